Context: an optimization exercise on an open-source flow, tuned for small area. The choices shown serve that exercise and are no tape-out recipe.
At most, simulation tests tie the RTL to the original design; equivalence was not proved.
Order is by start time. A run may have started before the one above it ended, and the first run may already hold edits.
The series may have gaps, and a smaller design here may also do less where the tests do not look.
Function not checked in runs 6 to 10: the RTL went through the layout flow alone.

==> design/flow/design.v <==
module ControlLoop(
    input  logic       clock, reset, start, 
	input  logic signed [8:0] pitch_kP, pitch_kI, pitch_kD,  
    input  logic signed [8:0] yaw_kP, yaw_kI, yaw_kD,  
	input  logic signed [9:0] mpu_pitch, mpu_yaw,   
	input  logic signed [8:0] set_pitch, set_yaw,  
  	output logic signed [9:0] target_speed_left, target_speed_right
);
  logic [9:0] P, I, D;  
  logic starting;  
	logic signed [9:0] pitch_correction;
    logic signed [9:0] yaw_correction;
	PID pitch_pid(.clock(clock), 
				  .reset(reset), 
				  .set_point(set_pitch), 
				  .process_point(mpu_pitch), 
				  .out(pitch_correction), 
				  .KP(pitch_kP), 
				  .KI(pitch_kI),
				  .KD(pitch_kD));
	PID yaw_pid(.clock(clock), 
				.reset(reset), 
				.set_point(set_yaw), 
				.process_point(mpu_yaw), 
				.out(yaw_correction), 
				.KP(yaw_kP),  
				.KI(yaw_kI),
				.KD(yaw_kD));
	logic signed [11:0] full_left, full_right;
    always_comb begin
        full_left  = pitch_correction + yaw_correction;
        full_right = pitch_correction - yaw_correction;
		if (full_left > 10'sd511)  target_speed_left = 10'sd511;
    	else if (full_left < -10'sd511) target_speed_left = -10'sd511;
    	else target_speed_left = full_left[9:0];
		if (full_right > 10'sd511)  target_speed_right = 10'sd511;
    	else if (full_right < -10'sd511) target_speed_right = -10'sd511;
    	else target_speed_right = full_right[9:0];
    end
	always_ff @(posedge clock) begin
		if(reset) begin
			starting <= 1'd0;
		end
		else if(start) begin
			starting <= 1'd1;
		end
	end
endmodule
module PID
#(parameter WIDTH = 9)
(
	input  logic signed [8:0] KP, KI, KD,
	input  logic clock, reset,
	input  logic signed [8:0] set_point, process_point,
	output logic signed [9:0] out
);
logic [WIDTH:0] error, prev_error;
logic signed [31:0] P, I, D;
logic signed [31:0] integral;
assign error = set_point - process_point;
always_ff @(posedge clock, posedge reset) begin
        if (reset) begin
            prev_error <= 0;
            integral   <= 0;
        end else begin
            prev_error <= error;
            if (integral < 32'sd100000 && integral > -32'sd100000) 
                integral <= integral + error;
        end
end
assign P = error * KP;
assign I = integral * KI;
assign D = (error - prev_error) * KD;
assign out = (P + I + D) >>> 8;
endmodule
module MotorDriver(
    input logic clock, 
    input logic reset_n, 
    input logic dir_in,   
    input logic [9:0] speed,  
    input logic run_en, 
    output logic dir,
    output logic step, 
    output logic en_n, 
    output logic ms1, ms2, ms3
);
localparam PULSE_WIDTH = 32'd500;
logic [31:0] speed_period;
always_comb begin
    if (speed <= 10'd0) begin 
        speed_period = 32'd0;
    end
    else begin
        speed_period = 32'd100000000 / speed ;
        if (speed_period < 32'd100000)
            speed_period = 32'd100000;  
    end
end
logic [31:0] count;
logic reset_count;
logic count_en;
always_ff @ (posedge clock) begin
   if (~reset_n || reset_count)
      count <= 32'd0;
   else if (count_en) 
      count <= count + 32'd1;    
end
enum logic [1:0] {IDLE, HIGH, LOW} state, nextState;
always_ff @ (posedge clock) begin
  if (~reset_n) 
    state <= IDLE;
  else 
    state <= nextState;
end
always_comb begin
    count_en = 1'b0; 
    reset_count = 1'b0;
    case(state)
        IDLE: begin
            if (run_en && speed_period > 32'd0)
                nextState = HIGH;
            else
                nextState = IDLE;
        end
        HIGH: begin
            count_en = 1'b1;
            if (count >= (PULSE_WIDTH-1'b1))  
                nextState = LOW;
            else 
                nextState = HIGH;
        end
        LOW: begin
            if (~run_en || speed_period == 32'd0 )begin
                reset_count = 1'b1;
                nextState = IDLE;
            end
            else if (count >= (speed_period-1'b1)) begin
                reset_count = 1'b1;
                nextState = HIGH;
            end
            else begin
                count_en = 1'b1;
                nextState = LOW;
            end
        end
        default: nextState = IDLE;
    endcase 
end
assign step = (state == HIGH);
assign dir = dir_in;
assign en_n = ~run_en;
assign ms1 = 1'b0;
assign ms2 = 1'b0;
assign ms3 = 1'b0;
endmodule
module bb8_drive (
  input  logic              clock,
  input  logic              reset,    
  input  logic              run_en,
  input  logic signed [8:0] pitch_kP, pitch_kI, pitch_kD,
  input  logic signed [8:0] yaw_kP, yaw_kI, yaw_kD,
  input  logic signed [9:0] mpu_pitch, mpu_yaw,
  input  logic signed [8:0] set_pitch, set_yaw,
  output logic signed [9:0] target_speed_left, target_speed_right,
  output logic              step_l, dir_l,
  output logic              step_r, dir_r,
  output logic              en_n
);
  logic reset_n;
  assign reset_n = ~reset;
  ControlLoop controlloop (.clock(clock), .reset(reset), .start(1'b0),
                           .pitch_kP(pitch_kP), .pitch_kI(pitch_kI), .pitch_kD(pitch_kD),
                           .yaw_kP(yaw_kP), .yaw_kI(yaw_kI), .yaw_kD(yaw_kD),
                           .mpu_pitch(mpu_pitch), .mpu_yaw(mpu_yaw),
                           .set_pitch(set_pitch), .set_yaw(set_yaw),
                           .target_speed_left(target_speed_left),
                           .target_speed_right(target_speed_right));
  logic       motor_dir_x, motor_dir_y;
  logic [9:0] motor_speed_x, motor_speed_y;
  always_comb begin
    motor_dir_x   = (target_speed_left < 0) ? 1'b0 : 1'b1;
    motor_speed_x = (target_speed_left < 0) ? -target_speed_left : target_speed_left;
    motor_dir_y   = (target_speed_right < 0) ? 1'b0 : 1'b1;
    motor_speed_y = (target_speed_right < 0) ? -target_speed_right : target_speed_right;
  end
  logic en_n_x, en_n_y;
  logic ms1_x, ms2_x, ms3_x, ms1_y, ms2_y, ms3_y;
  MotorDriver motor_x (.clock(clock), .reset_n(reset_n),
                       .dir_in(motor_dir_x), .speed(motor_speed_x), .run_en(run_en),
                       .step(step_l), .dir(dir_l), .en_n(en_n_x),
                       .ms1(ms1_x), .ms2(ms2_x), .ms3(ms3_x));
  MotorDriver motor_y (.clock(clock), .reset_n(reset_n),
                       .dir_in(motor_dir_y), .speed(motor_speed_y), .run_en(run_en),
                       .step(step_r), .dir(dir_r), .en_n(en_n_y),
                       .ms1(ms1_y), .ms2(ms2_y), .ms3(ms3_y));
  assign en_n = en_n_x;
endmodule
==> design/flow/run.sh <==
#!/bin/bash
# synth_recipe.tcl (not shown) runs the flow's synth.tcl, then flattens the netlist and writes it again
# the make line also repeats each setting of config.mk as NAME=value (left out here)
make -C /OpenROAD-flow-scripts/flow DESIGN_CONFIG=/design/flow/config.mk WORK_HOME=/design/flow/orfs CLKGATE_MAP_FILE= SYNTH_SCRIPT=/design/flow/synth_recipe.tcl finish
==> design/flow/config.mk <==
export PLATFORM = sky130hd
export DESIGN_NAME = bb8_drive
export DESIGN_NICKNAME = bb8_drive
export VERILOG_FILES = /design/flow/design.v
export SDC_FILE = /design/flow/constraint.sdc
export NUM_CORES = 4
export LEC_CHECK = 0
export CAP_MARGIN = 20
export CORE_MARGIN = 2
export CORE_UTILIZATION = 40
export SLEW_MARGIN = 20
==> design/flow/constraint.sdc <==
create_clock -name core_clock -period 130.0 [get_ports {clock}]
set_input_delay 26.0000 -clock core_clock [delete_from_list [all_inputs] [get_ports {clock}]]
set_output_delay 26.0000 -clock core_clock [all_outputs]
set_load 0.01 [all_outputs]
==> results.ini, run 1 <==
[cts]
cts_root_buf=clkbuf_16
clock_sinks=152
clkTransAtPathRegs_ns=0.08
clk_latency_ns=0.51
cts_buffer_depth=2
numCtsBuffers=17
htree_levels=4
cts_tree=built
cts_hold_buffers=0

[synthesis]
synth.distinct_cells=210
synthTopCellsByArea=fa_1 13%, ha_1 12%, a21oi_1 5.2%
synthFlopType=dfrtp_1
syn-cell-area_um2=82200
ys_warn_count=6
synth.avg_cell_area_um2=7.59
ys_ff_latch=152
synth_top_area_share_pct=13.2
async_flop_share_pct=55.3
ys_seq_area_share_pct=4.21
synth_edf_count=0
synth_cells=10827
yosys.area.top_type=fa_1

[setup_path]
critPathBufInv=42
required_ns=130.39
path_class=in2reg
r2r_end=motor_y.count[23]
start_kind=primary input
critPathMaxFanout=22
crit_path_frequent_cell=a21oi_1
worstRegToRegCells=496
cp-end-kind=flop
arrival_ns=123.02
crit_family=compound AO/OA/AOI/OAI gates
crit_path_top_delay_cell=or4_4
critPathLaunch=mpu_yaw[0]
cp.depth=499
reg2reg_from=controlloop.yaw_pid.prev_error[1]
r2r_slack_ns=33.79
cp_slowest_stage_delay_ns=0.61
cp-endpoint=motor_y.count[23]

[routing]
vias=80798
final_antenna_net_count=0
routedWlPerCell_um=18.5
drt_iter0_drc=5541
vias_per_cell=5.85
drc=0
wl_um=256000
drtPass1Iterations=6

[global_route]
first_global_vias=79529
grt_max_degree=68
grt_pass1_wl_um=416000
gr-total-overflow=0
grtUsageTotal_pct=23.7
antenna_found_initial=3

[timing]
slew_headroom_pct=27.2
final.setup.worst_slack_ns=7.37
maxSlewViolCount=0
period_needed_ns=122.63
tns_ns=0
min_period_over_period_pct=94.3
finalClockSkew_ns=0.0272
fmax_mhz=8.15
finalHoldViolCount=0
worst_pin_slew_ns=1.09
setup_violations=0

[die]
core_area_um2=204000
rows=166
ioPinCount=120
start_util_pct=40.2
die_h_um=457
dieArea_um2=209000
die_w_um=457

[final_layout]
final_nets=12549
layout-area-overhead-vs-synth_pct=8.93
drive_gt1_share_pct=13.6

[outcome]
outcome=finished clean

[min_path]
worst_hold_path.num_cells=2
min_from=motor_x.count[1]
hold_path.class=reg2reg
hold_end=motor_x.count[1]

[place]
hpwl_um=207000
io_buffer_count=117
finalWeightedCongestion=0.912
pre_cts_slack_ns=0.119

[job]
maxCapViolCount=0

cell usage in the layout (no fill, tap or decap), types with 61 or more instances in the layout:
cell type	instances
a211oi_1	67
a21o_1	217
a21o_2	61
a21oi_1	821
a31oi_1	103
and2_1	299
and3_1	71
buf_4	440
clkdlybuf4s50_1	117
dfrtp_1	84
dfxtp_1	68
fa_1	539
ha_1	789
inv_1	1034
mux2_2	121
mux2i_1	78
nand2_1	929
nand2b_1	206
nand3_1	264
nand4_1	137
nor2_1	871
nor2b_1	151
nor3_1	251
nor4_1	91
o211ai_1	87
o21a_1	154
o21ai_0	426
o21bai_1	123
o31ai_1	97
or2_2	72
or3_1	78
xnor2_1	477
xor2_1	257
sequential cells by signal, indices dropped and copies added (netlist names):
register / flops
controlloop.pitch_pid.integral: 32
controlloop.pitch_pid.prev_error: 10
controlloop.yaw_pid.integral: 32
controlloop.yaw_pid.prev_error: 10
motor_x.count: 32
motor_x.state: 2
motor_y.count: 32
motor_y.state: 2
cells in the mapped netlist, drive strengths merged (35+ instances only):
cell type / number
a2111oi: 50
a211oi: 93
a21o: 281
a21oi: 866
a221oi: 35
a31o: 35
a31oi: 110
and2: 353
and3: 120
and4: 36
buf: 124
clkbuf: 209
dfrtp: 84
dfxtp: 68
fa: 540
ha: 796
inv: 1044
mux2: 129
mux2i: 86
nand2: 950
nand2b: 209
nand3: 276
nand4: 152
nor2: 908
nor2b: 157
nor3: 280
nor4: 133
o211ai: 98
o21a: 157
o21ai: 493
o21bai: 127
o22ai: 42
o31ai: 103
or2: 90
or3: 107
or4: 45
xnor2: 487
xor2: 265
metrics by stage:
stage / instance area (um^2) / cells / hold slack (ns) / util (%)
after global placement: 87600 / 13723 / 0.483 / 42.8
after floorplan: 82400 / 10873 / 0.470 / -
after global routing: 89500 / 13821 / 0.525 / 43.8
after detailed placement: 87600 / 13723 / 0.493 / 42.8
after CTS: 88100 / 13755 / 0.509 / 43.1
final: 89500 / 13821 / 0.509 / 43.8
layer usage:
layer | share of wire (%) | vias to the layer above | routed length [um] | track usage, %
li1 | - | 39243 | - | -
met1 | 46 | 39043 | 117000 | 32.0
met2 | 47 | 2130 | 119000 | 40.2
met3 | 4.3 | 382 | 10900 | 1.60
met4 | 3.4 | 0 | 8670 | 7.67
met5 | 0 | - | 0 | 0
worst max path at each step:
stage                           end  slack [ns]  cells past startpoint
floorplan         motor_y.count[23]        7.21                    534
global placement  motor_y.count[29]        1.49                    496
cell type report:
| class | instances | area [um^2] |
|---|---|---|
| inverter | 1044 | 3930 |
| fill | 20772 | 115000 |
| antenna | 2 | 5.00 |
| clock inverter | 14 | 131 |
| clock buffer | 18 | 450 |
| multi-input combinational | 9341 | 73600 |
| timing repair buffer | 562 | 4570 |
| tap | 2688 | 3360 |
| sequential | 152 | 3460 |
logic make-up (layout without fill, tap and decap cells):
kind of cell             count (synthesis)  count (layout)  synth area share, %
AND/OR/NAND/NOR                       4004            4005                 26.1
AO/OA/AOI/OAI                         2983            2983                 25.7
buffers and inverters                 1381            1638                 7.71
adder cells (fa/ha/maj)               1337            1337                 25.3
XOR/XNOR                               753             753                 8.14
multiplexers                           215             215                 2.88
flip-flops                             152             152                 4.21
other                                    2              50              0.00914
repair_timing:
action,CTS,global route
endpoints found under the setup margin,0,68
resized for setup,0,195
setup buffers,0,62
Power of run 1 is not shown: the default activity estimate is doubtful for this run.
==> inputs of run 2 (changes only) <==
==> design/flow/design.v (replaced) <==
module PID (
  input  logic       clock,
  input  logic       reset,
  input  logic [8:0] KP, KI, KD,
  input  logic [8:0] set_point, process_point,
  output logic [9:0] out
);
  logic [9:0]  e, prev_e;
  logic [16:0] integ;
  assign e = {set_point[8], set_point} - {process_point[8], process_point};
  always_ff @(posedge clock, posedge reset) begin
    if (reset) begin
      prev_e <= 10'd0;
      integ  <= 17'd0;
    end else begin
      prev_e <= e;
      if (integ < 17'd100000)
        integ <= integ + {7'd0, e};
    end
  end
  logic [17:0] P, I, D, sum;
  assign P   = {8'd0, e} * {9'd0, KP};
  assign I   = {1'b0, integ} * {{9{KI[8]}}, KI};
  assign D   = ({8'd0, e} - {8'd0, prev_e}) * {9'd0, KD};
  assign sum = P + I + D;
  assign out = sum[17:8];
endmodule
module ControlLoop (
  input  logic       clock, reset,
  input  logic [8:0] pitch_kP, pitch_kI, pitch_kD,
  input  logic [8:0] yaw_kP, yaw_kI, yaw_kD,
  input  logic [8:0] mpu_pitch, mpu_yaw,
  input  logic [8:0] set_pitch, set_yaw,
  output logic [9:0] target_speed_left, target_speed_right
);
  logic [9:0] p, y;
  PID pitch_pid (.clock(clock), .reset(reset), .KP(pitch_kP), .KI(pitch_kI), .KD(pitch_kD),
                 .set_point(set_pitch), .process_point(mpu_pitch), .out(p));
  PID yaw_pid   (.clock(clock), .reset(reset), .KP(yaw_kP), .KI(yaw_kI), .KD(yaw_kD),
                 .set_point(set_yaw), .process_point(mpu_yaw), .out(y));
  logic [10:0] l, r;
  assign l = {p[9], p} + {y[9], y};
  assign r = {p[9], p} - {y[9], y};
  function automatic logic [9:0] clamp(input logic [10:0] v);
    if (!v[10] && v[9])                   clamp = 10'd511;             
    else if (v[10] && (!v[9] || v[8:0] == 9'd0)) clamp = 10'b1000000001;  
    else                                  clamp = v[9:0];
  endfunction
  assign target_speed_left  = clamp(l);
  assign target_speed_right = clamp(r);
endmodule
module MotorDriver (
  input  logic       clock,
  input  logic       reset,
  input  logic       run_en,
  input  logic [8:0] speed,
  output logic       step
);
  localparam logic [26:0] R_INIT = 27'd99998978;    
  localparam logic [26:0] N_INIT = 27'd3;           
  logic        hi, lo;        
  logic [26:0] n;             
  logic [26:0] r;
  logic [8:0]  s;
  logic go, hend, gt, inc, borrow;
  logic [26:0] r_nx;
  assign go     = run_en & (|speed);
  assign hend   = (n == 27'd502);                   
  assign gt     = (speed > s);
  assign inc    = hi | (lo & go & ~gt);
  assign borrow = (r < {18'd0, s});
  assign r_nx   = borrow ? (r + n - {18'd0, s}) : (r - {18'd0, s});
  always_ff @(posedge clock) begin
    if (reset) begin
      hi <= 1'b0;
      lo <= 1'b0;
    end else begin
      hi <= (~hi & ~lo & go) | (hi & ~hend) | (lo & go & gt);
      lo <= (hi & hend) | (lo & go & ~gt);
    end
    if (reset || !inc) begin
      n <= N_INIT;
      r <= R_INIT;
      s <= 9'd511;
    end else begin
      n <= n + 27'd1;
      r <= r_nx;
      s <= s - {8'd0, borrow};
    end
  end
  assign step = hi;
endmodule
module bb8_drive (
  input  logic              clock,
  input  logic              reset,    
  input  logic              run_en,
  input  logic signed [8:0] pitch_kP, pitch_kI, pitch_kD,
  input  logic signed [8:0] yaw_kP, yaw_kI, yaw_kD,
  input  logic signed [9:0] mpu_pitch, mpu_yaw,
  input  logic signed [8:0] set_pitch, set_yaw,
  output logic signed [9:0] target_speed_left, target_speed_right,
  output logic              step_l, dir_l,
  output logic              step_r, dir_r,
  output logic              en_n
);
  ControlLoop controlloop (.clock(clock), .reset(reset),
                           .pitch_kP(pitch_kP), .pitch_kI(pitch_kI), .pitch_kD(pitch_kD),
                           .yaw_kP(yaw_kP), .yaw_kI(yaw_kI), .yaw_kD(yaw_kD),
                           .mpu_pitch(mpu_pitch[8:0]), .mpu_yaw(mpu_yaw[8:0]),
                           .set_pitch(set_pitch), .set_yaw(set_yaw),
                           .target_speed_left(target_speed_left),
                           .target_speed_right(target_speed_right));
  logic [8:0] speed_l, speed_r;
  assign dir_l   = ~target_speed_left[9];
  assign dir_r   = ~target_speed_right[9];
  assign speed_l = target_speed_left[9]  ? -target_speed_left[8:0]  : target_speed_left[8:0];
  assign speed_r = target_speed_right[9] ? -target_speed_right[8:0] : target_speed_right[8:0];
  MotorDriver motor_l (.clock(clock), .reset(reset), .run_en(run_en), .speed(speed_l), .step(step_l));
  MotorDriver motor_r (.clock(clock), .reset(reset), .run_en(run_en), .speed(speed_r), .step(step_r));
  assign en_n = ~run_en;
endmodule
==> results.ini, run 2 <==
[place]
placedCellCount=5487
finalWeightedCongestion=0.840
hpwl_um=74000
io_buffer_count=117

[global_route]
grtUsageTotal_pct=19.7
grt_max_degree=64
grt_pass1_wl_um=148000
gr-total-overflow=0
antenna_found_initial=0
busiest_layer=met2
grt_use_met2_pct=33.1
met1_usage_pct=26.8
first_global_vias=28480
grtUsageMet3_pct=2.86

[synthesis]
synth_top_area_share_pct=30.6
syn-cell-area_um2=36700
synth_cells=4272
synth_edf_count=0
ys_ff_latch=184
synth.avg_cell_area_um2=8.60
async_flop_share_pct=29.3
ys_warn_count=3
synthFlopType=dfxtp_1
synth.distinct_cells=95
ys_seq_area_share_pct=10.8
yosysMostFrequentCell=inv_1
yosys.area.top_type=fa_1
synth_top_cells_by_count=871 x inv_1, 562 x fa_1, 408 x ha_1
synthTopCellsByArea=fa_1 31%, ha_1 14%, inv_1 8.9%

[routing]
drtPass1Iterations=5
drt_iter0_drc=1281
wl_um=88100
final_antenna_net_count=0
routedWlPerCell_um=16.0
drc=0
vias=27367
vias_per_cell=4.96

[setup_path]
start_kind=primary input
crit_path_top_delay_cell=clkdlybuf4s50_1
crit_path_frequent_cell=xnor2_1
arrival_ns=39.46
cp-end-kind=output port
cp_slowest_stage_delay_ns=0.67
path_class=in2out
required_ns=104.00
critPathMaxFanout=17

[timing]
maxSlewViolCount=0
setup_violations=0
min_period_over_period_pct=50.4
worst_pin_slew_ns=0.942
finalClockSkew_ns=0.0183
fmax_mhz=15.3
slew_headroom_pct=36.7
period_needed_ns=65.46
tns_ns=0
rsz0062_at_grt=no
finalHoldViolCount=0

[final_layout]
num_antenna_cells=0
layout-area-overhead-vs-synth_pct=8.29
n_fill_cell=9107
mostFrequentLayoutCells=871 x inv_1, 562 x fa_1, 408 x ha_1
instances_no_fill=5519
drive_gt1_share_pct=2.63
final_nets=5385
final_common_cell=inv_1

[job]
maxCapViolCount=0

[die]
ioPinCount=120
rows=111
die_w_um=307
core_area_um2=91400
die_h_um=307
start_util_pct=40.2
dieArea_um2=94300

[cts]
cts_hold_buffers=0
cts_tree=built
postCtsSetupRepairBufs=0
htree_levels=4
cts_repair_resize_count=0
clkTransAtPathRegs_ns=0.08
cts_root_buf=clkbuf_16
clock_sinks=184
numCtsBuffers=17
clk_latency_ns=0.53
cts_buffer_depth=2

[outcome]
outcome=finished clean

[min_path]
hold_path.class=reg2reg

[run 2: cell types whose count changed after synthesis, sizes merged, moves of 208 or more]
cell   before  now
nand3     276   53
a21o      281   28
xor2      265   49
nor3      280   72
a21oi     866  136
xnor2     487  238
nor2      908  216
o21ai     493  111
ha        796  408
nand2     950  404
[run 2: logic make-up (layout without fill, tap and decap cells)]
kind of cell / count (synthesis) / in the layout / synth area share [%]
compound gates: 503 / 503 / 9.15
xor+xnor: 287 / 287 / 6.84
fa+ha+maj: 972 / 972 / 44.6
buf+inv: 995 / 1056 / 10.3
flops: 184 / 184 / 10.8
mux: 10 / 10 / 0.290
simple gates: 1321 / 1321 / 18.1
[run 2: critical path, delay by kind of cell]
family          cells  cell delay, ns
fa+ha+maj          12            4.98
compound gates      9            2.55
buf+inv            10            2.38
xor+xnor           11            2.26
simple gates        7            1.29
[run 2: area by class of cell]
| type | instances | area, um^2 | area share, % |
|---|---|---|---|
| clock buffer | 17 | 425 | 1.07 |
| clock inverter | 15 | 203 | 0.510 |
| inverter | 876 | 3290 | 8.27 |
| multi-input combinational | 3093 | 29000 | 73.0 |
| sequential | 184 | 3950 | 9.94 |
| tap | 1186 | 1480 | 3.73 |
| timing repair buffer | 148 | 1400 | 3.53 |
[run 2: worst paths after layout]
path / startpoint / end / slack, ns / cells past startpoint
worst min register to register: motor_r.n[0] / motor_r.n[0] / 0.44 / 1
worst min-delay path: motor_r.n[0] / motor_r.n[0] / 0.44 / 1
worst max-delay path: set_pitch[0] / target_speed_left[8] / 64.54 / 49
min in group asynchronous: reset / controlloop.yaw_pid.integ[14] / 26.33 / 2
max in group asynchronous: reset / controlloop.pitch_pid.integ[10] / 102.71 / 3
worst max register to register: controlloop.pitch_pid.prev_e[0] / motor_l.r[24] / 115.34 / 54
[run 2: metrics by stage]
stage	worst slack [ns]	util [%]	instance area, um^2	hold slack (ns)
2_1_floorplan	67.30	-	36700	0.400
4_1_cts	64.45	43.5	39800	0.444
6_report	64.54	43.5	39800	0.437
3_3_place_gp	64.52	42.8	39200	0.418
3_5_place_dp	64.46	42.8	39200	0.421
5_1_grt	63.59	43.5	39800	0.470
[run 2: metal layers]
| metal | vias up | routed length [um] |
|---|---|---|
| li1 | 13432 | - |
| met1 | 13467 | 41800 |
| met2 | 400 | 41300 |
| met3 | 68 | 3590 |
| met4 | 0 | 1430 |
| met5 | - | 0 |
Power of run 2 is left out: the tool's default activity adds up to more than one toggle a clock period on the data nets, which glitch-free logic cannot reach.
==> inputs of run 3 (changes only) <==
==> design/flow/design.v (replaced) <==
module PID (
  input  logic       clock,
  input  logic       reset,
  input  logic [8:0] KP, KI, KD,
  input  logic [8:0] set_point, process_point,
  output logic [9:0] out
);
  logic [9:0]  e, prev_e, ie;
  logic [10:0] d;
  logic [16:0] integ, integ_nx;
  logic        lt;
  assign e[0] = ~(set_point[0] ^ ~process_point[0]);
  wire eac1 = set_point[0] | ~process_point[0];
  wire eac2;
  FA ea1 (.a(set_point[1]), .b(~process_point[1]), .ci(eac1), .s(e[1]), .co(eac2));
  wire eac3;
  FA ea2 (.a(set_point[2]), .b(~process_point[2]), .ci(eac2), .s(e[2]), .co(eac3));
  wire eac4;
  FA ea3 (.a(set_point[3]), .b(~process_point[3]), .ci(eac3), .s(e[3]), .co(eac4));
  wire eac5;
  FA ea4 (.a(set_point[4]), .b(~process_point[4]), .ci(eac4), .s(e[4]), .co(eac5));
  wire eac6;
  FA ea5 (.a(set_point[5]), .b(~process_point[5]), .ci(eac5), .s(e[5]), .co(eac6));
  wire eac7;
  FA ea6 (.a(set_point[6]), .b(~process_point[6]), .ci(eac6), .s(e[6]), .co(eac7));
  wire eac8;
  FA ea7 (.a(set_point[7]), .b(~process_point[7]), .ci(eac7), .s(e[7]), .co(eac8));
  wire eac9;
  FA ea8 (.a(set_point[8]), .b(~process_point[8]), .ci(eac8), .s(e[8]), .co(eac9));
  assign e[9] = set_point[8] ^ ~process_point[8] ^ eac9;
  assign d[0] = ~(e[0] ^ ~prev_e[0]);
  wire dac1 = e[0] | ~prev_e[0];
  wire dac2;
  FA da1 (.a(e[1]), .b(~prev_e[1]), .ci(dac1), .s(d[1]), .co(dac2));
  wire dac3;
  FA da2 (.a(e[2]), .b(~prev_e[2]), .ci(dac2), .s(d[2]), .co(dac3));
  wire dac4;
  FA da3 (.a(e[3]), .b(~prev_e[3]), .ci(dac3), .s(d[3]), .co(dac4));
  wire dac5;
  FA da4 (.a(e[4]), .b(~prev_e[4]), .ci(dac4), .s(d[4]), .co(dac5));
  wire dac6;
  FA da5 (.a(e[5]), .b(~prev_e[5]), .ci(dac5), .s(d[5]), .co(dac6));
  wire dac7;
  FA da6 (.a(e[6]), .b(~prev_e[6]), .ci(dac6), .s(d[6]), .co(dac7));
  wire dac8;
  FA da7 (.a(e[7]), .b(~prev_e[7]), .ci(dac7), .s(d[7]), .co(dac8));
  wire dac9;
  FA da8 (.a(e[8]), .b(~prev_e[8]), .ci(dac8), .s(d[8]), .co(dac9));
  wire dac10;
  FA da9 (.a(e[9]), .b(~prev_e[9]), .ci(dac9), .s(d[9]), .co(dac10));
  assign d[10] = ~(1'b0 ^ dac10);
  assign lt = integ < 17'd100000;
  assign ie = e & {10{lt}};
  assign integ_nx[0] = integ[0] ^ ie[0];
  wire iac1 = integ[0] & ie[0];
  wire iac2;
  FA ia1 (.a(integ[1]), .b(ie[1]), .ci(iac1), .s(integ_nx[1]), .co(iac2));
  wire iac3;
  FA ia2 (.a(integ[2]), .b(ie[2]), .ci(iac2), .s(integ_nx[2]), .co(iac3));
  wire iac4;
  FA ia3 (.a(integ[3]), .b(ie[3]), .ci(iac3), .s(integ_nx[3]), .co(iac4));
  wire iac5;
  FA ia4 (.a(integ[4]), .b(ie[4]), .ci(iac4), .s(integ_nx[4]), .co(iac5));
  wire iac6;
  FA ia5 (.a(integ[5]), .b(ie[5]), .ci(iac5), .s(integ_nx[5]), .co(iac6));
  wire iac7;
  FA ia6 (.a(integ[6]), .b(ie[6]), .ci(iac6), .s(integ_nx[6]), .co(iac7));
  wire iac8;
  FA ia7 (.a(integ[7]), .b(ie[7]), .ci(iac7), .s(integ_nx[7]), .co(iac8));
  wire iac9;
  FA ia8 (.a(integ[8]), .b(ie[8]), .ci(iac8), .s(integ_nx[8]), .co(iac9));
  wire iac10;
  FA ia9 (.a(integ[9]), .b(ie[9]), .ci(iac9), .s(integ_nx[9]), .co(iac10));
  assign integ_nx[10] = integ[10] ^ iac10;
  wire iac11 = integ[10] & iac10;
  assign integ_nx[11] = integ[11] ^ iac11;
  wire iac12 = integ[11] & iac11;
  assign integ_nx[12] = integ[12] ^ iac12;
  wire iac13 = integ[12] & iac12;
  assign integ_nx[13] = integ[13] ^ iac13;
  wire iac14 = integ[13] & iac13;
  assign integ_nx[14] = integ[14] ^ iac14;
  wire iac15 = integ[14] & iac14;
  assign integ_nx[15] = integ[15] ^ iac15;
  wire iac16 = integ[15] & iac15;
  assign integ_nx[16] = integ[16] ^ iac16;
  always_ff @(posedge clock, posedge reset) begin
    if (reset) begin
      prev_e <= 10'd0;
      integ  <= 17'd0;
    end else begin
      prev_e <= e;
      integ  <= integ_nx;
    end
  end
  wire n1 = ~(e[0] & KP[0]);
  wire n2 = ~(e[0] & KP[1]);
  wire n3 = ~(e[0] & KP[2]);
  wire n4 = ~(e[0] & KP[3]);
  wire n5 = ~(e[0] & KP[4]);
  wire n6 = ~(e[0] & KP[5]);
  wire n7 = ~(e[0] & KP[6]);
  wire n8 = ~(e[0] & KP[7]);
  wire n9 = ~(e[0] & KP[8]);
  wire n10 = ~(e[1] & KP[0]);
  wire n11 = ~(e[1] & KP[1]);
  wire n12 = ~(e[1] & KP[2]);
  wire n13 = ~(e[1] & KP[3]);
  wire n14 = ~(e[1] & KP[4]);
  wire n15 = ~(e[1] & KP[5]);
  wire n16 = ~(e[1] & KP[6]);
  wire n17 = ~(e[1] & KP[7]);
  wire n18 = ~(e[1] & KP[8]);
  wire n19 = ~(e[2] & KP[0]);
  wire n20 = ~(e[2] & KP[1]);
  wire n21 = ~(e[2] & KP[2]);
  wire n22 = ~(e[2] & KP[3]);
  wire n23 = ~(e[2] & KP[4]);
  wire n24 = ~(e[2] & KP[5]);
  wire n25 = ~(e[2] & KP[6]);
  wire n26 = ~(e[2] & KP[7]);
  wire n27 = ~(e[2] & KP[8]);
  wire n28 = ~(e[3] & KP[0]);
  wire n29 = ~(e[3] & KP[1]);
  wire n30 = ~(e[3] & KP[2]);
  wire n31 = ~(e[3] & KP[3]);
  wire n32 = ~(e[3] & KP[4]);
  wire n33 = ~(e[3] & KP[5]);
  wire n34 = ~(e[3] & KP[6]);
  wire n35 = ~(e[3] & KP[7]);
  wire n36 = ~(e[3] & KP[8]);
  wire n37 = ~(e[4] & KP[0]);
  wire n38 = ~(e[4] & KP[1]);
  wire n39 = ~(e[4] & KP[2]);
  wire n40 = ~(e[4] & KP[3]);
  wire n41 = ~(e[4] & KP[4]);
  wire n42 = ~(e[4] & KP[5]);
  wire n43 = ~(e[4] & KP[6]);
  wire n44 = ~(e[4] & KP[7]);
  wire n45 = ~(e[4] & KP[8]);
  wire n46 = ~(e[5] & KP[0]);
  wire n47 = ~(e[5] & KP[1]);
  wire n48 = ~(e[5] & KP[2]);
  wire n49 = ~(e[5] & KP[3]);
  wire n50 = ~(e[5] & KP[4]);
  wire n51 = ~(e[5] & KP[5]);
  wire n52 = ~(e[5] & KP[6]);
  wire n53 = ~(e[5] & KP[7]);
  wire n54 = ~(e[5] & KP[8]);
  wire n55 = ~(e[6] & KP[0]);
  wire n56 = ~(e[6] & KP[1]);
  wire n57 = ~(e[6] & KP[2]);
  wire n58 = ~(e[6] & KP[3]);
  wire n59 = ~(e[6] & KP[4]);
  wire n60 = ~(e[6] & KP[5]);
  wire n61 = ~(e[6] & KP[6]);
  wire n62 = ~(e[6] & KP[7]);
  wire n63 = ~(e[6] & KP[8]);
  wire n64 = ~(e[7] & KP[0]);
  wire n65 = ~(e[7] & KP[1]);
  wire n66 = ~(e[7] & KP[2]);
  wire n67 = ~(e[7] & KP[3]);
  wire n68 = ~(e[7] & KP[4]);
  wire n69 = ~(e[7] & KP[5]);
  wire n70 = ~(e[7] & KP[6]);
  wire n71 = ~(e[7] & KP[7]);
  wire n72 = ~(e[7] & KP[8]);
  wire n73 = ~(e[8] & KP[0]);
  wire n74 = ~(e[8] & KP[1]);
  wire n75 = ~(e[8] & KP[2]);
  wire n76 = ~(e[8] & KP[3]);
  wire n77 = ~(e[8] & KP[4]);
  wire n78 = ~(e[8] & KP[5]);
  wire n79 = ~(e[8] & KP[6]);
  wire n80 = ~(e[8] & KP[7]);
  wire n81 = ~(e[8] & KP[8]);
  wire n82 = ~(e[9] & KP[0]);
  wire n83 = ~(e[9] & KP[1]);
  wire n84 = ~(e[9] & KP[2]);
  wire n85 = ~(e[9] & KP[3]);
  wire n86 = ~(e[9] & KP[4]);
  wire n87 = ~(e[9] & KP[5]);
  wire n88 = ~(e[9] & KP[6]);
  wire n89 = ~(e[9] & KP[7]);
  wire n90 = ~(e[9] & KP[8]);
  wire n91 = ~(d[0] & KD[0]);
  wire n92 = ~(d[0] & KD[1]);
  wire n93 = ~(d[0] & KD[2]);
  wire n94 = ~(d[0] & KD[3]);
  wire n95 = ~(d[0] & KD[4]);
  wire n96 = ~(d[0] & KD[5]);
  wire n97 = ~(d[0] & KD[6]);
  wire n98 = ~(d[0] & KD[7]);
  wire n99 = ~(d[0] & KD[8]);
  wire n100 = ~(d[1] & KD[0]);
  wire n101 = ~(d[1] & KD[1]);
  wire n102 = ~(d[1] & KD[2]);
  wire n103 = ~(d[1] & KD[3]);
  wire n104 = ~(d[1] & KD[4]);
  wire n105 = ~(d[1] & KD[5]);
  wire n106 = ~(d[1] & KD[6]);
  wire n107 = ~(d[1] & KD[7]);
  wire n108 = ~(d[1] & KD[8]);
  wire n109 = ~(d[2] & KD[0]);
  wire n110 = ~(d[2] & KD[1]);
  wire n111 = ~(d[2] & KD[2]);
  wire n112 = ~(d[2] & KD[3]);
  wire n113 = ~(d[2] & KD[4]);
  wire n114 = ~(d[2] & KD[5]);
  wire n115 = ~(d[2] & KD[6]);
  wire n116 = ~(d[2] & KD[7]);
  wire n117 = ~(d[2] & KD[8]);
  wire n118 = ~(d[3] & KD[0]);
  wire n119 = ~(d[3] & KD[1]);
  wire n120 = ~(d[3] & KD[2]);
  wire n121 = ~(d[3] & KD[3]);
  wire n122 = ~(d[3] & KD[4]);
  wire n123 = ~(d[3] & KD[5]);
  wire n124 = ~(d[3] & KD[6]);
  wire n125 = ~(d[3] & KD[7]);
  wire n126 = ~(d[3] & KD[8]);
  wire n127 = ~(d[4] & KD[0]);
  wire n128 = ~(d[4] & KD[1]);
  wire n129 = ~(d[4] & KD[2]);
  wire n130 = ~(d[4] & KD[3]);
  wire n131 = ~(d[4] & KD[4]);
  wire n132 = ~(d[4] & KD[5]);
  wire n133 = ~(d[4] & KD[6]);
  wire n134 = ~(d[4] & KD[7]);
  wire n135 = ~(d[4] & KD[8]);
  wire n136 = ~(d[5] & KD[0]);
  wire n137 = ~(d[5] & KD[1]);
  wire n138 = ~(d[5] & KD[2]);
  wire n139 = ~(d[5] & KD[3]);
  wire n140 = ~(d[5] & KD[4]);
  wire n141 = ~(d[5] & KD[5]);
  wire n142 = ~(d[5] & KD[6]);
  wire n143 = ~(d[5] & KD[7]);
  wire n144 = ~(d[5] & KD[8]);
  wire n145 = ~(d[6] & KD[0]);
  wire n146 = ~(d[6] & KD[1]);
  wire n147 = ~(d[6] & KD[2]);
  wire n148 = ~(d[6] & KD[3]);
  wire n149 = ~(d[6] & KD[4]);
  wire n150 = ~(d[6] & KD[5]);
  wire n151 = ~(d[6] & KD[6]);
  wire n152 = ~(d[6] & KD[7]);
  wire n153 = ~(d[6] & KD[8]);
  wire n154 = ~(d[7] & KD[0]);
  wire n155 = ~(d[7] & KD[1]);
  wire n156 = ~(d[7] & KD[2]);
  wire n157 = ~(d[7] & KD[3]);
  wire n158 = ~(d[7] & KD[4]);
  wire n159 = ~(d[7] & KD[5]);
  wire n160 = ~(d[7] & KD[6]);
  wire n161 = ~(d[7] & KD[7]);
  wire n162 = ~(d[7] & KD[8]);
  wire n163 = ~(d[8] & KD[0]);
  wire n164 = ~(d[8] & KD[1]);
  wire n165 = ~(d[8] & KD[2]);
  wire n166 = ~(d[8] & KD[3]);
  wire n167 = ~(d[8] & KD[4]);
  wire n168 = ~(d[8] & KD[5]);
  wire n169 = ~(d[8] & KD[6]);
  wire n170 = ~(d[8] & KD[7]);
  wire n171 = ~(d[8] & KD[8]);
  wire n172 = ~(d[9] & KD[0]);
  wire n173 = ~(d[9] & KD[1]);
  wire n174 = ~(d[9] & KD[2]);
  wire n175 = ~(d[9] & KD[3]);
  wire n176 = ~(d[9] & KD[4]);
  wire n177 = ~(d[9] & KD[5]);
  wire n178 = ~(d[9] & KD[6]);
  wire n179 = ~(d[9] & KD[7]);
  wire n180 = ~(d[9] & KD[8]);
  wire p181 = d[10] & KD[0];
  wire p182 = d[10] & KD[1];
  wire p183 = d[10] & KD[2];
  wire p184 = d[10] & KD[3];
  wire p185 = d[10] & KD[4];
  wire p186 = d[10] & KD[5];
  wire p187 = d[10] & KD[6];
  wire p188 = d[10] & KD[7];
  wire n189 = ~(integ[0] & KI[0]);
  wire n190 = ~(integ[0] & KI[1]);
  wire n191 = ~(integ[0] & KI[2]);
  wire n192 = ~(integ[0] & KI[3]);
  wire n193 = ~(integ[0] & KI[4]);
  wire n194 = ~(integ[0] & KI[5]);
  wire n195 = ~(integ[0] & KI[6]);
  wire n196 = ~(integ[0] & KI[7]);
  wire p197 = integ[0] & KI[8];
  wire n198 = ~(integ[1] & KI[0]);
  wire n199 = ~(integ[1] & KI[1]);
  wire n200 = ~(integ[1] & KI[2]);
  wire n201 = ~(integ[1] & KI[3]);
  wire n202 = ~(integ[1] & KI[4]);
  wire n203 = ~(integ[1] & KI[5]);
  wire n204 = ~(integ[1] & KI[6]);
  wire n205 = ~(integ[1] & KI[7]);
  wire p206 = integ[1] & KI[8];
  wire n207 = ~(integ[2] & KI[0]);
  wire n208 = ~(integ[2] & KI[1]);
  wire n209 = ~(integ[2] & KI[2]);
  wire n210 = ~(integ[2] & KI[3]);
  wire n211 = ~(integ[2] & KI[4]);
  wire n212 = ~(integ[2] & KI[5]);
  wire n213 = ~(integ[2] & KI[6]);
  wire n214 = ~(integ[2] & KI[7]);
  wire p215 = integ[2] & KI[8];
  wire n216 = ~(integ[3] & KI[0]);
  wire n217 = ~(integ[3] & KI[1]);
  wire n218 = ~(integ[3] & KI[2]);
  wire n219 = ~(integ[3] & KI[3]);
  wire n220 = ~(integ[3] & KI[4]);
  wire n221 = ~(integ[3] & KI[5]);
  wire n222 = ~(integ[3] & KI[6]);
  wire n223 = ~(integ[3] & KI[7]);
  wire p224 = integ[3] & KI[8];
  wire n225 = ~(integ[4] & KI[0]);
  wire n226 = ~(integ[4] & KI[1]);
  wire n227 = ~(integ[4] & KI[2]);
  wire n228 = ~(integ[4] & KI[3]);
  wire n229 = ~(integ[4] & KI[4]);
  wire n230 = ~(integ[4] & KI[5]);
  wire n231 = ~(integ[4] & KI[6]);
  wire n232 = ~(integ[4] & KI[7]);
  wire p233 = integ[4] & KI[8];
  wire n234 = ~(integ[5] & KI[0]);
  wire n235 = ~(integ[5] & KI[1]);
  wire n236 = ~(integ[5] & KI[2]);
  wire n237 = ~(integ[5] & KI[3]);
  wire n238 = ~(integ[5] & KI[4]);
  wire n239 = ~(integ[5] & KI[5]);
  wire n240 = ~(integ[5] & KI[6]);
  wire n241 = ~(integ[5] & KI[7]);
  wire p242 = integ[5] & KI[8];
  wire n243 = ~(integ[6] & KI[0]);
  wire n244 = ~(integ[6] & KI[1]);
  wire n245 = ~(integ[6] & KI[2]);
  wire n246 = ~(integ[6] & KI[3]);
  wire n247 = ~(integ[6] & KI[4]);
  wire n248 = ~(integ[6] & KI[5]);
  wire n249 = ~(integ[6] & KI[6]);
  wire n250 = ~(integ[6] & KI[7]);
  wire p251 = integ[6] & KI[8];
  wire n252 = ~(integ[7] & KI[0]);
  wire n253 = ~(integ[7] & KI[1]);
  wire n254 = ~(integ[7] & KI[2]);
  wire n255 = ~(integ[7] & KI[3]);
  wire n256 = ~(integ[7] & KI[4]);
  wire n257 = ~(integ[7] & KI[5]);
  wire n258 = ~(integ[7] & KI[6]);
  wire n259 = ~(integ[7] & KI[7]);
  wire p260 = integ[7] & KI[8];
  wire n261 = ~(integ[8] & KI[0]);
  wire n262 = ~(integ[8] & KI[1]);
  wire n263 = ~(integ[8] & KI[2]);
  wire n264 = ~(integ[8] & KI[3]);
  wire n265 = ~(integ[8] & KI[4]);
  wire n266 = ~(integ[8] & KI[5]);
  wire n267 = ~(integ[8] & KI[6]);
  wire n268 = ~(integ[8] & KI[7]);
  wire p269 = integ[8] & KI[8];
  wire n270 = ~(integ[9] & KI[0]);
  wire n271 = ~(integ[9] & KI[1]);
  wire n272 = ~(integ[9] & KI[2]);
  wire n273 = ~(integ[9] & KI[3]);
  wire n274 = ~(integ[9] & KI[4]);
  wire n275 = ~(integ[9] & KI[5]);
  wire n276 = ~(integ[9] & KI[6]);
  wire n277 = ~(integ[9] & KI[7]);
  wire p278 = integ[9] & KI[8];
  wire n279 = ~(integ[10] & KI[0]);
  wire n280 = ~(integ[10] & KI[1]);
  wire n281 = ~(integ[10] & KI[2]);
  wire n282 = ~(integ[10] & KI[3]);
  wire n283 = ~(integ[10] & KI[4]);
  wire n284 = ~(integ[10] & KI[5]);
  wire n285 = ~(integ[10] & KI[6]);
  wire n286 = ~(integ[10] & KI[7]);
  wire n287 = ~(integ[11] & KI[0]);
  wire n288 = ~(integ[11] & KI[1]);
  wire n289 = ~(integ[11] & KI[2]);
  wire n290 = ~(integ[11] & KI[3]);
  wire n291 = ~(integ[11] & KI[4]);
  wire n292 = ~(integ[11] & KI[5]);
  wire n293 = ~(integ[11] & KI[6]);
  wire n294 = ~(integ[12] & KI[0]);
  wire n295 = ~(integ[12] & KI[1]);
  wire n296 = ~(integ[12] & KI[2]);
  wire n297 = ~(integ[12] & KI[3]);
  wire n298 = ~(integ[12] & KI[4]);
  wire n299 = ~(integ[12] & KI[5]);
  wire n300 = ~(integ[13] & KI[0]);
  wire n301 = ~(integ[13] & KI[1]);
  wire n302 = ~(integ[13] & KI[2]);
  wire n303 = ~(integ[13] & KI[3]);
  wire n304 = ~(integ[13] & KI[4]);
  wire n305 = ~(integ[14] & KI[0]);
  wire n306 = ~(integ[14] & KI[1]);
  wire n307 = ~(integ[14] & KI[2]);
  wire n308 = ~(integ[14] & KI[3]);
  wire n309 = ~(integ[15] & KI[0]);
  wire n310 = ~(integ[15] & KI[1]);
  wire n311 = ~(integ[15] & KI[2]);
  wire n312 = ~(integ[16] & KI[0]);
  wire n313 = ~(integ[16] & KI[1]);
  wire c314 = (n1 & n91) | (n1 & n189) | (n91 & n189);
  wire s316, c315;
  FA uc315 (.a(n2), .b(n10), .ci(n92), .s(s316), .co(c315));
  wire s318, c317;
  FA uc317 (.a(n100), .b(n190), .ci(n198), .s(s318), .co(c317));
  wire c319 = (c314 & s316) | (c314 & s318) | (s316 & s318);
  wire s321, c320;
  FA uc320 (.a(n3), .b(n11), .ci(n19), .s(s321), .co(c320));
  wire s323, c322;
  FA uc322 (.a(n93), .b(n101), .ci(n109), .s(s323), .co(c322));
  wire s325, c324;
  FA uc324 (.a(n191), .b(n199), .ci(n207), .s(s325), .co(c324));
  wire s327, c326;
  FA uc326 (.a(c315), .b(c317), .ci(c319), .s(s327), .co(c326));
  wire s329, c328;
  FA uc328 (.a(s321), .b(s323), .ci(s325), .s(s329), .co(c328));
  wire c330 = s327 | s329;
  wire s332, c331;
  FA uc331 (.a(n4), .b(n12), .ci(n20), .s(s332), .co(c331));
  wire s334, c333;
  FA uc333 (.a(n28), .b(n94), .ci(n102), .s(s334), .co(c333));
  wire s336, c335;
  FA uc335 (.a(n110), .b(n118), .ci(n192), .s(s336), .co(c335));
  wire s338, c337;
  FA uc337 (.a(n200), .b(n208), .ci(n216), .s(s338), .co(c337));
  wire s340, c339;
  FA uc339 (.a(c320), .b(c322), .ci(c324), .s(s340), .co(c339));
  wire s342, c341;
  FA uc341 (.a(c326), .b(c328), .ci(c330), .s(s342), .co(c341));
  wire s344, c343;
  FA uc343 (.a(s332), .b(s334), .ci(s336), .s(s344), .co(c343));
  wire s346, c345;
  FA uc345 (.a(s338), .b(s340), .ci(s342), .s(s346), .co(c345));
  wire c347 = s344 | s346;
  wire s349, c348;
  FA uc348 (.a(n5), .b(n13), .ci(n21), .s(s349), .co(c348));
  wire s351, c350;
  FA uc350 (.a(n29), .b(n37), .ci(n95), .s(s351), .co(c350));
  wire s353, c352;
  FA uc352 (.a(n103), .b(n111), .ci(n119), .s(s353), .co(c352));
  wire s355, c354;
  FA uc354 (.a(n127), .b(n193), .ci(n201), .s(s355), .co(c354));
  wire s357, c356;
  FA uc356 (.a(n209), .b(n217), .ci(n225), .s(s357), .co(c356));
  wire s359, c358;
  FA uc358 (.a(c331), .b(c333), .ci(c335), .s(s359), .co(c358));
  wire s361, c360;
  FA uc360 (.a(c337), .b(c339), .ci(c341), .s(s361), .co(c360));
  wire s363, c362;
  FA uc362 (.a(c343), .b(c345), .ci(c347), .s(s363), .co(c362));
  wire s365, c364;
  FA uc364 (.a(s349), .b(s351), .ci(s353), .s(s365), .co(c364));
  wire s367, c366;
  FA uc366 (.a(s355), .b(s357), .ci(s359), .s(s367), .co(c366));
  wire s369, c368;
  FA uc368 (.a(s361), .b(s363), .ci(s365), .s(s369), .co(c368));
  wire c370 = s367 | s369;
  wire s372, c371;
  FA uc371 (.a(n6), .b(n14), .ci(n22), .s(s372), .co(c371));
  wire s374, c373;
  FA uc373 (.a(n30), .b(n38), .ci(n46), .s(s374), .co(c373));
  wire s376, c375;
  FA uc375 (.a(n96), .b(n104), .ci(n112), .s(s376), .co(c375));
  wire s378, c377;
  FA uc377 (.a(n120), .b(n128), .ci(n136), .s(s378), .co(c377));
  wire s380, c379;
  FA uc379 (.a(n194), .b(n202), .ci(n210), .s(s380), .co(c379));
  wire s382, c381;
  FA uc381 (.a(n218), .b(n226), .ci(n234), .s(s382), .co(c381));
  wire s384, c383;
  FA uc383 (.a(c348), .b(c350), .ci(c352), .s(s384), .co(c383));
  wire s386, c385;
  FA uc385 (.a(c354), .b(c356), .ci(c358), .s(s386), .co(c385));
  wire s388, c387;
  FA uc387 (.a(c360), .b(c362), .ci(c364), .s(s388), .co(c387));
  wire s390, c389;
  FA uc389 (.a(c366), .b(c368), .ci(c370), .s(s390), .co(c389));
  wire s392, c391;
  FA uc391 (.a(s372), .b(s374), .ci(s376), .s(s392), .co(c391));
  wire s394, c393;
  FA uc393 (.a(s378), .b(s380), .ci(s382), .s(s394), .co(c393));
  wire s396, c395;
  FA uc395 (.a(s384), .b(s386), .ci(s388), .s(s396), .co(c395));
  wire s398, c397;
  FA uc397 (.a(s390), .b(s392), .ci(s394), .s(s398), .co(c397));
  wire c399 = s396 | s398;
  wire s401, c400;
  FA uc400 (.a(n7), .b(n15), .ci(n23), .s(s401), .co(c400));
  wire s403, c402;
  FA uc402 (.a(n31), .b(n39), .ci(n47), .s(s403), .co(c402));
  wire s405, c404;
  FA uc404 (.a(n55), .b(n97), .ci(n105), .s(s405), .co(c404));
  wire s407, c406;
  FA uc406 (.a(n113), .b(n121), .ci(n129), .s(s407), .co(c406));
  wire s409, c408;
  FA uc408 (.a(n137), .b(n145), .ci(n195), .s(s409), .co(c408));
  wire s411, c410;
  FA uc410 (.a(n203), .b(n211), .ci(n219), .s(s411), .co(c410));
  wire s413, c412;
  FA uc412 (.a(n227), .b(n235), .ci(n243), .s(s413), .co(c412));
  wire s415, c414;
  FA uc414 (.a(c371), .b(c373), .ci(c375), .s(s415), .co(c414));
  wire s417, c416;
  FA uc416 (.a(c377), .b(c379), .ci(c381), .s(s417), .co(c416));
  wire s419, c418;
  FA uc418 (.a(c383), .b(c385), .ci(c387), .s(s419), .co(c418));
  wire s421, c420;
  FA uc420 (.a(c389), .b(c391), .ci(c393), .s(s421), .co(c420));
  wire s423, c422;
  FA uc422 (.a(c395), .b(c397), .ci(c399), .s(s423), .co(c422));
  wire s425, c424;
  FA uc424 (.a(s401), .b(s403), .ci(s405), .s(s425), .co(c424));
  wire s427, c426;
  FA uc426 (.a(s407), .b(s409), .ci(s411), .s(s427), .co(c426));
  wire s429, c428;
  FA uc428 (.a(s413), .b(s415), .ci(s417), .s(s429), .co(c428));
  wire s431, c430;
  FA uc430 (.a(s419), .b(s421), .ci(s423), .s(s431), .co(c430));
  wire s433, c432;
  FA uc432 (.a(s425), .b(s427), .ci(s429), .s(s433), .co(c432));
  wire c434 = s431 | s433;
  wire s436, c435;
  FA uc435 (.a(n8), .b(n16), .ci(n24), .s(s436), .co(c435));
  wire s438, c437;
  FA uc437 (.a(n32), .b(n40), .ci(n48), .s(s438), .co(c437));
  wire s440, c439;
  FA uc439 (.a(n56), .b(n64), .ci(n98), .s(s440), .co(c439));
  wire s442, c441;
  FA uc441 (.a(n106), .b(n114), .ci(n122), .s(s442), .co(c441));
  wire s444, c443;
  FA uc443 (.a(n130), .b(n138), .ci(n146), .s(s444), .co(c443));
  wire s446, c445;
  FA uc445 (.a(n154), .b(n196), .ci(n204), .s(s446), .co(c445));
  wire s448, c447;
  FA uc447 (.a(n212), .b(n220), .ci(n228), .s(s448), .co(c447));
  wire s450, c449;
  FA uc449 (.a(n236), .b(n244), .ci(n252), .s(s450), .co(c449));
  wire s452, c451;
  FA uc451 (.a(c400), .b(c402), .ci(c404), .s(s452), .co(c451));
  wire s454, c453;
  FA uc453 (.a(c406), .b(c408), .ci(c410), .s(s454), .co(c453));
  wire s456, c455;
  FA uc455 (.a(c412), .b(c414), .ci(c416), .s(s456), .co(c455));
  wire s458, c457;
  FA uc457 (.a(c418), .b(c420), .ci(c422), .s(s458), .co(c457));
  wire s460, c459;
  FA uc459 (.a(c424), .b(c426), .ci(c428), .s(s460), .co(c459));
  wire s462, c461;
  FA uc461 (.a(c430), .b(c432), .ci(c434), .s(s462), .co(c461));
  wire s464, c463;
  FA uc463 (.a(s436), .b(s438), .ci(s440), .s(s464), .co(c463));
  wire s466, c465;
  FA uc465 (.a(s442), .b(s444), .ci(s446), .s(s466), .co(c465));
  wire s468, c467;
  FA uc467 (.a(s448), .b(s450), .ci(s452), .s(s468), .co(c467));
  wire s470, c469;
  FA uc469 (.a(s454), .b(s456), .ci(s458), .s(s470), .co(c469));
  wire s472, c471;
  FA uc471 (.a(s460), .b(s462), .ci(s464), .s(s472), .co(c471));
  wire s474, c473;
  FA uc473 (.a(s466), .b(s468), .ci(s470), .s(s474), .co(c473));
  wire c475 = s472 | s474;
  wire s476 = n9 ^ n17;
  wire c477 = n9 & n17;
  wire s479, c478;
  FA uc478 (.a(n25), .b(n33), .ci(n41), .s(s479), .co(c478));
  wire s481, c480;
  FA uc480 (.a(n49), .b(n57), .ci(n65), .s(s481), .co(c480));
  wire s483, c482;
  FA uc482 (.a(n73), .b(n99), .ci(n107), .s(s483), .co(c482));
  wire s485, c484;
  FA uc484 (.a(n115), .b(n123), .ci(n131), .s(s485), .co(c484));
  wire s487, c486;
  FA uc486 (.a(n139), .b(n147), .ci(n155), .s(s487), .co(c486));
  wire s489, c488;
  FA uc488 (.a(n163), .b(p197), .ci(n205), .s(s489), .co(c488));
  wire s491, c490;
  FA uc490 (.a(n213), .b(n221), .ci(n229), .s(s491), .co(c490));
  wire s493, c492;
  FA uc492 (.a(n237), .b(n245), .ci(n253), .s(s493), .co(c492));
  wire s495, c494;
  FA uc494 (.a(n261), .b(c435), .ci(c437), .s(s495), .co(c494));
  wire s497, c496;
  FA uc496 (.a(c439), .b(c441), .ci(c443), .s(s497), .co(c496));
  wire s499, c498;
  FA uc498 (.a(c445), .b(c447), .ci(c449), .s(s499), .co(c498));
  wire s501, c500;
  FA uc500 (.a(c451), .b(c453), .ci(c455), .s(s501), .co(c500));
  wire s503, c502;
  FA uc502 (.a(c457), .b(c459), .ci(c461), .s(s503), .co(c502));
  wire s505, c504;
  FA uc504 (.a(c463), .b(c465), .ci(c467), .s(s505), .co(c504));
  wire s507, c506;
  FA uc506 (.a(c469), .b(c471), .ci(c473), .s(s507), .co(c506));
  wire s509, c508;
  FA uc508 (.a(c475), .b(s476), .ci(s479), .s(s509), .co(c508));
  wire s511, c510;
  FA uc510 (.a(s481), .b(s483), .ci(s485), .s(s511), .co(c510));
  wire s513, c512;
  FA uc512 (.a(s487), .b(s489), .ci(s491), .s(s513), .co(c512));
  wire s515, c514;
  FA uc514 (.a(s493), .b(s495), .ci(s497), .s(s515), .co(c514));
  wire s517, c516;
  FA uc516 (.a(s499), .b(s501), .ci(s503), .s(s517), .co(c516));
  wire s519, c518;
  FA uc518 (.a(s505), .b(s507), .ci(s509), .s(s519), .co(c518));
  wire s521, c520;
  FA uc520 (.a(s511), .b(s513), .ci(s515), .s(s521), .co(c520));
  wire s523, c522;
  FA uc522 (.a(s517), .b(s519), .ci(s521), .s(s523), .co(c522));
  wire s525, c524;
  FA uc524 (.a(n18), .b(n26), .ci(n34), .s(s525), .co(c524));
  wire s527, c526;
  FA uc526 (.a(n42), .b(n50), .ci(n58), .s(s527), .co(c526));
  wire s529, c528;
  FA uc528 (.a(n66), .b(n74), .ci(n82), .s(s529), .co(c528));
  wire s531, c530;
  FA uc530 (.a(n108), .b(n116), .ci(n124), .s(s531), .co(c530));
  wire s533, c532;
  FA uc532 (.a(n132), .b(n140), .ci(n148), .s(s533), .co(c532));
  wire s535, c534;
  FA uc534 (.a(n156), .b(n164), .ci(n172), .s(s535), .co(c534));
  wire s537, c536;
  FA uc536 (.a(p206), .b(n214), .ci(n222), .s(s537), .co(c536));
  wire s539, c538;
  FA uc538 (.a(n230), .b(n238), .ci(n246), .s(s539), .co(c538));
  wire s541, c540;
  FA uc540 (.a(n254), .b(n262), .ci(n270), .s(s541), .co(c540));
  wire s543, c542;
  FA uc542 (.a(c477), .b(c478), .ci(c480), .s(s543), .co(c542));
  wire s545, c544;
  FA uc544 (.a(c482), .b(c484), .ci(c486), .s(s545), .co(c544));
  wire s547, c546;
  FA uc546 (.a(c488), .b(c490), .ci(c492), .s(s547), .co(c546));
  wire s549, c548;
  FA uc548 (.a(c494), .b(c496), .ci(c498), .s(s549), .co(c548));
  wire s551, c550;
  FA uc550 (.a(c500), .b(c502), .ci(c504), .s(s551), .co(c550));
  wire s553, c552;
  FA uc552 (.a(c506), .b(c508), .ci(c510), .s(s553), .co(c552));
  wire s555, c554;
  FA uc554 (.a(c512), .b(c514), .ci(c516), .s(s555), .co(c554));
  wire s557, c556;
  FA uc556 (.a(c518), .b(c520), .ci(c522), .s(s557), .co(c556));
  wire s559, c558;
  FA uc558 (.a(s525), .b(s527), .ci(s529), .s(s559), .co(c558));
  wire s561, c560;
  FA uc560 (.a(s531), .b(s533), .ci(s535), .s(s561), .co(c560));
  wire s563, c562;
  FA uc562 (.a(s537), .b(s539), .ci(s541), .s(s563), .co(c562));
  wire s565, c564;
  FA uc564 (.a(s543), .b(s545), .ci(s547), .s(s565), .co(c564));
  wire s567, c566;
  FA uc566 (.a(s549), .b(s551), .ci(s553), .s(s567), .co(c566));
  wire s569, c568;
  FA uc568 (.a(s555), .b(s557), .ci(s559), .s(s569), .co(c568));
  wire s571, c570;
  FA uc570 (.a(s561), .b(s563), .ci(s565), .s(s571), .co(c570));
  wire s573, c572;
  FA uc572 (.a(s567), .b(s569), .ci(s571), .s(s573), .co(c572));
  wire s574 = n27 ^ n35;
  wire c575 = n27 & n35;
  wire s577, c576;
  FA uc576 (.a(n43), .b(n51), .ci(n59), .s(s577), .co(c576));
  wire s579, c578;
  FA uc578 (.a(n67), .b(n75), .ci(n83), .s(s579), .co(c578));
  wire s581, c580;
  FA uc580 (.a(n117), .b(n125), .ci(n133), .s(s581), .co(c580));
  wire s583, c582;
  FA uc582 (.a(n141), .b(n149), .ci(n157), .s(s583), .co(c582));
  wire s585, c584;
  FA uc584 (.a(n165), .b(n173), .ci(p181), .s(s585), .co(c584));
  wire s587, c586;
  FA uc586 (.a(p215), .b(n223), .ci(n231), .s(s587), .co(c586));
  wire s589, c588;
  FA uc588 (.a(n239), .b(n247), .ci(n255), .s(s589), .co(c588));
  wire s591, c590;
  FA uc590 (.a(n263), .b(n271), .ci(n279), .s(s591), .co(c590));
  wire s593, c592;
  FA uc592 (.a(c524), .b(c526), .ci(c528), .s(s593), .co(c592));
  wire s595, c594;
  FA uc594 (.a(c530), .b(c532), .ci(c534), .s(s595), .co(c594));
  wire s597, c596;
  FA uc596 (.a(c536), .b(c538), .ci(c540), .s(s597), .co(c596));
  wire s599, c598;
  FA uc598 (.a(c542), .b(c544), .ci(c546), .s(s599), .co(c598));
  wire s601, c600;
  FA uc600 (.a(c548), .b(c550), .ci(c552), .s(s601), .co(c600));
  wire s603, c602;
  FA uc602 (.a(c554), .b(c556), .ci(c558), .s(s603), .co(c602));
  wire s605, c604;
  FA uc604 (.a(c560), .b(c562), .ci(c564), .s(s605), .co(c604));
  wire s607, c606;
  FA uc606 (.a(c566), .b(c568), .ci(c570), .s(s607), .co(c606));
  wire s609, c608;
  FA uc608 (.a(c572), .b(s574), .ci(s577), .s(s609), .co(c608));
  wire s611, c610;
  FA uc610 (.a(s579), .b(s581), .ci(s583), .s(s611), .co(c610));
  wire s613, c612;
  FA uc612 (.a(s585), .b(s587), .ci(s589), .s(s613), .co(c612));
  wire s615, c614;
  FA uc614 (.a(s591), .b(s593), .ci(s595), .s(s615), .co(c614));
  wire s617, c616;
  FA uc616 (.a(s597), .b(s599), .ci(s601), .s(s617), .co(c616));
  wire s619, c618;
  FA uc618 (.a(s603), .b(s605), .ci(s607), .s(s619), .co(c618));
  wire s621, c620;
  FA uc620 (.a(s609), .b(s611), .ci(s613), .s(s621), .co(c620));
  wire s623, c622;
  FA uc622 (.a(s615), .b(s617), .ci(s619), .s(s623), .co(c622));
  wire c624 = s621 | s623;
  wire s625 = ~(s621 ^ s623);
  wire s627, c626;
  FA uc626 (.a(n36), .b(n44), .ci(n52), .s(s627), .co(c626));
  wire s629, c628;
  FA uc628 (.a(n60), .b(n68), .ci(n76), .s(s629), .co(c628));
  wire s631, c630;
  FA uc630 (.a(n84), .b(n126), .ci(n134), .s(s631), .co(c630));
  wire s633, c632;
  FA uc632 (.a(n142), .b(n150), .ci(n158), .s(s633), .co(c632));
  wire s635, c634;
  FA uc634 (.a(n166), .b(n174), .ci(p182), .s(s635), .co(c634));
  wire s637, c636;
  FA uc636 (.a(p224), .b(n232), .ci(n240), .s(s637), .co(c636));
  wire s639, c638;
  FA uc638 (.a(n248), .b(n256), .ci(n264), .s(s639), .co(c638));
  wire s641, c640;
  FA uc640 (.a(n272), .b(n280), .ci(n287), .s(s641), .co(c640));
  wire s643, c642;
  FA uc642 (.a(c575), .b(c576), .ci(c578), .s(s643), .co(c642));
  wire s645, c644;
  FA uc644 (.a(c580), .b(c582), .ci(c584), .s(s645), .co(c644));
  wire s647, c646;
  FA uc646 (.a(c586), .b(c588), .ci(c590), .s(s647), .co(c646));
  wire s649, c648;
  FA uc648 (.a(c592), .b(c594), .ci(c596), .s(s649), .co(c648));
  wire s651, c650;
  FA uc650 (.a(c598), .b(c600), .ci(c602), .s(s651), .co(c650));
  wire s653, c652;
  FA uc652 (.a(c604), .b(c606), .ci(c608), .s(s653), .co(c652));
  wire s655, c654;
  FA uc654 (.a(c610), .b(c612), .ci(c614), .s(s655), .co(c654));
  wire s657, c656;
  FA uc656 (.a(c616), .b(c618), .ci(c620), .s(s657), .co(c656));
  wire s659, c658;
  FA uc658 (.a(c622), .b(c624), .ci(s627), .s(s659), .co(c658));
  wire s661, c660;
  FA uc660 (.a(s629), .b(s631), .ci(s633), .s(s661), .co(c660));
  wire s663, c662;
  FA uc662 (.a(s635), .b(s637), .ci(s639), .s(s663), .co(c662));
  wire s665, c664;
  FA uc664 (.a(s641), .b(s643), .ci(s645), .s(s665), .co(c664));
  wire s667, c666;
  FA uc666 (.a(s647), .b(s649), .ci(s651), .s(s667), .co(c666));
  wire s669, c668;
  FA uc668 (.a(s653), .b(s655), .ci(s657), .s(s669), .co(c668));
  wire s671, c670;
  FA uc670 (.a(s659), .b(s661), .ci(s663), .s(s671), .co(c670));
  wire s673, c672;
  FA uc672 (.a(s665), .b(s667), .ci(s669), .s(s673), .co(c672));
  wire c674 = s671 | s673;
  wire s675 = ~(s671 ^ s673);
  wire s677, c676;
  FA uc676 (.a(n45), .b(n53), .ci(n61), .s(s677), .co(c676));
  wire s679, c678;
  FA uc678 (.a(n69), .b(n77), .ci(n85), .s(s679), .co(c678));
  wire s681, c680;
  FA uc680 (.a(n135), .b(n143), .ci(n151), .s(s681), .co(c680));
  wire s683, c682;
  FA uc682 (.a(n159), .b(n167), .ci(n175), .s(s683), .co(c682));
  wire s685, c684;
  FA uc684 (.a(p183), .b(p233), .ci(n241), .s(s685), .co(c684));
  wire s687, c686;
  FA uc686 (.a(n249), .b(n257), .ci(n265), .s(s687), .co(c686));
  wire s689, c688;
  FA uc688 (.a(n273), .b(n281), .ci(n288), .s(s689), .co(c688));
  wire s691, c690;
  FA uc690 (.a(n294), .b(c626), .ci(c628), .s(s691), .co(c690));
  wire s693, c692;
  FA uc692 (.a(c630), .b(c632), .ci(c634), .s(s693), .co(c692));
  wire s695, c694;
  FA uc694 (.a(c636), .b(c638), .ci(c640), .s(s695), .co(c694));
  wire s697, c696;
  FA uc696 (.a(c642), .b(c644), .ci(c646), .s(s697), .co(c696));
  wire s699, c698;
  FA uc698 (.a(c648), .b(c650), .ci(c652), .s(s699), .co(c698));
  wire s701, c700;
  FA uc700 (.a(c654), .b(c656), .ci(c658), .s(s701), .co(c700));
  wire s703, c702;
  FA uc702 (.a(c660), .b(c662), .ci(c664), .s(s703), .co(c702));
  wire s705, c704;
  FA uc704 (.a(c666), .b(c668), .ci(c670), .s(s705), .co(c704));
  wire s707, c706;
  FA uc706 (.a(c672), .b(c674), .ci(s677), .s(s707), .co(c706));
  wire s709, c708;
  FA uc708 (.a(s679), .b(s681), .ci(s683), .s(s709), .co(c708));
  wire s711, c710;
  FA uc710 (.a(s685), .b(s687), .ci(s689), .s(s711), .co(c710));
  wire s713, c712;
  FA uc712 (.a(s691), .b(s693), .ci(s695), .s(s713), .co(c712));
  wire s715, c714;
  FA uc714 (.a(s697), .b(s699), .ci(s701), .s(s715), .co(c714));
  wire s717, c716;
  FA uc716 (.a(s703), .b(s705), .ci(s707), .s(s717), .co(c716));
  wire s719, c718;
  FA uc718 (.a(s709), .b(s711), .ci(s713), .s(s719), .co(c718));
  wire s721, c720;
  FA uc720 (.a(s715), .b(s717), .ci(s719), .s(s721), .co(c720));
  wire s723, c722;
  FA uc722 (.a(n54), .b(n62), .ci(n70), .s(s723), .co(c722));
  wire s725, c724;
  FA uc724 (.a(n78), .b(n86), .ci(n144), .s(s725), .co(c724));
  wire s727, c726;
  FA uc726 (.a(n152), .b(n160), .ci(n168), .s(s727), .co(c726));
  wire s729, c728;
  FA uc728 (.a(n176), .b(p184), .ci(p242), .s(s729), .co(c728));
  wire s731, c730;
  FA uc730 (.a(n250), .b(n258), .ci(n266), .s(s731), .co(c730));
  wire s733, c732;
  FA uc732 (.a(n274), .b(n282), .ci(n289), .s(s733), .co(c732));
  wire s735, c734;
  FA uc734 (.a(n295), .b(n300), .ci(c676), .s(s735), .co(c734));
  wire s737, c736;
  FA uc736 (.a(c678), .b(c680), .ci(c682), .s(s737), .co(c736));
  wire s739, c738;
  FA uc738 (.a(c684), .b(c686), .ci(c688), .s(s739), .co(c738));
  wire s741, c740;
  FA uc740 (.a(c690), .b(c692), .ci(c694), .s(s741), .co(c740));
  wire s743, c742;
  FA uc742 (.a(c696), .b(c698), .ci(c700), .s(s743), .co(c742));
  wire s745, c744;
  FA uc744 (.a(c702), .b(c704), .ci(c706), .s(s745), .co(c744));
  wire s747, c746;
  FA uc746 (.a(c708), .b(c710), .ci(c712), .s(s747), .co(c746));
  wire s749, c748;
  FA uc748 (.a(c714), .b(c716), .ci(c718), .s(s749), .co(c748));
  wire s751, c750;
  FA uc750 (.a(c720), .b(s723), .ci(s725), .s(s751), .co(c750));
  wire s753, c752;
  FA uc752 (.a(s727), .b(s729), .ci(s731), .s(s753), .co(c752));
  wire s755, c754;
  FA uc754 (.a(s733), .b(s735), .ci(s737), .s(s755), .co(c754));
  wire s757, c756;
  FA uc756 (.a(s739), .b(s741), .ci(s743), .s(s757), .co(c756));
  wire s759, c758;
  FA uc758 (.a(s745), .b(s747), .ci(s749), .s(s759), .co(c758));
  wire s761, c760;
  FA uc760 (.a(s751), .b(s753), .ci(s755), .s(s761), .co(c760));
  wire s763, c762;
  FA uc762 (.a(s757), .b(s759), .ci(s761), .s(s763), .co(c762));
  wire s765, c764;
  FA uc764 (.a(n63), .b(n71), .ci(n79), .s(s765), .co(c764));
  wire s767, c766;
  FA uc766 (.a(n87), .b(n153), .ci(n161), .s(s767), .co(c766));
  wire s769, c768;
  FA uc768 (.a(n169), .b(n177), .ci(p185), .s(s769), .co(c768));
  wire s771, c770;
  FA uc770 (.a(p251), .b(n259), .ci(n267), .s(s771), .co(c770));
  wire s773, c772;
  FA uc772 (.a(n275), .b(n283), .ci(n290), .s(s773), .co(c772));
  wire s775, c774;
  FA uc774 (.a(n296), .b(n301), .ci(n305), .s(s775), .co(c774));
  wire s777, c776;
  FA uc776 (.a(c722), .b(c724), .ci(c726), .s(s777), .co(c776));
  wire s779, c778;
  FA uc778 (.a(c728), .b(c730), .ci(c732), .s(s779), .co(c778));
  wire s781, c780;
  FA uc780 (.a(c734), .b(c736), .ci(c738), .s(s781), .co(c780));
  wire s783, c782;
  FA uc782 (.a(c740), .b(c742), .ci(c744), .s(s783), .co(c782));
  wire s785, c784;
  FA uc784 (.a(c746), .b(c748), .ci(c750), .s(s785), .co(c784));
  wire s787, c786;
  FA uc786 (.a(c752), .b(c754), .ci(c756), .s(s787), .co(c786));
  wire s789, c788;
  FA uc788 (.a(c758), .b(c760), .ci(c762), .s(s789), .co(c788));
  wire s791, c790;
  FA uc790 (.a(s765), .b(s767), .ci(s769), .s(s791), .co(c790));
  wire s793, c792;
  FA uc792 (.a(s771), .b(s773), .ci(s775), .s(s793), .co(c792));
  wire s795, c794;
  FA uc794 (.a(s777), .b(s779), .ci(s781), .s(s795), .co(c794));
  wire s797, c796;
  FA uc796 (.a(s783), .b(s785), .ci(s787), .s(s797), .co(c796));
  wire s799, c798;
  FA uc798 (.a(s789), .b(s791), .ci(s793), .s(s799), .co(c798));
  wire s801, c800;
  FA uc800 (.a(s795), .b(s797), .ci(s799), .s(s801), .co(c800));
  wire s803, c802;
  FA uc802 (.a(n72), .b(n80), .ci(n88), .s(s803), .co(c802));
  wire s805, c804;
  FA uc804 (.a(n162), .b(n170), .ci(n178), .s(s805), .co(c804));
  wire s807, c806;
  FA uc806 (.a(p186), .b(p260), .ci(n268), .s(s807), .co(c806));
  wire s809, c808;
  FA uc808 (.a(n276), .b(n284), .ci(n291), .s(s809), .co(c808));
  wire s811, c810;
  FA uc810 (.a(n297), .b(n302), .ci(n306), .s(s811), .co(c810));
  wire s813, c812;
  FA uc812 (.a(n309), .b(c764), .ci(c766), .s(s813), .co(c812));
  wire s815, c814;
  FA uc814 (.a(c768), .b(c770), .ci(c772), .s(s815), .co(c814));
  wire s817, c816;
  FA uc816 (.a(c774), .b(c776), .ci(c778), .s(s817), .co(c816));
  wire s819, c818;
  FA uc818 (.a(c780), .b(c782), .ci(c784), .s(s819), .co(c818));
  wire s821, c820;
  FA uc820 (.a(c786), .b(c788), .ci(c790), .s(s821), .co(c820));
  wire s823, c822;
  FA uc822 (.a(c792), .b(c794), .ci(c796), .s(s823), .co(c822));
  wire s825, c824;
  FA uc824 (.a(c798), .b(c800), .ci(s803), .s(s825), .co(c824));
  wire s827, c826;
  FA uc826 (.a(s805), .b(s807), .ci(s809), .s(s827), .co(c826));
  wire s829, c828;
  FA uc828 (.a(s811), .b(s813), .ci(s815), .s(s829), .co(c828));
  wire s831, c830;
  FA uc830 (.a(s817), .b(s819), .ci(s821), .s(s831), .co(c830));
  wire s833, c832;
  FA uc832 (.a(s823), .b(s825), .ci(s827), .s(s833), .co(c832));
  wire s835, c834;
  FA uc834 (.a(s829), .b(s831), .ci(s833), .s(s835), .co(c834));
  wire s837, c836;
  FA uc836 (.a(n81), .b(n89), .ci(n171), .s(s837), .co(c836));
  wire s839, c838;
  FA uc838 (.a(n179), .b(p187), .ci(p269), .s(s839), .co(c838));
  wire s841, c840;
  FA uc840 (.a(n277), .b(n285), .ci(n292), .s(s841), .co(c840));
  wire s843, c842;
  FA uc842 (.a(n298), .b(n303), .ci(n307), .s(s843), .co(c842));
  wire s845, c844;
  FA uc844 (.a(n310), .b(n312), .ci(c802), .s(s845), .co(c844));
  wire s847, c846;
  FA uc846 (.a(c804), .b(c806), .ci(c808), .s(s847), .co(c846));
  wire s849, c848;
  FA uc848 (.a(c810), .b(c812), .ci(c814), .s(s849), .co(c848));
  wire s851, c850;
  FA uc850 (.a(c816), .b(c818), .ci(c820), .s(s851), .co(c850));
  wire s853, c852;
  FA uc852 (.a(c822), .b(c824), .ci(c826), .s(s853), .co(c852));
  wire s855, c854;
  FA uc854 (.a(c828), .b(c830), .ci(c832), .s(s855), .co(c854));
  wire s857, c856;
  FA uc856 (.a(c834), .b(s837), .ci(s839), .s(s857), .co(c856));
  wire s859, c858;
  FA uc858 (.a(s841), .b(s843), .ci(s845), .s(s859), .co(c858));
  wire s861, c860;
  FA uc860 (.a(s847), .b(s849), .ci(s851), .s(s861), .co(c860));
  wire s863, c862;
  FA uc862 (.a(s853), .b(s855), .ci(s857), .s(s863), .co(c862));
  wire s865, c864;
  FA uc864 (.a(s859), .b(s861), .ci(s863), .s(s865), .co(c864));
  wire o866 = ~n90 ^ ~n180 ^ ~p188 ^ ~p278 ^ ~n286 ^ ~n293 ^ ~n299 ^ ~n304 ^ ~n308 ^ ~n311 ^ ~n313 ^ ~c836 ^ ~c838 ^ ~c840 ^ ~c842 ^ ~c844 ^ ~c846 ^ ~c848 ^ ~c850 ^ ~c852 ^ ~c854 ^ ~c856 ^ ~c858 ^ ~c860 ^ ~c862 ^ ~c864;
  assign out = {o866, ~s865, ~s835, ~s801, ~s763, ~s721, ~s675, ~s625, ~s573, ~s523};
endmodule
module FA (input logic a, b, ci, output logic s, co);
  assign s  = a ^ b ^ ci;
  assign co = (a & b) | (a & ci) | (b & ci);
endmodule
module ControlLoop (
  input  logic       clock, reset,
  input  logic [8:0] pitch_kP, pitch_kI, pitch_kD,
  input  logic [8:0] yaw_kP, yaw_kI, yaw_kD,
  input  logic [8:0] mpu_pitch, mpu_yaw,
  input  logic [8:0] set_pitch, set_yaw,
  output logic [9:0] target_speed_left, target_speed_right
);
  logic [9:0] p, y;
  PID pitch_pid (.clock(clock), .reset(reset), .KP(pitch_kP), .KI(pitch_kI), .KD(pitch_kD),
                 .set_point(set_pitch), .process_point(mpu_pitch), .out(p));
  PID yaw_pid   (.clock(clock), .reset(reset), .KP(yaw_kP), .KI(yaw_kI), .KD(yaw_kD),
                 .set_point(set_yaw), .process_point(mpu_yaw), .out(y));
  logic [10:0] l, r;
  logic [10:0] lc, rc;
  assign lc[0] = 1'b0;
  assign rc[0] = 1'b1;
  genvar i;
  generate for (i = 0; i < 10; i = i + 1) begin : g_mix
    FA fal (.a(p[i]), .b(y[i]), .ci(lc[i]), .s(l[i]), .co(lc[i+1]));
    FA far (.a(p[i]), .b(~y[i]), .ci(rc[i]), .s(r[i]), .co(rc[i+1]));
  end endgenerate
  assign l[10] = p[9] ^ y[9] ^ lc[10];
  assign r[10] = p[9] ^ ~y[9] ^ rc[10];
  always_comb begin
    if (!l[10] && l[9])                        target_speed_left = 10'd511;
    else if (l[10] && (!l[9] || l[8:0] == 9'd0)) target_speed_left = 10'b1000000001;
    else                                       target_speed_left = l[9:0];
    if (!r[10] && r[9])                        target_speed_right = 10'd511;
    else if (r[10] && (!r[9] || r[8:0] == 9'd0)) target_speed_right = 10'b1000000001;
    else                                       target_speed_right = r[9:0];
  end
endmodule
module MotorDriver (
  input  logic       clock,
  input  logic       reset,
  input  logic       run_en,
  input  logic [8:0] speed,
  output logic       step
);
  localparam logic [26:0] R_INIT = 27'd99998978;    
  localparam logic [26:0] N_INIT = 27'd3;           
  logic        hi, lo;        
  logic [26:0] n;             
  logic [26:0] r;
  logic [8:0]  s;
  logic go, hend, gt, inc;
  assign go   = run_en & (|speed);
  assign hend = n[8] & n[7] & n[6] & n[5] & n[4] & n[2] & n[1];    
  assign gt   = speed > s;
  assign inc  = hi | (lo & go & ~gt);
  logic [26:0] n1;
  logic [27:0] nc;
  assign nc[0] = 1'b1;
  genvar i;
  generate for (i = 0; i < 27; i = i + 1) begin : g_n
    HA ha (.a(n[i]), .b(nc[i]), .s(n1[i]), .co(nc[i+1]));
  end endgenerate
  logic [8:0] t;
  logic [9:0] tc;
  assign tc[0] = 1'b1;
  generate for (i = 0; i < 9; i = i + 1) begin : g_t
    FA fa (.a(r[i]), .b(~s[i]), .ci(tc[i]), .s(t[i]), .co(tc[i+1]));
  end endgenerate
  logic b9, borrow;
  assign b9     = ~tc[9];
  assign borrow = b9 & ~(|r[26:9]);             
  logic [8:0] u;
  logic [9:0] uc;
  assign uc[0] = 1'b0;
  generate for (i = 0; i < 9; i = i + 1) begin : g_u
    FA fa (.a(n[i]), .b(t[i]), .ci(uc[i]), .s(u[i]), .co(uc[i+1]));
  end endgenerate
  logic [17:0] x, y;
  logic [18:0] xb;
  assign x     = borrow ? n[26:9] : r[26:9];
  assign xb[0] = borrow ? ~uc[9] : b9;
  generate for (i = 0; i < 18; i = i + 1) begin : g_x
    assign y[i]    = x[i] ^ xb[i];
    assign xb[i+1] = ~x[i] & xb[i];
  end endgenerate
  logic [26:0] r_nx;
  assign r_nx = {y, borrow ? u : t};
  logic [8:0] s1;
  logic [9:0] sb;
  assign sb[0] = borrow;
  generate for (i = 0; i < 9; i = i + 1) begin : g_s
    assign s1[i]   = s[i] ^ sb[i];
    assign sb[i+1] = ~s[i] & sb[i];
  end endgenerate
  always_ff @(posedge clock) begin
    if (reset) begin
      hi <= 1'b0;
      lo <= 1'b0;
    end else begin
      hi <= (~hi & ~lo & go) | (hi & ~hend) | (lo & go & gt);
      lo <= (hi & hend) | (lo & go & ~gt);
    end
    if (reset || !inc) begin
      n <= N_INIT;
      r <= R_INIT;
      s <= 9'd511;
    end else begin
      n <= n1;
      r <= r_nx;
      s <= s1;
    end
  end
  assign step = hi;
endmodule
module HA (input logic a, b, output logic s, co);
  assign s  = a ^ b;
  assign co = a & b;
endmodule
module bb8_drive (
  input  logic              clock,
  input  logic              reset,    
  input  logic              run_en,
  input  logic signed [8:0] pitch_kP, pitch_kI, pitch_kD,
  input  logic signed [8:0] yaw_kP, yaw_kI, yaw_kD,
  input  logic signed [9:0] mpu_pitch, mpu_yaw,
  input  logic signed [8:0] set_pitch, set_yaw,
  output logic signed [9:0] target_speed_left, target_speed_right,
  output logic              step_l, dir_l,
  output logic              step_r, dir_r,
  output logic              en_n
);
  ControlLoop controlloop (.clock(clock), .reset(reset),
                           .pitch_kP(pitch_kP), .pitch_kI(pitch_kI), .pitch_kD(pitch_kD),
                           .yaw_kP(yaw_kP), .yaw_kI(yaw_kI), .yaw_kD(yaw_kD),
                           .mpu_pitch(mpu_pitch[8:0]), .mpu_yaw(mpu_yaw[8:0]),
                           .set_pitch(set_pitch), .set_yaw(set_yaw),
                           .target_speed_left(target_speed_left),
                           .target_speed_right(target_speed_right));
  logic [8:0] speed_l, speed_r;
  assign dir_l   = ~target_speed_left[9];
  assign dir_r   = ~target_speed_right[9];
  logic [8:0] xl, xr;
  logic [9:0] cl, cr;
  assign xl = target_speed_left[8:0]  ^ {9{target_speed_left[9]}};
  assign xr = target_speed_right[8:0] ^ {9{target_speed_right[9]}};
  assign cl[0] = target_speed_left[9];
  assign cr[0] = target_speed_right[9];
  genvar i;
  generate for (i = 0; i < 9; i = i + 1) begin : g_abs
    HA hal (.a(xl[i]), .b(cl[i]), .s(speed_l[i]), .co(cl[i+1]));
    HA har (.a(xr[i]), .b(cr[i]), .s(speed_r[i]), .co(cr[i+1]));
  end endgenerate
  MotorDriver motor_l (.clock(clock), .reset(reset), .run_en(run_en), .speed(speed_l), .step(step_l));
  MotorDriver motor_r (.clock(clock), .reset(reset), .run_en(run_en), .speed(speed_r), .step(step_r));
  assign en_n = ~run_en;
endmodule
--- a/design/flow/config.mk
+++ b/design/flow/config.mk
@@ -5,7 +5,9 @@
 export SDC_FILE = /design/flow/constraint.sdc
 export NUM_CORES = 4
 export LEC_CHECK = 0
+export ABC_AREA = 1
 export CAP_MARGIN = 20
 export CORE_MARGIN = 2
 export CORE_UTILIZATION = 40
 export SLEW_MARGIN = 20
+export SYNTH_HIERARCHICAL = 1
==> results.ini, run 3 <==
[outcome]
outcome=finished clean

[setup_path]
start_kind=primary input
crit_path_top_delay_cell=fa_1
cp-end-kind=output port
r2r_end=motor_r.s[1]
cp_slowest_stage_delay_ns=0.84
critPathMaxFanout=13
critPathLaunch=set_yaw[0]
r2r_slack_ns=102.36
arrival_ns=51.78
required_ns=104.00
reg2reg_from=controlloop.yaw_pid.prev_e[0]
cp-endpoint=target_speed_right[6]
path_class=in2out
worstRegToRegCells=91
crit_path_frequent_cell=fa_1

[final_layout]
final_common_cell=nand2_1
drive_gt1_share_pct=4.74
final_nets=3763
layout-area-overhead-vs-synth_pct=8.41
num_antenna_cells=0
mostFrequentLayoutCells=970 x nand2_1, 644 x fa_1, 364 x inv_1

[synthesis]
synthTopCellsByArea=fa_1 48%, nand2_1 14%, dfxtp_1 9.7%
syn-cell-area_um2=26700
synth_top_cells_by_count=970 x nand2_1, 644 x fa_1, 366 x inv_1
ys_ff_latch=184
synth_cells=2842
ys_seq_area_share_pct=14.8
synthFlopType=dfxtp_1
synth_top_area_share_pct=48.2
synth_edf_count=0
ys_warn_count=9
yosysMostFrequentCell=nand2_1
yosys.area.top_type=fa_1
async_flop_share_pct=29.3
synth.distinct_cells=41
synth.avg_cell_area_um2=9.41

[die]
core_area_um2=66000
dieArea_um2=68900
die_h_um=263
die_w_um=263
rows=94
start_util_pct=40.5
ioPinCount=120

[cts]
numCtsBuffers=17
cts_tree=built
postCtsSetupRepairBufs=0
clock_sinks=184
cts_buffer_depth=2
clk_latency_ns=0.50
htree_levels=4
cts_hold_buffers=0
cts_root_buf=clkbuf_16
cts_repair_resize_count=0
clkTransAtPathRegs_ns=0.07

[global_route]
busiest_layer=met2
grtUsageMet3_pct=5.06
gr-total-overflow=0
antenna_found_initial=0
met1_usage_pct=27.2
first_global_vias=21144
grtUsageTotal_pct=21.2
grt_use_met2_pct=34.9
grt_max_degree=38
grt_pass1_wl_um=113000

[routing]
drc=0
drtPass1Iterations=6
routedWlPerCell_um=18.3
vias_per_cell=4.97
final_antenna_net_count=0
wl_um=68400
drt_iter0_drc=1108
vias=18554

[place]
io_buffer_count=117
finalWeightedCongestion=0.885
hpwl_um=54900

[timing]
maxSlewViolCount=0
setup_violations=0
period_needed_ns=77.78
finalHoldViolCount=0
tns_ns=0
finalClockSkew_ns=0.0266
min_period_over_period_pct=59.8
rsz0062_at_grt=no
worst_pin_slew_ns=0.939
slew_headroom_pct=37.2
fmax_mhz=12.9

[job]
maxCapViolCount=0

[min_path]
hold_path.class=reg2reg

-- run 3: cell types whose count changed after synthesis, sizes merged, moves of 70 or more --
cell   change
a21oi    -100
ha       -242
and2     -288
nor3      -70
nand2    +604
inv      -496
xnor2    -230
fa        +82
o21ai    -101
nor2b     -82
-- run 3: kinds of logic (layout without fill, tap and decap cells) --
logic type,count (synthesis),in the layout,synth area share (%)
xor gates and xnor gates,22,22,0.777
buffers and inverters,528,555,8.41
adders and majority gates,814,814,56.1
and+or+nand+nor,1236,1236,18.7
AOI/OAI and AO/OA,50,50,1.09
DFF,184,184,14.8
muxes,2,2,0.0749
other,6,8,0.0842
-- run 3: per-module statistics from Yosys, one instance, submodules excluded --
| module | cell area (um^2) | flops+latches | copies in the design |
|---|---|---|---|
| HA | 12.5 | 0 | 72 |
| FA | 20.0 | 0 | 644 |
| MotorDriver | 2850 | 65 | 2 |
| PID | 3190 | 27 | 2 |
| ControlLoop | 549 | 0 | 1 |
| bb8_drive | 304 | 0 | 1 |
-- run 3: metal layers --
metal	share of wire (%)	vias to the layer above
li1	-	8337
met1	41	9348
met2	48	711
met3	7.8	158
met4	3.3	0
met5	0	-
-- run 3: area by class of cell --
| cell class | count | area (um^2) |
|---|---|---|
| Clock buffer | 17 | 425 |
| Clock inverter | 15 | 209 |
| Fill cell | 6223 | 37000 |
| Inverter | 386 | 1450 |
| Multi-Input combinational cell | 2132 | 20500 |
| Sequential cell | 184 | 3950 |
| Tap cell | 864 | 1080 |
| Timing Repair Buffer | 137 | 1320 |
-- run 3: worst max-delay path, delay by kind of cell --
family / cells / cell delay (ns)
buffers and inverters: 13 / 2.03
adders and majority gates: 44 / 20.84
and+or+nand+nor: 19 / 2.92
-- run 3: worst min-delay path by stage --
| stage | from | to | slack, ns | cells after the start |
|---|---|---|---|---|
| after floorplan | motor_l.s[8] | motor_l.s[8] | 0.46 | 2 |
| after global placement | motor_r.s[8] | motor_r.s[8] | 0.48 | 2 |
| after detailed placement | motor_l.s[8] | motor_l.s[8] | 0.49 | 2 |
| after CTS | motor_l.s[8] | motor_l.s[8] | 0.51 | 2 |
| after global routing | motor_l.s[8] | motor_l.s[8] | 0.54 | 2 |
| final | motor_l.s[8] | motor_l.s[8] | 0.51 | 2 |
-- run 3: through the flow --
step           worst slack, ns  cell area [um^2]  util [%]  instances  hold WS (ns)
2_1_floorplan            54.95             26700         -       2844         0.463
3_3_place_gp             52.56             28400      43.0       3703         0.476
3_5_place_dp             52.21             28400      43.0       3703         0.487
4_1_cts                  52.19             29000      43.9       3735         0.509
5_1_grt                  51.11             29000      43.9       3735         0.538
6_report                 52.22             29000      43.9       3735         0.509
Power of run 3 is left out for the same reason.
==> inputs of run 4 (changes only) <==
--- a/design/flow/config.mk
+++ b/design/flow/config.mk
@@ -5,7 +5,6 @@
 export SDC_FILE = /design/flow/constraint.sdc
 export NUM_CORES = 4
 export LEC_CHECK = 0
-export ABC_AREA = 1
 export CAP_MARGIN = 20
 export CORE_MARGIN = 2
 export CORE_UTILIZATION = 40
==> results.ini, run 4 <==
[global_route]
first_global_vias=19403
grtUsageTotal_pct=21.1
gr-total-overflow=0
grt_pass1_wl_um=107000
grt_max_degree=64
antenna_found_initial=0

[routing]
final_antenna_net_count=0
vias_per_cell=5.25
vias=16647
drtPass1Iterations=5
drc=0
drt_iter0_drc=1321
wl_um=65600
routedWlPerCell_um=20.7

[timing]
period_needed_ns=78.25
fmax_mhz=12.8
slew_headroom_pct=34.6
finalClockSkew_ns=0.0110
rsz0062_at_grt=no
maxSlewViolCount=0
finalHoldViolCount=0
hold_slack_ns=0.500
setup_violations=0
worst_pin_slew_ns=0.978
tns_ns=0
min_period_over_period_pct=60.2

[place]
io_buffer_count=117
hpwl_um=52600
finalWeightedCongestion=0.888

[cts]
clkTransAtPathRegs_ns=0.07
htree_levels=4
numCtsBuffers=17
cts_repair_resize_count=0
cts_hold_buffers=0
cts_root_buf=clkbuf_16
clk_latency_ns=0.50
postCtsSetupRepairBufs=0
cts_buffer_depth=2
clock_sinks=184
cts_tree=built

[synthesis]
ys_seq_area_share_pct=15.5
synth_edf_count=0
yosysMostFrequentCell=fa_1
synthTopCellsByArea=fa_1 51%, dfxtp_1 10%, nand2_1 9.2%
ys_ff_latch=184
async_flop_share_pct=29.3
syn-cell-area_um2=25500
synth.avg_cell_area_um2=11.2
synth_cells=2286
synth_top_cells_by_count=644 x fa_1, 622 x nand2_1, 166 x ha_1
synth.distinct_cells=50
yosys.area.top_type=fa_1
synthFlopType=dfxtp_1
synth_top_area_share_pct=50.6
ys_warn_count=9

[setup_path]
crit_path_top_delay_cell=fa_1
critPathMaxFanout=12
path_class=in2out
critPathLaunch=set_yaw[0]
worstRegToRegCells=77
r2r_end=motor_r.n[15]
required_ns=104.00
arrival_ns=52.25
cp-end-kind=output port
cp_slowest_stage_delay_ns=0.84
start_kind=primary input
r2r_slack_ns=101.50
reg2reg_from=controlloop.yaw_pid.prev_e[0]
crit_path_frequent_cell=fa_1

[final_layout]
regArea_um2=3950
final_common_cell=fa_1
num_antenna_cells=0
n_fill_cell=5894
multi_input_area_um2=20500
final_nets=3217
layout-area-overhead-vs-synth_pct=9.53
drive_gt1_share_pct=6.62
mostFrequentLayoutCells=644 x fa_1, 622 x nand2_1, 166 x ha_1

[die]
ioPinCount=120
rows=92
die_h_um=256
core_area_um2=63100
dieArea_um2=65800
die_w_um=256
start_util_pct=40.4

[job]
maxCapViolCount=0

[min_path]
worst_hold_path.num_cells=2
hold_path.class=reg2reg
hold_end=motor_l.s[8]
min_from=motor_l.s[8]

[outcome]
outcome=finished clean

## run 4: cells by family (layout without fill, tap and decap cells)
logic type,Yosys count,count (layout),share of synthesized area (%)
AOI/OAI and AO/OA,74,74,1.69
xor gates and xnor gates,79,79,3.10
adders and majority gates,830,830,59.5
buffers and inverters,253,290,4.30
DFF,184,184,15.5
muxes,20,20,0.785
other,6,8,0.0883
and+or+nand+nor,840,840,15.0
## run 4: Yosys stat by module, one instance, submodules excluded
| module | flops+latches | cell area, um^2 |
|---|---|---|
| PID | 27 | 2870 |
| MotorDriver | 65 | 2700 |
| ControlLoop | 0 | 388 |
| bb8_drive | 0 | 191 |
| FA | 0 | 20.0 |
| HA | 0 | 12.5 |
## run 4: critical path: cells and delay by family
| family | cells | cell delay [ns] |
|---|---|---|
| simple gates | 7 | 1.99 |
| buf+inv | 9 | 1.96 |
| fa+ha+maj | 44 | 20.92 |
| xor+xnor | 5 | 1.33 |
## run 4: how the worst max path moves through the flow
stage / end
detailed placement: dir_r
global placement: dir_r
finish: dir_r
global route: dir_r
CTS: dir_r
floorplan: dir_r
## run 4: cell type report
cell class                 instances  area share [%]
tap                              846            3.79
inverter                         109            1.47
multi-input combinational       1851            73.3
timing repair buffer             149            5.10
clock buffer                      18            1.57
clock inverter                    14           0.663
sequential                       184            14.2
## run 4: through the flow
stage	utilization (%)	instances	setup WS [ns]	area, um^2
2_1_floorplan	-	2288	54.56	25500
3_3_place_gp	43.2	3138	52.03	27300
3_5_place_dp	43.3	3139	51.74	27300
4_1_cts	44.3	3171	51.68	27900
5_1_grt	44.3	3171	50.88	27900
6_report	44.3	3171	51.75	27900
## run 4: routing by layer
layer  vias up  GRT usage, %  wire length, um
met5         -             0                0
met4         0          7.15             1950
met3       160          5.42             5270
met2       733          34.5            31800
met1      8690          27.4            26600
li1       7064             -                -
Power of run 4 is left out for the same reason.
==> inputs of run 5 (changes only) <==
==> design/flow/flow/run.sh (new file) <==
#!/bin/bash
# Own layout flow: the standard ORFS flow, with two changes:
#  - the port buffers that global placement inserts are the smallest buffer
#    (sky130_fd_sc_hd__buf_1) instead of the one buffer_ports picks itself;
#  - after global routing, cells on paths with positive slack are downsized
#    (RECOVER_POWER=100), which undoes the upsizing done by ABC in synthesis.
# Everything else (synthesis, floorplan, power grid, taps, CTS, routing) is
# the standard flow unchanged.  The make output goes to flow_make.log; each
# ORFS step keeps its own log under orfs/logs/.
set -euo pipefail
bash standard.sh "BUFFER_PORTS_ARGS=-buffer_cell sky130_fd_sc_hd__buf_1" RECOVER_POWER=100 finish > flow_make.log 2>&1
==> design/flow/standard.sh (new file) <==
#!/bin/bash
# synth_recipe.tcl (not shown) runs the flow's synth.tcl, then flattens the netlist and writes it again
# the make line also repeats each setting of config.mk as NAME=value (left out here)
make -C /OpenROAD-flow-scripts/flow DESIGN_CONFIG=/design/flow/config.mk WORK_HOME=/design/flow/orfs CLKGATE_MAP_FILE= SYNTH_SCRIPT=/design/flow/synth_recipe.tcl "${@:-finish}"
removed: design/flow/run.sh
==> results.ini, run 5 <==
[synthesis]
yosysMostFrequentCell=fa_1
yosys.area.top_type=fa_1
syn-cell-area_um2=25500
ys_warn_count=9
synth_edf_count=0
async_flop_share_pct=29.3
synth_cells=2286
synthTopCellsByArea=fa_1 51%, dfxtp_1 10%, nand2_1 9.2%
synth_top_cells_by_count=644 x fa_1, 622 x nand2_1, 166 x ha_1
synthFlopType=dfxtp_1
synth.avg_cell_area_um2=11.2
synth_top_area_share_pct=50.6
ys_seq_area_share_pct=15.5
synth.distinct_cells=50
ys_ff_latch=184

[die]
rows=92
dieArea_um2=65800
die_w_um=256
start_util_pct=40.4
die_h_um=256
ioPinCount=120
core_area_um2=63100

[outcome]
violations=max-capacitance violations, max-slew violations
outcome=failed layout checks

[timing]
tns_ns=0
fmax_mhz=12.8
hold_slack_ns=0.500
maxSlewViolCount=64
rsz0062_at_grt=no
finalHoldViolCount=0
slew_headroom_pct=-50.2
finalClockSkew_ns=0.0150
setup_violations=0
min_period_over_period_pct=60.0
worst_pin_slew_ns=2.25
period_needed_ns=78.04

[global_route]
first_global_vias=19268
grt_max_degree=64
grtUsageTotal_pct=21.2
gr-total-overflow=0
grt_pass1_wl_um=106000
antenna_found_initial=1

[setup_path]
crit_family=adder cells
start_kind=primary input
crit_path_frequent_cell=fa_1
critPathMaxFanout=12
worstRegToRegCells=77
arrival_ns=52.04
cp-end-kind=output port
crit_path_top_delay_cell=fa_1
cp_slowest_stage_delay_ns=1.02
critPathBufInv=9
cp.depth=65
path_class=in2out
required_ns=104.00

[job]
maxCapViolCount=1

[routing]
wl_um=65600
vias=16736
drtPass1Iterations=11
final_antenna_net_count=0
drt_iter0_drc=1210
drc=0
routedWlPerCell_um=20.6
vias_per_cell=5.26

[cts]
clkTransAtPathRegs_ns=0.07
cts_buffer_depth=2
clk_latency_ns=0.50
clock_sinks=184
cts_hold_buffers=0
cts_repair_resize_count=0
cts_root_buf=clkbuf_16
cts_tree=built
numCtsBuffers=17
htree_levels=4
postCtsSetupRepairBufs=0

[place]
hpwl_um=52200
finalWeightedCongestion=0.874
placedCellCount=3146
io_buffer_count=117

[min_path]
hold_path.class=reg2reg
worst_hold_path.num_cells=2

[final_layout]
utilization_pct=42.8
instances_no_fill=3179
mostFrequentLayoutCells=644 x fa_1, 622 x nand2_1, 166 x ha_1
final_common_cell=fa_1
drive_gt1_share_pct=5.57
layout-area-overhead-vs-synth_pct=5.95
final_nets=3224

run 5: cell types whose count changed in the layout (fill, tap and decap cells not counted), sizes merged:
cell / previous run / this run
clkdlybuf4s50: 117 / 0
buf: 32 / 139
clkbuf: 18 / 35
inv: 117 / 113
clkinv: 6 / 9
clkinvlp: 0 / 1
diode: 0 / 1
run 5: layer usage:
layer	wire length, um	vias up	global-route usage [%]
li1	-	7072	-
met1	26700	8752	27.9
met2	31200	748	33.9
met3	5350	162	5.03
met4	2310	2	7.90
met5	77	-	0.804
run 5: area by class of cell:
class / count / area (um^2)
Clock inverter: 14 / 136
Multi-Input combinational cell: 1851 / 20300
Clock buffer: 18 / 439
Inverter: 109 / 409
Antenna cell: 1 / 2.50
Tap cell: 846 / 1060
Fill cell: 6055 / 36100
Timing Repair Buffer: 156 / 672
Sequential cell: 184 / 3950
run 5: metrics by stage:
| step | instance area (um^2) | setup WS [ns] |
|---|---|---|
| 3_3_place_gp | 26600 | 52.78 |
| 3_5_place_dp | 26600 | 52.51 |
| 6_report | 27000 | 51.96 |
| 4_1_cts | 27200 | 52.48 |
| 2_1_floorplan | 25500 | 54.56 |
| 5_1_grt | 27000 | 51.05 |
run 5: final timing paths:
kind                                                    start                               to  slack [ns]
worst max-delay path                               set_yaw[0]                            dir_r       51.96
worst min-delay path                             motor_r.s[8]                     motor_r.s[8]        0.50
worst max register to register  controlloop.yaw_pid.prev_e[0]                    motor_r.n[12]       99.78
worst min register to register                   motor_r.s[8]                     motor_r.s[8]        0.50
max in group asynchronous                               reset    controlloop.yaw_pid.prev_e[0]      103.09
min in group asynchronous                               reset  controlloop.pitch_pid.prev_e[3]       26.19
run 5: worst reg2reg max path, delay by kind of cell (launching register included):
family | cells | cell delay, ns
adder cells (fa/ha/maj) | 53 | 22.06
AND/OR/NAND/NOR | 9 | 2.78
buffers and inverters | 6 | 2.42
XOR/XNOR | 6 | 2.06
AO/OA/AOI/OAI | 3 | 0.49
flip-flops | 1 | 0.33
run 5: logic make-up after synthesis:
logic type / Yosys count / share of synthesized area, %
adders and majority gates: 830 / 59.5
xor gates and xnor gates: 79 / 3.10
muxes: 20 / 0.785
other: 6 / 0.0883
buffers and inverters: 253 / 4.30
AOI/OAI and AO/OA: 74 / 1.69
and+or+nand+nor: 840 / 15.0
DFF: 184 / 15.5
run 5: modules after synthesis, one instance, submodules excluded:
module	flip-flops and latches	cells inside	cell area (um^2)
MotorDriver	65	252	2700
HA	0	1	12.5
bb8_drive	0	23	191
ControlLoop	0	47	388
FA	0	1	20.0
PID	27	498	2870
Power of run 5 is left out for the same reason.
==> inputs of run 6 (changes only) <==
--- a/design/flow/design.v
+++ b/design/flow/design.v
@@ -3,7 +3,7 @@
   input  logic       reset,
   input  logic [8:0] KP, KI, KD,
   input  logic [8:0] set_point, process_point,
-  output logic [9:0] out
+  output logic [9:0] out_n       
 );
   logic [9:0]  e, prev_e, ie;
   logic [10:0] d;
@@ -959,7 +959,7 @@
   wire s865, c864;
   FA uc864 (.a(s859), .b(s861), .ci(s863), .s(s865), .co(c864));
   wire o866 = ~n90 ^ ~n180 ^ ~p188 ^ ~p278 ^ ~n286 ^ ~n293 ^ ~n299 ^ ~n304 ^ ~n308 ^ ~n311 ^ ~n313 ^ ~c836 ^ ~c838 ^ ~c840 ^ ~c842 ^ ~c844 ^ ~c846 ^ ~c848 ^ ~c850 ^ ~c852 ^ ~c854 ^ ~c856 ^ ~c858 ^ ~c860 ^ ~c862 ^ ~c864;
-  assign out = {o866, ~s865, ~s835, ~s801, ~s763, ~s721, ~s675, ~s625, ~s573, ~s523};
+  assign out_n = {~o866, s865, s835, s801, s763, s721, s675, s625, s573, s523};
 endmodule
 module FA (input logic a, b, ci, output logic s, co);
   assign s  = a ^ b ^ ci;
@@ -973,22 +973,24 @@
   input  logic [8:0] set_pitch, set_yaw,
   output logic [9:0] target_speed_left, target_speed_right
 );
-  logic [9:0] p, y;
+  logic [9:0] pn, yn;     
   PID pitch_pid (.clock(clock), .reset(reset), .KP(pitch_kP), .KI(pitch_kI), .KD(pitch_kD),
-                 .set_point(set_pitch), .process_point(mpu_pitch), .out(p));
+                 .set_point(set_pitch), .process_point(mpu_pitch), .out_n(pn));
   PID yaw_pid   (.clock(clock), .reset(reset), .KP(yaw_kP), .KI(yaw_kI), .KD(yaw_kD),
-                 .set_point(set_yaw), .process_point(mpu_yaw), .out(y));
-  logic [10:0] l, r;
+                 .set_point(set_yaw), .process_point(mpu_yaw), .out_n(yn));
+  logic [10:0] l, r, ln, rn;
   logic [10:0] lc, rc;
-  assign lc[0] = 1'b0;
-  assign rc[0] = 1'b1;
+  assign lc[0] = 1'b1;
+  assign rc[0] = 1'b0;
   genvar i;
   generate for (i = 0; i < 10; i = i + 1) begin : g_mix
-    FA fal (.a(p[i]), .b(y[i]), .ci(lc[i]), .s(l[i]), .co(lc[i+1]));
-    FA far (.a(p[i]), .b(~y[i]), .ci(rc[i]), .s(r[i]), .co(rc[i+1]));
+    FA fal (.a(pn[i]), .b(yn[i]), .ci(lc[i]), .s(ln[i]), .co(lc[i+1]));
+    FA far (.a(pn[i]), .b(~yn[i]), .ci(rc[i]), .s(rn[i]), .co(rc[i+1]));
   end endgenerate
-  assign l[10] = p[9] ^ y[9] ^ lc[10];
-  assign r[10] = p[9] ^ ~y[9] ^ rc[10];
+  assign ln[10] = pn[9] ^ yn[9] ^ lc[10];
+  assign rn[10] = pn[9] ^ ~yn[9] ^ rc[10];
+  assign l = ~ln;
+  assign r = ~rn;
   always_comb begin
     if (!l[10] && l[9])                        target_speed_left = 10'd511;
     else if (l[10] && (!l[9] || l[8:0] == 9'd0)) target_speed_left = 10'b1000000001;
@@ -1010,11 +1012,11 @@
   logic        hi, lo;        
   logic [26:0] n;             
   logic [26:0] r;
-  logic [8:0]  s;
+  logic [8:0]  sn;            
   logic go, hend, gt, inc;
   assign go   = run_en & (|speed);
   assign hend = n[8] & n[7] & n[6] & n[5] & n[4] & n[2] & n[1];    
-  assign gt   = speed > s;
+  assign gt   = speed > ~sn;
   assign inc  = hi | (lo & go & ~gt);
   logic [26:0] n1;
   logic [27:0] nc;
@@ -1027,7 +1029,7 @@
   logic [9:0] tc;
   assign tc[0] = 1'b1;
   generate for (i = 0; i < 9; i = i + 1) begin : g_t
-    FA fa (.a(r[i]), .b(~s[i]), .ci(tc[i]), .s(t[i]), .co(tc[i+1]));
+    FA fa (.a(r[i]), .b(sn[i]), .ci(tc[i]), .s(t[i]), .co(tc[i+1]));
   end endgenerate
   logic b9, borrow;
   assign b9     = ~tc[9];
@@ -1040,7 +1042,7 @@
   end endgenerate
   logic [17:0] x, y;
   logic [18:0] xb;
-  assign x     = borrow ? n[26:9] : r[26:9];
+  assign x     = r[26:9] | ({18{borrow}} & n[26:9]);    
   assign xb[0] = borrow ? ~uc[9] : b9;
   generate for (i = 0; i < 18; i = i + 1) begin : g_x
     assign y[i]    = x[i] ^ xb[i];
@@ -1048,12 +1050,11 @@
   end endgenerate
   logic [26:0] r_nx;
   assign r_nx = {y, borrow ? u : t};
-  logic [8:0] s1;
+  logic [8:0] sn1;
   logic [9:0] sb;
   assign sb[0] = borrow;
   generate for (i = 0; i < 9; i = i + 1) begin : g_s
-    assign s1[i]   = s[i] ^ sb[i];
-    assign sb[i+1] = ~s[i] & sb[i];
+    HA ha (.a(sn[i]), .b(sb[i]), .s(sn1[i]), .co(sb[i+1]));
   end endgenerate
   always_ff @(posedge clock) begin
     if (reset) begin
@@ -1066,11 +1067,11 @@
     if (reset || !inc) begin
       n <= N_INIT;
       r <= R_INIT;
-      s <= 9'd511;
+      sn <= 9'd0;
     end else begin
       n <= n1;
       r <= r_nx;
-      s <= s1;
+      sn <= sn1;
     end
   end
   assign step = hi;
==> design/flow/flow/run.sh (replaced) <==
#!/bin/bash
# Own layout flow: the standard ORFS flow (standard.sh) unchanged except
# that the buffers global placement puts on every input and output port are
# the smallest buffer, sky130_fd_sc_hd__buf_1, instead of the cell
# buffer_ports picks by itself (clkdlybuf4s50_1).  repair_design still runs
# after it and fixes any slew or capacitance the small buffers cause.
# make's output goes to flow_make.log; each ORFS step keeps its own log under
# orfs/logs/.
set -euo pipefail
bash standard.sh "BUFFER_PORTS_ARGS=-buffer_cell sky130_fd_sc_hd__buf_1" finish > flow_make.log 2>&1
==> results.ini, run 6 <==
[die]
ioPinCount=120
die_w_um=256
start_util_pct=40.3
core_area_um2=62900
rows=92
die_h_um=256
dieArea_um2=65300

[timing]
finalHoldViolCount=0
fmax_mhz=12.9
maxSlewViolCount=0
hold_slack_ns=0.524
tns_ns=0
rsz0062_at_grt=no
worst_pin_slew_ns=1.04
setup_violations=0
slew_headroom_pct=30.6
period_needed_ns=77.80
finalClockSkew_ns=0.0127
min_period_over_period_pct=59.8

[synthesis]
synth_edf_count=0
yosysMostFrequentCell=fa_1
async_flop_share_pct=29.3
ys_seq_area_share_pct=15.6
synth_top_area_share_pct=50.9
synthFlopType=dfxtp_1
synth.avg_cell_area_um2=11.0
ys_warn_count=9
synthTopCellsByArea=fa_1 51%, dfxtp_1 10%, nand2_1 9.1%
ys_ff_latch=184
synth_cells=2291
yosys.area.top_type=fa_1
syn-cell-area_um2=25300
synth_top_cells_by_count=644 x fa_1, 616 x nand2_1, 168 x ha_1
synth.distinct_cells=47

[cts]
numCtsBuffers=17
clkTransAtPathRegs_ns=0.07
cts_hold_buffers=0
cts_buffer_depth=2
cts_repair_resize_count=0
cts_root_buf=clkbuf_16
htree_levels=4
postCtsSetupRepairBufs=0
cts_tree=built
clock_sinks=184
clk_latency_ns=0.50

[setup_path]
crit_path_frequent_cell=fa_1
crit_path_top_delay_cell=fa_1
required_ns=104.00
path_class=in2out
arrival_ns=51.80
start_kind=primary input
critPathMaxFanout=30
cp_slowest_stage_delay_ns=1.03
cp-end-kind=output port

[final_layout]
utilization_pct=43.0
layout-area-overhead-vs-synth_pct=6.77
n_fill_cell=5944
final_nets=3216
instances_no_fill=3169
mostFrequentLayoutCells=644 x fa_1, 616 x nand2_1, 168 x ha_1
drive_gt1_share_pct=4.13
final_common_cell=fa_1

[routing]
wl_um=65600
drc=0
drt_iter0_drc=1200
drtPass1Iterations=6
routedWlPerCell_um=20.7
vias=16546
final_antenna_net_count=0
vias_per_cell=5.22

[place]
io_buffer_count=117
finalWeightedCongestion=0.897
placedCellCount=3134
hpwl_um=52000

[job]
maxCapViolCount=0

[global_route]
grt_pass1_wl_um=106000
first_global_vias=19423
grt_max_degree=40
grtUsageTotal_pct=21.2
gr-total-overflow=0
antenna_found_initial=0

[outcome]
outcome=finished clean

[min_path]
hold_path.class=reg2reg

## run 6: changes by cell type after synthesis, sizes merged, moves of 16 or more
cell / change
nor2b: -28
a21o: +16
inv: -28
maj3: -16
and2: +18
nor2: +26
## run 6: layout make-up
class | count | area [um^2] | share of cell area [%]
clock buffer | 22 | 505 | 1.87
timing repair buffer | 157 | 779 | 2.89
sequential | 184 | 3950 | 14.6
multi-input combinational | 1868 | 20300 | 75.1
inverter | 81 | 304 | 1.13
antenna | 1 | 2.50 | 0.00926
clock inverter | 10 | 116 | 0.431
tap | 846 | 1060 | 3.92
## run 6: per-layer routing
layer	GRT usage [%]	vias up	part of all wire, %
li1	-	7070	-
met1	26.9	8599	39
met2	34.8	721	48
met3	5.82	156	9.0
met4	7.63	0	3.1
met5	0	-	0
## run 6: critical path, delay by kind of cell
kind                       cells  cell delay [ns]
adders and majority gates     44            20.88
and+or+nand+nor                7             1.99
xor gates and xnor gates       5             1.61
AOI/OAI and AO/OA              1             0.66
buffers and inverters          8             0.65
## run 6: final timing paths
| path | start | endpoint | slack [ns] | cells past startpoint |
|---|---|---|---|---|
| max | set_yaw[0] | target_speed_left[1] | 52.20 | 65 |
| min | controlloop.pitch_pid.integ[16] | controlloop.pitch_pid.integ[16] | 0.52 | 1 |
| max reg2reg | controlloop.yaw_pid.prev_e[0] | motor_r.n[10] | 101.11 | 81 |
| min reg2reg | controlloop.pitch_pid.integ[16] | controlloop.pitch_pid.integ[16] | 0.52 | 1 |
| max in group asynchronous | reset | controlloop.yaw_pid.integ[5] | 103.76 | 3 |
| min in group asynchronous | reset | controlloop.pitch_pid.prev_e[4] | 25.82 | 2 |
## run 6: per-stage QoR
| stage | instance area [um^2] | setup WS (ns) |
|---|---|---|
| after floorplan | 25300 | 54.45 |
| after global placement | 26300 | 52.63 |
| after detailed placement | 26300 | 52.28 |
| after CTS | 27000 | 52.25 |
| after global routing | 27000 | 51.32 |
| final | 27000 | 52.20 |
## run 6: kinds of logic after synthesis
logic type	Yosys count	synth area share, %
other cells	6	0.0890
buf+inv	241	4.26
mux	18	0.712
compound gates	104	2.46
flops	184	15.6
fa+ha+maj	816	59.4
xor+xnor	76	2.86
simple gates	846	14.6
## run 6: modules after synthesis, one instance, submodules excluded
module,times used,flops+latches
bb8_drive,1,0
PID,2,27
HA,90,0
MotorDriver,2,65
ControlLoop,1,0
FA,644,0
Power of run 6 is left out for the same reason.
==> inputs of run 7 (changes only) <==
--- a/design/flow/config.mk
+++ b/design/flow/config.mk
@@ -8,5 +8,6 @@
 export CAP_MARGIN = 20
 export CORE_MARGIN = 2
 export CORE_UTILIZATION = 40
+export CTS_BUF_LIST = sky130_fd_sc_hd__clkbuf_8
 export SLEW_MARGIN = 20
 export SYNTH_HIERARCHICAL = 1
==> results.ini, run 7 <==
[synthesis]
synth_edf_count=0
synth.distinct_cells=47
synthFlopType=dfxtp_1
async_flop_share_pct=29.3
syn-cell-area_um2=25300
synthTopCellsByArea=fa_1 51%, dfxtp_1 10%, nand2_1 9.1%
synth.avg_cell_area_um2=11.0
synth_cells=2291
yosys.area.top_type=fa_1
yosysMostFrequentCell=fa_1
synth_top_cells_by_count=644 x fa_1, 616 x nand2_1, 168 x ha_1
synth_top_area_share_pct=50.9
ys_seq_area_share_pct=15.6
ys_ff_latch=184
ys_warn_count=9

[final_layout]
drive_gt1_share_pct=4.14
mostFrequentLayoutCells=644 x fa_1, 616 x nand2_1, 168 x ha_1
regArea_um2=3950
multi_input_area_um2=20300
final_nets=3215
stdcell_area_um2=26800
utilization_pct=42.6
n_fill_cell=5966
num_antenna_cells=0
layout-area-overhead-vs-synth_pct=5.92
final_common_cell=fa_1

[timing]
finalHoldViolCount=0
setup_violations=0
fmax_mhz=12.9
period_needed_ns=77.76
slew_headroom_pct=27.7
finalClockSkew_ns=0.0220
maxSlewViolCount=0
rsz0062_at_grt=no
tns_ns=0
worst_pin_slew_ns=1.08
min_period_over_period_pct=59.8

[setup_path]
path_class=in2out
critPathMaxFanout=30
cp_slowest_stage_delay_ns=1.03
cp-end-kind=output port
crit_path_frequent_cell=fa_1
arrival_ns=51.76
crit_path_top_delay_cell=fa_1
required_ns=104.00
start_kind=primary input

[place]
placed_cell_area_um2=26300
io_buffer_count=117
finalWeightedCongestion=0.897
hpwl_um=52000

[cts]
cts_hold_buffers=0
htree_levels=4
cts_root_buf=clkbuf_8
clkTransAtPathRegs_ns=0.09
clock_sinks=184
cts_tree=built
cts_repair_resize_count=0
clk_latency_ns=0.57
cts_buffer_depth=2
postCtsSetupRepairBufs=0
numCtsBuffers=17

[min_path]
hold_path.class=reg2reg

[job]
maxCapViolCount=0

[die]
ioPinCount=120
dieArea_um2=65300
start_util_pct=40.3
die_w_um=256
die_h_um=256
core_area_um2=62900
rows=92

[routing]
drt_iter0_drc=1164
wl_um=65500
drtPass1Iterations=5
vias=16588
final_antenna_net_count=0
drc=0
routedWlPerCell_um=20.7
vias_per_cell=5.24

[outcome]
outcome=finished clean

[global_route]
antenna_found_initial=0
gr-total-overflow=0
first_global_vias=19388
grt_pass1_wl_um=106000
grt_max_degree=40
grtUsageTotal_pct=21.1

==> run 7: final timing paths <==
check / startpoint / end / slack [ns] / cells after the start
worst max register to register: controlloop.yaw_pid.prev_e[0] / motor_r.n[10] / 101.16 / 81
worst min register to register: controlloop.pitch_pid.integ[16] / controlloop.pitch_pid.integ[16] / 0.52 / 1
min in group asynchronous: reset / controlloop.pitch_pid.prev_e[0] / 25.75 / 2
worst min-delay path: controlloop.pitch_pid.integ[16] / controlloop.pitch_pid.integ[16] / 0.52 / 1
max in group asynchronous: reset / controlloop.yaw_pid.integ[1] / 103.75 / 2
worst max-delay path: set_yaw[0] / target_speed_left[2] / 52.24 / 65
==> run 7: cell type report <==
class	count	share of cell area, %
clock buffer	21	1.08
clock inverter	11	0.546
inverter	81	1.13
multi-input combinational	1868	75.7
sequential	184	14.8
tap	846	3.95
timing repair buffer	156	2.81
==> run 7: modules after synthesis (local to each module, per instance) <==
module / cell area (um^2) / cells / times used / flip-flops and latches
MotorDriver: 2460 / 235 / 2 / 65
HA: 12.5 / 1 / 90 / 0
bb8_drive: 191 / 23 / 1 / 0
PID: 2890 / 501 / 2 / 27
FA: 20.0 / 1 / 644 / 0
ControlLoop: 397 / 62 / 1 / 0
==> run 7: cells by family (layout without fill, tap and decap cells) <==
logic type	Yosys count	count (layout)	synth area share, %
other	6	8	0.0890
DFF	184	184	15.6
AOI/OAI and AO/OA	104	104	2.46
adders and majority gates	816	816	59.4
xor gates and xnor gates	76	76	2.86
buffers and inverters	241	269	4.26
muxes	18	18	0.712
and+or+nand+nor	846	846	14.6
==> run 7: critical path: cells and delay by family <==
family          cells  cell delay (ns)
fa+ha+maj          44            20.86
compound gates      1             0.65
simple gates        7             1.98
xor+xnor            5             1.61
buf+inv             8             0.64
==> run 7: metal layers <==
metal	GRT usage (%)	up-vias	wire length, um
met5	0	-	0
met4	8.19	0	2230
met3	5.69	152	5920
met2	34.4	779	31800
met1	27.0	8600	25600
li1	-	7057	-
==> run 7: per-stage QoR <==
stage,setup slack (ns),std cells,hold slack [ns]
final,52.24,3167,0.525
after global routing,51.32,3167,0.543
after CTS,52.25,3166,0.522
after detailed placement,52.28,3134,0.505
after global placement,52.63,3134,0.507
after floorplan,54.45,2293,0.473
Power of run 7 is left out for the same reason.
==> inputs of run 8 (changes only) <==
--- a/design/flow/design.v
+++ b/design/flow/design.v
@@ -980,10 +980,12 @@
                  .set_point(set_yaw), .process_point(mpu_yaw), .out_n(yn));
   logic [10:0] l, r, ln, rn;
   logic [10:0] lc, rc;
-  assign lc[0] = 1'b1;
-  assign rc[0] = 1'b0;
+  assign ln[0] = ~(pn[0] ^ yn[0]);
+  assign lc[1] = pn[0] | yn[0];
+  assign rn[0] = pn[0] ^ ~yn[0];
+  assign rc[1] = pn[0] & ~yn[0];
   genvar i;
-  generate for (i = 0; i < 10; i = i + 1) begin : g_mix
+  generate for (i = 1; i < 10; i = i + 1) begin : g_mix
     FA fal (.a(pn[i]), .b(yn[i]), .ci(lc[i]), .s(ln[i]), .co(lc[i+1]));
     FA far (.a(pn[i]), .b(~yn[i]), .ci(rc[i]), .s(rn[i]), .co(rc[i+1]));
   end endgenerate
@@ -1020,15 +1022,17 @@
   assign inc  = hi | (lo & go & ~gt);
   logic [26:0] n1;
   logic [27:0] nc;
-  assign nc[0] = 1'b1;
+  assign n1[0] = ~n[0];
+  assign nc[1] = n[0];
   genvar i;
-  generate for (i = 0; i < 27; i = i + 1) begin : g_n
+  generate for (i = 1; i < 27; i = i + 1) begin : g_n
     HA ha (.a(n[i]), .b(nc[i]), .s(n1[i]), .co(nc[i+1]));
   end endgenerate
   logic [8:0] t;
   logic [9:0] tc;
-  assign tc[0] = 1'b1;
-  generate for (i = 0; i < 9; i = i + 1) begin : g_t
+  assign t[0]  = ~(r[0] ^ sn[0]);
+  assign tc[1] = r[0] | sn[0];
+  generate for (i = 1; i < 9; i = i + 1) begin : g_t
     FA fa (.a(r[i]), .b(sn[i]), .ci(tc[i]), .s(t[i]), .co(tc[i+1]));
   end endgenerate
   logic b9, borrow;
@@ -1036,8 +1040,9 @@
   assign borrow = b9 & ~(|r[26:9]);             
   logic [8:0] u;
   logic [9:0] uc;
-  assign uc[0] = 1'b0;
-  generate for (i = 0; i < 9; i = i + 1) begin : g_u
+  assign u[0]  = n[0] ^ t[0];
+  assign uc[1] = n[0] & t[0];
+  generate for (i = 1; i < 9; i = i + 1) begin : g_u
     FA fa (.a(n[i]), .b(t[i]), .ci(uc[i]), .s(u[i]), .co(uc[i+1]));
   end endgenerate
   logic [17:0] x, y;
==> design/flow/flow/run.sh (replaced) <==
#!/bin/bash
# Own layout flow: the standard ORFS flow (standard.sh) with these
# settings changed, to keep the buffering the layout adds small:
#  - the buffer put on every input and output port is the smallest buffer,
#    sky130_fd_sc_hd__buf_1 (BUFFER_PORTS_ARGS); repair_design still fixes any
#    slew or capacitance it causes;
#  - the buffers ABC inserts are removed at floorplan (REMOVE_ABC_BUFFERS=1)
#    and global placement is not timing driven, so it keeps no buffers of its
#    own (the clock period leaves > 50 ns of slack);
#  - clock tree: clkbuf_8 buffers and no dummy loads (CTS_ARGS).
# Synthesis, floorplan, power grid, taps and routing are the standard flow.
# make's output goes to flow_make.log; each ORFS step keeps its own log under
# orfs/logs/.
set -euo pipefail
bash standard.sh \
  "BUFFER_PORTS_ARGS=-buffer_cell sky130_fd_sc_hd__buf_1" \
  REMOVE_ABC_BUFFERS=1 \
  GPL_TIMING_DRIVEN=0 \
  "CTS_ARGS=-sink_clustering_enable -repair_clock_nets -dont_use_dummy_load -buf_list sky130_fd_sc_hd__clkbuf_8" \
  finish > flow_make.log 2>&1
--- a/design/flow/config.mk
+++ b/design/flow/config.mk
@@ -8,6 +8,5 @@
 export CAP_MARGIN = 20
 export CORE_MARGIN = 2
 export CORE_UTILIZATION = 40
-export CTS_BUF_LIST = sky130_fd_sc_hd__clkbuf_8
 export SLEW_MARGIN = 20
 export SYNTH_HIERARCHICAL = 1
==> results.ini, run 8 <==
[synthesis]
synthFlopType=dfxtp_1
yosysMostFrequentCell=fa_1
ys_seq_area_share_pct=15.5
async_flop_share_pct=29.3
synth_top_cells_by_count=638 x fa_1, 582 x nand2_1, 172 x ha_1
synth_edf_count=0
yosys.area.top_type=fa_1
synthTopCellsByArea=fa_1 50%, dfxtp_1 10%, nand2_1 8.6%
ys_ff_latch=184
synth.avg_cell_area_um2=11.1
ys_warn_count=9
synth_top_area_share_pct=50.1
synth_cells=2305
syn-cell-area_um2=25500
synth.distinct_cells=51

[global_route]
grtUsageTotal_pct=21.2
grt_pass1_wl_um=108000
antenna_found_initial=1
gr-total-overflow=0
first_global_vias=19664
grt_max_degree=51

[die]
rows=92
core_area_um2=63100
die_w_um=256
ioPinCount=120
dieArea_um2=65700
start_util_pct=40.4
die_h_um=256

[timing]
worst_pin_slew_ns=1.15
finalHoldViolCount=0
tns_ns=0
rsz0062_at_grt=no
maxSlewViolCount=0
min_period_over_period_pct=59.7
fmax_mhz=12.9
final.setup.worst_slack_ns=52.43
setup_violations=0
finalClockSkew_ns=0.0353
period_needed_ns=77.57
slew_headroom_pct=23.6

[min_path]
hold_path.class=reg2reg
worst_hold_path.num_cells=1
min_from=motor_r.n[0]
hold_end=motor_r.n[0]

[cts]
cts_hold_buffers=0
numCtsBuffers=17
cts_root_buf=clkbuf_8
cts_repair_resize_count=0
htree_levels=4
postCtsSetupRepairBufs=0
clkTransAtPathRegs_ns=0.08
clock_sinks=184
clk_latency_ns=0.53
cts_buffer_depth=2
cts_tree=built

[final_layout]
num_antenna_cells=0
mostFrequentLayoutCells=638 x fa_1, 582 x nand2_1, 172 x ha_1
layout-area-overhead-vs-synth_pct=3.78
final_nets=3178
instances_no_fill=3117
final_common_cell=fa_1
drive_gt1_share_pct=2.86
utilization_pct=41.9

[routing]
wl_met3_um=5920
wl_met2_um=31700
vias=16866
wl_met1_um=27000
drt_iter0_drc=1337
final_antenna_net_count=0
drc=0
dr.max_layer_used=met4
wl_um=66500
routedWlPerCell_um=21.3
drtPass1Iterations=5
vias_per_cell=5.41

[place]
hpwl_um=52200
pre_cts_slack_ns=52.45
io_buffer_count=117
placedCellCount=3100
finalWeightedCongestion=0.892

[setup_path]
cp-end-kind=output port
arrival_ns=51.57
crit_path_top_delay_cell=fa_1
required_ns=104.00
worstRegToRegCells=75
critPathBufInv=6
path_class=in2out
critPathMaxFanout=30
r2r_slack_ns=101.72
r2r_end=motor_l.r[7]
crit_path_frequent_cell=fa_1
cp_slowest_stage_delay_ns=0.99
reg2reg_from=controlloop.pitch_pid.prev_e[0]
crit_family=adder cells
start_kind=primary input

[outcome]
outcome=finished clean

[job]
maxCapViolCount=0

## run 8: layout make-up
type | count | area, um^2
sequential | 184 | 3950
clock buffer | 17 | 234
multi-input combinational | 1860 | 20300
timing repair buffer | 121 | 517
tap | 846 | 1060
inverter | 89 | 334
fill | 6060 | 36600
## run 8: worst max-delay path by stage
stage | start | to | slack (ns) | depth (start not counted)
finish | set_pitch[0] | target_speed_right[8] | 52.43 | 63
global route | set_pitch[0] | target_speed_right[8] | 51.50 | 65
CTS | set_pitch[0] | target_speed_right[8] | 52.41 | 63
detailed placement | set_yaw[0] | target_speed_right[8] | 52.45 | 64
global placement | set_yaw[0] | target_speed_right[8] | 52.67 | 64
floorplan | set_pitch[0] | target_speed_left[1] | 54.49 | 62
## run 8: worst reg2reg max path, delay by kind of cell, from the launching register on
family          cells  cell delay, ns
compound gates      4            1.25
xor+xnor            6            1.64
fa+ha+maj          52           21.98
buf+inv             3            0.17
flops               1            0.33
simple gates       10            2.78
## run 8: cells by family (layout without fill, tap and decap cells)
logic type | Yosys count | after routing | synth area share (%)
simple gates | 850 | 850 | 14.8
buf+inv | 261 | 227 | 4.76
fa+ha+maj | 814 | 814 | 58.7
mux | 16 | 16 | 0.629
flops | 184 | 184 | 15.5
xor+xnor | 76 | 76 | 2.85
compound gates | 104 | 104 | 2.68
## run 8: layer usage
metal / vias up / track usage, %
li1: 7122 / -
met1: 8794 / 27.9
met2: 791 / 34.5
met3: 159 / 5.42
met4: 0 / 6.44
met5: - / 0
## run 8: metrics by stage
step	area (um^2)	hold WS [ns]
floorplan	24600	0.389
global placement	26100	0.401
detailed placement	26200	0.408
CTS	26400	0.428
global route	26400	0.449
finish	26400	0.431
## run 8: modules after synthesis, one instance, submodules excluded
| module | cells | flops+latches |
|---|---|---|
| bb8_drive | 23 | 0 |
| HA | 1 | 0 |
| MotorDriver | 248 | 65 |
| ControlLoop | 58 | 0 |
| FA | 1 | 0 |
| PID | 501 | 27 |
Power of run 8 is left out for the same reason.
==> inputs of run 9 (changes only) <==
--- a/design/flow/config.mk
+++ b/design/flow/config.mk
@@ -5,8 +5,8 @@
 export SDC_FILE = /design/flow/constraint.sdc
 export NUM_CORES = 4
 export LEC_CHECK = 0
-export CAP_MARGIN = 20
+export CAP_MARGIN = 5
 export CORE_MARGIN = 2
 export CORE_UTILIZATION = 40
-export SLEW_MARGIN = 20
+export SLEW_MARGIN = 5
 export SYNTH_HIERARCHICAL = 1
==> results.ini, run 9 <==
[setup_path]
cp-end-kind=output port
path_class=in2out
reg2reg_from=controlloop.pitch_pid.prev_e[0]
r2r_end=motor_l.r[7]
required_ns=104.00
start_kind=primary input
arrival_ns=51.66
r2r_slack_ns=101.68
crit_path_frequent_cell=fa_1
critPathMaxFanout=30
cp_slowest_stage_delay_ns=1.02
crit_path_top_delay_cell=fa_1
worstRegToRegCells=75

[die]
die_w_um=256
ioPinCount=120
core_area_um2=63100
start_util_pct=40.4
rows=92
die_h_um=256
dieArea_um2=65700

[cts]
cts_hold_buffers=0
clkTransAtPathRegs_ns=0.09
clock_sinks=184
cts_tree=built
postCtsSetupRepairBufs=0
cts_repair_resize_count=0
clk_latency_ns=0.52
htree_levels=4
numCtsBuffers=17
cts_root_buf=clkbuf_8
cts_buffer_depth=2

[global_route]
grt_max_degree=51
first_global_vias=19708
grt_pass1_wl_um=108000
antenna_found_initial=2
grtUsageTotal_pct=21.2
gr-total-overflow=0

[synthesis]
yosys.area.top_type=fa_1
ys_seq_area_share_pct=15.5
async_flop_share_pct=29.3
ys_warn_count=9
synth.avg_cell_area_um2=11.1
synth_top_cells_by_count=638 x fa_1, 582 x nand2_1, 172 x ha_1
synthFlopType=dfxtp_1
synth_cells=2305
synth_top_area_share_pct=50.1
synthTopCellsByArea=fa_1 50%, dfxtp_1 10%, nand2_1 8.6%
synth.distinct_cells=51
ys_ff_latch=184
yosysMostFrequentCell=fa_1
synth_edf_count=0
syn-cell-area_um2=25500

[timing]
worst_pin_slew_ns=1.25
min_period_over_period_pct=59.7
maxSlewViolCount=0
final.setup.worst_slack_ns=52.34
finalClockSkew_ns=0.0338
rsz0062_at_grt=no
fmax_mhz=12.9
period_needed_ns=77.66
tns_ns=0
finalHoldViolCount=0
slew_headroom_pct=16.7
setup_violations=0
hold_slack_ns=0.429

[place]
pre_cts_slack_ns=52.42
hpwl_um=52100
finalWeightedCongestion=0.892
placed_cell_area_um2=26200
io_buffer_count=117

[final_layout]
final_nets=3176
final_common_cell=fa_1
regArea_um2=3950
drive_gt1_share_pct=2.60
n_fill_cell=6002
layout-area-overhead-vs-synth_pct=3.71
stdcell_area_um2=26400
mostFrequentLayoutCells=638 x fa_1, 582 x nand2_1, 172 x ha_1
multi_input_area_um2=20300

[min_path]
hold_path.class=reg2reg
hold_end=motor_r.n[0]
min_from=motor_r.n[0]
worst_hold_path.num_cells=1

[routing]
drtPass1Iterations=5
wl_um=66500
drt_iter0_drc=1290
final_antenna_net_count=0
vias_per_cell=5.44
drc=0
routedWlPerCell_um=21.3
vias=16961

[outcome]
outcome=finished clean

[job]
maxCapViolCount=0

-- run 9: cell counts after synthesis --
Identical to the previous run, type by type.
-- run 9: metal layers --
| layer | vias up | GRT usage [%] | routed length (um) | part of all wire (%) |
|---|---|---|---|---|
| li1 | 7117 | - | - | - |
| met1 | 8894 | 27.6 | 26900 | 40 |
| met2 | 778 | 34.3 | 31600 | 48 |
| met3 | 172 | 5.93 | 5750 | 8.6 |
| met4 | 0 | 6.96 | 2180 | 3.3 |
| met5 | - | 0 | 0 | 0 |
-- run 9: cell families (layout without fill, tap and decap cells) --
family,Yosys count,after routing,synth area share (%)
adder cells (fa/ha/maj),814,814,58.7
multiplexers,16,16,0.629
buffers and inverters,261,225,4.76
XOR/XNOR,76,76,2.85
other,0,3,0
AO/OA/AOI/OAI,104,104,2.68
flip-flops,184,184,15.5
AND/OR/NAND/NOR,850,850,14.8
-- run 9: layout make-up --
cell class                      instances  area share, %
Antenna cell                            3         0.0284
Timing Repair Buffer                  119           1.87
Tap cell                              846           4.01
Sequential cell                       184           15.0
Clock buffer                           17          0.885
Inverter                               89           1.26
Multi-Input combinational cell       1860           77.0
-- run 9: worst max path at each step --
stage / start / slack [ns] / cells past startpoint / endpoint
after floorplan: set_pitch[0] / 54.49 / 62 / target_speed_left[1]
after global placement: set_yaw[0] / 52.67 / 64 / target_speed_right[8]
after detailed placement: set_yaw[0] / 52.42 / 64 / target_speed_right[8]
after CTS: set_yaw[0] / 52.40 / 64 / target_speed_right[8]
after global routing: set_pitch[0] / 51.52 / 63 / target_speed_right[8]
final: set_pitch[0] / 52.34 / 63 / target_speed_right[8]
-- run 9: modules after synthesis, one instance, submodules excluded --
module,flip-flops and latches,cells
PID,27,501
MotorDriver,65,248
ControlLoop,0,58
bb8_drive,0,23
FA,0,1
HA,0,1
-- run 9: critical path: cells and delay by family --
family | cells | cell delay [ns]
adders and majority gates | 44 | 20.91
buffers and inverters | 6 | 0.51
xor gates and xnor gates | 5 | 1.42
and+or+nand+nor | 7 | 2.01
AOI/OAI and AO/OA | 1 | 0.77
-- run 9: stage by stage --
stage	util [%]	instances
floorplan	-	2133
global placement	41.4	3096
detailed placement	41.5	3098
CTS	41.9	3115
global route	41.9	3116
finish	41.9	3118
Power of run 9 is left out for the same reason.
==> inputs of run 10 (changes only) <==
--- a/design/flow/design.v
+++ b/design/flow/design.v
@@ -1006,7 +1006,7 @@
   input  logic       clock,
   input  logic       reset,
   input  logic       run_en,
-  input  logic [8:0] speed,
+  input  logic [9:0] target,     
   output logic       step
 );
   localparam logic [26:0] R_INIT = 27'd99998978;    
@@ -1015,16 +1015,23 @@
   logic [26:0] n;             
   logic [26:0] r;
   logic [8:0]  sn;            
+  logic [8:0] xt;
+  logic [9:0] gc;
+  assign xt    = target[8:0] ^ {9{target[9]}};
+  assign gc[0] = target[9];
+  genvar i;
+  generate for (i = 0; i < 9; i = i + 1) begin : g_gt
+    assign gc[i+1] = (sn[i] & xt[i]) | (sn[i] & gc[i]) | (xt[i] & gc[i]);
+  end endgenerate
   logic go, hend, gt, inc;
-  assign go   = run_en & (|speed);
+  assign go   = run_en & (|target);
   assign hend = n[8] & n[7] & n[6] & n[5] & n[4] & n[2] & n[1];    
-  assign gt   = speed > ~sn;
+  assign gt   = gc[9];
   assign inc  = hi | (lo & go & ~gt);
   logic [26:0] n1;
   logic [27:0] nc;
   assign n1[0] = ~n[0];
   assign nc[1] = n[0];
-  genvar i;
   generate for (i = 1; i < 27; i = i + 1) begin : g_n
     HA ha (.a(n[i]), .b(nc[i]), .s(n1[i]), .co(nc[i+1]));
   end endgenerate
@@ -1105,21 +1112,9 @@
                            .set_pitch(set_pitch), .set_yaw(set_yaw),
                            .target_speed_left(target_speed_left),
                            .target_speed_right(target_speed_right));
-  logic [8:0] speed_l, speed_r;
-  assign dir_l   = ~target_speed_left[9];
-  assign dir_r   = ~target_speed_right[9];
-  logic [8:0] xl, xr;
-  logic [9:0] cl, cr;
-  assign xl = target_speed_left[8:0]  ^ {9{target_speed_left[9]}};
-  assign xr = target_speed_right[8:0] ^ {9{target_speed_right[9]}};
-  assign cl[0] = target_speed_left[9];
-  assign cr[0] = target_speed_right[9];
-  genvar i;
-  generate for (i = 0; i < 9; i = i + 1) begin : g_abs
-    HA hal (.a(xl[i]), .b(cl[i]), .s(speed_l[i]), .co(cl[i+1]));
-    HA har (.a(xr[i]), .b(cr[i]), .s(speed_r[i]), .co(cr[i+1]));
-  end endgenerate
-  MotorDriver motor_l (.clock(clock), .reset(reset), .run_en(run_en), .speed(speed_l), .step(step_l));
-  MotorDriver motor_r (.clock(clock), .reset(reset), .run_en(run_en), .speed(speed_r), .step(step_r));
+  assign dir_l = ~target_speed_left[9];
+  assign dir_r = ~target_speed_right[9];
+  MotorDriver motor_l (.clock(clock), .reset(reset), .run_en(run_en), .target(target_speed_left), .step(step_l));
+  MotorDriver motor_r (.clock(clock), .reset(reset), .run_en(run_en), .target(target_speed_right), .step(step_r));
   assign en_n = ~run_en;
 endmodule
--- a/design/flow/config.mk
+++ b/design/flow/config.mk
@@ -5,8 +5,8 @@
 export SDC_FILE = /design/flow/constraint.sdc
 export NUM_CORES = 4
 export LEC_CHECK = 0
-export CAP_MARGIN = 5
+export CAP_MARGIN = 20
 export CORE_MARGIN = 2
 export CORE_UTILIZATION = 40
-export SLEW_MARGIN = 5
+export SLEW_MARGIN = 20
 export SYNTH_HIERARCHICAL = 1
==> results.ini, run 10 <==
[global_route]
grtUsageTotal_pct=21.6
grt_pass1_wl_um=107000
first_global_vias=19209
antenna_found_initial=1
grt_max_degree=48
met1_usage_pct=28.1
busiest_layer=met2
grtUsageMet3_pct=5.84
gr-total-overflow=0
grt_use_met2_pct=35.1

[timing]
period_needed_ns=77.65
worst_pin_slew_ns=1.09
rsz0062_at_grt=no
finalHoldViolCount=0
slew_headroom_pct=27.2
setup_violations=0
hold_slack_ns=0.433
fmax_mhz=12.9
min_period_over_period_pct=59.7
maxSlewViolCount=0
tns_ns=0
finalClockSkew_ns=0.0428

[cts]
cts_tree=built
cts_repair_resize_count=0
postCtsSetupRepairBufs=0
numCtsBuffers=17
cts_buffer_depth=2
clkTransAtPathRegs_ns=0.09
htree_levels=4
cts_root_buf=clkbuf_8
clock_sinks=184
cts_hold_buffers=0
clk_latency_ns=0.54

[final_layout]
utilization_pct=41.9
mostFrequentLayoutCells=638 x fa_1, 582 x nand2_1, 138 x ha_1
final_common_cell=fa_1
drive_gt1_share_pct=2.82
multi_input_area_um2=20100
instances_no_fill=3117
final_nets=3143
layout-area-overhead-vs-synth_pct=4.20
regArea_um2=3950
n_fill_cell=5857

[synthesis]
synth.distinct_cells=54
yosysMostFrequentCell=fa_1
synth_top_area_share_pct=50.6
syn-cell-area_um2=25200
synth_top_cells_by_count=638 x fa_1, 582 x nand2_1, 138 x ha_1
async_flop_share_pct=29.3
synth_cells=2303
ys_seq_area_share_pct=15.7
synth_edf_count=0
synthTopCellsByArea=fa_1 51%, dfxtp_1 10%, nand2_1 8.7%
yosys.area.top_type=fa_1
synthFlopType=dfxtp_1
ys_warn_count=9
synth.avg_cell_area_um2=11.0
ys_ff_latch=184

[die]
die_w_um=255
rows=92
start_util_pct=40.2
die_h_um=255
dieArea_um2=65100
core_area_um2=62700
ioPinCount=120

[setup_path]
cp.depth=63
start_kind=primary input
r2r_end=motor_l.n[6]
critPathLaunch=set_pitch[0]
crit_family=adder cells
arrival_ns=51.65
cp_slowest_stage_delay_ns=0.84
cp-endpoint=target_speed_right[4]
crit_path_frequent_cell=fa_1
path_class=in2out
worstRegToRegCells=66
required_ns=104.00
cp-end-kind=output port
crit_path_top_delay_cell=fa_1
critPathMaxFanout=33
r2r_slack_ns=103.32
reg2reg_from=controlloop.pitch_pid.prev_e[0]
critPathBufInv=6

[place]
finalWeightedCongestion=0.887
hpwl_um=51800
placedCellCount=3099
io_buffer_count=117

[routing]
wl_um=66100
vias_per_cell=5.42
drt_iter0_drc=1291
routedWlPerCell_um=21.2
drc=0
final_antenna_net_count=0
vias=16884
drtPass1Iterations=6

[job]
maxCapViolCount=0

[outcome]
outcome=finished clean

[min_path]
worst_hold_path.num_cells=1
hold_path.class=reg2reg

-- run 10: cell count changes after synthesis, moves of 14 or more --
cell      delta
nand3_1     -26
nor3_1      -28
ha_1        -34
a21oi_1     +22
inv_1       +14
xor2_1      -14
o21ai_0     +34
and3_1      -68
a21boi_1    +40
a21boi_0    +28
-- run 10: cells by family (layout without fill, tap and decap cells) --
logic type	count (synthesis)	in the layout	synth area share, %
AO/OA/AOI/OAI	254	254	6.57
XOR/XNOR	62	62	2.40
adder cells (fa/ha/maj)	782	782	57.7
buffers and inverters	275	242	4.82
flip-flops	184	184	15.7
multiplexers	16	16	0.635
other	0	1	0
AND/OR/NAND/NOR	730	730	12.2
-- run 10: per-layer routing --
layer  wire, um  vias up
met3       5570      147
met5          0        -
met2      32300      757
met4       1780        0
li1           -     7149
met1      26400     8831
-- run 10: layout make-up --
type                    count  area share (%)
diodes                      1         0.00952
flip-flops and latches    184            15.0
clock buffers              17           0.890
well taps                 846            4.03
repair buffers            122            2.07
inverters                 103            1.47
multi-input cells        1844            76.5
-- run 10: worst min path at each step --
stage | from | end
2_1_floorplan | motor_l.n[0] | motor_l.n[0]
3_3_place_gp | motor_r.n[0] | motor_r.n[0]
3_5_place_dp | motor_l.n[0] | motor_l.n[0]
4_1_cts | motor_l.n[0] | motor_l.n[0]
5_1_grt | motor_r.n[0] | motor_r.n[0]
6_report | motor_r.n[0] | motor_r.n[0]
-- run 10: per-module statistics from Yosys, one instance, submodules excluded --
| module | cell area (um^2) | flops+latches |
|---|---|---|
| PID | 2890 | 27 |
| MotorDriver | 2680 | 65 |
| FA | 20.0 | 0 |
| bb8_drive | 11.3 | 0 |
| HA | 12.5 | 0 |
| ControlLoop | 423 | 0 |
-- run 10: through the flow --
step,setup WS [ns],area (um^2)
detailed placement,52.37,26000
global placement,52.57,25900
finish,52.35,26300
CTS,52.34,26300
floorplan,54.31,24400
global route,51.48,26300
Power of run 10 is left out for the same reason.
==> inputs of run 11 (changes only) <==
==> design/flow/design.v (replaced) <==
module PID (
  input  logic       clock,
  input  logic       reset,
  input  logic [8:0] KP, KI, KD,
  input  logic [8:0] set_point, process_point,
  output logic [9:0] out_n       
);
  logic [9:0]  e, prev_e, ie;
  logic [10:0] d;
  logic [11:0] f;      
  logic [17:0] t3;     
  logic [16:0] integ, integ_nx;
  logic        lt;
  assign e[0] = ~(set_point[0] ^ ~process_point[0]);
  wire eac1 = set_point[0] | ~process_point[0];
  wire eac2;
  FA ea1 (.a(set_point[1]), .b(~process_point[1]), .ci(eac1), .s(e[1]), .co(eac2));
  wire eac3;
  FA ea2 (.a(set_point[2]), .b(~process_point[2]), .ci(eac2), .s(e[2]), .co(eac3));
  wire eac4;
  FA ea3 (.a(set_point[3]), .b(~process_point[3]), .ci(eac3), .s(e[3]), .co(eac4));
  wire eac5;
  FA ea4 (.a(set_point[4]), .b(~process_point[4]), .ci(eac4), .s(e[4]), .co(eac5));
  wire eac6;
  FA ea5 (.a(set_point[5]), .b(~process_point[5]), .ci(eac5), .s(e[5]), .co(eac6));
  wire eac7;
  FA ea6 (.a(set_point[6]), .b(~process_point[6]), .ci(eac6), .s(e[6]), .co(eac7));
  wire eac8;
  FA ea7 (.a(set_point[7]), .b(~process_point[7]), .ci(eac7), .s(e[7]), .co(eac8));
  wire eac9;
  FA ea8 (.a(set_point[8]), .b(~process_point[8]), .ci(eac8), .s(e[8]), .co(eac9));
  assign e[9] = set_point[8] ^ ~process_point[8] ^ eac9;
  assign d[0] = ~(e[0] ^ ~prev_e[0]);
  wire dac1 = e[0] | ~prev_e[0];
  wire dac2;
  FA da1 (.a(e[1]), .b(~prev_e[1]), .ci(dac1), .s(d[1]), .co(dac2));
  wire dac3;
  FA da2 (.a(e[2]), .b(~prev_e[2]), .ci(dac2), .s(d[2]), .co(dac3));
  wire dac4;
  FA da3 (.a(e[3]), .b(~prev_e[3]), .ci(dac3), .s(d[3]), .co(dac4));
  wire dac5;
  FA da4 (.a(e[4]), .b(~prev_e[4]), .ci(dac4), .s(d[4]), .co(dac5));
  wire dac6;
  FA da5 (.a(e[5]), .b(~prev_e[5]), .ci(dac5), .s(d[5]), .co(dac6));
  wire dac7;
  FA da6 (.a(e[6]), .b(~prev_e[6]), .ci(dac6), .s(d[6]), .co(dac7));
  wire dac8;
  FA da7 (.a(e[7]), .b(~prev_e[7]), .ci(dac7), .s(d[7]), .co(dac8));
  wire dac9;
  FA da8 (.a(e[8]), .b(~prev_e[8]), .ci(dac8), .s(d[8]), .co(dac9));
  wire dac10;
  FA da9 (.a(e[9]), .b(~prev_e[9]), .ci(dac9), .s(d[9]), .co(dac10));
  assign d[10] = ~(1'b0 ^ dac10);
  assign lt = integ < 17'd100000;
  assign ie = e & {10{lt}};
  assign integ_nx[0] = integ[0] ^ ie[0];
  wire iac1 = integ[0] & ie[0];
  wire iac2;
  FA ia1 (.a(integ[1]), .b(ie[1]), .ci(iac1), .s(integ_nx[1]), .co(iac2));
  wire iac3;
  FA ia2 (.a(integ[2]), .b(ie[2]), .ci(iac2), .s(integ_nx[2]), .co(iac3));
  wire iac4;
  FA ia3 (.a(integ[3]), .b(ie[3]), .ci(iac3), .s(integ_nx[3]), .co(iac4));
  wire iac5;
  FA ia4 (.a(integ[4]), .b(ie[4]), .ci(iac4), .s(integ_nx[4]), .co(iac5));
  wire iac6;
  FA ia5 (.a(integ[5]), .b(ie[5]), .ci(iac5), .s(integ_nx[5]), .co(iac6));
  wire iac7;
  FA ia6 (.a(integ[6]), .b(ie[6]), .ci(iac6), .s(integ_nx[6]), .co(iac7));
  wire iac8;
  FA ia7 (.a(integ[7]), .b(ie[7]), .ci(iac7), .s(integ_nx[7]), .co(iac8));
  wire iac9;
  FA ia8 (.a(integ[8]), .b(ie[8]), .ci(iac8), .s(integ_nx[8]), .co(iac9));
  wire iac10;
  FA ia9 (.a(integ[9]), .b(ie[9]), .ci(iac9), .s(integ_nx[9]), .co(iac10));
  assign integ_nx[10] = integ[10] ^ iac10;
  wire iac11 = integ[10] & iac10;
  assign integ_nx[11] = integ[11] ^ iac11;
  wire iac12 = integ[11] & iac11;
  assign integ_nx[12] = integ[12] ^ iac12;
  wire iac13 = integ[12] & iac12;
  assign integ_nx[13] = integ[13] ^ iac13;
  wire iac14 = integ[13] & iac13;
  assign integ_nx[14] = integ[14] ^ iac14;
  wire iac15 = integ[14] & iac14;
  assign integ_nx[15] = integ[15] ^ iac15;
  wire iac16 = integ[15] & iac15;
  assign integ_nx[16] = integ[16] ^ iac16;
  assign f[0] = d[0] ^ e[0];
  wire fac1 = d[0] & e[0];
  wire fac2;
  FA fa1 (.a(d[1]), .b(e[1]), .ci(fac1), .s(f[1]), .co(fac2));
  wire fac3;
  FA fa2 (.a(d[2]), .b(e[2]), .ci(fac2), .s(f[2]), .co(fac3));
  wire fac4;
  FA fa3 (.a(d[3]), .b(e[3]), .ci(fac3), .s(f[3]), .co(fac4));
  wire fac5;
  FA fa4 (.a(d[4]), .b(e[4]), .ci(fac4), .s(f[4]), .co(fac5));
  wire fac6;
  FA fa5 (.a(d[5]), .b(e[5]), .ci(fac5), .s(f[5]), .co(fac6));
  wire fac7;
  FA fa6 (.a(d[6]), .b(e[6]), .ci(fac6), .s(f[6]), .co(fac7));
  wire fac8;
  FA fa7 (.a(d[7]), .b(e[7]), .ci(fac7), .s(f[7]), .co(fac8));
  wire fac9;
  FA fa8 (.a(d[8]), .b(e[8]), .ci(fac8), .s(f[8]), .co(fac9));
  wire fac10;
  FA fa9 (.a(d[9]), .b(e[9]), .ci(fac9), .s(f[9]), .co(fac10));
  assign f[10] = d[10] ^ fac10;
  wire fac11 = d[10] & fac10;
  assign f[11] = d[10] ^ fac11;
  assign t3[0] = integ[0];
  assign t3[1] = integ[1] ^ integ[0];
  wire tac2 = integ[1] & integ[0];
  wire tac3;
  FA ta2 (.a(integ[2]), .b(integ[1]), .ci(tac2), .s(t3[2]), .co(tac3));
  wire tac4;
  FA ta3 (.a(integ[3]), .b(integ[2]), .ci(tac3), .s(t3[3]), .co(tac4));
  wire tac5;
  FA ta4 (.a(integ[4]), .b(integ[3]), .ci(tac4), .s(t3[4]), .co(tac5));
  wire tac6;
  FA ta5 (.a(integ[5]), .b(integ[4]), .ci(tac5), .s(t3[5]), .co(tac6));
  wire tac7;
  FA ta6 (.a(integ[6]), .b(integ[5]), .ci(tac6), .s(t3[6]), .co(tac7));
  wire tac8;
  FA ta7 (.a(integ[7]), .b(integ[6]), .ci(tac7), .s(t3[7]), .co(tac8));
  wire tac9;
  FA ta8 (.a(integ[8]), .b(integ[7]), .ci(tac8), .s(t3[8]), .co(tac9));
  wire tac10;
  FA ta9 (.a(integ[9]), .b(integ[8]), .ci(tac9), .s(t3[9]), .co(tac10));
  wire tac11;
  FA ta10 (.a(integ[10]), .b(integ[9]), .ci(tac10), .s(t3[10]), .co(tac11));
  wire tac12;
  FA ta11 (.a(integ[11]), .b(integ[10]), .ci(tac11), .s(t3[11]), .co(tac12));
  wire tac13;
  FA ta12 (.a(integ[12]), .b(integ[11]), .ci(tac12), .s(t3[12]), .co(tac13));
  wire tac14;
  FA ta13 (.a(integ[13]), .b(integ[12]), .ci(tac13), .s(t3[13]), .co(tac14));
  wire tac15;
  FA ta14 (.a(integ[14]), .b(integ[13]), .ci(tac14), .s(t3[14]), .co(tac15));
  wire tac16;
  FA ta15 (.a(integ[15]), .b(integ[14]), .ci(tac15), .s(t3[15]), .co(tac16));
  wire tac17;
  FA ta16 (.a(integ[16]), .b(integ[15]), .ci(tac16), .s(t3[16]), .co(tac17));
  assign t3[17] = 1'b0 ^ integ[16] ^ tac17;
  always_ff @(posedge clock, posedge reset) begin
    if (reset) begin
      prev_e <= 10'd0;
      integ  <= 17'd0;
    end else begin
      prev_e <= e;
      integ  <= integ_nx;
    end
  end
  wire sp0 = KP[0] & ~KD[0];
  wire sd0 = ~KP[0] & KD[0];
  wire sf0 = KP[0] & KD[0];
  wire n1;
  AOI222 un1 (.a0(sp0), .b0(e[0]), .a1(sd0), .b1(d[0]), .a2(sf0), .b2(f[0]), .y(n1));
  wire n2;
  AOI222 un2 (.a0(sp0), .b0(e[1]), .a1(sd0), .b1(d[1]), .a2(sf0), .b2(f[1]), .y(n2));
  wire n3;
  AOI222 un3 (.a0(sp0), .b0(e[2]), .a1(sd0), .b1(d[2]), .a2(sf0), .b2(f[2]), .y(n3));
  wire n4;
  AOI222 un4 (.a0(sp0), .b0(e[3]), .a1(sd0), .b1(d[3]), .a2(sf0), .b2(f[3]), .y(n4));
  wire n5;
  AOI222 un5 (.a0(sp0), .b0(e[4]), .a1(sd0), .b1(d[4]), .a2(sf0), .b2(f[4]), .y(n5));
  wire n6;
  AOI222 un6 (.a0(sp0), .b0(e[5]), .a1(sd0), .b1(d[5]), .a2(sf0), .b2(f[5]), .y(n6));
  wire n7;
  AOI222 un7 (.a0(sp0), .b0(e[6]), .a1(sd0), .b1(d[6]), .a2(sf0), .b2(f[6]), .y(n7));
  wire n8;
  AOI222 un8 (.a0(sp0), .b0(e[7]), .a1(sd0), .b1(d[7]), .a2(sf0), .b2(f[7]), .y(n8));
  wire n9;
  AOI222 un9 (.a0(sp0), .b0(e[8]), .a1(sd0), .b1(d[8]), .a2(sf0), .b2(f[8]), .y(n9));
  wire n10;
  AOI222 un10 (.a0(sp0), .b0(e[9]), .a1(sd0), .b1(d[9]), .a2(sf0), .b2(f[9]), .y(n10));
  wire n11;
  AOI22 un11 (.a0(sd0), .b0(d[10]), .a1(sf0), .b1(f[10]), .y(n11));
  wire n12;
  AOI22 un12 (.a0(sd0), .b0(d[10]), .a1(sf0), .b1(f[11]), .y(n12));
  wire sp1 = KP[1] & ~KD[1];
  wire sd1 = ~KP[1] & KD[1];
  wire sf1 = KP[1] & KD[1];
  wire n13;
  AOI222 un13 (.a0(sp1), .b0(e[0]), .a1(sd1), .b1(d[0]), .a2(sf1), .b2(f[0]), .y(n13));
  wire n14;
  AOI222 un14 (.a0(sp1), .b0(e[1]), .a1(sd1), .b1(d[1]), .a2(sf1), .b2(f[1]), .y(n14));
  wire n15;
  AOI222 un15 (.a0(sp1), .b0(e[2]), .a1(sd1), .b1(d[2]), .a2(sf1), .b2(f[2]), .y(n15));
  wire n16;
  AOI222 un16 (.a0(sp1), .b0(e[3]), .a1(sd1), .b1(d[3]), .a2(sf1), .b2(f[3]), .y(n16));
  wire n17;
  AOI222 un17 (.a0(sp1), .b0(e[4]), .a1(sd1), .b1(d[4]), .a2(sf1), .b2(f[4]), .y(n17));
  wire n18;
  AOI222 un18 (.a0(sp1), .b0(e[5]), .a1(sd1), .b1(d[5]), .a2(sf1), .b2(f[5]), .y(n18));
  wire n19;
  AOI222 un19 (.a0(sp1), .b0(e[6]), .a1(sd1), .b1(d[6]), .a2(sf1), .b2(f[6]), .y(n19));
  wire n20;
  AOI222 un20 (.a0(sp1), .b0(e[7]), .a1(sd1), .b1(d[7]), .a2(sf1), .b2(f[7]), .y(n20));
  wire n21;
  AOI222 un21 (.a0(sp1), .b0(e[8]), .a1(sd1), .b1(d[8]), .a2(sf1), .b2(f[8]), .y(n21));
  wire n22;
  AOI222 un22 (.a0(sp1), .b0(e[9]), .a1(sd1), .b1(d[9]), .a2(sf1), .b2(f[9]), .y(n22));
  wire n23;
  AOI22 un23 (.a0(sd1), .b0(d[10]), .a1(sf1), .b1(f[10]), .y(n23));
  wire n24;
  AOI22 un24 (.a0(sd1), .b0(d[10]), .a1(sf1), .b1(f[11]), .y(n24));
  wire sp2 = KP[2] & ~KD[2];
  wire sd2 = ~KP[2] & KD[2];
  wire sf2 = KP[2] & KD[2];
  wire n25;
  AOI222 un25 (.a0(sp2), .b0(e[0]), .a1(sd2), .b1(d[0]), .a2(sf2), .b2(f[0]), .y(n25));
  wire n26;
  AOI222 un26 (.a0(sp2), .b0(e[1]), .a1(sd2), .b1(d[1]), .a2(sf2), .b2(f[1]), .y(n26));
  wire n27;
  AOI222 un27 (.a0(sp2), .b0(e[2]), .a1(sd2), .b1(d[2]), .a2(sf2), .b2(f[2]), .y(n27));
  wire n28;
  AOI222 un28 (.a0(sp2), .b0(e[3]), .a1(sd2), .b1(d[3]), .a2(sf2), .b2(f[3]), .y(n28));
  wire n29;
  AOI222 un29 (.a0(sp2), .b0(e[4]), .a1(sd2), .b1(d[4]), .a2(sf2), .b2(f[4]), .y(n29));
  wire n30;
  AOI222 un30 (.a0(sp2), .b0(e[5]), .a1(sd2), .b1(d[5]), .a2(sf2), .b2(f[5]), .y(n30));
  wire n31;
  AOI222 un31 (.a0(sp2), .b0(e[6]), .a1(sd2), .b1(d[6]), .a2(sf2), .b2(f[6]), .y(n31));
  wire n32;
  AOI222 un32 (.a0(sp2), .b0(e[7]), .a1(sd2), .b1(d[7]), .a2(sf2), .b2(f[7]), .y(n32));
  wire n33;
  AOI222 un33 (.a0(sp2), .b0(e[8]), .a1(sd2), .b1(d[8]), .a2(sf2), .b2(f[8]), .y(n33));
  wire n34;
  AOI222 un34 (.a0(sp2), .b0(e[9]), .a1(sd2), .b1(d[9]), .a2(sf2), .b2(f[9]), .y(n34));
  wire n35;
  AOI22 un35 (.a0(sd2), .b0(d[10]), .a1(sf2), .b1(f[10]), .y(n35));
  wire n36;
  AOI22 un36 (.a0(sd2), .b0(d[10]), .a1(sf2), .b1(f[11]), .y(n36));
  wire sp3 = KP[3] & ~KD[3];
  wire sd3 = ~KP[3] & KD[3];
  wire sf3 = KP[3] & KD[3];
  wire n37;
  AOI222 un37 (.a0(sp3), .b0(e[0]), .a1(sd3), .b1(d[0]), .a2(sf3), .b2(f[0]), .y(n37));
  wire n38;
  AOI222 un38 (.a0(sp3), .b0(e[1]), .a1(sd3), .b1(d[1]), .a2(sf3), .b2(f[1]), .y(n38));
  wire n39;
  AOI222 un39 (.a0(sp3), .b0(e[2]), .a1(sd3), .b1(d[2]), .a2(sf3), .b2(f[2]), .y(n39));
  wire n40;
  AOI222 un40 (.a0(sp3), .b0(e[3]), .a1(sd3), .b1(d[3]), .a2(sf3), .b2(f[3]), .y(n40));
  wire n41;
  AOI222 un41 (.a0(sp3), .b0(e[4]), .a1(sd3), .b1(d[4]), .a2(sf3), .b2(f[4]), .y(n41));
  wire n42;
  AOI222 un42 (.a0(sp3), .b0(e[5]), .a1(sd3), .b1(d[5]), .a2(sf3), .b2(f[5]), .y(n42));
  wire n43;
  AOI222 un43 (.a0(sp3), .b0(e[6]), .a1(sd3), .b1(d[6]), .a2(sf3), .b2(f[6]), .y(n43));
  wire n44;
  AOI222 un44 (.a0(sp3), .b0(e[7]), .a1(sd3), .b1(d[7]), .a2(sf3), .b2(f[7]), .y(n44));
  wire n45;
  AOI222 un45 (.a0(sp3), .b0(e[8]), .a1(sd3), .b1(d[8]), .a2(sf3), .b2(f[8]), .y(n45));
  wire n46;
  AOI222 un46 (.a0(sp3), .b0(e[9]), .a1(sd3), .b1(d[9]), .a2(sf3), .b2(f[9]), .y(n46));
  wire n47;
  AOI22 un47 (.a0(sd3), .b0(d[10]), .a1(sf3), .b1(f[10]), .y(n47));
  wire n48;
  AOI22 un48 (.a0(sd3), .b0(d[10]), .a1(sf3), .b1(f[11]), .y(n48));
  wire sp4 = KP[4] & ~KD[4];
  wire sd4 = ~KP[4] & KD[4];
  wire sf4 = KP[4] & KD[4];
  wire n49;
  AOI222 un49 (.a0(sp4), .b0(e[0]), .a1(sd4), .b1(d[0]), .a2(sf4), .b2(f[0]), .y(n49));
  wire n50;
  AOI222 un50 (.a0(sp4), .b0(e[1]), .a1(sd4), .b1(d[1]), .a2(sf4), .b2(f[1]), .y(n50));
  wire n51;
  AOI222 un51 (.a0(sp4), .b0(e[2]), .a1(sd4), .b1(d[2]), .a2(sf4), .b2(f[2]), .y(n51));
  wire n52;
  AOI222 un52 (.a0(sp4), .b0(e[3]), .a1(sd4), .b1(d[3]), .a2(sf4), .b2(f[3]), .y(n52));
  wire n53;
  AOI222 un53 (.a0(sp4), .b0(e[4]), .a1(sd4), .b1(d[4]), .a2(sf4), .b2(f[4]), .y(n53));
  wire n54;
  AOI222 un54 (.a0(sp4), .b0(e[5]), .a1(sd4), .b1(d[5]), .a2(sf4), .b2(f[5]), .y(n54));
  wire n55;
  AOI222 un55 (.a0(sp4), .b0(e[6]), .a1(sd4), .b1(d[6]), .a2(sf4), .b2(f[6]), .y(n55));
  wire n56;
  AOI222 un56 (.a0(sp4), .b0(e[7]), .a1(sd4), .b1(d[7]), .a2(sf4), .b2(f[7]), .y(n56));
  wire n57;
  AOI222 un57 (.a0(sp4), .b0(e[8]), .a1(sd4), .b1(d[8]), .a2(sf4), .b2(f[8]), .y(n57));
  wire n58;
  AOI222 un58 (.a0(sp4), .b0(e[9]), .a1(sd4), .b1(d[9]), .a2(sf4), .b2(f[9]), .y(n58));
  wire n59;
  AOI22 un59 (.a0(sd4), .b0(d[10]), .a1(sf4), .b1(f[10]), .y(n59));
  wire n60;
  AOI22 un60 (.a0(sd4), .b0(d[10]), .a1(sf4), .b1(f[11]), .y(n60));
  wire sp5 = KP[5] & ~KD[5];
  wire sd5 = ~KP[5] & KD[5];
  wire sf5 = KP[5] & KD[5];
  wire n61;
  AOI222 un61 (.a0(sp5), .b0(e[0]), .a1(sd5), .b1(d[0]), .a2(sf5), .b2(f[0]), .y(n61));
  wire n62;
  AOI222 un62 (.a0(sp5), .b0(e[1]), .a1(sd5), .b1(d[1]), .a2(sf5), .b2(f[1]), .y(n62));
  wire n63;
  AOI222 un63 (.a0(sp5), .b0(e[2]), .a1(sd5), .b1(d[2]), .a2(sf5), .b2(f[2]), .y(n63));
  wire n64;
  AOI222 un64 (.a0(sp5), .b0(e[3]), .a1(sd5), .b1(d[3]), .a2(sf5), .b2(f[3]), .y(n64));
  wire n65;
  AOI222 un65 (.a0(sp5), .b0(e[4]), .a1(sd5), .b1(d[4]), .a2(sf5), .b2(f[4]), .y(n65));
  wire n66;
  AOI222 un66 (.a0(sp5), .b0(e[5]), .a1(sd5), .b1(d[5]), .a2(sf5), .b2(f[5]), .y(n66));
  wire n67;
  AOI222 un67 (.a0(sp5), .b0(e[6]), .a1(sd5), .b1(d[6]), .a2(sf5), .b2(f[6]), .y(n67));
  wire n68;
  AOI222 un68 (.a0(sp5), .b0(e[7]), .a1(sd5), .b1(d[7]), .a2(sf5), .b2(f[7]), .y(n68));
  wire n69;
  AOI222 un69 (.a0(sp5), .b0(e[8]), .a1(sd5), .b1(d[8]), .a2(sf5), .b2(f[8]), .y(n69));
  wire n70;
  AOI222 un70 (.a0(sp5), .b0(e[9]), .a1(sd5), .b1(d[9]), .a2(sf5), .b2(f[9]), .y(n70));
  wire n71;
  AOI22 un71 (.a0(sd5), .b0(d[10]), .a1(sf5), .b1(f[10]), .y(n71));
  wire n72;
  AOI22 un72 (.a0(sd5), .b0(d[10]), .a1(sf5), .b1(f[11]), .y(n72));
  wire sp6 = KP[6] & ~KD[6];
  wire sd6 = ~KP[6] & KD[6];
  wire sf6 = KP[6] & KD[6];
  wire n73;
  AOI222 un73 (.a0(sp6), .b0(e[0]), .a1(sd6), .b1(d[0]), .a2(sf6), .b2(f[0]), .y(n73));
  wire n74;
  AOI222 un74 (.a0(sp6), .b0(e[1]), .a1(sd6), .b1(d[1]), .a2(sf6), .b2(f[1]), .y(n74));
  wire n75;
  AOI222 un75 (.a0(sp6), .b0(e[2]), .a1(sd6), .b1(d[2]), .a2(sf6), .b2(f[2]), .y(n75));
  wire n76;
  AOI222 un76 (.a0(sp6), .b0(e[3]), .a1(sd6), .b1(d[3]), .a2(sf6), .b2(f[3]), .y(n76));
  wire n77;
  AOI222 un77 (.a0(sp6), .b0(e[4]), .a1(sd6), .b1(d[4]), .a2(sf6), .b2(f[4]), .y(n77));
  wire n78;
  AOI222 un78 (.a0(sp6), .b0(e[5]), .a1(sd6), .b1(d[5]), .a2(sf6), .b2(f[5]), .y(n78));
  wire n79;
  AOI222 un79 (.a0(sp6), .b0(e[6]), .a1(sd6), .b1(d[6]), .a2(sf6), .b2(f[6]), .y(n79));
  wire n80;
  AOI222 un80 (.a0(sp6), .b0(e[7]), .a1(sd6), .b1(d[7]), .a2(sf6), .b2(f[7]), .y(n80));
  wire n81;
  AOI222 un81 (.a0(sp6), .b0(e[8]), .a1(sd6), .b1(d[8]), .a2(sf6), .b2(f[8]), .y(n81));
  wire n82;
  AOI222 un82 (.a0(sp6), .b0(e[9]), .a1(sd6), .b1(d[9]), .a2(sf6), .b2(f[9]), .y(n82));
  wire n83;
  AOI22 un83 (.a0(sd6), .b0(d[10]), .a1(sf6), .b1(f[10]), .y(n83));
  wire n84;
  AOI22 un84 (.a0(sd6), .b0(d[10]), .a1(sf6), .b1(f[11]), .y(n84));
  wire sp7 = KP[7] & ~KD[7];
  wire sd7 = ~KP[7] & KD[7];
  wire sf7 = KP[7] & KD[7];
  wire n85;
  AOI222 un85 (.a0(sp7), .b0(e[0]), .a1(sd7), .b1(d[0]), .a2(sf7), .b2(f[0]), .y(n85));
  wire n86;
  AOI222 un86 (.a0(sp7), .b0(e[1]), .a1(sd7), .b1(d[1]), .a2(sf7), .b2(f[1]), .y(n86));
  wire n87;
  AOI222 un87 (.a0(sp7), .b0(e[2]), .a1(sd7), .b1(d[2]), .a2(sf7), .b2(f[2]), .y(n87));
  wire n88;
  AOI222 un88 (.a0(sp7), .b0(e[3]), .a1(sd7), .b1(d[3]), .a2(sf7), .b2(f[3]), .y(n88));
  wire n89;
  AOI222 un89 (.a0(sp7), .b0(e[4]), .a1(sd7), .b1(d[4]), .a2(sf7), .b2(f[4]), .y(n89));
  wire n90;
  AOI222 un90 (.a0(sp7), .b0(e[5]), .a1(sd7), .b1(d[5]), .a2(sf7), .b2(f[5]), .y(n90));
  wire n91;
  AOI222 un91 (.a0(sp7), .b0(e[6]), .a1(sd7), .b1(d[6]), .a2(sf7), .b2(f[6]), .y(n91));
  wire n92;
  AOI222 un92 (.a0(sp7), .b0(e[7]), .a1(sd7), .b1(d[7]), .a2(sf7), .b2(f[7]), .y(n92));
  wire n93;
  AOI222 un93 (.a0(sp7), .b0(e[8]), .a1(sd7), .b1(d[8]), .a2(sf7), .b2(f[8]), .y(n93));
  wire n94;
  AOI222 un94 (.a0(sp7), .b0(e[9]), .a1(sd7), .b1(d[9]), .a2(sf7), .b2(f[9]), .y(n94));
  wire n95;
  AOI22 un95 (.a0(sd7), .b0(d[10]), .a1(sf7), .b1(f[10]), .y(n95));
  wire sp8 = KP[8] & ~KD[8];
  wire sd8 = ~KP[8] & KD[8];
  wire sf8 = KP[8] & KD[8];
  wire n96;
  AOI222 un96 (.a0(sp8), .b0(e[0]), .a1(sd8), .b1(d[0]), .a2(sf8), .b2(f[0]), .y(n96));
  wire n97;
  AOI222 un97 (.a0(sp8), .b0(e[1]), .a1(sd8), .b1(d[1]), .a2(sf8), .b2(f[1]), .y(n97));
  wire n98;
  AOI222 un98 (.a0(sp8), .b0(e[2]), .a1(sd8), .b1(d[2]), .a2(sf8), .b2(f[2]), .y(n98));
  wire n99;
  AOI222 un99 (.a0(sp8), .b0(e[3]), .a1(sd8), .b1(d[3]), .a2(sf8), .b2(f[3]), .y(n99));
  wire n100;
  AOI222 un100 (.a0(sp8), .b0(e[4]), .a1(sd8), .b1(d[4]), .a2(sf8), .b2(f[4]), .y(n100));
  wire n101;
  AOI222 un101 (.a0(sp8), .b0(e[5]), .a1(sd8), .b1(d[5]), .a2(sf8), .b2(f[5]), .y(n101));
  wire n102;
  AOI222 un102 (.a0(sp8), .b0(e[6]), .a1(sd8), .b1(d[6]), .a2(sf8), .b2(f[6]), .y(n102));
  wire n103;
  AOI222 un103 (.a0(sp8), .b0(e[7]), .a1(sd8), .b1(d[7]), .a2(sf8), .b2(f[7]), .y(n103));
  wire n104;
  AOI222 un104 (.a0(sp8), .b0(e[8]), .a1(sd8), .b1(d[8]), .a2(sf8), .b2(f[8]), .y(n104));
  wire n105;
  AOI222 un105 (.a0(sp8), .b0(e[9]), .a1(sd8), .b1(d[9]), .a2(sf8), .b2(f[9]), .y(n105));
  wire s1_0 = KI[0] & ~KI[1];
  wire s2_0 = ~KI[0] & KI[1];
  wire s3_0 = KI[0] & KI[1];
  wire n106;
  AOI22 un106 (.a0(s1_0), .b0(integ[0]), .a1(s3_0), .b1(t3[0]), .y(n106));
  wire n107;
  AOI222 un107 (.a0(s1_0), .b0(integ[1]), .a1(s2_0), .b1(integ[0]), .a2(s3_0), .b2(t3[1]), .y(n107));
  wire n108;
  AOI222 un108 (.a0(s1_0), .b0(integ[2]), .a1(s2_0), .b1(integ[1]), .a2(s3_0), .b2(t3[2]), .y(n108));
  wire n109;
  AOI222 un109 (.a0(s1_0), .b0(integ[3]), .a1(s2_0), .b1(integ[2]), .a2(s3_0), .b2(t3[3]), .y(n109));
  wire n110;
  AOI222 un110 (.a0(s1_0), .b0(integ[4]), .a1(s2_0), .b1(integ[3]), .a2(s3_0), .b2(t3[4]), .y(n110));
  wire n111;
  AOI222 un111 (.a0(s1_0), .b0(integ[5]), .a1(s2_0), .b1(integ[4]), .a2(s3_0), .b2(t3[5]), .y(n111));
  wire n112;
  AOI222 un112 (.a0(s1_0), .b0(integ[6]), .a1(s2_0), .b1(integ[5]), .a2(s3_0), .b2(t3[6]), .y(n112));
  wire n113;
  AOI222 un113 (.a0(s1_0), .b0(integ[7]), .a1(s2_0), .b1(integ[6]), .a2(s3_0), .b2(t3[7]), .y(n113));
  wire n114;
  AOI222 un114 (.a0(s1_0), .b0(integ[8]), .a1(s2_0), .b1(integ[7]), .a2(s3_0), .b2(t3[8]), .y(n114));
  wire n115;
  AOI222 un115 (.a0(s1_0), .b0(integ[9]), .a1(s2_0), .b1(integ[8]), .a2(s3_0), .b2(t3[9]), .y(n115));
  wire n116;
  AOI222 un116 (.a0(s1_0), .b0(integ[10]), .a1(s2_0), .b1(integ[9]), .a2(s3_0), .b2(t3[10]), .y(n116));
  wire n117;
  AOI222 un117 (.a0(s1_0), .b0(integ[11]), .a1(s2_0), .b1(integ[10]), .a2(s3_0), .b2(t3[11]), .y(n117));
  wire n118;
  AOI222 un118 (.a0(s1_0), .b0(integ[12]), .a1(s2_0), .b1(integ[11]), .a2(s3_0), .b2(t3[12]), .y(n118));
  wire n119;
  AOI222 un119 (.a0(s1_0), .b0(integ[13]), .a1(s2_0), .b1(integ[12]), .a2(s3_0), .b2(t3[13]), .y(n119));
  wire n120;
  AOI222 un120 (.a0(s1_0), .b0(integ[14]), .a1(s2_0), .b1(integ[13]), .a2(s3_0), .b2(t3[14]), .y(n120));
  wire n121;
  AOI222 un121 (.a0(s1_0), .b0(integ[15]), .a1(s2_0), .b1(integ[14]), .a2(s3_0), .b2(t3[15]), .y(n121));
  wire n122;
  AOI222 un122 (.a0(s1_0), .b0(integ[16]), .a1(s2_0), .b1(integ[15]), .a2(s3_0), .b2(t3[16]), .y(n122));
  wire n123;
  AOI22 un123 (.a0(s2_0), .b0(integ[16]), .a1(s3_0), .b1(t3[17]), .y(n123));
  wire s1_1 = KI[2] & ~KI[3];
  wire s2_1 = ~KI[2] & KI[3];
  wire s3_1 = KI[2] & KI[3];
  wire n124;
  AOI22 un124 (.a0(s1_1), .b0(integ[0]), .a1(s3_1), .b1(t3[0]), .y(n124));
  wire n125;
  AOI222 un125 (.a0(s1_1), .b0(integ[1]), .a1(s2_1), .b1(integ[0]), .a2(s3_1), .b2(t3[1]), .y(n125));
  wire n126;
  AOI222 un126 (.a0(s1_1), .b0(integ[2]), .a1(s2_1), .b1(integ[1]), .a2(s3_1), .b2(t3[2]), .y(n126));
  wire n127;
  AOI222 un127 (.a0(s1_1), .b0(integ[3]), .a1(s2_1), .b1(integ[2]), .a2(s3_1), .b2(t3[3]), .y(n127));
  wire n128;
  AOI222 un128 (.a0(s1_1), .b0(integ[4]), .a1(s2_1), .b1(integ[3]), .a2(s3_1), .b2(t3[4]), .y(n128));
  wire n129;
  AOI222 un129 (.a0(s1_1), .b0(integ[5]), .a1(s2_1), .b1(integ[4]), .a2(s3_1), .b2(t3[5]), .y(n129));
  wire n130;
  AOI222 un130 (.a0(s1_1), .b0(integ[6]), .a1(s2_1), .b1(integ[5]), .a2(s3_1), .b2(t3[6]), .y(n130));
  wire n131;
  AOI222 un131 (.a0(s1_1), .b0(integ[7]), .a1(s2_1), .b1(integ[6]), .a2(s3_1), .b2(t3[7]), .y(n131));
  wire n132;
  AOI222 un132 (.a0(s1_1), .b0(integ[8]), .a1(s2_1), .b1(integ[7]), .a2(s3_1), .b2(t3[8]), .y(n132));
  wire n133;
  AOI222 un133 (.a0(s1_1), .b0(integ[9]), .a1(s2_1), .b1(integ[8]), .a2(s3_1), .b2(t3[9]), .y(n133));
  wire n134;
  AOI222 un134 (.a0(s1_1), .b0(integ[10]), .a1(s2_1), .b1(integ[9]), .a2(s3_1), .b2(t3[10]), .y(n134));
  wire n135;
  AOI222 un135 (.a0(s1_1), .b0(integ[11]), .a1(s2_1), .b1(integ[10]), .a2(s3_1), .b2(t3[11]), .y(n135));
  wire n136;
  AOI222 un136 (.a0(s1_1), .b0(integ[12]), .a1(s2_1), .b1(integ[11]), .a2(s3_1), .b2(t3[12]), .y(n136));
  wire n137;
  AOI222 un137 (.a0(s1_1), .b0(integ[13]), .a1(s2_1), .b1(integ[12]), .a2(s3_1), .b2(t3[13]), .y(n137));
  wire n138;
  AOI222 un138 (.a0(s1_1), .b0(integ[14]), .a1(s2_1), .b1(integ[13]), .a2(s3_1), .b2(t3[14]), .y(n138));
  wire n139;
  AOI222 un139 (.a0(s1_1), .b0(integ[15]), .a1(s2_1), .b1(integ[14]), .a2(s3_1), .b2(t3[15]), .y(n139));
  wire s1_2 = KI[4] & ~KI[5];
  wire s2_2 = ~KI[4] & KI[5];
  wire s3_2 = KI[4] & KI[5];
  wire n140;
  AOI22 un140 (.a0(s1_2), .b0(integ[0]), .a1(s3_2), .b1(t3[0]), .y(n140));
  wire n141;
  AOI222 un141 (.a0(s1_2), .b0(integ[1]), .a1(s2_2), .b1(integ[0]), .a2(s3_2), .b2(t3[1]), .y(n141));
  wire n142;
  AOI222 un142 (.a0(s1_2), .b0(integ[2]), .a1(s2_2), .b1(integ[1]), .a2(s3_2), .b2(t3[2]), .y(n142));
  wire n143;
  AOI222 un143 (.a0(s1_2), .b0(integ[3]), .a1(s2_2), .b1(integ[2]), .a2(s3_2), .b2(t3[3]), .y(n143));
  wire n144;
  AOI222 un144 (.a0(s1_2), .b0(integ[4]), .a1(s2_2), .b1(integ[3]), .a2(s3_2), .b2(t3[4]), .y(n144));
  wire n145;
  AOI222 un145 (.a0(s1_2), .b0(integ[5]), .a1(s2_2), .b1(integ[4]), .a2(s3_2), .b2(t3[5]), .y(n145));
  wire n146;
  AOI222 un146 (.a0(s1_2), .b0(integ[6]), .a1(s2_2), .b1(integ[5]), .a2(s3_2), .b2(t3[6]), .y(n146));
  wire n147;
  AOI222 un147 (.a0(s1_2), .b0(integ[7]), .a1(s2_2), .b1(integ[6]), .a2(s3_2), .b2(t3[7]), .y(n147));
  wire n148;
  AOI222 un148 (.a0(s1_2), .b0(integ[8]), .a1(s2_2), .b1(integ[7]), .a2(s3_2), .b2(t3[8]), .y(n148));
  wire n149;
  AOI222 un149 (.a0(s1_2), .b0(integ[9]), .a1(s2_2), .b1(integ[8]), .a2(s3_2), .b2(t3[9]), .y(n149));
  wire n150;
  AOI222 un150 (.a0(s1_2), .b0(integ[10]), .a1(s2_2), .b1(integ[9]), .a2(s3_2), .b2(t3[10]), .y(n150));
  wire n151;
  AOI222 un151 (.a0(s1_2), .b0(integ[11]), .a1(s2_2), .b1(integ[10]), .a2(s3_2), .b2(t3[11]), .y(n151));
  wire n152;
  AOI222 un152 (.a0(s1_2), .b0(integ[12]), .a1(s2_2), .b1(integ[11]), .a2(s3_2), .b2(t3[12]), .y(n152));
  wire n153;
  AOI222 un153 (.a0(s1_2), .b0(integ[13]), .a1(s2_2), .b1(integ[12]), .a2(s3_2), .b2(t3[13]), .y(n153));
  wire s1_3 = KI[6] & ~KI[7];
  wire s2_3 = ~KI[6] & KI[7];
  wire s3_3 = KI[6] & KI[7];
  wire n154;
  AOI22 un154 (.a0(s1_3), .b0(integ[0]), .a1(s3_3), .b1(t3[0]), .y(n154));
  wire n155;
  AOI222 un155 (.a0(s1_3), .b0(integ[1]), .a1(s2_3), .b1(integ[0]), .a2(s3_3), .b2(t3[1]), .y(n155));
  wire n156;
  AOI222 un156 (.a0(s1_3), .b0(integ[2]), .a1(s2_3), .b1(integ[1]), .a2(s3_3), .b2(t3[2]), .y(n156));
  wire n157;
  AOI222 un157 (.a0(s1_3), .b0(integ[3]), .a1(s2_3), .b1(integ[2]), .a2(s3_3), .b2(t3[3]), .y(n157));
  wire n158;
  AOI222 un158 (.a0(s1_3), .b0(integ[4]), .a1(s2_3), .b1(integ[3]), .a2(s3_3), .b2(t3[4]), .y(n158));
  wire n159;
  AOI222 un159 (.a0(s1_3), .b0(integ[5]), .a1(s2_3), .b1(integ[4]), .a2(s3_3), .b2(t3[5]), .y(n159));
  wire n160;
  AOI222 un160 (.a0(s1_3), .b0(integ[6]), .a1(s2_3), .b1(integ[5]), .a2(s3_3), .b2(t3[6]), .y(n160));
  wire n161;
  AOI222 un161 (.a0(s1_3), .b0(integ[7]), .a1(s2_3), .b1(integ[6]), .a2(s3_3), .b2(t3[7]), .y(n161));
  wire n162;
  AOI222 un162 (.a0(s1_3), .b0(integ[8]), .a1(s2_3), .b1(integ[7]), .a2(s3_3), .b2(t3[8]), .y(n162));
  wire n163;
  AOI222 un163 (.a0(s1_3), .b0(integ[9]), .a1(s2_3), .b1(integ[8]), .a2(s3_3), .b2(t3[9]), .y(n163));
  wire n164;
  AOI222 un164 (.a0(s1_3), .b0(integ[10]), .a1(s2_3), .b1(integ[9]), .a2(s3_3), .b2(t3[10]), .y(n164));
  wire n165;
  AOI222 un165 (.a0(s1_3), .b0(integ[11]), .a1(s2_3), .b1(integ[10]), .a2(s3_3), .b2(t3[11]), .y(n165));
  wire p166 = integ[0] & KI[8];
  wire p167 = integ[1] & KI[8];
  wire p168 = integ[2] & KI[8];
  wire p169 = integ[3] & KI[8];
  wire p170 = integ[4] & KI[8];
  wire p171 = integ[5] & KI[8];
  wire p172 = integ[6] & KI[8];
  wire p173 = integ[7] & KI[8];
  wire p174 = integ[8] & KI[8];
  wire p175 = integ[9] & KI[8];
  wire c176 = n1 | n106;
  wire s178, c177;
  FA uc177 (.a(n2), .b(n13), .ci(n107), .s(s178), .co(c177));
  wire c179 = c176 | s178;
  wire s181, c180;
  FA uc180 (.a(n3), .b(n14), .ci(n25), .s(s181), .co(c180));
  wire s183, c182;
  FA uc182 (.a(n108), .b(n124), .ci(c177), .s(s183), .co(c182));
  wire c184 = (c179 & s181) | (c179 & s183) | (s181 & s183);
  wire s186, c185;
  FA uc185 (.a(n4), .b(n15), .ci(n26), .s(s186), .co(c185));
  wire s188, c187;
  FA uc187 (.a(n37), .b(n109), .ci(n125), .s(s188), .co(c187));
  wire s190, c189;
  FA uc189 (.a(c180), .b(c182), .ci(c184), .s(s190), .co(c189));
  wire c191 = (s186 & s188) | (s186 & s190) | (s188 & s190);
  wire s193, c192;
  FA uc192 (.a(n5), .b(n16), .ci(n27), .s(s193), .co(c192));
  wire s195, c194;
  FA uc194 (.a(n38), .b(n49), .ci(n110), .s(s195), .co(c194));
  wire s197, c196;
  FA uc196 (.a(n126), .b(n140), .ci(c185), .s(s197), .co(c196));
  wire s199, c198;
  FA uc198 (.a(c187), .b(c189), .ci(c191), .s(s199), .co(c198));
  wire s201, c200;
  FA uc200 (.a(s193), .b(s195), .ci(s197), .s(s201), .co(c200));
  wire c202 = s199 | s201;
  wire s204, c203;
  FA uc203 (.a(n6), .b(n17), .ci(n28), .s(s204), .co(c203));
  wire s206, c205;
  FA uc205 (.a(n39), .b(n50), .ci(n61), .s(s206), .co(c205));
  wire s208, c207;
  FA uc207 (.a(n111), .b(n127), .ci(n141), .s(s208), .co(c207));
  wire s210, c209;
  FA uc209 (.a(c192), .b(c194), .ci(c196), .s(s210), .co(c209));
  wire s212, c211;
  FA uc211 (.a(c198), .b(c200), .ci(c202), .s(s212), .co(c211));
  wire s214, c213;
  FA uc213 (.a(s204), .b(s206), .ci(s208), .s(s214), .co(c213));
  wire c215 = (s210 & s212) | (s210 & s214) | (s212 & s214);
  wire s217, c216;
  FA uc216 (.a(n7), .b(n18), .ci(n29), .s(s217), .co(c216));
  wire s219, c218;
  FA uc218 (.a(n40), .b(n51), .ci(n62), .s(s219), .co(c218));
  wire s221, c220;
  FA uc220 (.a(n73), .b(n112), .ci(n128), .s(s221), .co(c220));
  wire s223, c222;
  FA uc222 (.a(n142), .b(n154), .ci(c203), .s(s223), .co(c222));
  wire s225, c224;
  FA uc224 (.a(c205), .b(c207), .ci(c209), .s(s225), .co(c224));
  wire s227, c226;
  FA uc226 (.a(c211), .b(c213), .ci(c215), .s(s227), .co(c226));
  wire s229, c228;
  FA uc228 (.a(s217), .b(s219), .ci(s221), .s(s229), .co(c228));
  wire s231, c230;
  FA uc230 (.a(s223), .b(s225), .ci(s227), .s(s231), .co(c230));
  wire c232 = s229 | s231;
  wire s234, c233;
  FA uc233 (.a(n8), .b(n19), .ci(n30), .s(s234), .co(c233));
  wire s236, c235;
  FA uc235 (.a(n41), .b(n52), .ci(n63), .s(s236), .co(c235));
  wire s238, c237;
  FA uc237 (.a(n74), .b(n85), .ci(n113), .s(s238), .co(c237));
  wire s240, c239;
  FA uc239 (.a(n129), .b(n143), .ci(n155), .s(s240), .co(c239));
  wire s242, c241;
  FA uc241 (.a(c216), .b(c218), .ci(c220), .s(s242), .co(c241));
  wire s244, c243;
  FA uc243 (.a(c222), .b(c224), .ci(c226), .s(s244), .co(c243));
  wire s246, c245;
  FA uc245 (.a(c228), .b(c230), .ci(c232), .s(s246), .co(c245));
  wire s248, c247;
  FA uc247 (.a(s234), .b(s236), .ci(s238), .s(s248), .co(c247));
  wire s250, c249;
  FA uc249 (.a(s240), .b(s242), .ci(s244), .s(s250), .co(c249));
  wire c251 = (s246 & s248) | (s246 & s250) | (s248 & s250);
  wire s252 = n9 ^ n20;
  wire c253 = n9 & n20;
  wire s255, c254;
  FA uc254 (.a(n31), .b(n42), .ci(n53), .s(s255), .co(c254));
  wire s257, c256;
  FA uc256 (.a(n64), .b(n75), .ci(n86), .s(s257), .co(c256));
  wire s259, c258;
  FA uc258 (.a(n96), .b(n114), .ci(n130), .s(s259), .co(c258));
  wire s261, c260;
  FA uc260 (.a(n144), .b(n156), .ci(p166), .s(s261), .co(c260));
  wire s263, c262;
  FA uc262 (.a(c233), .b(c235), .ci(c237), .s(s263), .co(c262));
  wire s265, c264;
  FA uc264 (.a(c239), .b(c241), .ci(c243), .s(s265), .co(c264));
  wire s267, c266;
  FA uc266 (.a(c245), .b(c247), .ci(c249), .s(s267), .co(c266));
  wire s269, c268;
  FA uc268 (.a(c251), .b(s252), .ci(s255), .s(s269), .co(c268));
  wire s271, c270;
  FA uc270 (.a(s257), .b(s259), .ci(s261), .s(s271), .co(c270));
  wire s273, c272;
  FA uc272 (.a(s263), .b(s265), .ci(s267), .s(s273), .co(c272));
  wire s275, c274;
  FA uc274 (.a(s269), .b(s271), .ci(s273), .s(s275), .co(c274));
  wire s277, c276;
  FA uc276 (.a(n10), .b(n21), .ci(n32), .s(s277), .co(c276));
  wire s279, c278;
  FA uc278 (.a(n43), .b(n54), .ci(n65), .s(s279), .co(c278));
  wire s281, c280;
  FA uc280 (.a(n76), .b(n87), .ci(n97), .s(s281), .co(c280));
  wire s283, c282;
  FA uc282 (.a(n115), .b(n131), .ci(n145), .s(s283), .co(c282));
  wire s285, c284;
  FA uc284 (.a(n157), .b(p167), .ci(c253), .s(s285), .co(c284));
  wire s287, c286;
  FA uc286 (.a(c254), .b(c256), .ci(c258), .s(s287), .co(c286));
  wire s289, c288;
  FA uc288 (.a(c260), .b(c262), .ci(c264), .s(s289), .co(c288));
  wire s291, c290;
  FA uc290 (.a(c266), .b(c268), .ci(c270), .s(s291), .co(c290));
  wire s293, c292;
  FA uc292 (.a(c272), .b(c274), .ci(s277), .s(s293), .co(c292));
  wire s295, c294;
  FA uc294 (.a(s279), .b(s281), .ci(s283), .s(s295), .co(c294));
  wire s297, c296;
  FA uc296 (.a(s285), .b(s287), .ci(s289), .s(s297), .co(c296));
  wire s299, c298;
  FA uc298 (.a(s291), .b(s293), .ci(s295), .s(s299), .co(c298));
  wire c300 = s297 | s299;
  wire s301 = ~(s297 ^ s299);
  wire s303, c302;
  FA uc302 (.a(n11), .b(n22), .ci(n33), .s(s303), .co(c302));
  wire s305, c304;
  FA uc304 (.a(n44), .b(n55), .ci(n66), .s(s305), .co(c304));
  wire s307, c306;
  FA uc306 (.a(n77), .b(n88), .ci(n98), .s(s307), .co(c306));
  wire s309, c308;
  FA uc308 (.a(n116), .b(n132), .ci(n146), .s(s309), .co(c308));
  wire s311, c310;
  FA uc310 (.a(n158), .b(p168), .ci(c276), .s(s311), .co(c310));
  wire s313, c312;
  FA uc312 (.a(c278), .b(c280), .ci(c282), .s(s313), .co(c312));
  wire s315, c314;
  FA uc314 (.a(c284), .b(c286), .ci(c288), .s(s315), .co(c314));
  wire s317, c316;
  FA uc316 (.a(c290), .b(c292), .ci(c294), .s(s317), .co(c316));
  wire s319, c318;
  FA uc318 (.a(c296), .b(c298), .ci(c300), .s(s319), .co(c318));
  wire s321, c320;
  FA uc320 (.a(s303), .b(s305), .ci(s307), .s(s321), .co(c320));
  wire s323, c322;
  FA uc322 (.a(s309), .b(s311), .ci(s313), .s(s323), .co(c322));
  wire s325, c324;
  FA uc324 (.a(s315), .b(s317), .ci(s319), .s(s325), .co(c324));
  wire s327, c326;
  FA uc326 (.a(s321), .b(s323), .ci(s325), .s(s327), .co(c326));
  wire s328 = n23 ^ n34;
  wire c329 = n23 & n34;
  wire s331, c330;
  FA uc330 (.a(n45), .b(n56), .ci(n67), .s(s331), .co(c330));
  wire s333, c332;
  FA uc332 (.a(n78), .b(n89), .ci(n99), .s(s333), .co(c332));
  wire s335, c334;
  FA uc334 (.a(n117), .b(n133), .ci(n147), .s(s335), .co(c334));
  wire s337, c336;
  FA uc336 (.a(n159), .b(p169), .ci(c302), .s(s337), .co(c336));
  wire s339, c338;
  FA uc338 (.a(c304), .b(c306), .ci(c308), .s(s339), .co(c338));
  wire s341, c340;
  FA uc340 (.a(c310), .b(c312), .ci(c314), .s(s341), .co(c340));
  wire s343, c342;
  FA uc342 (.a(c316), .b(c318), .ci(c320), .s(s343), .co(c342));
  wire s345, c344;
  FA uc344 (.a(c322), .b(c324), .ci(c326), .s(s345), .co(c344));
  wire s347, c346;
  FA uc346 (.a(s328), .b(s331), .ci(s333), .s(s347), .co(c346));
  wire s349, c348;
  FA uc348 (.a(s335), .b(s337), .ci(s339), .s(s349), .co(c348));
  wire s351, c350;
  FA uc350 (.a(s341), .b(s343), .ci(s345), .s(s351), .co(c350));
  wire s353, c352;
  FA uc352 (.a(s347), .b(s349), .ci(s351), .s(s353), .co(c352));
  wire c354 = n12 & ~s353;
  wire s355 = n12 ^ ~s353;
  wire s357, c356;
  FA uc356 (.a(n35), .b(n46), .ci(n57), .s(s357), .co(c356));
  wire s359, c358;
  FA uc358 (.a(n68), .b(n79), .ci(n90), .s(s359), .co(c358));
  wire s361, c360;
  FA uc360 (.a(n100), .b(n118), .ci(n134), .s(s361), .co(c360));
  wire s363, c362;
  FA uc362 (.a(n148), .b(n160), .ci(p170), .s(s363), .co(c362));
  wire s365, c364;
  FA uc364 (.a(c329), .b(c330), .ci(c332), .s(s365), .co(c364));
  wire s367, c366;
  FA uc366 (.a(c334), .b(c336), .ci(c338), .s(s367), .co(c366));
  wire s369, c368;
  FA uc368 (.a(c340), .b(c342), .ci(c344), .s(s369), .co(c368));
  wire s371, c370;
  FA uc370 (.a(c346), .b(c348), .ci(c350), .s(s371), .co(c370));
  wire s373, c372;
  FA uc372 (.a(c352), .b(s357), .ci(s359), .s(s373), .co(c372));
  wire s375, c374;
  FA uc374 (.a(s361), .b(s363), .ci(s365), .s(s375), .co(c374));
  wire s377, c376;
  FA uc376 (.a(s367), .b(s369), .ci(s371), .s(s377), .co(c376));
  wire s379, c378;
  FA uc378 (.a(s373), .b(s375), .ci(s377), .s(s379), .co(c378));
  wire i380 = ~s379;
  wire s382, c381;
  FA uc381 (.a(n24), .b(c354), .ci(i380), .s(s382), .co(c381));
  wire s384, c383;
  FA uc383 (.a(n47), .b(n58), .ci(n69), .s(s384), .co(c383));
  wire s386, c385;
  FA uc385 (.a(n80), .b(n91), .ci(n101), .s(s386), .co(c385));
  wire s388, c387;
  FA uc387 (.a(n119), .b(n135), .ci(n149), .s(s388), .co(c387));
  wire s390, c389;
  FA uc389 (.a(n161), .b(p171), .ci(c356), .s(s390), .co(c389));
  wire s392, c391;
  FA uc391 (.a(c358), .b(c360), .ci(c362), .s(s392), .co(c391));
  wire s394, c393;
  FA uc393 (.a(c364), .b(c366), .ci(c368), .s(s394), .co(c393));
  wire s396, c395;
  FA uc395 (.a(c370), .b(c372), .ci(c374), .s(s396), .co(c395));
  wire s398, c397;
  FA uc397 (.a(c376), .b(c378), .ci(s384), .s(s398), .co(c397));
  wire s400, c399;
  FA uc399 (.a(s386), .b(s388), .ci(s390), .s(s400), .co(c399));
  wire s402, c401;
  FA uc401 (.a(s392), .b(s394), .ci(s396), .s(s402), .co(c401));
  wire s404, c403;
  FA uc403 (.a(s398), .b(s400), .ci(s402), .s(s404), .co(c403));
  wire i405 = ~s404;
  wire s407, c406;
  FA uc406 (.a(n36), .b(c381), .ci(i405), .s(s407), .co(c406));
  wire s409, c408;
  FA uc408 (.a(n59), .b(n70), .ci(n81), .s(s409), .co(c408));
  wire s411, c410;
  FA uc410 (.a(n92), .b(n102), .ci(n120), .s(s411), .co(c410));
  wire s413, c412;
  FA uc412 (.a(n136), .b(n150), .ci(n162), .s(s413), .co(c412));
  wire s415, c414;
  FA uc414 (.a(p172), .b(c383), .ci(c385), .s(s415), .co(c414));
  wire s417, c416;
  FA uc416 (.a(c387), .b(c389), .ci(c391), .s(s417), .co(c416));
  wire s419, c418;
  FA uc418 (.a(c393), .b(c395), .ci(c397), .s(s419), .co(c418));
  wire s421, c420;
  FA uc420 (.a(c399), .b(c401), .ci(c403), .s(s421), .co(c420));
  wire s423, c422;
  FA uc422 (.a(s409), .b(s411), .ci(s413), .s(s423), .co(c422));
  wire s425, c424;
  FA uc424 (.a(s415), .b(s417), .ci(s419), .s(s425), .co(c424));
  wire s427, c426;
  FA uc426 (.a(s421), .b(s423), .ci(s425), .s(s427), .co(c426));
  wire i428 = ~s427;
  wire s430, c429;
  FA uc429 (.a(n48), .b(c406), .ci(i428), .s(s430), .co(c429));
  wire s432, c431;
  FA uc431 (.a(n71), .b(n82), .ci(n93), .s(s432), .co(c431));
  wire s434, c433;
  FA uc433 (.a(n103), .b(n121), .ci(n137), .s(s434), .co(c433));
  wire s436, c435;
  FA uc435 (.a(n151), .b(n163), .ci(p173), .s(s436), .co(c435));
  wire s438, c437;
  FA uc437 (.a(c408), .b(c410), .ci(c412), .s(s438), .co(c437));
  wire s440, c439;
  FA uc439 (.a(c414), .b(c416), .ci(c418), .s(s440), .co(c439));
  wire s442, c441;
  FA uc441 (.a(c420), .b(c422), .ci(c424), .s(s442), .co(c441));
  wire s444, c443;
  FA uc443 (.a(c426), .b(s432), .ci(s434), .s(s444), .co(c443));
  wire s446, c445;
  FA uc445 (.a(s436), .b(s438), .ci(s440), .s(s446), .co(c445));
  wire s448, c447;
  FA uc447 (.a(s442), .b(s444), .ci(s446), .s(s448), .co(c447));
  wire i449 = ~s448;
  wire s451, c450;
  FA uc450 (.a(n60), .b(c429), .ci(i449), .s(s451), .co(c450));
  wire s453, c452;
  FA uc452 (.a(n83), .b(n94), .ci(n104), .s(s453), .co(c452));
  wire s455, c454;
  FA uc454 (.a(n122), .b(n138), .ci(n152), .s(s455), .co(c454));
  wire s457, c456;
  FA uc456 (.a(n164), .b(p174), .ci(c431), .s(s457), .co(c456));
  wire s459, c458;
  FA uc458 (.a(c433), .b(c435), .ci(c437), .s(s459), .co(c458));
  wire s461, c460;
  FA uc460 (.a(c439), .b(c441), .ci(c443), .s(s461), .co(c460));
  wire s463, c462;
  FA uc462 (.a(c445), .b(c447), .ci(s453), .s(s463), .co(c462));
  wire s465, c464;
  FA uc464 (.a(s455), .b(s457), .ci(s459), .s(s465), .co(c464));
  wire s467, c466;
  FA uc466 (.a(s461), .b(s463), .ci(s465), .s(s467), .co(c466));
  wire i468 = ~s467;
  wire s470, c469;
  FA uc469 (.a(n72), .b(c450), .ci(i468), .s(s470), .co(c469));
  wire o471 = n84 ^ ~n95 ^ ~n105 ^ ~n123 ^ ~n139 ^ ~n153 ^ ~n165 ^ ~p175 ^ ~c452 ^ ~c454 ^ ~c456 ^ ~c458 ^ ~c460 ^ ~c462 ^ ~c464 ^ ~c466 ^ c469;
  assign out_n = {~o471, ~s470, ~s451, ~s430, ~s407, ~s382, ~s355, s327, s301, s275};
endmodule
module FA (input logic a, b, ci, output logic s, co);
  assign s  = a ^ b ^ ci;
  assign co = (a & b) | (a & ci) | (b & ci);
endmodule
module AOI222 (input logic a0, b0, a1, b1, a2, b2, output logic y);
  assign y = ~((a0 & b0) | (a1 & b1) | (a2 & b2));
endmodule
module AOI22 (input logic a0, b0, a1, b1, output logic y);
  assign y = ~((a0 & b0) | (a1 & b1));
endmodule
module ControlLoop (
  input  logic       clock, reset,
  input  logic [8:0] pitch_kP, pitch_kI, pitch_kD,
  input  logic [8:0] yaw_kP, yaw_kI, yaw_kD,
  input  logic [8:0] mpu_pitch, mpu_yaw,
  input  logic [8:0] set_pitch, set_yaw,
  output logic [9:0] target_speed_left, target_speed_right
);
  logic [9:0] pn, yn;     
  PID pitch_pid (.clock(clock), .reset(reset), .KP(pitch_kP), .KI(pitch_kI), .KD(pitch_kD),
                 .set_point(set_pitch), .process_point(mpu_pitch), .out_n(pn));
  PID yaw_pid   (.clock(clock), .reset(reset), .KP(yaw_kP), .KI(yaw_kI), .KD(yaw_kD),
                 .set_point(set_yaw), .process_point(mpu_yaw), .out_n(yn));
  logic [10:0] l, r, ln, rn;
  logic [10:0] lc, rc;
  assign ln[0] = ~(pn[0] ^ yn[0]);
  assign lc[1] = pn[0] | yn[0];
  assign rn[0] = pn[0] ^ ~yn[0];
  assign rc[1] = pn[0] & ~yn[0];
  genvar i;
  generate for (i = 1; i < 10; i = i + 1) begin : g_mix
    FA fal (.a(pn[i]), .b(yn[i]), .ci(lc[i]), .s(ln[i]), .co(lc[i+1]));
    FA far (.a(pn[i]), .b(~yn[i]), .ci(rc[i]), .s(rn[i]), .co(rc[i+1]));
  end endgenerate
  assign ln[10] = pn[9] ^ yn[9] ^ lc[10];
  assign rn[10] = pn[9] ^ ~yn[9] ^ rc[10];
  assign l = ~ln;
  assign r = ~rn;
  always_comb begin
    if (!l[10] && l[9])                        target_speed_left = 10'd511;
    else if (l[10] && (!l[9] || l[8:0] == 9'd0)) target_speed_left = 10'b1000000001;
    else                                       target_speed_left = l[9:0];
    if (!r[10] && r[9])                        target_speed_right = 10'd511;
    else if (r[10] && (!r[9] || r[8:0] == 9'd0)) target_speed_right = 10'b1000000001;
    else                                       target_speed_right = r[9:0];
  end
endmodule
module MotorDriver (
  input  logic       clock,
  input  logic       reset,
  input  logic       run_en,
  input  logic [9:0] target,     
  output logic       step
);
  localparam logic [26:0] R_INIT = 27'd99998978;    
  localparam logic [26:0] N_INIT = 27'd3;           
  logic        hi, lo;        
  logic [26:0] n;             
  logic [26:0] r;
  logic [8:0]  sn;            
  logic [8:0] xt;
  logic [9:0] gc;
  assign xt    = target[8:0] ^ {9{target[9]}};
  assign gc[0] = target[9];
  genvar i;
  generate for (i = 0; i < 9; i = i + 1) begin : g_gt
    assign gc[i+1] = (sn[i] & xt[i]) | (sn[i] & gc[i]) | (xt[i] & gc[i]);
  end endgenerate
  logic go, hend, gt, inc;
  assign go   = run_en & (|target);
  assign hend = n[8] & n[7] & n[6] & n[5] & n[4] & n[2] & n[1];    
  assign gt   = gc[9];
  assign inc  = hi | (lo & go & ~gt);
  logic [26:0] n1;
  logic [27:0] nc;
  assign n1[0] = ~n[0];
  assign nc[1] = n[0];
  generate for (i = 1; i < 27; i = i + 1) begin : g_n
    HA ha (.a(n[i]), .b(nc[i]), .s(n1[i]), .co(nc[i+1]));
  end endgenerate
  logic [8:0] t;
  logic [9:0] tc;
  assign t[0]  = ~(r[0] ^ sn[0]);
  assign tc[1] = r[0] | sn[0];
  generate for (i = 1; i < 9; i = i + 1) begin : g_t
    FA fa (.a(r[i]), .b(sn[i]), .ci(tc[i]), .s(t[i]), .co(tc[i+1]));
  end endgenerate
  logic b9, borrow;
  assign b9     = ~tc[9];
  assign borrow = b9 & ~(|r[26:9]);             
  logic [8:0] u;
  logic [9:0] uc;
  assign u[0]  = n[0] ^ t[0];
  assign uc[1] = n[0] & t[0];
  generate for (i = 1; i < 9; i = i + 1) begin : g_u
    FA fa (.a(n[i]), .b(t[i]), .ci(uc[i]), .s(u[i]), .co(uc[i+1]));
  end endgenerate
  logic [17:0] x, y;
  logic [18:0] xb;
  assign x     = r[26:9] | ({18{borrow}} & n[26:9]);    
  assign xb[0] = borrow ? ~uc[9] : b9;
  generate for (i = 0; i < 18; i = i + 1) begin : g_x
    assign y[i]    = x[i] ^ xb[i];
    assign xb[i+1] = ~x[i] & xb[i];
  end endgenerate
  logic [26:0] r_nx;
  assign r_nx = {y, borrow ? u : t};
  logic [8:0] sn1;
  logic [9:0] sb;
  assign sb[0] = borrow;
  generate for (i = 0; i < 9; i = i + 1) begin : g_s
    HA ha (.a(sn[i]), .b(sb[i]), .s(sn1[i]), .co(sb[i+1]));
  end endgenerate
  always_ff @(posedge clock) begin
    if (reset) begin
      hi <= 1'b0;
      lo <= 1'b0;
    end else begin
      hi <= (~hi & ~lo & go) | (hi & ~hend) | (lo & go & gt);
      lo <= (hi & hend) | (lo & go & ~gt);
    end
    if (reset || !inc) begin
      n <= N_INIT;
      r <= R_INIT;
      sn <= 9'd0;
    end else begin
      n <= n1;
      r <= r_nx;
      sn <= sn1;
    end
  end
  assign step = hi;
endmodule
module HA (input logic a, b, output logic s, co);
  assign s  = a ^ b;
  assign co = a & b;
endmodule
module bb8_drive (
  input  logic              clock,
  input  logic              reset,    
  input  logic              run_en,
  input  logic signed [8:0] pitch_kP, pitch_kI, pitch_kD,
  input  logic signed [8:0] yaw_kP, yaw_kI, yaw_kD,
  input  logic signed [9:0] mpu_pitch, mpu_yaw,
  input  logic signed [8:0] set_pitch, set_yaw,
  output logic signed [9:0] target_speed_left, target_speed_right,
  output logic              step_l, dir_l,
  output logic              step_r, dir_r,
  output logic              en_n
);
  ControlLoop controlloop (.clock(clock), .reset(reset),
                           .pitch_kP(pitch_kP), .pitch_kI(pitch_kI), .pitch_kD(pitch_kD),
                           .yaw_kP(yaw_kP), .yaw_kI(yaw_kI), .yaw_kD(yaw_kD),
                           .mpu_pitch(mpu_pitch[8:0]), .mpu_yaw(mpu_yaw[8:0]),
                           .set_pitch(set_pitch), .set_yaw(set_yaw),
                           .target_speed_left(target_speed_left),
                           .target_speed_right(target_speed_right));
  assign dir_l = ~target_speed_left[9];
  assign dir_r = ~target_speed_right[9];
  MotorDriver motor_l (.clock(clock), .reset(reset), .run_en(run_en), .target(target_speed_left), .step(step_l));
  MotorDriver motor_r (.clock(clock), .reset(reset), .run_en(run_en), .target(target_speed_right), .step(step_r));
  assign en_n = ~run_en;
endmodule
==> results.ini, run 11 <==
[routing]
drt_iter0_drc=3380
dr.max_layer_used=met5
vias_per_cell=6.53
wl_met2_um=28500
routedWlPerCell_um=24.0
drtPass1Iterations=15
wl_um=61800
wl_met3_um=6120
wl_met1_um=25900
drc=0
final_antenna_net_count=0
vias=16828

[global_route]
antenna_found_initial=7
grtUsageTotal_pct=22.4
gr-total-overflow=0
grt_pass1_wl_um=99900
first_global_vias=17613
grt_max_degree=48

[setup_path]
required_ns=104.00
crit_path_frequent_cell=fa_1
crit_path_top_delay_cell=fa_1
critPathMaxFanout=33
path_class=in2out
worstRegToRegCells=59
start_kind=primary input
cp_slowest_stage_delay_ns=1.00
arrival_ns=48.70
cp-end-kind=output port

[cts]
cts_tree=built
cts_buffer_depth=2
cts_root_buf=clkbuf_8
clock_sinks=184
numCtsBuffers=17
cts_hold_buffers=0
clkTransAtPathRegs_ns=0.06
clk_latency_ns=0.57
postCtsSetupRepairBufs=0
cts_repair_resize_count=0
htree_levels=4

[synthesis]
synth-xor-area-share_pct=2.19
synthFlopType=dfxtp_1
synth.distinct_cells=56
synth.avg_cell_area_um2=12.4
yosys.area.top_type=fa_1
yosys.area_share.simple_pct=5.37
synth_top_cells_by_count=424 x fa_1, 292 x a222oi_1, 144 x ha_1
synth_top_area_share_pct=38.6
ys_warn_count=9
synth_edf_count=0
ys_seq_area_share_pct=18.0
synth-compound-area-share_pct=23.1
muxShareOfSynthArea_pct=0.728
synthAdderAreaFrac_pct=47.2
yosysMostFrequentCell=fa_1
async_flop_share_pct=29.3
synth_top_family_by_area=adder cells
ys_ff_latch=184
synthTopCellsByArea=fa_1 39%, a222oi_1 13%, dfxtp_1 12%
synth_cells=1779
syn-cell-area_um2=22000

[final_layout]
stdcell_area_um2=23400
final_common_cell=fa_1
instances_no_fill=2576
layout-area-overhead-vs-synth_pct=6.61
final_nets=2541
n_fill_cell=5020
drive_gt1_share_pct=6.98
mostFrequentLayoutCells=424 x fa_1, 292 x a222oi_1, 144 x ha_1

[timing]
hold_slack_ns=0.425
tns_ns=0
maxSlewViolCount=0
worst_pin_slew_ns=1.17
fmax_mhz=13.4
finalHoldViolCount=0
period_needed_ns=74.70
setup_violations=0
finalClockSkew_ns=0.0560
min_period_over_period_pct=57.5
rsz0062_at_grt=no
slew_headroom_pct=21.8

[outcome]
outcome=finished clean

[job]
maxCapViolCount=0

[die]
core_area_um2=54100
start_util_pct=40.6
dieArea_um2=56900
rows=85
ioPinCount=120
die_h_um=238
die_w_um=238

[place]
hpwl_um=47200
io_buffer_count=117
placedCellCount=2555
finalWeightedCongestion=0.932
placed_cell_area_um2=23200

[min_path]
worst_hold_path.num_cells=1
hold_path.class=reg2reg

[run 11: cell type report]
cell class	count	area [um^2]	share of cell area, %
diodes	4	10.0	0.0427
repair buffers	122	529	2.26
well taps	696	871	3.71
inverters	129	484	2.07
clock buffers	17	234	0.998
flip-flops and latches	184	3950	16.9
multi-input cells	1424	17400	74.1
[run 11: final timing paths]
path | from | endpoint | slack [ns]
setup / recovery | set_yaw[0] | target_speed_right[7] | 55.30
hold / removal | motor_r.n[0] | motor_r.n[0] | 0.42
setup reg to reg | controlloop.yaw_pid.prev_e[0] | motor_r.n[6] | 106.17
hold reg to reg | motor_r.n[0] | motor_r.n[0] | 0.42
max in group asynchronous | reset | controlloop.yaw_pid.integ[15] | 103.61
min in group asynchronous | reset | controlloop.pitch_pid.prev_e[3] | 25.87
[run 11: layer usage]
metal	up-vias	global-route usage, %
met4	8	6.42
met2	935	34.6
li1	7205	-
met5	-	0
met1	8567	31.2
met3	113	5.66
[run 11: cell families after synthesis]
| kind of cell | Yosys count |
|---|---|
| compound gates | 586 |
| fa+ha+maj | 576 |
| simple gates | 198 |
| flops | 184 |
| buf+inv | 171 |
| xor+xnor | 48 |
| mux | 16 |
[run 11: worst max-delay path, delay by kind of cell]
kind	cells	cell delay [ns]
adders and majority gates	38	17.99
xor gates and xnor gates	5	1.90
AOI/OAI and AO/OA	3	1.33
buffers and inverters	8	0.77
and+or+nand+nor	3	0.71
[run 11: per-module statistics from Yosys, one instance, submodules excluded]
| module | area [um^2] | times used | cells inside | flops+latches |
|---|---|---|---|---|
| AOI222 | 10.0 | 290 | 1 | 0 |
| PID | 1720 | 2 | 181 | 27 |
| FA | 20.0 | 424 | 1 | 0 |
| ControlLoop | 423 | 1 | 58 | 0 |
| AOI22 | 12.5 | 40 | 1 | 0 |
| bb8_drive | 11.3 | 1 | 3 | 0 |
| MotorDriver | 2680 | 2 | 266 | 65 |
| HA | 12.5 | 70 | 1 | 0 |
[run 11: metrics by stage]
| stage | utilization (%) | setup WS [ns] |
|---|---|---|
| 2_1_floorplan | - | 57.48 |
| 3_3_place_gp | 42.5 | 55.68 |
| 3_5_place_dp | 42.8 | 55.41 |
| 4_1_cts | 43.3 | 55.37 |
| 5_1_grt | 43.3 | 54.51 |
| 6_report | 43.3 | 55.30 |
Power of run 11 is left out for the same reason.
==> inputs of run 12 (changes only) <==
==> design/flow/run.sh (new file) <==
#!/bin/bash
# synth_recipe.tcl (not shown) runs the flow's synth.tcl, then flattens the netlist and writes it again
# the make line also repeats each setting of config.mk as NAME=value (left out here)
make -C /OpenROAD-flow-scripts/flow DESIGN_CONFIG=/design/flow/config.mk WORK_HOME=/design/flow/orfs CLKGATE_MAP_FILE= SYNTH_SCRIPT=/design/flow/synth_recipe.tcl finish
removed: design/flow/flow/run.sh
removed: design/flow/standard.sh
==> results.ini, run 12 <==
[timing]
setup_violations=0
min_period_over_period_pct=58.0
period_needed_ns=75.43
worst_pin_slew_ns=1.20
maxSlewViolCount=0
rsz0062_at_grt=no
tns_ns=0
finalHoldViolCount=0
fmax_mhz=13.3
slew_headroom_pct=19.7
finalClockSkew_ns=0.0124

[cts]
cts_tree=built
clk_latency_ns=0.45
postCtsSetupRepairBufs=0
cts_hold_buffers=0
htree_levels=4
clock_sinks=184
cts_root_buf=clkbuf_16
cts_repair_resize_count=0
clkTransAtPathRegs_ns=0.08
numCtsBuffers=17
cts_buffer_depth=2

[synthesis]
synth.distinct_cells=56
yosys.area.top_type=fa_1
synth_top_area_share_pct=38.6
ys_seq_area_share_pct=18.0
synthFlopType=dfxtp_1
syn-cell-area_um2=22000
async_flop_share_pct=29.3
synth_top_cells_by_count=424 x fa_1, 292 x a222oi_1, 144 x ha_1
synthTopCellsByArea=fa_1 39%, a222oi_1 13%, dfxtp_1 12%
synth_edf_count=0
ys_ff_latch=184
synth.avg_cell_area_um2=12.4
ys_warn_count=9
yosysMostFrequentCell=fa_1
synth_cells=1779

[global_route]
gr-total-overflow=0
first_global_vias=17239
grtUsageTotal_pct=21.5
antenna_found_initial=2
grt_pass1_wl_um=97100
grt_max_degree=48

[die]
die_h_um=238
start_util_pct=40.6
dieArea_um2=56900
ioPinCount=120
rows=85
core_area_um2=54100
die_w_um=238

[routing]
drtPass1Iterations=17
vias_per_cell=6.49
wl_um=59600
vias=16878
drt_iter0_drc=3247
drc=0
routedWlPerCell_um=22.9
final_antenna_net_count=0

[final_layout]
instances_no_fill=2600
final_nets=2554
final_common_cell=fa_1
num_antenna_cells=0
drive_gt1_share_pct=7.67
layout-area-overhead-vs-synth_pct=11.5
mostFrequentLayoutCells=424 x fa_1, 292 x a222oi_1, 144 x ha_1

[setup_path]
critPathBufInv=7
critPathMaxFanout=33
start_kind=primary input
cp-end-kind=output port
crit_path_frequent_cell=fa_1
crit_path_top_delay_cell=fa_1
arrival_ns=49.43
path_class=in2out
cp_slowest_stage_delay_ns=0.96
crit_family=adder cells
required_ns=104.00

[min_path]
hold_path.class=reg2reg

[outcome]
outcome=finished clean

[place]
io_buffer_count=117
placedCellCount=2568
hpwl_um=46300
finalWeightedCongestion=0.910

[job]
maxCapViolCount=0

-- run 12: layout make-up --
class | count | area (um^2)
Clock inverter | 14 | 148
Inverter | 129 | 484
Multi-Input combinational cell | 1424 | 17300
Fill cell | 4889 | 29600
Timing Repair Buffer | 135 | 1310
Tap cell | 696 | 871
Sequential cell | 184 | 3950
Clock buffer | 18 | 439
-- run 12: path summary, 6_finish.rpt --
kind,slack (ns),from,to,depth (start not counted)
worst min register to register,0.44,motor_r.n[0],motor_r.n[0],1
max in group asynchronous,103.29,reset,controlloop.yaw_pid.integ[15],3
min in group asynchronous,26.41,reset,controlloop.yaw_pid.prev_e[8],3
worst max-delay path,54.57,mpu_yaw[0],target_speed_right[3],56
worst max register to register,106.44,controlloop.yaw_pid.prev_e[0],motor_r.n[9],59
worst min-delay path,0.44,motor_r.n[0],motor_r.n[0],1
-- run 12: cells by family (layout without fill, tap and decap cells) --
| group | count (synthesis) | count (layout) | share of synthesized area [%] |
|---|---|---|---|
| buffers and inverters | 171 | 296 | 3.45 |
| adder cells (fa/ha/maj) | 576 | 576 | 47.2 |
| XOR/XNOR | 48 | 48 | 2.19 |
| AO/OA/AOI/OAI | 586 | 586 | 23.1 |
| flip-flops | 184 | 184 | 18.0 |
| AND/OR/NAND/NOR | 198 | 198 | 5.37 |
| multiplexers | 16 | 16 | 0.728 |
-- run 12: modules after synthesis, one instance, submodules excluded --
module	flops+latches	cells inside	cell area [um^2]	times used
AOI22	0	1	12.5	40
AOI222	0	1	10.0	290
ControlLoop	0	58	423	1
FA	0	1	20.0	424
HA	0	1	12.5	70
MotorDriver	65	266	2680	2
PID	27	181	1720	2
bb8_drive	0	3	11.3	1
-- run 12: metrics by stage --
stage	hold slack (ns)	utilization, %	instance area [um^2]	setup WS [ns]
finish	0.441	45.3	24500	54.57
global route	0.462	45.3	24500	53.78
CTS	0.443	45.3	24500	54.68
detailed placement	0.421	44.2	23900	54.72
global placement	0.405	44.1	23900	54.98
floorplan	0.390	-	22000	57.47
-- run 12: layer usage --
layer	GRT usage (%)	vias up	share of wire (%)
met5	0	-	0.030
met4	4.64	4	1.4
met3	4.73	92	10
met2	33.8	1029	46
met1	30.5	8513	42
li1	-	7240	-
Power of run 12 is left out for the same reason.
==> inputs of run 13 (changes only) <==
==> design/flow/flow/run.sh (new file) <==
#!/bin/bash
# Own layout flow: the standard ORFS flow (standard.sh) with these
# settings changed, to keep the buffering the layout adds small:
#  - the buffer put on every input and output port is the smallest buffer,
#    sky130_fd_sc_hd__buf_1 (BUFFER_PORTS_ARGS); repair_design still fixes any
#    slew or capacitance it causes;
#  - the buffers ABC inserts are removed at floorplan (REMOVE_ABC_BUFFERS=1)
#    and global placement is not timing driven, so it keeps no buffers of its
#    own (the clock period leaves > 50 ns of slack);
#  - clock tree: clkbuf_8 buffers and no dummy loads (CTS_ARGS).
# Synthesis, floorplan, power grid, taps and routing are the standard flow.
# make's output goes to flow_make.log; each ORFS step keeps its own log under
# orfs/logs/.
set -euo pipefail
bash standard.sh \
  "BUFFER_PORTS_ARGS=-buffer_cell sky130_fd_sc_hd__buf_1" \
  REMOVE_ABC_BUFFERS=1 \
  GPL_TIMING_DRIVEN=0 \
  "CTS_ARGS=-sink_clustering_enable -repair_clock_nets -dont_use_dummy_load -buf_list sky130_fd_sc_hd__clkbuf_8" \
  finish > flow_make.log 2>&1
==> design/flow/standard.sh (new file) <==
#!/bin/bash
# synth_recipe.tcl (not shown) runs the flow's synth.tcl, then flattens the netlist and writes it again
# the make line also repeats each setting of config.mk as NAME=value (left out here)
make -C /OpenROAD-flow-scripts/flow DESIGN_CONFIG=/design/flow/config.mk WORK_HOME=/design/flow/orfs CLKGATE_MAP_FILE= SYNTH_SCRIPT=/design/flow/synth_recipe.tcl "${@:-finish}"
--- a/design/flow/config.mk
+++ b/design/flow/config.mk
@@ -7,6 +7,7 @@
 export LEC_CHECK = 0
 export CAP_MARGIN = 20
 export CORE_MARGIN = 2
-export CORE_UTILIZATION = 40
+export CORE_UTILIZATION = 30
+export PLACE_DENSITY = 0.4
 export SLEW_MARGIN = 20
 export SYNTH_HIERARCHICAL = 1
removed: design/flow/run.sh
==> results.ini, run 13 <==
[place]
pre_cts_slack_ns=55.15
placed_cell_area_um2=23600
hpwl_um=53600
finalWeightedCongestion=0.828
io_buffer_count=117

[routing]
final_antenna_net_count=0
wl_um=68600
drc=0
vias_per_cell=5.88
vias=16708
drt_iter0_drc=3282
drtPass1Iterations=15
routedWlPerCell_um=24.1

[setup_path]
worstRegToRegCells=59
cp_slowest_stage_delay_ns=1.05
path_class=in2out
arrival_ns=48.85
r2r_end=motor_r.n[1]
critPathMaxFanout=33
crit_path_frequent_cell=fa_1
r2r_slack_ns=106.35
reg2reg_from=controlloop.yaw_pid.prev_e[0]
start_kind=primary input
cp-end-kind=output port
critPathBufInv=8
required_ns=104.00
crit_path_top_delay_cell=fa_1
crit_family=adder cells

[final_layout]
mostFrequentLayoutCells=424 x fa_1, 292 x a222oi_1, 144 x ha_1
final_common_cell=fa_1
utilization_pct=32.8
layout-area-overhead-vs-synth_pct=8.42
final_nets=2545
n_fill_cell=7310
drive_gt1_share_pct=7.07
stdcell_area_um2=23800

[cts]
cts_tree=built
postCtsSetupRepairBufs=0
cts_repair_resize_count=0
clkTransAtPathRegs_ns=0.07
clk_latency_ns=0.56
cts_hold_buffers=0
numCtsBuffers=17
htree_levels=4
clock_sinks=184
cts_buffer_depth=2
cts_root_buf=clkbuf_8

[timing]
setup_violations=0
period_needed_ns=74.85
final.setup.worst_slack_ns=55.15
min_period_over_period_pct=57.6
finalHoldViolCount=0
slew_headroom_pct=19.1
rsz0062_at_grt=no
finalClockSkew_ns=0.0674
tns_ns=0
maxSlewViolCount=0
worst_pin_slew_ns=1.21
fmax_mhz=13.4

[job]
maxCapViolCount=0

[synthesis]
synth_top_cells_by_count=424 x fa_1, 292 x a222oi_1, 144 x ha_1
synth.distinct_cells=56
yosys.area.top_type=fa_1
synth-compound-area-share_pct=23.1
muxShareOfSynthArea_pct=0.728
synth-xor-area-share_pct=2.19
yosysMostFrequentCell=fa_1
synthAdderAreaFrac_pct=47.2
syn-cell-area_um2=22000
ys_ff_latch=184
synthFlopType=dfxtp_1
synth.avg_cell_area_um2=12.4
synthTopCellsByArea=fa_1 39%, a222oi_1 13%, dfxtp_1 12%
ys_seq_area_share_pct=18.0
synth_top_area_share_pct=38.6
synth_top_family_by_area=adder cells
synth_edf_count=0
async_flop_share_pct=29.3
ys_warn_count=9
yosys.area_share.simple_pct=5.37
synth_cells=1779

[global_route]
antenna_found_initial=10
grtUsageTotal_pct=18.7
grt_max_degree=48
gr-total-overflow=0
first_global_vias=17735
grt_pass1_wl_um=109000

[min_path]
worst_hold_path.num_cells=1
hold_end=motor_r.n[0]
hold_path.class=reg2reg
min_from=motor_r.n[0]

[die]
die_h_um=275
start_util_pct=30.2
die_w_um=275
rows=99
ioPinCount=120
core_area_um2=72700
dieArea_um2=75500

[outcome]
outcome=finished clean

[run 13: cell families after synthesis]
kind of cell	count (synthesis)
AO/OA/AOI/OAI	586
buffers and inverters	171
adder cells (fa/ha/maj)	576
flip-flops	184
XOR/XNOR	48
multiplexers	16
AND/OR/NAND/NOR	198
[run 13: layout make-up]
class / instances / area [um^2] / area share (%)
clock buffer: 17 / 234 / 0.981
sequential: 184 / 3950 / 16.6
inverter: 129 / 484 / 2.03
tap: 959 / 1200 / 5.03
multi-input combinational: 1424 / 17400 / 72.8
antenna: 4 / 10.0 / 0.0420
timing repair buffer: 126 / 594 / 2.49
[run 13: stage by stage]
| step | hold WS [ns] | std cells |
|---|---|---|
| floorplan | 0.390 | 1737 |
| global placement | 0.417 | 2813 |
| detailed placement | 0.421 | 2821 |
| CTS | 0.442 | 2838 |
| global route | 0.466 | 2842 |
| finish | 0.434 | 2843 |
[run 13: per-layer routing]
layer	track usage, %	share of wire, %	vias to the layer above
met5	0	0.020	-
met4	4.48	1.4	2
met3	3.81	7.3	70
met2	28.9	46	731
met1	26.8	46	8697
li1	-	-	7208
[run 13: worst max-delay path by stage]
| stage | start | endpoint | slack [ns] | cells after the start |
|---|---|---|---|---|
| global route | set_yaw[0] | target_speed_right[7] | 54.09 | 57 |
| CTS | set_yaw[0] | target_speed_right[1] | 55.15 | 57 |
| floorplan | set_yaw[0] | target_speed_right[4] | 57.48 | 55 |
| global placement | set_yaw[0] | target_speed_right[1] | 55.31 | 57 |
| finish | set_yaw[0] | target_speed_right[1] | 55.15 | 57 |
| detailed placement | set_yaw[0] | target_speed_right[1] | 55.15 | 57 |
[run 13: modules after synthesis (local to each module, per instance), excerpt]
module / flops+latches / cells / cell area (um^2) / copies in the design
PID: 27 / 181 / 1720 / 2
AOI22: 0 / 1 / 12.5 / 40
ControlLoop: 0 / 58 / 423 / 1
AOI222: 0 / 1 / 10.0 / 290
MotorDriver: 65 / 266 / 2680 / 2
HA: 0 / 1 / 12.5 / 70
bb8_drive: 0 / 3 / 11.3 / 1
Power of run 13 is left out for the same reason.
==> inputs of run 14 (changes only) <==
==> design/flow/flow/run.sh (replaced) <==
#!/bin/bash
# Own layout flow: the standard ORFS flow (standard.sh), with these
# changes, all to keep the cells the layout adds or upsizes small:
#  - after the standard synthesis, every combinational gate of the netlist is
#    set to its _1 drive strength (flow/downsize.py; flip-flops untouched);
#    repair_design upsizes again wherever slew or capacitance needs it;
#  - the buffer put on every input and output port is the smallest buffer,
#    sky130_fd_sc_hd__buf_1 (BUFFER_PORTS_ARGS);
#  - the buffers ABC inserts are removed at floorplan (REMOVE_ABC_BUFFERS=1)
#    and global placement is not timing driven, so it keeps no buffers of its
#    own (the clock period leaves > 50 ns of slack);
#  - clock tree: clkbuf_8 buffers and no dummy loads (CTS_ARGS).
# Synthesis itself, floorplan, power grid, taps and routing are the standard
# flow. Each tool's output goes to its own log here (flow_synth.log,
# flow_downsize.log, flow_make.log); each ORFS step also keeps its log under
# orfs/logs/.
set -euo pipefail
W=$(sed -n 's/.* WORK_HOME=\([^ ]*\) .*/\1/p' standard.sh | head -1 | tr -d "'\"")
R="$W/results/$FLOW_PLATFORM/bb8_drive/base"
bash standard.sh "$R/1_2_yosys.v" > flow_synth.log 2>&1
python3 flow/downsize.py "$R/1_2_yosys.v" \
  "$FLOW_HOME/platforms/$FLOW_PLATFORM/lib/sky130_fd_sc_hd__tt_025C_1v80.lib" > flow_downsize.log 2>&1
bash standard.sh \
  "BUFFER_PORTS_ARGS=-buffer_cell sky130_fd_sc_hd__buf_1" \
  REMOVE_ABC_BUFFERS=1 \
  GPL_TIMING_DRIVEN=0 \
  "CTS_ARGS=-sink_clustering_enable -repair_clock_nets -dont_use_dummy_load -buf_list sky130_fd_sc_hd__clkbuf_8" \
  finish > flow_make.log 2>&1
==> design/flow/flow/downsize.py (new file) <==
#!/usr/bin/env python3
"""Set every combinational gate of the synthesized netlist to its smallest
drive strength (_1).  ABC's mapping upsizes gates (for example each
one-gate AOI22 module maps to a22oi_2) although the clock period leaves more
than 50 ns of slack; repair_design later upsizes again wherever a slew or
capacitance limit needs it.  Flip-flops, buffers and clock cells are left
alone.  Usage: downsize.py NETLIST LIBERTY"""
import re
import sys

net, lib = sys.argv[1], sys.argv[2]
cells = set(re.findall(r'cell\s*\(\s*"?(sky130_fd_sc_hd__\w+)"?\s*\)', open(lib).read()))
text = open(net).read()
count = {}


def swap(m):
    name, base, size = m.group(0), m.group(1), m.group(2)
    if size in ('0', '1') or re.search(r'buf|clk|df|dl|sdf|edf|conb|tap|fill|decap|probe|lpflow', base):
        return name
    small = f"sky130_fd_sc_hd__{base}_1"
    if small not in cells:
        return name
    count[name] = count.get(name, 0) + 1
    return small


text = re.sub(r'(?m)(?<=^  )sky130_fd_sc_hd__(\w+?)_(\d+)(?= )', swap, text)
open(net, 'w').write(text)
for k, v in sorted(count.items()):
    print(f"{k}: {v} -> _1")
--- a/design/flow/config.mk
+++ b/design/flow/config.mk
@@ -7,7 +7,6 @@
 export LEC_CHECK = 0
 export CAP_MARGIN = 20
 export CORE_MARGIN = 2
-export CORE_UTILIZATION = 30
-export PLACE_DENSITY = 0.4
+export CORE_UTILIZATION = 40
 export SLEW_MARGIN = 20
 export SYNTH_HIERARCHICAL = 1
==> results.ini, run 14 <==
[setup_path]
path_class=in2out
worstRegToRegCells=59
reg2reg_from=controlloop.yaw_pid.prev_e[0]
critPathLaunch=set_yaw[0]
critPathMaxFanout=33
required_ns=104.00
crit_path_top_delay_cell=fa_1
cp-end-kind=output port
cp_slowest_stage_delay_ns=0.96
crit_path_frequent_cell=fa_1
r2r_slack_ns=106.45
r2r_end=motor_r.r[18]
start_kind=primary input
arrival_ns=48.60

[final_layout]
instances_no_fill=2575
layout-area-overhead-vs-synth_pct=6.70
mostFrequentLayoutCells=424 x fa_1, 292 x a222oi_1, 144 x ha_1
multi_input_area_um2=17100
n_fill_cell=4960
drive_gt1_share_pct=2.34
regArea_um2=3950
final_nets=2543
final_common_cell=fa_1

[timing]
maxSlewViolCount=0
slew_headroom_pct=21.8
min_period_over_period_pct=57.4
worst_pin_slew_ns=1.17
fmax_mhz=13.4
tns_ns=0
rsz0062_at_grt=no
setup_violations=0
finalHoldViolCount=0
period_needed_ns=74.60
finalClockSkew_ns=0.0595
final.setup.worst_slack_ns=55.40

[cts]
cts_tree=built
cts_root_buf=clkbuf_8
clock_sinks=184
cts_repair_resize_count=0
clk_latency_ns=0.50
numCtsBuffers=17
htree_levels=4
cts_hold_buffers=0
cts_buffer_depth=2
postCtsSetupRepairBufs=0
clkTransAtPathRegs_ns=0.09

[routing]
final_antenna_net_count=0
drtPass1Iterations=22
drt_iter0_drc=3157
drc=0
routedWlPerCell_um=23.3
vias=16936
vias_per_cell=6.58
wl_um=60000

[synthesis]
ys_warn_count=9
synth.avg_cell_area_um2=12.2
synth_cells=1779
syn-cell-area_um2=21700

[global_route]
antenna_found_initial=3
grtUsageTotal_pct=21.7
grtUsageMet3_pct=4.03
grt_max_degree=42
gr-total-overflow=0
grt_pass1_wl_um=97000
first_global_vias=17240
met1_usage_pct=31.2
grt_use_met2_pct=33.7
busiest_layer=met2

[die]
die_w_um=237
start_util_pct=40.4
ioPinCount=120
die_h_um=237
rows=85
dieArea_um2=56200
core_area_um2=53700

[place]
io_buffer_count=117
finalWeightedCongestion=0.903
hpwl_um=46700
pre_cts_slack_ns=55.38
placedCellCount=2557

[outcome]
outcome=finished clean

[min_path]
min_from=motor_r.n[0]
hold_end=motor_r.n[0]
worst_hold_path.num_cells=1
hold_path.class=reg2reg

[job]
maxCapViolCount=0

[run 14: worst max-delay path by stage]
| stage | end |
|---|---|
| final | target_speed_right[4] |
| after global routing | target_speed_right[7] |
| after CTS | target_speed_right[4] |
| after detailed placement | target_speed_right[4] |
| after global placement | target_speed_right[4] |
| after floorplan | target_speed_right[4] |
[run 14: critical path: cells and delay by family]
| family | cells | cell delay [ns] |
|---|---|---|
| AOI/OAI and AO/OA | 3 | 1.53 |
| xor gates and xnor gates | 5 | 1.96 |
| adders and majority gates | 38 | 17.82 |
| buffers and inverters | 8 | 0.70 |
| and+or+nand+nor | 3 | 0.57 |
[run 14: stage by stage]
step | hold slack [ns] | util (%) | cell area [um^2]
CTS | 0.439 | 43.1 | 23200
detailed placement | 0.415 | 42.7 | 22900
floorplan | 0.390 | - | 21400
global placement | 0.404 | 42.4 | 22700
global route | 0.445 | 43.1 | 23200
finish | 0.442 | 43.1 | 23200
[run 14: per-layer routing]
layer	part of all wire, %	up-vias
li1	-	7200
met2	46	1005
met5	0.045	-
met4	2.2	4
met1	42	8603
met3	9.7	124
[run 14: layout make-up]
cell class	count	area share, %
Timing Repair Buffer	124	2.40
Tap cell	696	3.76
Antenna cell	1	0.0108
Sequential cell	184	17.1
Inverter	129	2.09
Multi-Input combinational cell	1424	73.7
Clock buffer	17	1.01
Power of run 14 is left out for the same reason.

what the ideal ports hide:
The results above use ideal ports. As a check the final layouts listed here were re-extracted and re-timed, cells and wires unchanged.
Step 1 sets driving cells, clkbuf_16 on the clock port and buf_2 on the other inputs (assumed; they add their load-dependent delay and slew).
Step 2, shift: input delay + t, output delay - t, t = (earliest + latest rising clock arrival at the registers) / 2. This alone moves slack from input paths to output paths.
Slacks: ideal ports / drivers / drivers and shift; pairs: ideal ports / drivers.
run	t (ns)	setup WS [ns]	hold slack, ns	worst setup path after step 2	latest minus earliest clock arrival (ns)
run 1	0.558	7.374 / 7.405 / 6.847	0.509 / 0.509 / 0.509	input to register	0.027 / 0.027
run 2	0.575	64.541 / 64.519 / 64.519	0.437 / 0.437 / 0.437	input to output	0.020 / 0.020
run 3	0.546	52.220 / 52.184 / 52.184	0.509 / 0.509 / 0.509	input to output	0.026 / 0.027
run 4	0.557	51.750 / 51.727 / 51.727	0.500 / 0.500 / 0.500	input to output	0.011 / 0.011
run 5	0.552	51.956 / 51.930 / 51.930	0.500 / 0.500 / 0.500	input to output	0.015 / 0.015
run 6	0.548	52.204 / 52.176 / 52.176	0.524 / 0.524 / 0.524	input to output	0.013 / 0.013
run 7	0.611	52.242 / 52.214 / 52.214	0.525 / 0.525 / 0.525	input to output	0.023 / 0.023
run 8	0.558	52.431 / 52.409 / 52.409	0.431 / 0.431 / 0.431	input to output	0.035 / 0.036
run 9	0.561	52.341 / 52.318 / 52.318	0.429 / 0.429 / 0.429	input to output	0.034 / 0.034
run 10	0.569	52.354 / 52.331 / 52.331	0.433 / 0.433 / 0.433	input to output	0.042 / 0.042
run 11	0.596	55.297 / 55.274 / 55.274	0.425 / 0.425 / 0.425	input to output	0.056 / 0.056
run 12	0.504	54.575 / 54.548 / 54.548	0.441 / 0.441 / 0.441	input to output	0.012 / 0.013
run 13	0.586	55.155 / 55.133 / 55.133	0.434 / 0.434 / 0.434	input to output	0.068 / 0.067
run 14	0.528	55.396 / 55.376 / 55.376	0.442 / 0.442 / 0.442	input to output	0.059 / 0.059
The setup slack of run 1, which loses most, moves by +0.031 ns with the drivers and by -0.527 ns with both steps.
